This design comes from an exercise in tuning for small area, a short achievable clock period and few clock cycles on the open sky130 flow, not from production work.
Only simulation tests tie the RTL to the original design; equivalence was not proved.
The runs stand in the order in which they began. Some may have run side by side, so a run need not build on the results above it, and the first need not be the original design.
Not every run is shown, and edits may drop behaviour that the tests do not exercise.

**flow/run.sh**
```bash
#!/bin/bash
# synth_recipe.tcl (not shown) runs the flow's synth.tcl, then flattens the netlist and writes it again
# the make line also repeats each setting of config.mk as NAME=value (left out here)
make -C /OpenROAD-flow-scripts/flow DESIGN_CONFIG=/design/flow/config.mk WORK_HOME=/design/flow/orfs CLKGATE_MAP_FILE= SYNTH_SCRIPT=/design/flow/synth_recipe.tcl finish
```
**flow/config.mk**
```make
export PLATFORM = sky130hd
export DESIGN_NAME = JAM
export DESIGN_NICKNAME = JAM
export VERILOG_FILES = /design/flow/design.v
export SDC_FILE = /design/flow/constraint.sdc
export NUM_CORES = 4
export LEC_CHECK = 0
export CAP_MARGIN = 20
export CORE_MARGIN = 2
export CORE_UTILIZATION = 40
export SLEW_MARGIN = 20
```
**flow/constraint.sdc**
```tcl
create_clock -name core_clock -period 4.5 [get_ports {CLK}]
set_input_delay 0.9000 -clock core_clock [delete_from_list [all_inputs] [get_ports {CLK}]]
set_output_delay 0.9000 -clock core_clock [all_outputs]
set_load 0.01 [all_outputs]
```
**flow/design.v**
```verilog
module permutation ( 
input CLK,
input RST,
input [4 - 1 : 0] cnt,
input [24 - 1 : 0] top_order,
output reg [24 - 1 : 0] new_order
);
reg write_order_en, sw_en, sw_en2, swap_en, rev_en, sw_not_yet, sw_done ;
reg [2 : 0] sw_pt, n_sw_pt, left_pt, right_pt, left_val, middle_val, right_val ;
reg [23 : 0] swap_order, rev_order, n_new_order ;
always@* begin
    sw_en2 = 0 ;
    n_sw_pt = right_pt ;
    if(middle_val < right_val) begin
        sw_en2 = 1 ;
    end
    else begin
        if(left_val < middle_val) begin
            sw_en2 = 1 ;
            n_sw_pt = left_pt ;
        end
    end
end
always@* begin
    swap_order = new_order ;
    case(sw_pt)
        3'd1 : begin
            swap_order[2 : 0] = new_order[5 : 3] ;
            swap_order[5 : 3] = new_order[2 : 0] ;
        end 
        3'd2 : begin
            if(new_order[2 : 0] > new_order[8 : 6]) begin
                swap_order[2 : 0] = new_order[8 : 6] ;
                swap_order[8 : 6] = new_order[2 : 0] ;
            end
            else begin
                swap_order[5 : 3] = new_order[8 : 6] ;
                swap_order[8 : 6] = new_order[5 : 3] ;
            end
        end
        3'd3 : begin
            if(new_order[5 : 3] > new_order[11 : 9]) begin
                if(new_order[2 : 0] > new_order[11 : 9]) begin
                    swap_order[2 : 0] = new_order[11 : 9] ;
                    swap_order[11 : 9] = new_order[2 : 0] ;
                end
                else begin
                    swap_order[5 : 3] = new_order[11 : 9] ;
                    swap_order[11 : 9] = new_order[5 : 3] ;
                end
            end
            else begin
                swap_order[8 : 6] = new_order[11 : 9] ;
                swap_order[11 : 9] = new_order[8 : 6] ;
            end
        end
        3'd4 : begin
            if(new_order[8 : 6] > new_order[14 : 12]) begin
                if(new_order[5 : 3] > new_order[14 : 12]) begin
                    if(new_order[2 : 0] > new_order[14 : 12]) begin
                        swap_order[2 : 0] = new_order[14 : 12] ;
                        swap_order[14 : 12] = new_order[2 : 0] ;
                    end
                    else begin
                        swap_order[5 : 3] = new_order[14 : 12] ;
                        swap_order[14 : 12] = new_order[5 : 3] ;
                    end
                end
                else begin
                    swap_order[8 : 6] = new_order[14 : 12] ;
                    swap_order[14 : 12] = new_order[8 : 6] ;
                end
            end
            else begin
                swap_order[11 : 9] = new_order[14 : 12] ;
                swap_order[14 : 12] = new_order[11 : 9] ;
            end
        end
        3'd5 : begin
            if(new_order[11 : 9] > new_order[17 : 15]) begin
                if(new_order[8 : 6] > new_order[17 : 15]) begin
                    if(new_order[5 : 3] > new_order[17 : 15]) begin
                        if(new_order[2 : 0] > new_order[17 : 15]) begin
                            swap_order[2 : 0] = new_order[17 : 15] ;
                            swap_order[17 : 15] = new_order[2 : 0] ;                   
                        end
                        else begin
                            swap_order[5 : 3] = new_order[17 : 15] ;
                            swap_order[17 : 15] = new_order[5 : 3] ;      
                        end
                    end
                    else begin
                        swap_order[8 : 6] = new_order[17 : 15] ;
                        swap_order[17 : 15] = new_order[8 : 6] ;        
                    end
                end
                else begin
                    swap_order[11 : 9] = new_order[17 : 15] ;
                    swap_order[17 : 15] = new_order[11 : 9] ;      
                end
            end
            else begin
                swap_order[14 : 12] = new_order[17 : 15] ;
                swap_order[17 : 15] = new_order[14 : 12] ;   
            end
        end
        3'd6 : begin
            if(new_order[14 : 12] > new_order[20 : 18]) begin
                if(new_order[11 : 9] > new_order[20 : 18]) begin
                    if(new_order[8 : 6] > new_order[20 : 18]) begin
                        if(new_order[5 : 3] > new_order[20 : 18]) begin
                            if(new_order[2 : 0] > new_order[20 : 18]) begin
                                swap_order[2 : 0] = new_order[20 : 18] ;
                                swap_order[20 : 18] = new_order[2 : 0] ;                     
                            end
                            else begin
                                swap_order[5 : 3] = new_order[20 : 18] ;
                                swap_order[20 : 18] = new_order[5 : 3] ; 
                            end
                        end
                        else begin
                            swap_order[8 : 6] = new_order[20 : 18] ;
                            swap_order[20 : 18] = new_order[8 : 6] ;   
                        end
                    end
                    else begin
                        swap_order[11 : 9] = new_order[20 : 18] ;
                        swap_order[20 : 18] = new_order[11 : 9] ;   
                    end
                end
                else begin
                    swap_order[14 : 12] = new_order[20 : 18] ;
                    swap_order[20 : 18] = new_order[14 : 12] ;    
                end
            end
            else begin
                swap_order[17 : 15] = new_order[20 : 18] ;
                swap_order[20 : 18] = new_order[17 : 15] ;    
            end
        end
        3'd7 : begin
            if(new_order[17 : 15] > new_order[23 : 21]) begin
                if(new_order[14 : 12] > new_order[23 : 21]) begin
                    if(new_order[11 : 9] > new_order[23 : 21]) begin
                        if(new_order[8 : 6] > new_order[23 : 21]) begin
                            if(new_order[5 : 3] > new_order[23 : 21]) begin
                                if(new_order[2 : 0] > new_order[23 : 21]) begin
                                    swap_order[2 : 0] = new_order[23 : 21] ;
                                    swap_order[23 : 21] = new_order[2 : 0] ;                        
                                end
                                else begin
                                    swap_order[5 : 3] = new_order[23 : 21] ;
                                    swap_order[23 : 21] = new_order[5 : 3] ;  
                                end
                            end
                            else begin
                                swap_order[8 : 6] = new_order[23 : 21] ;
                                swap_order[23 : 21] = new_order[8 : 6] ;     
                            end
                        end
                        else begin
                            swap_order[11 : 9] = new_order[23 : 21] ;
                            swap_order[23 : 21] = new_order[11 : 9] ;     
                        end
                    end
                    else begin
                        swap_order[14 : 12] = new_order[23 : 21] ;
                        swap_order[23 : 21] = new_order[14 : 12] ;  
                    end
                end
                else begin
                    swap_order[17 : 15] = new_order[23 : 21] ;
                    swap_order[23 : 21] = new_order[17 : 15] ;  
                end
            end
            else begin
                swap_order[20 : 18] = new_order[23 : 21] ;
                swap_order[23 : 21] = new_order[20 : 18] ;  
            end
        end
    endcase
end
always@* begin
    rev_order = new_order ;
    case(sw_pt) 
        3'd2 : begin
            rev_order[2 : 0] = new_order[5 : 3] ;
            rev_order[5 : 3] = new_order[2 : 0] ;
        end
        3'd3 : begin
            rev_order[2 : 0] = new_order[8 : 6] ;
            rev_order[5 : 3] = new_order[5 : 3] ;
            rev_order[8 : 6] = new_order[2 : 0] ;
        end
        3'd4 : begin
            rev_order[2 : 0] = new_order[11 : 9] ;
            rev_order[5 : 3] = new_order[8 : 6] ;
            rev_order[8 : 6] = new_order[5 : 3] ;
            rev_order[11 : 9] = new_order[2 : 0] ;
        end
        3'd5 : begin
            rev_order[2 : 0] = new_order[14 : 12] ;
            rev_order[5 : 3] = new_order[11 : 9] ;
            rev_order[8 : 6] = new_order[8 : 6] ;
            rev_order[11 : 9] = new_order[5 : 3] ;
            rev_order[14 : 12] = new_order[2 : 0] ;
        end
        3'd6 : begin
            rev_order[2 : 0] = new_order[17 : 15] ;
            rev_order[5 : 3] = new_order[14 : 12] ;
            rev_order[8 : 6] = new_order[11 : 9] ;
            rev_order[11 : 9] = new_order[8 : 6] ;
            rev_order[14 : 12] = new_order[5 : 3] ;
            rev_order[17 : 15] = new_order[2 : 0] ;
        end
        3'd7 : begin
            rev_order[2 : 0] = new_order[20 : 18] ;
            rev_order[5 : 3] = new_order[17 : 15] ;
            rev_order[8 : 6] = new_order[14 : 12] ;
            rev_order[11 : 9] = new_order[11 : 9] ;
            rev_order[14 : 12] = new_order[8 : 6] ;
            rev_order[17 : 15] = new_order[5 : 3] ;
            rev_order[20 : 18] = new_order[2 : 0] ;
        end
        default : begin
            rev_order = new_order ;
        end
    endcase
end
always@* begin
    n_new_order = new_order ;
    write_order_en = 0 ;
    sw_not_yet = 0 ;
    sw_en = 0 ;
    swap_en = 0 ;
    rev_en = 0 ;
    right_pt = 1 ;
    left_pt = 2 ;
    right_val = new_order[2 : 0] ;
    middle_val = new_order[5 : 3] ;
    left_val = new_order[8 : 6] ;
    case(cnt)
        4'd0 : begin
            write_order_en = 1 ;
        end
        4'd1 : begin
            sw_en = 1 ;
            right_pt = 1 ;
            left_pt = 2 ;
            right_val = new_order[2 : 0] ;
            middle_val = new_order[5 : 3] ;
            left_val = new_order[8 : 6] ;
        end
        4'd2 : begin
            sw_en = 1 ;
            right_pt = 3 ;
            left_pt = 4 ;
            right_val = new_order[8 : 6] ;
            middle_val = new_order[11 : 9] ;
            left_val = new_order[14 : 12] ;
        end
        4'd3 : begin
            sw_en = 1 ;
            right_pt = 5 ;
            left_pt = 6 ;
            right_val = new_order[14 : 12] ;
            middle_val = new_order[17 : 15] ;
            left_val = new_order[20 : 18] ;
        end
        4'd4 : begin
            sw_en = 1 ;
            right_pt = 7 ;
            left_pt = 7 ;
            right_val = new_order[20 : 18] ;
            middle_val = new_order[23 : 21] ;
            left_val = new_order[23 : 21] ;
        end
        4'd5 : begin
            swap_en = 1 ;
        end
        4'd6 : begin
            rev_en = 1 ;
        end
        4'd7 : begin
            sw_not_yet = 1 ;
        end
        default : begin
            sw_not_yet = 0 ;
        end
    endcase
end
always@(posedge CLK) begin
    if(RST) begin
        sw_done <= 1'b0 ;
    end
    else begin
        if(write_order_en) begin 
            new_order <= top_order ;
        end
        else if(swap_en) begin
            new_order <= swap_order ;
        end
        else if(rev_en) begin
            new_order <= rev_order ;
        end
        else begin
            new_order <= n_new_order ;
        end
        if(sw_en & sw_en2 & (~sw_done)) begin
            sw_done <= 1'b1 ;
            sw_pt <= n_sw_pt ;
        end
        else if(sw_not_yet) begin
            sw_done <= 1'b0 ;
        end
    end
end
endmodule
module sum_update(
    input clk,
    input rst_p,
    input [4-1:0] cnt,
    input [24-1:0] order,
    input [7-1:0] cost,
    output reg [4-1:0] match_count,
    output reg [10-1:0] min_cost,
    output reg [3-1:0] J,
    output reg [3-1:0] W
);
reg [4-1:0] match_count_next;
reg [10-1:0] min_cost_next;
reg [10-1:0] sum, sum_next;
reg [7-1:0] prev, prev_next;
always @* begin
    W = cnt[2:0];
end
always @* begin
    case (cnt)
        4'd0: J = order[2:0];
        4'd1: J = order[5:3];
        4'd2: J = order[8:6];
        4'd3: J = order[11:9];
        4'd4: J = order[14:12];
        4'd5: J = order[17:15];
        4'd6: J = order[20:18];
        4'd7: J = order[23:21];
        default: J = order[2:0];
    endcase
end
always @* begin
    prev_next = cost;
end
always @* begin
    if (cnt == 0) begin
        sum_next = 0;
    end
    else if (cnt >= 1 && cnt <= 8) begin
        sum_next = sum + prev;
    end
    else begin
        sum_next = sum;
    end
end
always @* begin
    if (cnt == 9) begin
        if (sum == min_cost) begin
            min_cost_next = min_cost;
            match_count_next = match_count + 1;
        end
        else if (sum < min_cost) begin
            min_cost_next = sum;
            match_count_next = 1;
        end
        else begin
            min_cost_next = min_cost;
            match_count_next = match_count;
        end
    end
    else begin
        min_cost_next = min_cost;
        match_count_next = match_count;
    end
end
always @(posedge clk) begin
    if (rst_p) begin     
        match_count <= 0;
        min_cost <= 10'h3ff;     
        prev <= 0;
        sum <= 0;
    end
    else begin
        match_count <= match_count_next;
        min_cost <= min_cost_next;
        prev <= prev_next;
        sum <= sum_next;
    end
end
endmodule
module JAM (
    input CLK,
    input RST,
    output [2:0] W,
    output [2:0] J,
    input [6:0] Cost,
    output [3:0] MatchCount,
    output [9:0] MinCost,
    output reg Valid 
);
parameter IDLE = 2'd0, CAL = 2'd1, FINISH = 2'd2;
reg [2-1:0] state, state_next;
reg [4-1:0] cnt, cnt_next;
reg [24-1:0] top_order, top_order_next;
reg Valid_next;
wire [24-1:0] new_order;
always @* begin
    if (cnt == 9) begin
        top_order_next = new_order;
    end
    else begin
        top_order_next = top_order;
    end
end
always @* begin
    if (RST == 0) begin
        if (top_order == {3'd7, 3'd6, 3'd5, 3'd4, 3'd3, 3'd2, 3'd1, 3'd0} && cnt == 4'd8) begin
            state_next = FINISH;
        end
        else begin
            state_next = CAL;
        end
    end
    else begin
        state_next = IDLE;
    end
end
always @* begin
    if (state == CAL) begin
        if (cnt == 9) begin
            cnt_next = 0;
        end
        else begin
            cnt_next = cnt + 1;
        end
    end
    else begin
        cnt_next = cnt;
    end
end
always @(posedge CLK) begin
    if (RST == 1) begin
        state <= IDLE;
        cnt <= 0;
        top_order <= {3'd0, 3'd1, 3'd2, 3'd3, 3'd4, 3'd5, 3'd6, 3'd7};
        Valid <= 0;
    end
    else begin
        state <= state_next;
        cnt <= cnt_next;
        top_order <= top_order_next;
        Valid <= Valid_next;
    end
end
sum_update U0 (
    .clk(CLK),
    .rst_p(RST),
    .cnt(cnt),
    .order(top_order),
    .cost(Cost),
    .match_count(MatchCount),
    .min_cost(MinCost),
    .J(J),
    .W(W)
);
permutation U1 ( 
    .CLK(CLK),
    .RST(RST),
    .cnt(cnt),
    .top_order(top_order),
    .new_order(new_order)
);
always @* begin
    if (state == FINISH)
        Valid_next = 1;
    else 
        Valid_next = 0;
end
endmodule
```
==> flow_summary_export.csv, run 1 <==
group,metric,value,unit
sta,setup_viol,0,
global_routing,grt_pass1_vias,7843,
floorplanning,die_y,148,microns
logic_synthesis,post_synth.cell_area_avg,7.86,sq um
logic_synthesis,synth_top_area_frac,0.153,
placement,dp_hpwl,21900,microns
floorplanning,rows,52,
detailed_routing,initialDrtViolationCount,998,
setup_path,cp-start-kind,"flip-flop",
sta,setup_slack,0.760,ns
floorplanning,boundaryPins,30,
logic_synthesis,yosysWarnings,3,
setup_path,critPathArrivalTime,2.84,ns
sta,worst_slew_pin_slew,1.01,ns
clocking,post_cts_buffers,0,
sta,fin_skew,0.0131,ns
cells_and_area,final_cell_mix,"nand2_1 (125), a21oi_1 (85), ha_1 (83), o21ai_0 (78), nor2_1 (70)",
cells_and_area,drive_above_1_share,0.0850,
logic_synthesis,synth_nets,1143,
global_routing,antenna_found_initial,0,
clocking,cts_root_buf,"clkbuf_16",
logic_synthesis,async_flop_share,0,
sta,fmax,0.267,GHz
sta,fin_crit,3.74,ns
clocking,ctsHtreeMaxLevel,3,
detailed_routing,viasPerCell,6.47,
global_routing,grt_pass1_wl,47100,microns
cells_and_area,finish.instance_area,9150,sq um
placement,gp_congestion,0.996,
global_routing,use_met3,0.0556,
floorplanning,die_w,148,microns
setup_path,cp_cell_sequence,"buf_4, nand2b_1, o311ai_0, a21oi_1, o21ai_0, clkdlybuf4s50_1",
clocking,cts_resized,0,
sta,report.final.slew_viol_count,0,
floorplanning,initial_core_util,0.408,
global_routing,use_met2,0.422,
setup_path,critPathCaptureType,"primary output",
global_routing,overflow,0,
setup_path,crit_path_max_fanout,17,
clocking,cts_tree,"built",
logic_synthesis,ys_types,84,
clocking,clk-insertion-delay-late,0.36,ns
run,cap_violations,0,
setup_path,critPathKind,"reg -> out",
cells_and_area,nets,1147,
logic_synthesis,synth_flop_cell,"dfxtp_1",
global_routing,grt_max_degree,40,
logic_synthesis,synth_seq_cells,90,
sta,hold_violations,0,
detailed_routing,drc,0,
clocking,cts_sinks,90,
placement,placed_cell_area,8850,sq um
floorplanning,dieArea,21800,sq um
sta,rsz0062_at_grt,"false",
cells_and_area,fill_cells,2029,
setup_path,crit_buf_inv,2,
setup_path,cp_slowest_cell,"dfxtp_1",
logic_synthesis,synth_edf_count,27,
logic_synthesis,synth_top_area_cell,"dfxtp_1",
detailed_routing,drt_pass1_iterations,6,
logic_synthesis,seq_area_frac_synth,0.251,
global_routing,use_met1,0.379,
clocking,postCtsHoldBufs,0,
global_routing,top_usage_layer,"met2",
placement,io_buffers,29,
clocking,clockBufferDepth,2,
cells_and_area,syn_to_final_growth,10.9,%
placement,post-place-ws,1.04,ns
setup_path,slowest_delay,0.75,ns
sta,worst_slew_margin_rel,0.326,
logic_synthesis,synth_area_leaders,"dfxtp_1 (15%), ha_1 (13%), edfxtp_1 (9.8%)",
floorplanning,core-area,20200,sq um
cells_and_area,diodes,0,
cells_and_area,mostFrequentLayoutCell,"nand2_1",
hold_path,hold_path_class,"reg -> reg",
clocking,cts-buffers-inserted,9,
global_routing,grtUsageTotal,0.278,
detailed_routing,final_antenna_net_count,0,
clocking,clkTransAtPathRegs,0.08,ns
logic_synthesis,synthCells,1050,
setup_path,worst_ep_required_time,3.60,ns
detailed_routing,wl_per_cell,23.0,microns
logic_synthesis,synth_area,8260,sq um
sta,setup_tns,0,ns
run_status,outcome,"complete, no violations",
detailed_routing,vias,8592,
detailed_routing,routed_wl,30600,microns
sta,fin_crit_sh,0.831,
setup_path,path_delay_family,"buffers and inverters",
synthesized netlist by cell type, types with 6 or more instances:
library cell  count
a211oi_1         32
a21o_1            9
a21oi_1          85
a221oi_1         13
a22oi_1          13
a32o_1            8
a32oi_1          15
and3_1           10
buf_1             6
clkbuf_1         57
dfxtp_1          63
edfxtp_1         27
ha_1             83
inv_1            64
mux2i_1          30
nand2_1         125
nand3_1          23
nor2_1           70
nor2b_1          38
nor3_1           13
nor4_1            6
o211ai_1         28
o21a_1            6
o21ai_0          78
o22ai_1          12
xnor2_1           7
area by class of cell:
class,instances,area (sq um),area share
multi-input cells,817,5600,0.611
well taps,270,338,0.0369
clock inverters,7,76.3,0.00834
clock buffers,9,225,0.0246
repair buffers,70,598,0.0653
flip-flops and latches,90,2070,0.226
inverters,66,248,0.0271
metrics by stage:
stage	cells	utilization	hold slack (ns)
floorplan	1050	-	0.390
detailed placement	1313	0.437	0.399
finish	1329	0.452	0.412
global placement	1313	0.437	0.398
global route	1329	0.452	0.448
CTS	1329	0.452	0.411
path summary, 6_finish.rpt:
| kind | start | endpoint | slack (ns) | cells past startpoint |
|---|---|---|---|---|
| setup / recovery | cnt[0] | J[2] | 0.76 | 6 |
| hold / removal | state[0] | Valid | 0.41 | 1 |
| setup reg to reg | cnt[2] | U1.sw_pt[1] | 0.90 | 11 |
| hold reg to reg | state[0] | Valid | 0.41 | 1 |
cell families (layout without fill, tap and decap cells):
group	Yosys count	count (layout)	synth area share
buffers and inverters	143	152	0.0727
muxes	38	38	0.0527
adders and majority gates	84	84	0.128
DFF	90	90	0.251
AOI/OAI and AO/OA	368	368	0.301
xor gates and xnor gates	9	9	0.00955
and+or+nand+nor	318	318	0.185
metal layers:
| metal | routed length [microns] | vias to the layer above |
|---|---|---|
| met2 | 13300 | 518 |
| met3 | 3070 | 104 |
| met5 | 0 | - |
| met1 | 12700 | 4036 |
| li1 | - | 3934 |
| met4 | 1530 | 0 |
state kept, by name, summed over array words and instances (netlist names), 2 cells and up:
signal	flops
U0.match_count	4
U0.min_cost	10
U0.prev	7
U0.sum	10
U1.new_order	24
U1.sw_pt	3
cnt	4
state	2
top_order	24
Testbench counts, summed over its fixed seeds: cycles 3,225,624.
Power of run 1 is not shown: the default activity estimate is doubtful for this run.
==> run 2, diff against run 1 <==
==> flow/design.v (replaced) <==
module JAM (
    input CLK,
    input RST,
    output [2:0] W,
    output [2:0] J,
    input [6:0] Cost,
    output reg [3:0] MatchCount,
    output reg [9:0] MinCost,
    output reg Valid
);
reg [7:0] t;           
reg [3:0] pat;         
assign W = RST ? 3'd0 : t[5:3];
assign J = RST ? 3'd0 : t[2:0];
reg [6:0] R [0:7][0:7];
integer wi, pi;
always @(posedge CLK) begin
    for (wi = 0; wi < 8; wi = wi + 1) begin
        for (pi = 7; pi > 0; pi = pi - 1)
            R[wi][pi] <= R[wi][pi-1];
        if (RST ? (wi == 0) : (t < 8'd64 && t[5:3] == wi))
            R[wi][0] <= Cost;
        else
            R[wi][0] <= R[wi][7];
    end
end
function [3:0] pat_of(input [7:0] tt);
    begin
        pat_of = 4'd0;
        case (tt)
            8'd71: pat_of = 4'd1;
            8'd72: pat_of = 4'd1;
            8'd73: pat_of = 4'd1;
            8'd74: pat_of = 4'd1;
            8'd75: pat_of = 4'd1;
            8'd76: pat_of = 4'd1;
            8'd77: pat_of = 4'd1;
            8'd78: pat_of = 4'd1;
            8'd79: pat_of = 4'd2;
            8'd80: pat_of = 4'd2;
            8'd81: pat_of = 4'd2;
            8'd82: pat_of = 4'd2;
            8'd83: pat_of = 4'd2;
            8'd84: pat_of = 4'd2;
            8'd85: pat_of = 4'd2;
            8'd86: pat_of = 4'd2;
            8'd87: pat_of = 4'd3;
            8'd88: pat_of = 4'd3;
            8'd89: pat_of = 4'd3;
            8'd90: pat_of = 4'd3;
            8'd91: pat_of = 4'd3;
            8'd92: pat_of = 4'd3;
            8'd93: pat_of = 4'd3;
            8'd94: pat_of = 4'd3;
            8'd95: pat_of = 4'd4;
            8'd96: pat_of = 4'd4;
            8'd97: pat_of = 4'd4;
            8'd98: pat_of = 4'd4;
            8'd99: pat_of = 4'd4;
            8'd100: pat_of = 4'd4;
            8'd101: pat_of = 4'd4;
            8'd102: pat_of = 4'd4;
            8'd103: pat_of = 4'd5;
            8'd104: pat_of = 4'd5;
            8'd105: pat_of = 4'd5;
            8'd106: pat_of = 4'd5;
            8'd107: pat_of = 4'd5;
            8'd108: pat_of = 4'd5;
            8'd109: pat_of = 4'd5;
            8'd110: pat_of = 4'd5;
            8'd111: pat_of = 4'd6;
            8'd112: pat_of = 4'd6;
            8'd113: pat_of = 4'd6;
            8'd114: pat_of = 4'd6;
            8'd115: pat_of = 4'd6;
            8'd116: pat_of = 4'd6;
            8'd117: pat_of = 4'd6;
            8'd118: pat_of = 4'd6;
            8'd119: pat_of = 4'd7;
            8'd120: pat_of = 4'd7;
            8'd121: pat_of = 4'd7;
            8'd122: pat_of = 4'd7;
            8'd123: pat_of = 4'd7;
            8'd124: pat_of = 4'd7;
            8'd125: pat_of = 4'd7;
            8'd126: pat_of = 4'd7;
            8'd127: pat_of = 4'd8;
            8'd128: pat_of = 4'd8;
            8'd129: pat_of = 4'd8;
            8'd130: pat_of = 4'd8;
            8'd131: pat_of = 4'd9;
            8'd132: pat_of = 4'd9;
            default: pat_of = 4'd0;
        endcase
    end
endfunction
wire [7:0] t_next = RST ? 8'd1 : (t == 8'd135 ? t : t + 8'd1);
always @(posedge CLK) begin
    t <= t_next;
    pat <= pat_of(t_next);
end
reg [6:0] a00;
always @* a00 = R[0][0];
reg [6:0] a10;
always @* a10 = R[1][0];
reg [6:0] a20;
always @* a20 = R[2][0];
reg [6:0] a30;
always @* a30 = R[3][0];
reg [6:0] a01;
always @* begin
    case (pat)
        4'd2, 4'd4, 4'd5, 4'd6, 4'd7, 4'd8: a01 = R[0][1];
        default: a01 = R[0][2];
    endcase
end
reg [6:0] a11;
always @* begin
    case (pat)
        4'd2, 4'd4, 4'd5, 4'd6, 4'd7, 4'd8: a11 = R[1][1];
        default: a11 = R[1][2];
    endcase
end
reg [6:0] a21;
always @* begin
    case (pat)
        4'd2, 4'd4, 4'd5, 4'd6, 4'd7, 4'd8: a21 = R[2][1];
        default: a21 = R[2][2];
    endcase
end
reg [6:0] a31;
always @* begin
    case (pat)
        4'd2, 4'd4, 4'd5, 4'd6, 4'd7, 4'd8: a31 = R[3][1];
        default: a31 = R[3][2];
    endcase
end
reg [6:0] a02;
always @* begin
    case (pat)
        4'd0, 4'd1, 4'd3: a02 = R[0][1];
        4'd4, 4'd6: a02 = R[0][3];
        4'd2, 4'd7, 4'd9: a02 = R[0][4];
        default: a02 = R[0][5];
    endcase
end
reg [6:0] a12;
always @* begin
    case (pat)
        4'd0, 4'd1, 4'd3: a12 = R[1][1];
        4'd4, 4'd6: a12 = R[1][3];
        4'd2, 4'd7, 4'd9: a12 = R[1][4];
        default: a12 = R[1][5];
    endcase
end
reg [6:0] a22;
always @* begin
    case (pat)
        4'd0, 4'd1, 4'd3: a22 = R[2][1];
        4'd4, 4'd6: a22 = R[2][3];
        4'd2, 4'd7, 4'd9: a22 = R[2][4];
        default: a22 = R[2][5];
    endcase
end
reg [6:0] a32;
always @* begin
    case (pat)
        4'd0, 4'd1, 4'd3: a32 = R[3][1];
        4'd4, 4'd6: a32 = R[3][3];
        4'd2, 4'd7, 4'd9: a32 = R[3][4];
        default: a32 = R[3][5];
    endcase
end
reg [6:0] a03;
always @* begin
    case (pat)
        4'd5: a03 = R[0][3];
        4'd1, 4'd4, 4'd8: a03 = R[0][4];
        4'd3, 4'd6, 4'd7, 4'd9: a03 = R[0][6];
        default: a03 = R[0][7];
    endcase
end
reg [6:0] a13;
always @* begin
    case (pat)
        4'd5: a13 = R[1][3];
        4'd1, 4'd4, 4'd8: a13 = R[1][4];
        4'd3, 4'd6, 4'd7, 4'd9: a13 = R[1][6];
        default: a13 = R[1][7];
    endcase
end
reg [6:0] a23;
always @* begin
    case (pat)
        4'd5: a23 = R[2][3];
        4'd1, 4'd4, 4'd8: a23 = R[2][4];
        4'd3, 4'd6, 4'd7, 4'd9: a23 = R[2][6];
        default: a23 = R[2][7];
    endcase
end
reg [6:0] a33;
always @* begin
    case (pat)
        4'd5: a33 = R[3][3];
        4'd1, 4'd4, 4'd8: a33 = R[3][4];
        4'd3, 4'd6, 4'd7, 4'd9: a33 = R[3][6];
        default: a33 = R[3][7];
    endcase
end
reg [6:0] b00;
always @* begin
    case (pat)
        4'd9: b00 = R[4][1];
        4'd2, 4'd7, 4'd8: b00 = R[4][2];
        4'd0, 4'd3, 4'd5, 4'd6: b00 = R[4][4];
        default: b00 = R[4][5];
    endcase
end
reg [6:0] b10;
always @* begin
    case (pat)
        4'd9: b10 = R[5][1];
        4'd2, 4'd7, 4'd8: b10 = R[5][2];
        4'd0, 4'd3, 4'd5, 4'd6: b10 = R[5][4];
        default: b10 = R[5][5];
    endcase
end
reg [6:0] b20;
always @* begin
    case (pat)
        4'd9: b20 = R[6][1];
        4'd2, 4'd7, 4'd8: b20 = R[6][2];
        4'd0, 4'd3, 4'd5, 4'd6: b20 = R[6][4];
        default: b20 = R[6][5];
    endcase
end
reg [6:0] b30;
always @* begin
    case (pat)
        4'd9: b30 = R[7][1];
        4'd2, 4'd7, 4'd8: b30 = R[7][2];
        4'd0, 4'd3, 4'd5, 4'd6: b30 = R[7][4];
        default: b30 = R[7][5];
    endcase
end
reg [6:0] b01;
always @* begin
    case (pat)
        4'd4, 4'd5, 4'd6: b01 = R[4][2];
        default: b01 = R[4][3];
    endcase
end
reg [6:0] b11;
always @* begin
    case (pat)
        4'd4, 4'd5, 4'd6: b11 = R[5][2];
        default: b11 = R[5][3];
    endcase
end
reg [6:0] b21;
always @* begin
    case (pat)
        4'd4, 4'd5, 4'd6: b21 = R[6][2];
        default: b21 = R[6][3];
    endcase
end
reg [6:0] b31;
always @* begin
    case (pat)
        4'd4, 4'd5, 4'd6: b31 = R[7][2];
        default: b31 = R[7][3];
    endcase
end
reg [6:0] b02;
always @* begin
    case (pat)
        4'd0, 4'd2, 4'd3, 4'd6, 4'd7, 4'd9: b02 = R[4][5];
        default: b02 = R[4][7];
    endcase
end
reg [6:0] b12;
always @* begin
    case (pat)
        4'd0, 4'd2, 4'd3, 4'd6, 4'd7, 4'd9: b12 = R[5][5];
        default: b12 = R[5][7];
    endcase
end
reg [6:0] b22;
always @* begin
    case (pat)
        4'd0, 4'd2, 4'd3, 4'd6, 4'd7, 4'd9: b22 = R[6][5];
        default: b22 = R[6][7];
    endcase
end
reg [6:0] b32;
always @* begin
    case (pat)
        4'd0, 4'd2, 4'd3, 4'd6, 4'd7, 4'd9: b32 = R[7][5];
        default: b32 = R[7][7];
    endcase
end
reg [6:0] b03;
always @* begin
    case (pat)
        4'd0, 4'd1, 4'd2, 4'd4, 4'd5, 4'd8: b03 = R[4][6];
        default: b03 = R[4][7];
    endcase
end
reg [6:0] b13;
always @* begin
    case (pat)
        4'd0, 4'd1, 4'd2, 4'd4, 4'd5, 4'd8: b13 = R[5][6];
        default: b13 = R[5][7];
    endcase
end
reg [6:0] b23;
always @* begin
    case (pat)
        4'd0, 4'd1, 4'd2, 4'd4, 4'd5, 4'd8: b23 = R[6][6];
        default: b23 = R[6][7];
    endcase
end
reg [6:0] b33;
always @* begin
    case (pat)
        4'd0, 4'd1, 4'd2, 4'd4, 4'd5, 4'd8: b33 = R[7][6];
        default: b33 = R[7][7];
    endcase
end
wire [65:0] sa, sb;
side_split UA (.c({a33, a32, a31, a30, a23, a22, a21, a20, a13, a12, a11, a10, a03, a02, a01, a00}), .s(sa));
side_split UB (.c({b33, b32, b31, b30, b23, b22, b21, b20, b13, b12, b11, b10, b03, b02, b01, b00}), .s(sb));
reg [65:0] sa_q, sb_q;
reg v1, v2;
always @(posedge CLK) begin
    sa_q <= sa;
    sb_q <= sb;
    v1 <= ~RST && t >= 8'd63 && t <= 8'd132;
    v2 <= ~RST && v1;
end
wire [8:0] ma, mb;
wire [3:0] ka, kb;
side_min UMA (.s(sa_q), .m(ma), .k(ka));
side_min UMB (.s(sb_q), .m(mb), .k(kb));
reg [8:0] ma_q, mb_q;
reg [3:0] ka_q, kb_q;
always @(posedge CLK) begin
    ma_q <= ma; mb_q <= mb; ka_q <= ka; kb_q <= kb;
end
wire vg = v2;
wire [9:0] cand = ma_q + mb_q;
wire [3:0] cc = ka_q * kb_q;
always @(posedge CLK) begin
    if (RST) begin
        MinCost <= 10'h3ff;
        MatchCount <= 4'd0;
        Valid <= 1'b0;
    end else begin
        if (vg) begin
            if (cand < MinCost) begin
                MinCost <= cand;
                MatchCount <= cc;
            end else if (cand == MinCost) begin
                MatchCount <= MatchCount + cc;
            end
        end
        Valid <= (t == 8'd134);
    end
end
endmodule
module side_split (
    input  [111:0] c,       
    output [65:0] s         
);
function [8:0] pair;        
    input [6:0] x0, y1, y0, x1;    
    reg [7:0] u, v;
    begin
        u = x0 + y1;
        v = y0 + x1;
        pair = {u == v, (u < v) ? u : v};
    end
endfunction
wire [6:0] q [0:3][0:3];
genvar gr, gs;
generate for (gr = 0; gr < 4; gr = gr + 1) begin : g_r
    for (gs = 0; gs < 4; gs = gs + 1) begin : g_s
        assign q[gr][gs] = c[(gr*4+gs)*7 +: 7];
    end
end endgenerate
wire [8:0] p01_01 = pair(q[0][0], q[1][1], q[0][1], q[1][0]);
wire [8:0] p23_01 = pair(q[2][0], q[3][1], q[2][1], q[3][0]);
wire [8:0] p01_02 = pair(q[0][0], q[1][2], q[0][2], q[1][0]);
wire [8:0] p23_02 = pair(q[2][0], q[3][2], q[2][2], q[3][0]);
wire [8:0] p01_03 = pair(q[0][0], q[1][3], q[0][3], q[1][0]);
wire [8:0] p23_03 = pair(q[2][0], q[3][3], q[2][3], q[3][0]);
wire [8:0] p01_12 = pair(q[0][1], q[1][2], q[0][2], q[1][1]);
wire [8:0] p23_12 = pair(q[2][1], q[3][2], q[2][2], q[3][1]);
wire [8:0] p01_13 = pair(q[0][1], q[1][3], q[0][3], q[1][1]);
wire [8:0] p23_13 = pair(q[2][1], q[3][3], q[2][3], q[3][1]);
wire [8:0] p01_23 = pair(q[0][2], q[1][3], q[0][3], q[1][2]);
wire [8:0] p23_23 = pair(q[2][2], q[3][3], q[2][3], q[3][2]);
assign s[0*11 +: 11] = {{1'b0, p01_01[8]} + {1'b0, p23_23[8]}, {1'b0, p01_01[7:0]} + {1'b0, p23_23[7:0]}};
assign s[1*11 +: 11] = {{1'b0, p01_02[8]} + {1'b0, p23_13[8]}, {1'b0, p01_02[7:0]} + {1'b0, p23_13[7:0]}};
assign s[2*11 +: 11] = {{1'b0, p01_03[8]} + {1'b0, p23_12[8]}, {1'b0, p01_03[7:0]} + {1'b0, p23_12[7:0]}};
assign s[3*11 +: 11] = {{1'b0, p01_12[8]} + {1'b0, p23_03[8]}, {1'b0, p01_12[7:0]} + {1'b0, p23_03[7:0]}};
assign s[4*11 +: 11] = {{1'b0, p01_13[8]} + {1'b0, p23_02[8]}, {1'b0, p01_13[7:0]} + {1'b0, p23_02[7:0]}};
assign s[5*11 +: 11] = {{1'b0, p01_23[8]} + {1'b0, p23_01[8]}, {1'b0, p01_23[7:0]} + {1'b0, p23_01[7:0]}};
endmodule
module side_min (
    input  [65:0] s,
    output [8:0] m,
    output [3:0] k
);
function [12:0] comb;       
    input [12:0] a, b;
    begin
        if (a[8:0] < b[8:0]) comb = a;
        else if (b[8:0] < a[8:0]) comb = b;
        else comb = {a[12:9] + b[12:9], a[8:0]};
    end
endfunction
wire [12:0] e [0:5];
genvar gi;
generate for (gi = 0; gi < 6; gi = gi + 1) begin : g_e
    assign e[gi] = {4'd1 << s[gi*11+9 +: 2], s[gi*11 +: 9]};
end endgenerate
wire [12:0] x0 = comb(e[0], e[1]);
wire [12:0] x1 = comb(e[2], e[3]);
wire [12:0] x2 = comb(e[4], e[5]);
wire [12:0] x3 = comb(x0, x1);
wire [12:0] x4 = comb(x3, x2);
assign m = x4[8:0];
assign k = x4[12:9];
endmodule
==> flow_summary_export.csv, run 2 <==
group,metric,value,unit
setup_path,critPathCaptureType,"flip-flop",
clocking,cts_root_buf,"clkbuf_16",
sta,fin_crit_sh,1.27,
logic_synthesis,synth_area,44500,sq um
floorplanning,rows,122,
floorplanning,die_y,338,microns
logic_synthesis,synth_top_area_cell,"dfxtp_1",
clocking,cts_sinks,635,
cells_and_area,diodes,0,
placement,dp_hpwl,121000,microns
logic_synthesis,synth_top_area_frac,0.285,
cells_and_area,fill_cells,9209,
setup_path,slowest_delay,0.38,ns
logic_synthesis,synth_most_common_cell,"ha_1",
sta,rsz0062_at_grt,"true",
run_status,so_faults,"negative setup slack",
cells_and_area,final_cell_mix,"buf_4 (1368), ha_1 (639), dfxtp_1 (617), inv_1 (480), nand2_1 (235)",
logic_synthesis,ys_types,72,
logic_synthesis,synth_edf_count,0,
logic_synthesis,synth_common_cells,"ha_1 (785), dfxtp_1 (635), inv_1 (511), a21oi_1 (455)",
clocking,ctsHtreeMaxLevel,3,
global_routing,grt_max_degree,22,
cells_and_area,seqCellArea,12700,sq um
setup_path,worst_ep_required_time,5.02,ns
setup_path,worstReg2RegStart,"pat[0]",
sta,setup_viol,137,
setup_path,path_depth,30,
setup_path,rrSetupSlack,-1.23,ns
logic_synthesis,async_flop_share,0,
placement,gp_congestion,0.976,
setup_path,critPathArrivalTime,6.25,ns
global_routing,grtUsageTotal,0.253,
floorplanning,dieArea,114000,sq um
placement,io_buffers,29,
clocking,postCtsHoldBufs,0,
hold_path,hold_path_class,"reg -> reg",
logic_synthesis,synth_area_leaders,"dfxtp_1 (29%), ha_1 (22%), mux2_2 (5.7%)",
logic_synthesis,post_synth.cell_area_avg,9.36,sq um
placement,dp_cells,7512,
floorplanning,core-area,111000,sq um
setup_path,startpoint,"pat[0]",
logic_synthesis,synthCells,4758,
detailed_routing,initialDrtViolationCount,2587,
floorplanning,boundaryPins,30,
logic_synthesis,yosysWarnings,4,
setup_path,crit_buf_inv,5,
clocking,cts-buffers-inserted,69,
setup_path,cp-start-kind,"flip-flop",
setup_path,path_delay_family,"compound AO/OA/AOI/OAI gates",
placement,post-place-ws,-1.40,ns
global_routing,antenna_found_initial,5,
global_routing,grt_pass1_wl,221000,microns
global_routing,grt_pass1_vias,38861,
global_routing,overflow,0,
cells_and_area,syn_to_final_growth,48.6,%
floorplanning,initial_core_util,0.403,
clocking,clk-insertion-delay-late,0.68,ns
cells_and_area,drive_above_1_share,0.418,
clocking,clockBufferDepth,3,
sta,hold_ws,0.294,ns
cells_and_area,multiInputGateArea,34600,sq um
clocking,clkTransAtPathRegs,0.06,ns
logic_synthesis,synth_nets,5624,
detailed_routing,final_antenna_net_count,0,
sta,fmax,0.174,GHz
logic_synthesis,synth_flop_cell,"dfxtp_1",
setup_path,critPathKind,"reg -> reg",
sta,setup_slack,-1.23,ns
detailed_routing,wl_per_cell,19.3,microns
detailed_routing,drc,0,
sta,hold_violations,0,
detailed_routing,drt_pass1_iterations,7,
logic_synthesis,seq_area_frac_synth,0.285,
setup_path,ff2ff_path_depth,30,
cells_and_area,biggestRegsByFlops,"R: 448 flops, sa_q: 66 flops, sb_q: 66 flops",
detailed_routing,viasPerCell,5.14,
setup_path,cp_slowest_cell,"dfxtp_4",
clocking,cts_tree,"built",
setup_path,worst_setup_path_endpoint,"sa_q[30]",
floorplanning,die_w,338,microns
cells_and_area,largest_reg_flops,448,
cells_and_area,final_cells,7830,
cells_and_area,nets,7156,
sta,worst_slew_pin_slew,0.969,ns
setup_path,timing.rr.end,"sa_q[30]",
sta,fin_crit,5.73,ns
run_status,outcome,"finished with violations",
sta,worst_slew_margin_rel,0.352,
detailed_routing,routed_wl,151000,microns
setup_path,crit_path_max_fanout,7,
detailed_routing,vias,40276,
cells_and_area,regMostFlops,"R",
run,cap_violations,0,
cells_and_area,mostFrequentLayoutCell,"buf_4",
sta,report.final.slew_viol_count,0,
logic_synthesis,synth_seq_cells,635,
sta,fin_skew,0.0517,ns
run 2: worst register-to-register path: cells and delay by family (launching register included):
family                     cells  cell delay, ns
AOI/OAI and AO/OA             14            2.26
adders and majority gates      5            1.31
buffers and inverters          5            0.56
and+or+nand+nor                4            0.50
DFF                            1            0.38
muxes                          1            0.36
xor gates and xnor gates       1            0.25
run 2: worst min path at each step:
stage	slack, ns	startpoint	end	depth (start not counted)
2_1_floorplan	0.31	R[32][0]	R[33][0]	0
3_3_place_gp	0.31	R[56][2]	R[57][2]	0
3_5_place_dp	0.31	R[32][1]	R[33][1]	0
4_1_cts	0.31	R[32][2]	R[33][2]	0
5_1_grt	0.32	R[32][2]	R[33][2]	0
6_report	0.29	R[32][2]	R[33][2]	0
run 2: through the flow:
stage               area [sq um]   util  TNS, ns
finish                     66200  0.599   -98.06
global route               66200  0.599  -125.72
CTS                        62800  0.569   -88.44
detailed placement         57900  0.524  -113.28
global placement           57900  0.524  -103.83
floorplan                  46200      -   -55.10
run 2: cell families (layout without fill, tap and decap cells):
kind of cell,after synthesis,count (layout),share of synthesized area
buf+inv,602,2183,0.0509
compound gates,1152,1152,0.167
fa+ha+maj,858,859,0.253
xor+xnor,346,346,0.0680
mux,385,385,0.0930
simple gates,780,782,0.0829
flops,635,635,0.285
run 2: what timing repair did:
action	in CTS	in global routing
hold endpoints to repair	0	0
gates resized for setup	351	510
cloned	6	4
endpoints found under the setup margin	140	151
buffers inserted	111	130
pin swaps	173	275
run 2: area by class of cell:
| cell class | count | area share |
|---|---|---|
| clock buffer | 90 | 0.0285 |
| timing repair buffer | 1549 | 0.191 |
| tap | 1488 | 0.0281 |
| multi-input combinational | 3524 | 0.523 |
| inverter | 511 | 0.0290 |
| clock inverter | 33 | 0.00739 |
| sequential | 635 | 0.193 |
run 2: routing by layer:
metal,vias up,GRT usage,routed length (microns)
li1,19872,-,-
met1,19161,0.352,69500
met2,975,0.399,67800
met3,266,0.0322,7980
met4,2,0.0987,6260
met5,-,0,13
Testbench counts for the RTL of run 2, summed over its fixed seeds: cycles 1,088.
Power of run 2 is not shown: the default activity estimate is doubtful for this run.
==> run 3, diff against run 2 <==
==> flow/design.v (replaced) <==
module JAM (
    input CLK,
    input RST,
    output [2:0] W,
    output [2:0] J,
    input [6:0] Cost,
    output reg [3:0] MatchCount,
    output reg [9:0] MinCost,
    output reg Valid
);
reg [7:0] t;           
assign W = RST ? 3'd0 : t[5:3];
assign J = RST ? 3'd0 : t[2:0];
reg [6:0] R [0:7][0:7];
integer wi, pi;
always @(posedge CLK) begin
    for (wi = 0; wi < 8; wi = wi + 1) begin
        for (pi = 7; pi > 0; pi = pi - 1)
            R[wi][pi] <= R[wi][pi-1];
        if (RST ? (wi == 0) : (t < 8'd64 && t[5:3] == wi))
            R[wi][0] <= Cost;
        else
            R[wi][0] <= R[wi][7];
    end
end
function [3:0] pat_of(input [7:0] tt);
    begin
        pat_of = 4'd0;
        case (tt)
            8'd71: pat_of = 4'd1;
            8'd72: pat_of = 4'd1;
            8'd73: pat_of = 4'd1;
            8'd74: pat_of = 4'd1;
            8'd75: pat_of = 4'd1;
            8'd76: pat_of = 4'd1;
            8'd77: pat_of = 4'd1;
            8'd78: pat_of = 4'd1;
            8'd79: pat_of = 4'd2;
            8'd80: pat_of = 4'd2;
            8'd81: pat_of = 4'd2;
            8'd82: pat_of = 4'd2;
            8'd83: pat_of = 4'd2;
            8'd84: pat_of = 4'd2;
            8'd85: pat_of = 4'd2;
            8'd86: pat_of = 4'd2;
            8'd87: pat_of = 4'd3;
            8'd88: pat_of = 4'd3;
            8'd89: pat_of = 4'd3;
            8'd90: pat_of = 4'd3;
            8'd91: pat_of = 4'd3;
            8'd92: pat_of = 4'd3;
            8'd93: pat_of = 4'd3;
            8'd94: pat_of = 4'd3;
            8'd95: pat_of = 4'd4;
            8'd96: pat_of = 4'd4;
            8'd97: pat_of = 4'd4;
            8'd98: pat_of = 4'd4;
            8'd99: pat_of = 4'd4;
            8'd100: pat_of = 4'd4;
            8'd101: pat_of = 4'd4;
            8'd102: pat_of = 4'd4;
            8'd103: pat_of = 4'd5;
            8'd104: pat_of = 4'd5;
            8'd105: pat_of = 4'd5;
            8'd106: pat_of = 4'd5;
            8'd107: pat_of = 4'd5;
            8'd108: pat_of = 4'd5;
            8'd109: pat_of = 4'd5;
            8'd110: pat_of = 4'd5;
            8'd111: pat_of = 4'd6;
            8'd112: pat_of = 4'd6;
            8'd113: pat_of = 4'd6;
            8'd114: pat_of = 4'd6;
            8'd115: pat_of = 4'd6;
            8'd116: pat_of = 4'd6;
            8'd117: pat_of = 4'd6;
            8'd118: pat_of = 4'd6;
            8'd119: pat_of = 4'd7;
            8'd120: pat_of = 4'd7;
            8'd121: pat_of = 4'd7;
            8'd122: pat_of = 4'd7;
            8'd123: pat_of = 4'd7;
            8'd124: pat_of = 4'd7;
            8'd125: pat_of = 4'd7;
            8'd126: pat_of = 4'd7;
            8'd127: pat_of = 4'd8;
            8'd128: pat_of = 4'd8;
            8'd129: pat_of = 4'd8;
            8'd130: pat_of = 4'd8;
            8'd131: pat_of = 4'd9;
            8'd132: pat_of = 4'd9;
            default: pat_of = 4'd0;
        endcase
    end
endfunction
wire [7:0] t_next = RST ? 8'd1 : (t == 8'd136 ? t : t + 8'd1);
always @(posedge CLK) begin
    t <= t_next;
end
wire [6:0] a00 = R[0][0];
wire [6:0] a10 = R[1][0];
wire [6:0] a20 = R[2][0];
wire [6:0] a30 = R[3][0];
reg [1:0] sel_a1;
always @(posedge CLK) begin
    case (pat_of(t_next))
        4'd2, 4'd4, 4'd5, 4'd6, 4'd7, 4'd8: sel_a1 <= 2'd1;
        default: sel_a1 <= 2'd2;
    endcase
end
wire [6:0] a01 = ({7{sel_a1[0]}} & R[0][1]) | ({7{sel_a1[1]}} & R[0][2]);
wire [6:0] a11 = ({7{sel_a1[0]}} & R[1][1]) | ({7{sel_a1[1]}} & R[1][2]);
wire [6:0] a21 = ({7{sel_a1[0]}} & R[2][1]) | ({7{sel_a1[1]}} & R[2][2]);
wire [6:0] a31 = ({7{sel_a1[0]}} & R[3][1]) | ({7{sel_a1[1]}} & R[3][2]);
reg [3:0] sel_a2;
always @(posedge CLK) begin
    case (pat_of(t_next))
        4'd0, 4'd1, 4'd3: sel_a2 <= 4'd1;
        4'd4, 4'd6: sel_a2 <= 4'd2;
        4'd2, 4'd7, 4'd9: sel_a2 <= 4'd4;
        default: sel_a2 <= 4'd8;
    endcase
end
wire [6:0] a02 = ({7{sel_a2[0]}} & R[0][1]) | ({7{sel_a2[1]}} & R[0][3]) | ({7{sel_a2[2]}} & R[0][4]) | ({7{sel_a2[3]}} & R[0][5]);
wire [6:0] a12 = ({7{sel_a2[0]}} & R[1][1]) | ({7{sel_a2[1]}} & R[1][3]) | ({7{sel_a2[2]}} & R[1][4]) | ({7{sel_a2[3]}} & R[1][5]);
wire [6:0] a22 = ({7{sel_a2[0]}} & R[2][1]) | ({7{sel_a2[1]}} & R[2][3]) | ({7{sel_a2[2]}} & R[2][4]) | ({7{sel_a2[3]}} & R[2][5]);
wire [6:0] a32 = ({7{sel_a2[0]}} & R[3][1]) | ({7{sel_a2[1]}} & R[3][3]) | ({7{sel_a2[2]}} & R[3][4]) | ({7{sel_a2[3]}} & R[3][5]);
reg [3:0] sel_a3;
always @(posedge CLK) begin
    case (pat_of(t_next))
        4'd5: sel_a3 <= 4'd1;
        4'd1, 4'd4, 4'd8: sel_a3 <= 4'd2;
        4'd3, 4'd6, 4'd7, 4'd9: sel_a3 <= 4'd4;
        default: sel_a3 <= 4'd8;
    endcase
end
wire [6:0] a03 = ({7{sel_a3[0]}} & R[0][3]) | ({7{sel_a3[1]}} & R[0][4]) | ({7{sel_a3[2]}} & R[0][6]) | ({7{sel_a3[3]}} & R[0][7]);
wire [6:0] a13 = ({7{sel_a3[0]}} & R[1][3]) | ({7{sel_a3[1]}} & R[1][4]) | ({7{sel_a3[2]}} & R[1][6]) | ({7{sel_a3[3]}} & R[1][7]);
wire [6:0] a23 = ({7{sel_a3[0]}} & R[2][3]) | ({7{sel_a3[1]}} & R[2][4]) | ({7{sel_a3[2]}} & R[2][6]) | ({7{sel_a3[3]}} & R[2][7]);
wire [6:0] a33 = ({7{sel_a3[0]}} & R[3][3]) | ({7{sel_a3[1]}} & R[3][4]) | ({7{sel_a3[2]}} & R[3][6]) | ({7{sel_a3[3]}} & R[3][7]);
reg [3:0] sel_b0;
always @(posedge CLK) begin
    case (pat_of(t_next))
        4'd9: sel_b0 <= 4'd1;
        4'd2, 4'd7, 4'd8: sel_b0 <= 4'd2;
        4'd0, 4'd3, 4'd5, 4'd6: sel_b0 <= 4'd4;
        default: sel_b0 <= 4'd8;
    endcase
end
wire [6:0] b00 = ({7{sel_b0[0]}} & R[4][1]) | ({7{sel_b0[1]}} & R[4][2]) | ({7{sel_b0[2]}} & R[4][4]) | ({7{sel_b0[3]}} & R[4][5]);
wire [6:0] b10 = ({7{sel_b0[0]}} & R[5][1]) | ({7{sel_b0[1]}} & R[5][2]) | ({7{sel_b0[2]}} & R[5][4]) | ({7{sel_b0[3]}} & R[5][5]);
wire [6:0] b20 = ({7{sel_b0[0]}} & R[6][1]) | ({7{sel_b0[1]}} & R[6][2]) | ({7{sel_b0[2]}} & R[6][4]) | ({7{sel_b0[3]}} & R[6][5]);
wire [6:0] b30 = ({7{sel_b0[0]}} & R[7][1]) | ({7{sel_b0[1]}} & R[7][2]) | ({7{sel_b0[2]}} & R[7][4]) | ({7{sel_b0[3]}} & R[7][5]);
reg [1:0] sel_b1;
always @(posedge CLK) begin
    case (pat_of(t_next))
        4'd4, 4'd5, 4'd6: sel_b1 <= 2'd1;
        default: sel_b1 <= 2'd2;
    endcase
end
wire [6:0] b01 = ({7{sel_b1[0]}} & R[4][2]) | ({7{sel_b1[1]}} & R[4][3]);
wire [6:0] b11 = ({7{sel_b1[0]}} & R[5][2]) | ({7{sel_b1[1]}} & R[5][3]);
wire [6:0] b21 = ({7{sel_b1[0]}} & R[6][2]) | ({7{sel_b1[1]}} & R[6][3]);
wire [6:0] b31 = ({7{sel_b1[0]}} & R[7][2]) | ({7{sel_b1[1]}} & R[7][3]);
reg [1:0] sel_b2;
always @(posedge CLK) begin
    case (pat_of(t_next))
        4'd0, 4'd2, 4'd3, 4'd6, 4'd7, 4'd9: sel_b2 <= 2'd1;
        default: sel_b2 <= 2'd2;
    endcase
end
wire [6:0] b02 = ({7{sel_b2[0]}} & R[4][5]) | ({7{sel_b2[1]}} & R[4][7]);
wire [6:0] b12 = ({7{sel_b2[0]}} & R[5][5]) | ({7{sel_b2[1]}} & R[5][7]);
wire [6:0] b22 = ({7{sel_b2[0]}} & R[6][5]) | ({7{sel_b2[1]}} & R[6][7]);
wire [6:0] b32 = ({7{sel_b2[0]}} & R[7][5]) | ({7{sel_b2[1]}} & R[7][7]);
reg [1:0] sel_b3;
always @(posedge CLK) begin
    case (pat_of(t_next))
        4'd0, 4'd1, 4'd2, 4'd4, 4'd5, 4'd8: sel_b3 <= 2'd1;
        default: sel_b3 <= 2'd2;
    endcase
end
wire [6:0] b03 = ({7{sel_b3[0]}} & R[4][6]) | ({7{sel_b3[1]}} & R[4][7]);
wire [6:0] b13 = ({7{sel_b3[0]}} & R[5][6]) | ({7{sel_b3[1]}} & R[5][7]);
wire [6:0] b23 = ({7{sel_b3[0]}} & R[6][6]) | ({7{sel_b3[1]}} & R[6][7]);
wire [6:0] b33 = ({7{sel_b3[0]}} & R[7][6]) | ({7{sel_b3[1]}} & R[7][7]);
wire [107:0] sa, sb;
side_pairs UA (.c({a33, a32, a31, a30, a23, a22, a21, a20, a13, a12, a11, a10, a03, a02, a01, a00}), .s(sa));
side_pairs UB (.c({b33, b32, b31, b30, b23, b22, b21, b20, b13, b12, b11, b10, b03, b02, b01, b00}), .s(sb));
reg [107:0] sa_q, sb_q;
reg v1, v2;
always @(posedge CLK) begin
    sa_q <= sa;
    sb_q <= sb;
    v1 <= ~RST && t >= 8'd63 && t <= 8'd132;
    v2 <= ~RST && v1;
end
wire [8:0] ma, mb;
wire [5:0] fa, fb;
wire [11:0] la, lb;
side_min UMA (.s(sa_q), .m(ma), .mf(fa), .lc(la));
side_min UMB (.s(sb_q), .m(mb), .mf(fb), .lc(lb));
reg [8:0] ma_q, mb_q;
reg [5:0] fa_q, fb_q;
reg [11:0] la_q, lb_q;
always @(posedge CLK) begin
    ma_q <= ma; mb_q <= mb; fa_q <= fa; fb_q <= fb; la_q <= la; lb_q <= lb;
end
wire vg = v2;
function [3:0] cnt6;        
    input [5:0] f;
    input [11:0] lg;
    integer i;
    reg [3:0] c1, c2, c4;
    begin
        c1 = 4'd0; c2 = 4'd0; c4 = 4'd0;
        for (i = 0; i < 6; i = i + 1) begin
            c1 = c1 + (f[i] && lg[2*i +: 2] == 2'd0);
            c2 = c2 + (f[i] && lg[2*i +: 2] == 2'd1);
            c4 = c4 + (f[i] && lg[2*i +: 2] == 2'd2);
        end
        cnt6 = c1 + {c2[2:0], 1'b0} + {c4[1:0], 2'b00};
    end
endfunction
wire [3:0] ka_q = cnt6(fa_q, la_q);
wire [3:0] kb_q = cnt6(fb_q, lb_q);
reg [9:0] cand;
reg [3:0] ka_r, kb_r;
reg v3;
wire [3:0] cc = ka_r * kb_r;
always @(posedge CLK) begin
    cand <= ma_q + mb_q;
    ka_r <= ka_q;
    kb_r <= kb_q;
    v3 <= ~RST && v2;
end
always @(posedge CLK) begin
    if (RST) begin
        MinCost <= 10'h3ff;
        MatchCount <= 4'd0;
        Valid <= 1'b0;
    end else begin
        if (v3) begin
            if (cand < MinCost) begin
                MinCost <= cand;
                MatchCount <= cc;
            end else if (cand == MinCost) begin
                MatchCount <= MatchCount + cc;
            end
        end
        Valid <= (t == 8'd135);
    end
end
endmodule
module side_pairs (
    input  [111:0] c,       
    output [107:0] s        
);
function [8:0] pair;        
    input [6:0] x0, y1, y0, x1;    
    reg [7:0] u, v;
    begin
        u = x0 + y1;
        v = y0 + x1;
        pair = {u == v, (u < v) ? u : v};
    end
endfunction
wire [6:0] q [0:3][0:3];
genvar gr, gs;
generate for (gr = 0; gr < 4; gr = gr + 1) begin : g_r
    for (gs = 0; gs < 4; gs = gs + 1) begin : g_s
        assign q[gr][gs] = c[(gr*4+gs)*7 +: 7];
    end
end endgenerate
assign s[0*9 +: 9] = pair(q[0][0], q[1][1], q[0][1], q[1][0]);
assign s[6*9 +: 9] = pair(q[2][0], q[3][1], q[2][1], q[3][0]);
assign s[1*9 +: 9] = pair(q[0][0], q[1][2], q[0][2], q[1][0]);
assign s[7*9 +: 9] = pair(q[2][0], q[3][2], q[2][2], q[3][0]);
assign s[2*9 +: 9] = pair(q[0][0], q[1][3], q[0][3], q[1][0]);
assign s[8*9 +: 9] = pair(q[2][0], q[3][3], q[2][3], q[3][0]);
assign s[3*9 +: 9] = pair(q[0][1], q[1][2], q[0][2], q[1][1]);
assign s[9*9 +: 9] = pair(q[2][1], q[3][2], q[2][2], q[3][1]);
assign s[4*9 +: 9] = pair(q[0][1], q[1][3], q[0][3], q[1][1]);
assign s[10*9 +: 9] = pair(q[2][1], q[3][3], q[2][3], q[3][1]);
assign s[5*9 +: 9] = pair(q[0][2], q[1][3], q[0][3], q[1][2]);
assign s[11*9 +: 9] = pair(q[2][2], q[3][3], q[2][3], q[3][2]);
endmodule
module side_min (
    input  [107:0] s,
    output [8:0] m,
    output [5:0] mf,           
    output [11:0] lc           
);
wire [8:0] v [0:5];
wire [1:0] l [0:5];
genvar gi, gj;
generate for (gi = 0; gi < 6; gi = gi + 1) begin : g_e
    assign v[gi] = {1'b0, s[gi*9 +: 8]} + {1'b0, s[(5-gi+6)*9 +: 8]};
    assign l[gi] = {1'b0, s[gi*9+8]} + {1'b0, s[(5-gi+6)*9+8]};
end endgenerate
wire le [0:5][0:5];
generate for (gi = 0; gi < 6; gi = gi + 1) begin : g_i
    for (gj = 0; gj < 6; gj = gj + 1) begin : g_j
        if (gi == gj) begin : g_same
            assign le[gi][gj] = 1'b1;
        end else if (gi < gj) begin : g_lo
            assign le[gi][gj] = v[gi] <= v[gj];
        end else begin : g_hi
            assign le[gi][gj] = ~le[gj][gi] | (v[gi] == v[gj]);
        end
    end
end endgenerate
wire [5:0] mn;              
generate for (gi = 0; gi < 6; gi = gi + 1) begin : g_m
    assign mn[gi] = le[gi][0] & le[gi][1] & le[gi][2] & le[gi][3] & le[gi][4] & le[gi][5];
end endgenerate
reg [8:0] mv;
integer ii;
always @* begin
    mv = 9'd0;
    for (ii = 0; ii < 6; ii = ii + 1)
        mv = mv | ({9{mn[ii]}} & v[ii]);
end
assign m = mv;
assign mf = mn;
assign lc = {l[5], l[4], l[3], l[2], l[1], l[0]};
endmodule
==> flow_summary_export.csv, run 3 <==
group,metric,value,unit
run_status,outcome,"complete, no violations",
logic_synthesis,synth_most_common_cell,"ha_1",
cells_and_area,regMostFlops,"R",
detailed_routing,topRoutingLayerUsed,"met5",
logic_synthesis,synth_top_area_frac,0.309,
clocking,cts_sinks,782,
logic_synthesis,synth_nets,6302,
setup_path,critPathKind,"reg -> reg",
clocking,postCtsHoldBufs,0,
cells_and_area,syn_to_final_growth,13.9,%
setup_path,crit_path_max_fanout,17,
hold_path,whs_path_depth,0,
placement,io_buffers,29,
logic_synthesis,synth_area_leaders,"dfxtp_1 (31%), ha_1 (23%), xnor2_1 (5.0%)",
setup_path,ff2ff_path_depth,15,
detailed_routing,vias,39946,
detailed_routing,final_antenna_net_count,0,
logic_synthesis,synthCells,5293,
detailed_routing,wl_per_cell,21.9,microns
clocking,cts-buffers-inserted,88,
placement,gp_congestion,0.977,
sta,fin_skew,0.0619,ns
setup_path,cp_slowest_cell,"dfxtp_1",
detailed_routing,drt_pass1_iterations,5,
clocking,cts_tree,"built",
detailed_routing,wl_met1,69100,microns
setup_path,critPathArrivalTime,4.80,ns
logic_synthesis,ys_types,94,
global_routing,grtUsageTotal,0.241,
global_routing,antenna_found_initial,9,
logic_synthesis,synth_common_cells,"ha_1 (922), dfxtp_1 (782), inv_1 (507), a21oi_1 (456), xnor2_1 (287)",
clocking,clk-insertion-delay-late,0.69,ns
sta,fmax,0.234,GHz
clocking,clkTransAtPathRegs,0.06,ns
cells_and_area,fill_cells,11858,
cells_and_area,nets,6553,
logic_synthesis,synth_area,50700,sq um
clocking,cts_root_buf,"clkbuf_16",
logic_synthesis,post_synth.cell_area_avg,9.58,sq um
logic_synthesis,synth_seq_cells,782,
global_routing,grt_pass1_wl,239000,microns
clocking,ctsHtreeMaxLevel,3,
detailed_routing,wl_met3,7110,microns
logic_synthesis,seq_area_frac_synth,0.309,
sta,hold_violations,0,
detailed_routing,viasPerCell,5.50,
detailed_routing,drc,0,
logic_synthesis,synth_edf_count,0,
floorplanning,dieArea,130000,sq um
global_routing,grt_pass1_vias,39751,
logic_synthesis,synth_flop_cell,"dfxtp_1",
setup_path,crit_path_frequent_cell,"a21oi_1",
detailed_routing,initialDrtViolationCount,2452,
detailed_routing,wl_met2,74300,microns
placement,post-place-ws,0.138,ns
sta,fin_crit,4.28,ns
logic_synthesis,async_flop_share,0,
cells_and_area,final_cell_mix,"ha_1 (922), dfxtp_1 (781), inv_1 (505), a21oi_1 (449), xnor2_1 (282)",
floorplanning,die_w,360,microns
logic_synthesis,yosysWarnings,4,
floorplanning,rows,130,
sta,worst_slew_margin_rel,0.337,
setup_path,path_depth,15,
hold_path,hold_path_class,"reg -> reg",
floorplanning,boundaryPins,30,
global_routing,grt_max_degree,22,
detailed_routing,routed_wl,159000,microns
cells_and_area,drive_above_1_share,0.103,
setup_path,cp_cell_sequence,"buf_4, a22o_1, ha_1, a21oi_1, o21bai_1, a21oi_1, xnor2_1, inv_1, ha_1, a21o_1, a21o_1, a21oi_1, o21ai_0, buf_4, mux2i_1",
cells_and_area,largest_reg_flops,448,
setup_path,critPathCaptureType,"flip-flop",
floorplanning,initial_core_util,0.403,
logic_synthesis,synth_top_area_cell,"dfxtp_1",
placement,dp_hpwl,131000,microns
global_routing,overflow,0,
floorplanning,core-area,126000,sq um
clocking,clockBufferDepth,3,
sta,worst_slew_pin_slew,0.990,ns
sta,fin_crit_sh,0.952,
setup_path,worst_ep_required_time,5.02,ns
setup_path,slowest_delay,0.74,ns
cells_and_area,biggestRegsByFlops,"R: 448 flops, sa_q: 108 flops, sb_q: 108 flops",
sta,setup_slack,0.218,ns
cells_and_area,mostFrequentLayoutCell,"ha_1",
sta,setup_viol,0,
setup_path,crit_buf_inv,3,
sta,report.final.slew_viol_count,0,
setup_path,path_delay_family,"compound AO/OA/AOI/OAI gates",
cells_and_area,finish.utilization,0.460,
setup_path,cp-start-kind,"flip-flop",
run,cap_violations,0,
floorplanning,die_y,360,microns
[run 3: metal layers]
metal,global-route usage,vias to the layer above
li1,-,19671
met1,0.302,18987
met2,0.411,970
met3,0.0245,316
met4,0.126,2
met5,0,-
[run 3: final timing paths]
| check | startpoint | endpoint | slack, ns |
|---|---|---|---|
| worst max register to register | sel_b3[1] | sb_q[95] | 0.22 |
| worst min register to register | R[56][6] | R[57][6] | 0.31 |
| worst max-delay path | sel_b3[1] | sb_q[95] | 0.22 |
| worst min-delay path | R[56][6] | R[57][6] | 0.31 |
[run 3: final cells by class]
| cell class | instances | area, sq um | share of cell area |
|---|---|---|---|
| diodes | 1 | 2.50 | 0.0000433 |
| clock buffers | 112 | 2440 | 0.0423 |
| inverters | 510 | 1910 | 0.0331 |
| well taps | 1650 | 2060 | 0.0357 |
| multi-input cells | 3892 | 32900 | 0.569 |
| repair buffers | 270 | 2120 | 0.0367 |
| clock inverters | 50 | 711 | 0.0123 |
| flip-flops and latches | 782 | 15700 | 0.271 |
[run 3: worst reg2reg max path, stage by stage (launching register included)]
cell,delay [ns]
dfxtp_1,0.74
buf_4,0.35
a22o_1,0.28
ha_1,0.30
a21oi_1,0.23
o21bai_1,0.13
a21oi_1,0.25
xnor2_1,0.21
inv_1,0.08
ha_1,0.32
a21o_1,0.19
a21o_1,0.17
a21oi_1,0.14
o21ai_0,0.13
buf_4,0.17
mux2i_1,0.42
[run 3: logic make-up (layout without fill, tap and decap cells)]
group,Yosys count,after routing,share of synthesized area
compound gates,1528,1528,0.203
fa+ha+maj,1009,1009,0.260
simple gates,817,817,0.0818
flops,782,782,0.309
buf+inv,619,942,0.0460
xor+xnor,353,353,0.0617
mux,185,185,0.0391
other cells,0,1,0
[run 3: stage by stage]
step / TNS [ns] / hold slack, ns / instance area (sq um) / instances
2_1_floorplan: 0 / 0.310 / 50700 / 5293
3_3_place_gp: 0 / 0.310 / 54500 / 7100
3_5_place_dp: 0 / 0.312 / 54500 / 7100
4_1_cts: 0 / 0.303 / 57600 / 7262
5_1_grt: -0.0176 / 0.329 / 57800 / 7267
6_report: 0 / 0.309 / 57800 / 7267
[run 3: what timing repair did]
item / in CTS / in global routing
buffers inserted: 0 / 4
gates resized for setup: 0 / 37
setup endpoints to repair: 0 / 24
Testbench counts for the RTL of run 3, summed over its fixed seeds: cycles 1,096.
Power of run 3 is not shown: the default activity estimate is doubtful for this run.
==> run 4, diff against run 3 <==
--- a/flow/config.mk
+++ b/flow/config.mk
@@ -9,3 +9,4 @@
 export CORE_MARGIN = 2
-export CORE_UTILIZATION = 40
+export CORE_UTILIZATION = 65
+export SETUP_SLACK_MARGIN = 0.4
 export SLEW_MARGIN = 20
==> flow_summary_export.csv, run 4 <==
group,metric,value,unit
detailed_routing,drt_pass1_iterations,6,
setup_path,critPathKind,"reg -> reg",
floorplanning,initial_core_util,0.656,
setup_path,timing.rr.end,"ma_q[2]",
logic_synthesis,async_flop_share,0,
detailed_routing,final_antenna_net_count,0,
setup_path,worst_ep_required_time,4.98,ns
detailed_routing,initialDrtViolationCount,4195,
clocking,ctsHtreeMaxLevel,3,
run_status,outcome,"complete, no violations",
logic_synthesis,synthCells,5293,
placement,placed_cell_area,53500,sq um
sta,rsz0062_at_grt,"true",
logic_synthesis,post_synth.cell_area_avg,9.58,sq um
setup_path,startpoint,"sa_q[54]",
sta,fmax,0.247,GHz
logic_synthesis,synth_top_area_frac,0.309,
floorplanning,dieArea,80300,sq um
global_routing,grt_max_degree,29,
clocking,cts_sinks,782,
setup_path,crit_path_max_fanout,5,
sta,report.final.slew_viol_count,0,
logic_synthesis,synth_nets,6302,
detailed_routing,viasPerCell,6.29,
floorplanning,die_w,283,microns
sta,worst_slew_pin_slew,1.18,ns
run,cap_violations,0,
setup_path,critPathCaptureType,"flip-flop",
sta,hold_violations,0,
floorplanning,rows,102,
global_routing,antenna_found_initial,9,
logic_synthesis,synth_most_common_cell,"ha_1",
cells_and_area,drive_above_1_share,0.144,
floorplanning,core-area,77300,sq um
global_routing,grt_pass1_wl,235000,microns
sta,fin_skew,0.0471,ns
setup_path,ff2ff_path_depth,18,
logic_synthesis,seq_area_frac_synth,0.309,
cells_and_area,final_cell_mix,"ha_1 (894), dfxtp_1 (762), inv_1 (492), a21oi_1 (420), xnor2_1 (272)",
cells_and_area,syn_to_final_growth,14.4,%
cells_and_area,nets,6575,
placement,io_buffers,29,
sta,hold_ws,0.326,ns
detailed_routing,drc,0,
clocking,cts-buffers-inserted,79,
clocking,postCtsHoldBufs,0,
cells_and_area,biggestRegsByFlops,"R: 448 flops, sa_q: 108 flops, sb_q: 108 flops",
global_routing,overflow,0,
setup_path,worstReg2RegStart,"sa_q[54]",
setup_path,worst_setup_path_endpoint,"ma_q[2]",
setup_path,cp-start-kind,"flip-flop",
clocking,clockBufferDepth,3,
sta,setup_tns,0,ns
global_routing,grt_pass1_vias,40050,
detailed_routing,vias,41933,
floorplanning,boundaryPins,30,
sta,setup_viol,0,
floorplanning,die_y,283,microns
placement,dp_hpwl,126000,microns
clocking,cts_tree,"built",
logic_synthesis,synth_common_cells,"ha_1 (922), dfxtp_1 (782), inv_1 (507), a21oi_1 (456), xnor2_1 (287)",
setup_path,critPathArrivalTime,4.54,ns
cells_and_area,regMostFlops,"R",
global_routing,grtUsageTotal,0.380,
logic_synthesis,yosysWarnings,4,
logic_synthesis,synth_flop_cell,"dfxtp_1",
logic_synthesis,synth_seq_cells,782,
detailed_routing,wl_per_cell,23.7,microns
logic_synthesis,synth_top_area_cell,"dfxtp_1",
clocking,clk-insertion-delay-late,0.66,ns
setup_path,rrSetupSlack,0.44,ns
clocking,clkTransAtPathRegs,0.06,ns
detailed_routing,routed_wl,158000,microns
cells_and_area,finish.utilization,0.750,
cells_and_area,finish.instance_area,58000,sq um
placement,gp_congestion,1.03,
logic_synthesis,synth_area,50700,sq um
sta,fin_crit,4.06,ns
cells_and_area,mostFrequentLayoutCell,"ha_1",
sta,fin_crit_sh,0.901,
cells_and_area,largest_reg_flops,448,
logic_synthesis,synth_edf_count,0,
hold_path,hold_path_class,"reg -> reg",
logic_synthesis,ys_types,94,
sta,worst_slew_margin_rel,0.210,
logic_synthesis,synth_area_leaders,"dfxtp_1 (31%), ha_1 (23%), xnor2_1 (5.0%)",
clocking,cts_root_buf,"clkbuf_16",
## run 4: cell types whose count changed in the layout (fill, tap and decap cells not counted), sizes merged
cell / before / now
buf: 242 / 270
bufinv: 11 / 5
clkinvlp: 9 / 4
clkinv: 17 / 14
clkbuf: 112 / 110
inv: 523 / 521
diode: 1 / 2
or2: 12 / 13
or3: 9 / 10
## run 4: critical path, stage by stage, from the launching register on
cell and delay (ns):
dfxtp_2 0.33, ha_4 0.16, fa_2 0.35, a21o_1 0.20, a21oi_2 0.16, o21bai_1 0.11, a21oi_2 0.22, o21bai_1 0.13
a21oi_2 0.30, buf_4 0.23, ha_1 0.29, nand4_1 0.13, o21ai_0 0.11, a211o_1 0.31, o211ai_1 0.15, buf_4 0.23
o22ai_2 0.07, a221oi_2 0.22, o221ai_1 0.18
## run 4: timing repair
| item | CTS | global route |
|---|---|---|
| buffers inserted | 20 | 40 |
| setup endpoints to repair | 39 | 182 |
| gates cloned | 2 | 7 |
| resized for setup | 81 | 249 |
| pin swaps | 22 | 108 |
## run 4: logic make-up (layout without fill, tap and decap cells)
| family | count (synthesis) | in the layout | synth area share |
|---|---|---|---|
| buffers and inverters | 619 | 952 | 0.0460 |
| muxes | 185 | 185 | 0.0391 |
| and+or+nand+nor | 817 | 819 | 0.0818 |
| adders and majority gates | 1009 | 1009 | 0.260 |
| xor gates and xnor gates | 353 | 353 | 0.0617 |
| AOI/OAI and AO/OA | 1528 | 1528 | 0.203 |
| DFF | 782 | 782 | 0.309 |
| other | 0 | 2 | 0 |
## run 4: area by class of cell
| cell class | instances | area, sq um |
|---|---|---|
| antenna | 2 | 5.00 |
| clock buffer | 109 | 2280 |
| clock inverter | 34 | 442 |
| fill | 5599 | 19300 |
| inverter | 510 | 1930 |
| multi-input combinational | 3894 | 34000 |
| sequential | 782 | 15700 |
| tap | 1040 | 1300 |
| timing repair buffer | 299 | 2420 |
## run 4: worst min-delay path by stage
stage / cells past startpoint / end / slack, ns / start
after detailed placement: 0 / R[41][1] / 0.31 / R[40][1]
after CTS: 0 / R[41][1] / 0.33 / R[40][1]
final: 0 / R[57][0] / 0.33 / R[56][0]
after floorplan: 0 / R[33][0] / 0.31 / R[32][0]
after global placement: 0 / R[49][3] / 0.31 / R[48][3]
after global routing: 0 / R[57][2] / 0.33 / R[56][2]
## run 4: per-layer routing
layer	GRT usage	part of all wire	wire [microns]
met5	0	0.00023	36
met4	0.154	0.045	7160
met3	0.0703	0.094	14800
met2	0.559	0.41	65100
met1	0.547	0.45	71000
## run 4: stage by stage
step	cells	setup slack, ns
5_1_grt	6668	0.285
2_1_floorplan	5293	0.449
6_report	6670	0.444
3_3_place_gp	6456	0.167
3_5_place_dp	6456	0.0370
4_1_cts	6621	0.404
Power of run 4 is not shown: the default activity estimate is doubtful for this run.
==> run 5, diff against run 4 <==
--- a/flow/config.mk
+++ b/flow/config.mk
@@ -7,2 +7,3 @@
 export LEC_CHECK = 0
+export ABC_AREA = 1
 export CAP_MARGIN = 20
@@ -10,3 +11,2 @@
 export CORE_UTILIZATION = 65
-export SETUP_SLACK_MARGIN = 0.4
 export SLEW_MARGIN = 20
==> flow_summary_export.csv, run 5 <==
group,metric,value,unit
logic_synthesis,ys_types,55,
placement,io_buffers,29,
detailed_routing,viasPerCell,5.86,
global_routing,overflow,0,
floorplanning,core-area,79000,sq um
sta,rsz0062_at_grt,"false",
detailed_routing,final_antenna_net_count,0,
logic_synthesis,seq_area_frac_synth,0.302,
hold_path,hold_path_class,"reg -> reg",
logic_synthesis,synth_top_area_frac,0.302,
global_routing,grtUsageTotal,0.388,
setup_path,worst_ep_required_time,5.01,ns
sta,worst_slew_margin_rel,0.245,
cells_and_area,final_cells,7963,
global_routing,grt_max_degree,29,
logic_synthesis,synth_area_leaders,"dfxtp_1 (30%), ha_1 (22%), nand2_1 (10%)",
run_status,outcome,"complete, no violations",
logic_synthesis,synth_top_area_cell,"dfxtp_1",
sta,setup_viol,0,
global_routing,grt_pass1_vias,43747,
cells_and_area,largest_reg_flops,448,
cells_and_area,regMostFlops,"R",
floorplanning,die_w,286,microns
cells_and_area,nets,7857,
placement,dp_hpwl,130000,microns
setup_path,cp-start-kind,"flip-flop",
logic_synthesis,synth_common_cells,"nand2_1 (1420), ha_1 (922), inv_1 (899), dfxtp_1 (782), o21ai_0 (542)",
clocking,clockBufferDepth,3,
cells_and_area,mostFrequentLayoutCell,"nand2_1",
cells_and_area,finish.utilization,0.727,
sta,fin_crit_sh,0.963,
hold_path,whs_path_depth,0,
sta,worst_slew_pin_slew,1.12,ns
clocking,postCtsHoldBufs,0,
floorplanning,initial_core_util,0.656,
sta,setup_tns,0,ns
cells_and_area,biggestRegsByFlops,"R: 448 flops, sa_q: 108 flops, sb_q: 108 flops",
placement,placed_cell_area,54500,sq um
placement,gp_congestion,1.08,
logic_synthesis,synth_nets,7645,
setup_path,critPathCaptureType,"flip-flop",
setup_path,cp_slowest_cell,"inv_1",
logic_synthesis,synth_most_common_cell,"nand2_1",
detailed_routing,drt_pass1_iterations,7,
detailed_routing,routed_wl,162000,microns
cells_and_area,seqCellArea,15700,sq um
cells_and_area,drive_above_1_share,0.0563,
setup_path,critPathArrivalTime,4.84,ns
sta,fmax,0.231,GHz
cells_and_area,final_cell_mix,"nand2_1 (1420), ha_1 (922), inv_1 (898), dfxtp_1 (781), o21ai_0 (537)",
logic_synthesis,async_flop_share,0,
setup_path,cp_cell_sequence,"inv_1, buf_4, o21ai_0, ha_1, fa_1, nand3_1, and2_1, nor2_1, o21ai_0, nand2_1, xnor2_1, ha_1, nand2_1, nor2_1, a211oi_1, nand2_1, inv_1, o21ai_0",
detailed_routing,vias,46698,
logic_synthesis,synth_flop_cell,"dfxtp_1",
placement,dp_cells,7815,
logic_synthesis,synthCells,6636,
clocking,cts_sinks,782,
floorplanning,rows,103,
clocking,cts-buffers-inserted,81,
setup_path,ff2ff_path_depth,18,
logic_synthesis,yosysWarnings,4,
setup_path,crit_path_max_fanout,16,
clocking,cts_tree,"built",
sta,fin_crit,4.33,ns
clocking,ctsHtreeMaxLevel,3,
global_routing,grt_pass1_wl,245000,microns
clocking,clkTransAtPathRegs,0.07,ns
detailed_routing,drc,0,
cells_and_area,fill_cells,6227,
floorplanning,boundaryPins,30,
setup_path,critPathKind,"reg -> reg",
cells_and_area,multiInputGateArea,32400,sq um
clocking,cts_root_buf,"clkbuf_16",
detailed_routing,wl_per_cell,20.3,microns
logic_synthesis,synth_area,51900,sq um
cells_and_area,finish.instance_area,57400,sq um
cells_and_area,syn_to_final_growth,10.7,%
floorplanning,dieArea,82100,sq um
logic_synthesis,synth_edf_count,0,
setup_path,slowest_delay,0.45,ns
sta,fin_skew,0.0539,ns
sta,report.final.slew_viol_count,0,
clocking,clk-insertion-delay-late,0.68,ns
logic_synthesis,synth_seq_cells,782,
sta,hold_violations,0,
logic_synthesis,post_synth.cell_area_avg,7.81,sq um
run,cap_violations,0,
floorplanning,die_y,286,microns
detailed_routing,initialDrtViolationCount,4789,
global_routing,antenna_found_initial,11,
run 5: cell count changes in the layout (fill, tap and decap cells not counted), sizes merged, moves of 72 or more:
cell,previous run,this run
nand2,200,1435
inv,521,916
o21ai,162,545
nand3,38,414
a21o,191,8
a22oi,174,0
xnor2,290,154
a22o,114,4
mux2,105,0
o21bai,173,72
buf,270,183
mux2i,80,0
nor2b,73,1
run 5: layer usage:
| layer | global-route usage | share of wire | wire, microns |
|---|---|---|---|
| met2 | 0.594 | 0.42 | 68200 |
| met5 | 0 | 0.00061 | 98 |
| met1 | 0.533 | 0.43 | 68900 |
| met3 | 0.0820 | 0.11 | 17400 |
| met4 | 0.155 | 0.046 | 7380 |
run 5: kinds of logic (layout without fill, tap and decap cells):
kind of cell | after synthesis | after routing | share of synthesized area
AND/OR/NAND/NOR | 2278 | 2278 | 0.188
AO/OA/AOI/OAI | 1285 | 1285 | 0.136
buffers and inverters | 1005 | 1281 | 0.0728
adder cells (fa/ha/maj) | 1000 | 1000 | 0.253
flip-flops | 782 | 782 | 0.302
XOR/XNOR | 286 | 286 | 0.0484
other | 0 | 1 | 0
run 5: repair_timing:
action / in CTS / in global routing
gates resized for setup: 0 / 9
buffers inserted: 0 / 0
setup endpoints to repair: 0 / 14
run 5: path summary, 6_finish.rpt:
check | startpoint | to | slack (ns)
max reg2reg | sel_b0[3] | sb_q[7] | 0.17
min reg2reg | R[37][0] | R[38][0] | 0.32
max | sel_b0[3] | sb_q[7] | 0.17
min | R[37][0] | R[38][0] | 0.32
run 5: cell type report:
class,count,share of cell area
multi-input cells,4849,0.565
flip-flops and latches,782,0.273
inverters,922,0.0604
clock buffers,108,0.0392
repair buffers,212,0.0289
well taps,1050,0.0229
clock inverters,39,0.0109
diodes,1,0.0000436
run 5: stage by stage:
step                hold slack (ns)  setup slack, ns
global placement              0.309           0.0478
detailed placement            0.312           0.0557
floorplan                     0.310            0.899
global route                  0.330          0.00328
finish                        0.320            0.167
CTS                           0.323          0.00336
run 5: critical path, delay by kind of cell, from the launching register on:
family | cells | cell delay (ns)
AO/OA/AOI/OAI | 4 | 0.86
XOR/XNOR | 1 | 0.24
adder cells (fa/ha/maj) | 3 | 1.07
buffers and inverters | 3 | 0.99
flip-flops | 1 | 0.34
AND/OR/NAND/NOR | 7 | 0.66
Power of run 5 is not shown: the default activity estimate is doubtful for this run.
==> run 6, diff against run 5 <==
==> flow/design.v (replaced) <==
module JAM (
    input CLK,
    input RST,
    output [2:0] W,
    output [2:0] J,
    input [6:0] Cost,
    output reg [3:0] MatchCount,
    output reg [9:0] MinCost,
    output reg Valid
);
reg [7:0] t;           
wire [7:0] t_next = RST ? 8'd1 : (t == 8'd127 ? t : t + 8'd1);
always @(posedge CLK) t <= t_next;
function [2:0] w_of(input [5:0] tt);
    begin
        case (tt)
            6'd0: w_of = 3'd4;
            6'd1: w_of = 3'd4;
            6'd2: w_of = 3'd5;
            6'd3: w_of = 3'd7;
            6'd4: w_of = 3'd1;
            6'd5: w_of = 3'd0;
            6'd6: w_of = 3'd3;
            6'd7: w_of = 3'd7;
            6'd8: w_of = 3'd2;
            6'd9: w_of = 3'd7;
            6'd10: w_of = 3'd7;
            6'd11: w_of = 3'd5;
            6'd12: w_of = 3'd2;
            6'd13: w_of = 3'd7;
            6'd14: w_of = 3'd4;
            6'd15: w_of = 3'd3;
            6'd16: w_of = 3'd5;
            6'd17: w_of = 3'd3;
            6'd18: w_of = 3'd3;
            6'd19: w_of = 3'd0;
            6'd20: w_of = 3'd7;
            6'd21: w_of = 3'd1;
            6'd22: w_of = 3'd0;
            6'd23: w_of = 3'd4;
            6'd24: w_of = 3'd6;
            6'd25: w_of = 3'd6;
            6'd26: w_of = 3'd4;
            6'd27: w_of = 3'd6;
            6'd28: w_of = 3'd3;
            6'd29: w_of = 3'd6;
            6'd30: w_of = 3'd2;
            6'd31: w_of = 3'd2;
            6'd32: w_of = 3'd1;
            6'd33: w_of = 3'd5;
            6'd34: w_of = 3'd2;
            6'd35: w_of = 3'd1;
            6'd36: w_of = 3'd4;
            6'd37: w_of = 3'd3;
            6'd38: w_of = 3'd7;
            6'd39: w_of = 3'd5;
            6'd40: w_of = 3'd0;
            6'd41: w_of = 3'd1;
            6'd42: w_of = 3'd6;
            6'd43: w_of = 3'd4;
            6'd44: w_of = 3'd5;
            6'd45: w_of = 3'd2;
            6'd46: w_of = 3'd1;
            6'd47: w_of = 3'd0;
            6'd48: w_of = 3'd7;
            6'd49: w_of = 3'd0;
            6'd50: w_of = 3'd1;
            6'd51: w_of = 3'd2;
            6'd52: w_of = 3'd6;
            6'd53: w_of = 3'd5;
            6'd54: w_of = 3'd6;
            6'd55: w_of = 3'd1;
            6'd56: w_of = 3'd3;
            6'd57: w_of = 3'd2;
            6'd58: w_of = 3'd0;
            6'd59: w_of = 3'd3;
            6'd60: w_of = 3'd0;
            6'd61: w_of = 3'd4;
            6'd62: w_of = 3'd5;
            6'd63: w_of = 3'd6;
            default: w_of = 3'd0;
        endcase
    end
endfunction
wire [2:0] lw = w_of(t[5:0]);
reg [2:0] lj;           
always @* begin
    case (lw)
        3'd0: lj = t[2:0] - 3'd0;
        3'd1: lj = t[2:0] - 3'd6;
        3'd2: lj = t[2:0] - 3'd7;
        3'd3: lj = t[2:0] - 3'd7;
        3'd4: lj = t[2:0] - 3'd5;
        3'd5: lj = t[2:0] - 3'd6;
        3'd6: lj = t[2:0] - 3'd7;
        3'd7: lj = t[2:0] - 3'd0;
        default: lj = t[2:0];
    endcase
end
assign W = RST ? 3'd4 : lw;
assign J = RST ? 3'd3 : lj;
reg [6:0] R [0:7][0:7];
integer wi, pi;
always @(posedge CLK) begin
    for (wi = 0; wi < 8; wi = wi + 1) begin
        for (pi = 7; pi > 0; pi = pi - 1)
            R[wi][pi] <= R[wi][pi-1];
        if (RST ? (wi == 4) : (t < 8'd64 && lw == wi))
            R[wi][0] <= Cost;
        else
            R[wi][0] <= R[wi][7];
    end
end
function [4:0] pat_of(input [7:0] tt);    
    begin
        case (tt)
            8'd46: pat_of = 5'd16;
            8'd47: pat_of = 5'd21;
            8'd53: pat_of = 5'd22;
            8'd54: pat_of = 5'd18;
            8'd55: pat_of = 5'd16;
            8'd56: pat_of = 5'd22;
            8'd57: pat_of = 5'd17;
            8'd58: pat_of = 5'd22;
            8'd59: pat_of = 5'd23;
            8'd60: pat_of = 5'd21;
            8'd61: pat_of = 5'd19;
            8'd62: pat_of = 5'd25;
            8'd63: pat_of = 5'd25;
            8'd64: pat_of = 5'd24;
            8'd65: pat_of = 5'd16;
            8'd66: pat_of = 5'd21;
            8'd67: pat_of = 5'd20;
            8'd68: pat_of = 5'd23;
            8'd69: pat_of = 5'd24;
            8'd70: pat_of = 5'd24;
            8'd71: pat_of = 5'd24;
            8'd72: pat_of = 5'd23;
            8'd73: pat_of = 5'd23;
            8'd74: pat_of = 5'd20;
            8'd75: pat_of = 5'd18;
            8'd76: pat_of = 5'd22;
            8'd77: pat_of = 5'd23;
            8'd78: pat_of = 5'd23;
            8'd79: pat_of = 5'd23;
            8'd80: pat_of = 5'd20;
            8'd81: pat_of = 5'd22;
            8'd82: pat_of = 5'd23;
            8'd83: pat_of = 5'd17;
            8'd84: pat_of = 5'd20;
            8'd85: pat_of = 5'd21;
            8'd86: pat_of = 5'd22;
            8'd87: pat_of = 5'd22;
            8'd88: pat_of = 5'd19;
            8'd89: pat_of = 5'd21;
            8'd90: pat_of = 5'd19;
            8'd91: pat_of = 5'd22;
            8'd92: pat_of = 5'd19;
            8'd93: pat_of = 5'd20;
            8'd94: pat_of = 5'd21;
            8'd95: pat_of = 5'd20;
            8'd96: pat_of = 5'd17;
            8'd97: pat_of = 5'd20;
            8'd98: pat_of = 5'd18;
            8'd99: pat_of = 5'd21;
            8'd100: pat_of = 5'd18;
            8'd101: pat_of = 5'd18;
            8'd102: pat_of = 5'd20;
            8'd103: pat_of = 5'd19;
            8'd104: pat_of = 5'd21;
            8'd105: pat_of = 5'd19;
            8'd106: pat_of = 5'd17;
            8'd107: pat_of = 5'd19;
            8'd108: pat_of = 5'd17;
            8'd109: pat_of = 5'd17;
            8'd110: pat_of = 5'd19;
            8'd111: pat_of = 5'd18;
            8'd112: pat_of = 5'd18;
            8'd113: pat_of = 5'd18;
            8'd114: pat_of = 5'd16;
            8'd115: pat_of = 5'd16;
            8'd116: pat_of = 5'd16;
            8'd117: pat_of = 5'd16;
            8'd118: pat_of = 5'd17;
            8'd119: pat_of = 5'd17;
            8'd120: pat_of = 5'd16;
            default: pat_of = 5'd0;
        endcase
    end
endfunction
reg [4:0] pn;           
reg iv;                 
always @(posedge CLK) begin
    pn <= RST ? pat_of(8'd0) : pat_of(t);
    iv <= ~RST & pn[4];
end
wire [6:0] a00 = R[0][0];
wire [6:0] a10 = R[1][2];
wire [6:0] a20 = R[2][1];
wire [6:0] a30 = R[3][1];
reg [1:0] sel_a1_0;
always @(posedge CLK) begin
    case (pn[3:0])
        4'd2, 4'd4, 4'd5, 4'd6, 4'd7, 4'd8: sel_a1_0 <= 2'd1;
        default: sel_a1_0 <= 2'd2;
    endcase
end
wire [6:0] a01 = ({7{sel_a1_0[0]}} & R[0][1]) | ({7{sel_a1_0[1]}} & R[0][2]);
reg [1:0] sel_a1_1;
always @(posedge CLK) begin
    if (RST) sel_a1_1 <= 2'd0;
    else begin
        case (pn[3:0])
            4'd2, 4'd4, 4'd5, 4'd6, 4'd7, 4'd8: sel_a1_1 <= 2'd1;
            default: sel_a1_1 <= 2'd2;
        endcase
    end
end
wire [6:0] a11 = ({7{sel_a1_1[0]}} & R[1][3]) | ({7{sel_a1_1[1]}} & R[1][4]);
reg [1:0] sel_a1_2;
always @(posedge CLK) begin
    if (RST) sel_a1_2 <= 2'd3;
    else begin
        case (pn[3:0])
            4'd2, 4'd4, 4'd5, 4'd6, 4'd7, 4'd8: sel_a1_2 <= 2'd1;
            default: sel_a1_2 <= 2'd2;
        endcase
    end
end
wire [6:0] a21 = ({7{sel_a1_2[0]}} & R[2][2]) | ({7{sel_a1_2[1]}} & R[2][3]);
reg [1:0] sel_a1_3;
always @(posedge CLK) begin
    if (RST) sel_a1_3 <= 2'd1;
    else begin
        case (pn[3:0])
            4'd2, 4'd4, 4'd5, 4'd6, 4'd7, 4'd8: sel_a1_3 <= 2'd1;
            default: sel_a1_3 <= 2'd2;
        endcase
    end
end
wire [6:0] a31 = ({7{sel_a1_3[0]}} & R[3][2]) | ({7{sel_a1_3[1]}} & R[3][3]);
reg [3:0] sel_a2_0;
always @(posedge CLK) begin
    case (pn[3:0])
        4'd0, 4'd1, 4'd3: sel_a2_0 <= 4'd1;
        4'd4, 4'd6: sel_a2_0 <= 4'd2;
        4'd2, 4'd7, 4'd9: sel_a2_0 <= 4'd4;
        default: sel_a2_0 <= 4'd8;
    endcase
end
wire [6:0] a02 = ({7{sel_a2_0[0]}} & R[0][1]) | ({7{sel_a2_0[1]}} & R[0][3]) | ({7{sel_a2_0[2]}} & R[0][4]) | ({7{sel_a2_0[3]}} & R[0][5]);
reg [3:0] sel_a2_1;
always @(posedge CLK) begin
    if (RST) sel_a2_1 <= 4'd0;
    else begin
        case (pn[3:0])
            4'd0, 4'd1, 4'd3: sel_a2_1 <= 4'd1;
            4'd4, 4'd6: sel_a2_1 <= 4'd2;
            4'd2, 4'd7, 4'd9: sel_a2_1 <= 4'd4;
            default: sel_a2_1 <= 4'd8;
        endcase
    end
end
wire [6:0] a12 = ({7{sel_a2_1[0]}} & R[1][3]) | ({7{sel_a2_1[1]}} & R[1][5]) | ({7{sel_a2_1[2]}} & R[1][6]) | ({7{sel_a2_1[3]}} & R[1][7]);
reg [3:0] sel_a2_2;
always @(posedge CLK) begin
    if (RST) sel_a2_2 <= 4'd15;
    else begin
        case (pn[3:0])
            4'd0, 4'd1, 4'd3: sel_a2_2 <= 4'd1;
            4'd4, 4'd6: sel_a2_2 <= 4'd2;
            4'd2, 4'd7, 4'd9: sel_a2_2 <= 4'd4;
            default: sel_a2_2 <= 4'd8;
        endcase
    end
end
wire [6:0] a22 = ({7{sel_a2_2[0]}} & R[2][2]) | ({7{sel_a2_2[1]}} & R[2][4]) | ({7{sel_a2_2[2]}} & R[2][5]) | ({7{sel_a2_2[3]}} & R[2][6]);
reg [3:0] sel_a2_3;
always @(posedge CLK) begin
    if (RST) sel_a2_3 <= 4'd1;
    else begin
        case (pn[3:0])
            4'd0, 4'd1, 4'd3: sel_a2_3 <= 4'd1;
            4'd4, 4'd6: sel_a2_3 <= 4'd2;
            4'd2, 4'd7, 4'd9: sel_a2_3 <= 4'd4;
            default: sel_a2_3 <= 4'd8;
        endcase
    end
end
wire [6:0] a32 = ({7{sel_a2_3[0]}} & R[3][2]) | ({7{sel_a2_3[1]}} & R[3][4]) | ({7{sel_a2_3[2]}} & R[3][5]) | ({7{sel_a2_3[3]}} & R[3][6]);
reg [3:0] sel_a3_0;
always @(posedge CLK) begin
    case (pn[3:0])
        4'd5: sel_a3_0 <= 4'd1;
        4'd1, 4'd4, 4'd8: sel_a3_0 <= 4'd2;
        4'd3, 4'd6, 4'd7, 4'd9: sel_a3_0 <= 4'd4;
        default: sel_a3_0 <= 4'd8;
    endcase
end
wire [6:0] a03 = ({7{sel_a3_0[0]}} & R[0][3]) | ({7{sel_a3_0[1]}} & R[0][4]) | ({7{sel_a3_0[2]}} & R[0][6]) | ({7{sel_a3_0[3]}} & R[0][7]);
reg [3:0] sel_a3_1;
always @(posedge CLK) begin
    if (RST) sel_a3_1 <= 4'd0;
    else begin
        case (pn[3:0])
            4'd5: sel_a3_1 <= 4'd1;
            4'd1, 4'd4, 4'd8: sel_a3_1 <= 4'd2;
            4'd3, 4'd6, 4'd7, 4'd9: sel_a3_1 <= 4'd4;
            default: sel_a3_1 <= 4'd8;
        endcase
    end
end
wire [6:0] a13 = ({7{sel_a3_1[0]}} & R[1][5]) | ({7{sel_a3_1[1]}} & R[1][6]) | ({7{sel_a3_1[2]}} & R[1][0]) | ({7{sel_a3_1[3]}} & R[1][1]);
reg [3:0] sel_a3_2;
always @(posedge CLK) begin
    if (RST) sel_a3_2 <= 4'd15;
    else begin
        case (pn[3:0])
            4'd5: sel_a3_2 <= 4'd1;
            4'd1, 4'd4, 4'd8: sel_a3_2 <= 4'd2;
            4'd3, 4'd6, 4'd7, 4'd9: sel_a3_2 <= 4'd4;
            default: sel_a3_2 <= 4'd8;
        endcase
    end
end
wire [6:0] a23 = ({7{sel_a3_2[0]}} & R[2][4]) | ({7{sel_a3_2[1]}} & R[2][5]) | ({7{sel_a3_2[2]}} & R[2][7]) | ({7{sel_a3_2[3]}} & R[2][0]);
reg [3:0] sel_a3_3;
always @(posedge CLK) begin
    if (RST) sel_a3_3 <= 4'd1;
    else begin
        case (pn[3:0])
            4'd5: sel_a3_3 <= 4'd1;
            4'd1, 4'd4, 4'd8: sel_a3_3 <= 4'd2;
            4'd3, 4'd6, 4'd7, 4'd9: sel_a3_3 <= 4'd4;
            default: sel_a3_3 <= 4'd8;
        endcase
    end
end
wire [6:0] a33 = ({7{sel_a3_3[0]}} & R[3][4]) | ({7{sel_a3_3[1]}} & R[3][5]) | ({7{sel_a3_3[2]}} & R[3][7]) | ({7{sel_a3_3[3]}} & R[3][0]);
reg [3:0] sel_b0_0;
always @(posedge CLK) begin
    case (pn[3:0])
        4'd9: sel_b0_0 <= 4'd1;
        4'd2, 4'd7, 4'd8: sel_b0_0 <= 4'd2;
        4'd0, 4'd3, 4'd5, 4'd6: sel_b0_0 <= 4'd4;
        default: sel_b0_0 <= 4'd8;
    endcase
end
wire [6:0] b00 = ({7{sel_b0_0[0]}} & R[4][4]) | ({7{sel_b0_0[1]}} & R[4][5]) | ({7{sel_b0_0[2]}} & R[4][7]) | ({7{sel_b0_0[3]}} & R[4][0]);
reg [3:0] sel_b0_1;
always @(posedge CLK) begin
    if (RST) sel_b0_1 <= 4'd0;
    else begin
        case (pn[3:0])
            4'd9: sel_b0_1 <= 4'd1;
            4'd2, 4'd7, 4'd8: sel_b0_1 <= 4'd2;
            4'd0, 4'd3, 4'd5, 4'd6: sel_b0_1 <= 4'd4;
            default: sel_b0_1 <= 4'd8;
        endcase
    end
end
wire [6:0] b10 = ({7{sel_b0_1[0]}} & R[5][3]) | ({7{sel_b0_1[1]}} & R[5][4]) | ({7{sel_b0_1[2]}} & R[5][6]) | ({7{sel_b0_1[3]}} & R[5][7]);
reg [3:0] sel_b0_2;
always @(posedge CLK) begin
    if (RST) sel_b0_2 <= 4'd15;
    else begin
        case (pn[3:0])
            4'd9: sel_b0_2 <= 4'd1;
            4'd2, 4'd7, 4'd8: sel_b0_2 <= 4'd2;
            4'd0, 4'd3, 4'd5, 4'd6: sel_b0_2 <= 4'd4;
            default: sel_b0_2 <= 4'd8;
        endcase
    end
end
wire [6:0] b20 = ({7{sel_b0_2[0]}} & R[6][2]) | ({7{sel_b0_2[1]}} & R[6][3]) | ({7{sel_b0_2[2]}} & R[6][5]) | ({7{sel_b0_2[3]}} & R[6][6]);
reg [3:0] sel_b0_3;
always @(posedge CLK) begin
    if (RST) sel_b0_3 <= 4'd1;
    else begin
        case (pn[3:0])
            4'd9: sel_b0_3 <= 4'd1;
            4'd2, 4'd7, 4'd8: sel_b0_3 <= 4'd2;
            4'd0, 4'd3, 4'd5, 4'd6: sel_b0_3 <= 4'd4;
            default: sel_b0_3 <= 4'd8;
        endcase
    end
end
wire [6:0] b30 = ({7{sel_b0_3[0]}} & R[7][1]) | ({7{sel_b0_3[1]}} & R[7][2]) | ({7{sel_b0_3[2]}} & R[7][4]) | ({7{sel_b0_3[3]}} & R[7][5]);
reg [1:0] sel_b1_0;
always @(posedge CLK) begin
    case (pn[3:0])
        4'd4, 4'd5, 4'd6: sel_b1_0 <= 2'd1;
        default: sel_b1_0 <= 2'd2;
    endcase
end
wire [6:0] b01 = ({7{sel_b1_0[0]}} & R[4][5]) | ({7{sel_b1_0[1]}} & R[4][6]);
reg [1:0] sel_b1_1;
always @(posedge CLK) begin
    if (RST) sel_b1_1 <= 2'd0;
    else begin
        case (pn[3:0])
            4'd4, 4'd5, 4'd6: sel_b1_1 <= 2'd1;
            default: sel_b1_1 <= 2'd2;
        endcase
    end
end
wire [6:0] b11 = ({7{sel_b1_1[0]}} & R[5][4]) | ({7{sel_b1_1[1]}} & R[5][5]);
reg [1:0] sel_b1_2;
always @(posedge CLK) begin
    if (RST) sel_b1_2 <= 2'd3;
    else begin
        case (pn[3:0])
            4'd4, 4'd5, 4'd6: sel_b1_2 <= 2'd1;
            default: sel_b1_2 <= 2'd2;
        endcase
    end
end
wire [6:0] b21 = ({7{sel_b1_2[0]}} & R[6][3]) | ({7{sel_b1_2[1]}} & R[6][4]);
reg [1:0] sel_b1_3;
always @(posedge CLK) begin
    if (RST) sel_b1_3 <= 2'd1;
    else begin
        case (pn[3:0])
            4'd4, 4'd5, 4'd6: sel_b1_3 <= 2'd1;
            default: sel_b1_3 <= 2'd2;
        endcase
    end
end
wire [6:0] b31 = ({7{sel_b1_3[0]}} & R[7][2]) | ({7{sel_b1_3[1]}} & R[7][3]);
reg [1:0] sel_b2_0;
always @(posedge CLK) begin
    case (pn[3:0])
        4'd0, 4'd2, 4'd3, 4'd6, 4'd7, 4'd9: sel_b2_0 <= 2'd1;
        default: sel_b2_0 <= 2'd2;
    endcase
end
wire [6:0] b02 = ({7{sel_b2_0[0]}} & R[4][0]) | ({7{sel_b2_0[1]}} & R[4][2]);
reg [1:0] sel_b2_1;
always @(posedge CLK) begin
    if (RST) sel_b2_1 <= 2'd0;
    else begin
        case (pn[3:0])
            4'd0, 4'd2, 4'd3, 4'd6, 4'd7, 4'd9: sel_b2_1 <= 2'd1;
            default: sel_b2_1 <= 2'd2;
        endcase
    end
end
wire [6:0] b12 = ({7{sel_b2_1[0]}} & R[5][7]) | ({7{sel_b2_1[1]}} & R[5][1]);
reg [1:0] sel_b2_2;
always @(posedge CLK) begin
    if (RST) sel_b2_2 <= 2'd3;
    else begin
        case (pn[3:0])
            4'd0, 4'd2, 4'd3, 4'd6, 4'd7, 4'd9: sel_b2_2 <= 2'd1;
            default: sel_b2_2 <= 2'd2;
        endcase
    end
end
wire [6:0] b22 = ({7{sel_b2_2[0]}} & R[6][6]) | ({7{sel_b2_2[1]}} & R[6][0]);
reg [1:0] sel_b2_3;
always @(posedge CLK) begin
    if (RST) sel_b2_3 <= 2'd1;
    else begin
        case (pn[3:0])
            4'd0, 4'd2, 4'd3, 4'd6, 4'd7, 4'd9: sel_b2_3 <= 2'd1;
            default: sel_b2_3 <= 2'd2;
        endcase
    end
end
wire [6:0] b32 = ({7{sel_b2_3[0]}} & R[7][5]) | ({7{sel_b2_3[1]}} & R[7][7]);
reg [1:0] sel_b3_0;
always @(posedge CLK) begin
    case (pn[3:0])
        4'd0, 4'd1, 4'd2, 4'd4, 4'd5, 4'd8: sel_b3_0 <= 2'd1;
        default: sel_b3_0 <= 2'd2;
    endcase
end
wire [6:0] b03 = ({7{sel_b3_0[0]}} & R[4][1]) | ({7{sel_b3_0[1]}} & R[4][2]);
reg [1:0] sel_b3_1;
always @(posedge CLK) begin
    if (RST) sel_b3_1 <= 2'd0;
    else begin
        case (pn[3:0])
            4'd0, 4'd1, 4'd2, 4'd4, 4'd5, 4'd8: sel_b3_1 <= 2'd1;
            default: sel_b3_1 <= 2'd2;
        endcase
    end
end
wire [6:0] b13 = ({7{sel_b3_1[0]}} & R[5][0]) | ({7{sel_b3_1[1]}} & R[5][1]);
reg [1:0] sel_b3_2;
always @(posedge CLK) begin
    if (RST) sel_b3_2 <= 2'd3;
    else begin
        case (pn[3:0])
            4'd0, 4'd1, 4'd2, 4'd4, 4'd5, 4'd8: sel_b3_2 <= 2'd1;
            default: sel_b3_2 <= 2'd2;
        endcase
    end
end
wire [6:0] b23 = ({7{sel_b3_2[0]}} & R[6][7]) | ({7{sel_b3_2[1]}} & R[6][0]);
reg [1:0] sel_b3_3;
always @(posedge CLK) begin
    if (RST) sel_b3_3 <= 2'd1;
    else begin
        case (pn[3:0])
            4'd0, 4'd1, 4'd2, 4'd4, 4'd5, 4'd8: sel_b3_3 <= 2'd1;
            default: sel_b3_3 <= 2'd2;
        endcase
    end
end
wire [6:0] b33 = ({7{sel_b3_3[0]}} & R[7][6]) | ({7{sel_b3_3[1]}} & R[7][7]);
wire [107:0] pa, pb;
side_pairs UPA (.c({a33, a32, a31, a30, a23, a22, a21, a20, a13, a12, a11, a10, a03, a02, a01, a00}), .s(pa));
side_pairs UPB (.c({b33, b32, b31, b30, b23, b22, b21, b20, b13, b12, b11, b10, b03, b02, b01, b00}), .s(pb));
reg [107:0] pa_q, pb_q;
reg v1, v2, v3, v4;
always @(posedge CLK) begin
    pa_q <= pa;
    pb_q <= pb;
    v1 <= ~RST & iv;
    v2 <= ~RST & v1;
    v3 <= ~RST & v2;
    v4 <= ~RST & v3;
end
wire [38:0] ha, hb;
side_half UHA (.s(pa_q), .h(ha));
side_half UHB (.s(pb_q), .h(hb));
reg [38:0] ha_q, hb_q;
always @(posedge CLK) begin
    ha_q <= ha;
    hb_q <= hb;
end
wire [25:0] ga, gb;
mc_comb UGA (.a(ha_q[12:0]), .b(ha_q[25:13]), .y(ga[12:0]));
mc_comb UGB (.a(hb_q[12:0]), .b(hb_q[25:13]), .y(gb[12:0]));
assign ga[25:13] = ha_q[38:26];
assign gb[25:13] = hb_q[38:26];
reg [25:0] ga_q, gb_q;
always @(posedge CLK) begin
    ga_q <= ga;
    gb_q <= gb;
end
wire [12:0] ma, mb;
mc_comb UMA (.a(ga_q[12:0]), .b(ga_q[25:13]), .y(ma));
mc_comb UMB (.a(gb_q[12:0]), .b(gb_q[25:13]), .y(mb));
reg [9:0] cand;
reg [3:0] ka, kb;
always @(posedge CLK) begin
    cand <= {1'b0, ma[8:0]} + {1'b0, mb[8:0]};
    ka <= ma[12:9];
    kb <= mb[12:9];
end
wire [3:0] cc = ka * kb;
always @(posedge CLK) begin
    if (RST) begin
        MinCost <= 10'h3ff;
        MatchCount <= 4'd0;
        Valid <= 1'b0;
    end else begin
        if (v4) begin
            if (cand < MinCost) begin
                MinCost <= cand;
                MatchCount <= cc;
            end else if (cand == MinCost) begin
                MatchCount <= MatchCount + cc;
            end
        end
        Valid <= (t == 8'd126);
    end
end
endmodule
module mc_comb (
    input  [12:0] a,
    input  [12:0] b,
    output [12:0] y
);
wire lt = a[8:0] < b[8:0];
wire eq = a[8:0] == b[8:0];
assign y = eq ? {a[12:9] + b[12:9], a[8:0]} : (lt ? a : b);
endmodule
module side_pairs (
    input  [111:0] c,       
    output [107:0] s        
);
function [8:0] pair;        
    input [6:0] x0, y1, y0, x1;    
    reg [7:0] u, v;
    begin
        u = x0 + y1;
        v = y0 + x1;
        pair = {u == v, (u < v) ? u : v};
    end
endfunction
wire [6:0] q [0:3][0:3];
genvar gr, gs;
generate for (gr = 0; gr < 4; gr = gr + 1) begin : g_r
    for (gs = 0; gs < 4; gs = gs + 1) begin : g_s
        assign q[gr][gs] = c[(gr*4+gs)*7 +: 7];
    end
end endgenerate
assign s[0*9 +: 9] = pair(q[0][0], q[1][1], q[0][1], q[1][0]);
assign s[6*9 +: 9] = pair(q[2][0], q[3][1], q[2][1], q[3][0]);
assign s[1*9 +: 9] = pair(q[0][0], q[1][2], q[0][2], q[1][0]);
assign s[7*9 +: 9] = pair(q[2][0], q[3][2], q[2][2], q[3][0]);
assign s[2*9 +: 9] = pair(q[0][0], q[1][3], q[0][3], q[1][0]);
assign s[8*9 +: 9] = pair(q[2][0], q[3][3], q[2][3], q[3][0]);
assign s[3*9 +: 9] = pair(q[0][1], q[1][2], q[0][2], q[1][1]);
assign s[9*9 +: 9] = pair(q[2][1], q[3][2], q[2][2], q[3][1]);
assign s[4*9 +: 9] = pair(q[0][1], q[1][3], q[0][3], q[1][1]);
assign s[10*9 +: 9] = pair(q[2][1], q[3][3], q[2][3], q[3][1]);
assign s[5*9 +: 9] = pair(q[0][2], q[1][3], q[0][3], q[1][2]);
assign s[11*9 +: 9] = pair(q[2][2], q[3][3], q[2][3], q[3][2]);
endmodule
module side_half (
    input  [107:0] s,
    output [38:0] h         
);
wire [12:0] e [0:5];
genvar gi;
generate for (gi = 0; gi < 6; gi = gi + 1) begin : g_e
    wire [1:0] lg = {1'b0, s[gi*9+8]} + {1'b0, s[(11-gi)*9+8]};
    assign e[gi] = {4'd1 << lg, {1'b0, s[gi*9 +: 8]} + {1'b0, s[(11-gi)*9 +: 8]}};
end endgenerate
mc_comb C0 (.a(e[0]), .b(e[1]), .y(h[12:0]));
mc_comb C1 (.a(e[2]), .b(e[3]), .y(h[25:13]));
mc_comb C2 (.a(e[4]), .b(e[5]), .y(h[38:26]));
endmodule
--- a/flow/config.mk
+++ b/flow/config.mk
@@ -7,3 +7,2 @@
 export LEC_CHECK = 0
-export ABC_AREA = 1
 export CAP_MARGIN = 20
@@ -11,2 +10,3 @@
 export CORE_UTILIZATION = 65
+export SETUP_SLACK_MARGIN = 0.6
 export SLEW_MARGIN = 20
==> flow_summary_export.csv, run 6 <==
group,metric,value,unit
setup_path,cp_cell_sequence,"buf_4, a22o_1, or2_4, xor2_1, ha_1, a211o_1, a21oi_2, o21bai_1, a21o_1, xnor2_2, ha_1, a21o_1, a21oi_1, o21ai_0, buf_4, mux2i_2",
logic_synthesis,synthCells,5277,
floorplanning,boundaryPins,30,
setup_path,critPathKind,"reg -> reg",
global_routing,grt_max_degree,39,
clocking,ctsHtreeMaxLevel,3,
clocking,cts-buffers-inserted,90,
global_routing,overflow,0,
sta,hold_ws,0.320,ns
clocking,cts_root_buf,"clkbuf_16",
global_routing,antenna_found_initial,16,
detailed_routing,initialDrtViolationCount,3350,
sta,setup_tns,0,ns
setup_path,cp_slowest_cell,"dfxtp_2",
cells_and_area,largest_reg_flops,448,
placement,dp_hpwl,114000,microns
cells_and_area,biggestRegsByFlops,"R: 448 flops, pa_q: 108 flops, pb_q: 108 flops",
logic_synthesis,synth_most_common_cell,"dfxtp_1",
placement,io_buffers,29,
setup_path,critPathCaptureType,"flip-flop",
placement,gp_congestion,0.995,
logic_synthesis,synth_area,51200,sq um
sta,fmax,0.259,GHz
setup_path,crit_path_max_fanout,10,
setup_path,worst_ep_required_time,5.02,ns
floorplanning,dieArea,81100,sq um
hold_path,worstHoldStart,"hb_q[38]",
clocking,cts_tree,"built",
cells_and_area,syn_to_final_growth,11.0,%
logic_synthesis,seq_area_frac_synth,0.355,
sta,setup_slack,0.646,ns
detailed_routing,final_antenna_net_count,0,
logic_synthesis,synth_nets,6190,
global_routing,grt_pass1_wl,217000,microns
cells_and_area,final_cell_mix,"dfxtp_1 (881), ha_1 (837), inv_1 (499), a21oi_1 (392), nand2_1 (287)",
logic_synthesis,async_flop_share,0,
cells_and_area,nets,6333,
hold_path,holdPathEnd,"gb_q[25]",
sta,fin_crit_sh,0.856,
detailed_routing,drc,0,
setup_path,cp-start-kind,"flip-flop",
floorplanning,die_y,285,microns
detailed_routing,viasPerCell,6.01,
floorplanning,die_w,285,microns
detailed_routing,drt_pass1_iterations,7,
sta,rsz0062_at_grt,"true",
sta,setup_viol,0,
sta,worst_slew_pin_slew,1.08,ns
logic_synthesis,synth_seq_cells,908,
detailed_routing,wl_per_cell,22.1,microns
logic_synthesis,synth_edf_count,0,
placement,post-place-ws,0.295,ns
setup_path,path_delay_family,"compound AO/OA/AOI/OAI gates",
detailed_routing,routed_wl,144000,microns
sta,hold_violations,0,
logic_synthesis,ys_types,67,
floorplanning,core-area,77700,sq um
setup_path,timing.rr.end,"pb_q[74]",
logic_synthesis,synth_top_area_frac,0.355,
sta,worst_slew_margin_rel,0.282,
setup_path,rrSetupSlack,0.65,ns
sta,fin_crit,3.85,ns
logic_synthesis,synth_common_cells,"dfxtp_1 (908), ha_1 (837), inv_1 (500), a21oi_1 (435), nand2_1 (298)",
setup_path,critPathArrivalTime,4.37,ns
sta,report.final.slew_viol_count,0,
logic_synthesis,post_synth.cell_area_avg,9.71,sq um
logic_synthesis,synth_area_leaders,"dfxtp_1 (35%), ha_1 (20%), a21oi_1 (4.3%)",
clocking,clk-insertion-delay-late,0.66,ns
setup_path,slowest_delay,0.36,ns
logic_synthesis,yosysWarnings,4,
cells_and_area,drive_above_1_share,0.109,
floorplanning,rows,102,
detailed_routing,vias,39283,
cells_and_area,regMostFlops,"R",
logic_synthesis,synth_flop_cell,"dfxtp_1",
logic_synthesis,synth_top_area_cell,"dfxtp_1",
floorplanning,initial_core_util,0.659,
hold_path,hold_path_class,"reg -> reg",
clocking,clockBufferDepth,3,
setup_path,worstReg2RegStart,"sel_b0_1[3]",
run,cap_violations,0,
sta,fin_skew,0.0245,ns
run_status,outcome,"complete, no violations",
hold_path,whs_path_depth,0,
clocking,clkTransAtPathRegs,0.06,ns
clocking,postCtsHoldBufs,0,
setup_path,crit_buf_inv,2,
cells_and_area,mostFrequentLayoutCell,"dfxtp_1",
setup_path,ff2ff_path_depth,16,
clocking,cts_sinks,908,
global_routing,grt_pass1_vias,37517,
global_routing,grtUsageTotal,0.348,
[run 6: cell types whose count changed after synthesis, moves of 60 or more]
cell	change
a22o_1	+114
o22ai_1	-60
o21ai_0	-307
a22oi_1	+167
mux2i_1	+71
nand3_1	-366
xnor2_1	+90
dfxtp_1	+126
nand2_1	-1122
inv_1	-399
mux2_2	+163
ha_1	-85
nand2b_1	+63
a21o_1	+201
[run 6: worst register-to-register path, stage by stage (launching register included)]
cell	delay, ns
dfxtp_2	0.36
buf_4	0.19
a22o_1	0.25
or2_4	0.32
xor2_1	0.18
ha_1	0.20
a211o_1	0.28
a21oi_2	0.18
o21bai_1	0.08
a21o_1	0.22
xnor2_2	0.22
ha_1	0.29
a21o_1	0.17
a21oi_1	0.14
o21ai_0	0.12
buf_4	0.18
mux2i_2	0.35
[run 6: cell type report]
type	instances	area (sq um)
clock buffer	124	2610
timing repair buffer	141	1140
sequential	908	18200
clock inverter	38	440
inverter	501	1880
fill	5806	20900
tap	1040	1300
antenna	5	12.5
multi-input combinational	3778	31200
[run 6: cell families (layout without fill, tap and decap cells)]
group                      count (synthesis)  after routing  synth area share
AOI/OAI and AO/OA                       1433           1433             0.183
adders and majority gates                910            910             0.232
DFF                                      908            908             0.355
and+or+nand+nor                          847            847            0.0760
buffers and inverters                    591            804            0.0441
xor gates and xnor gates                 353            353            0.0604
muxes                                    235            235            0.0502
other                                      0              5                 0
[run 6: what timing repair did]
item,4_1_cts,5_1_grt
setup buffers,1,14
gates cloned,0,0
endpoints found under the setup margin,66,230
gates resized for setup,36,142
pin swaps,1,18
[run 6: per-layer routing]
metal  wire (microns)  global-route usage  up-vias
met4             4320               0.108        6
met3            12900              0.0703      252
met1            65500               0.496    18596
li1                 -                   -    18995
met2            61500               0.527     1434
met5               41                   0        -
[run 6: how the worst max path moves through the flow]
| stage | start | cells past startpoint | to | slack [ns] |
|---|---|---|---|---|
| floorplan | ga_q[17] | 20 | cand[8] | 0.84 |
| global placement | sel_b0_2[0] | 17 | pb_q[54] | 0.24 |
| detailed placement | sel_b0_2[0] | 18 | pb_q[54] | 0.30 |
| CTS | sel_b0_2[0] | 18 | pb_q[54] | 0.53 |
| global route | sel_b1_3[1] | 17 | pb_q[54] | 0.54 |
| finish | sel_b0_1[3] | 16 | pb_q[74] | 0.65 |
[run 6: stage by stage]
stage               std cells  utilization  instance area, sq um
detailed placement       6353        0.684                 53200
floorplan                5277            -                 51200
global placement         6352        0.684                 53200
CTS                      6516        0.724                 56300
global route             6530        0.731                 56800
finish                   6535        0.731                 56800
Testbench counts for the RTL of run 6, summed over its fixed seeds: cycles 1,024.
Power of run 6 is not shown: the default activity estimate is doubtful for this run.
==> run 7, diff against run 6 <==
--- a/flow/design.v
+++ b/flow/design.v
@@ -6,4 +6,4 @@
     input [6:0] Cost,
-    output reg [3:0] MatchCount,
-    output reg [9:0] MinCost,
+    output [3:0] MatchCount,
+    output [9:0] MinCost,
     output reg Valid
@@ -553,17 +553,17 @@
 wire [3:0] cc = ka * kb;
+reg [9:0] best;
+reg [3:0] nbest;
+wire lt = v4 && cand < best;
+wire eq = v4 && cand == best;
+assign MinCost = lt ? cand : best;
+assign MatchCount = lt ? cc : (eq ? nbest + cc : nbest);
 always @(posedge CLK) begin
     if (RST) begin
-        MinCost <= 10'h3ff;
-        MatchCount <= 4'd0;
+        best <= 10'h3ff;
+        nbest <= 4'd0;
         Valid <= 1'b0;
     end else begin
-        if (v4) begin
-            if (cand < MinCost) begin
-                MinCost <= cand;
-                MatchCount <= cc;
-            end else if (cand == MinCost) begin
-                MatchCount <= MatchCount + cc;
-            end
-        end
-        Valid <= (t == 8'd126);
+        best <= MinCost;
+        nbest <= MatchCount;
+        Valid <= (t == 8'd125);
     end
--- a/flow/config.mk
+++ b/flow/config.mk
@@ -9,3 +9,3 @@
 export CORE_MARGIN = 2
-export CORE_UTILIZATION = 65
+export CORE_UTILIZATION = 72
 export SETUP_SLACK_MARGIN = 0.6
==> flow_summary_export.csv, run 7 <==
group,metric,value,unit
sta,fin_crit_sh,0.863,
global_routing,top_usage_layer,"met2",
global_routing,grt_max_degree,68,
setup_path,ff2ff_path_depth,16,
clocking,cts_tree,"built",
sta,rsz0062_at_grt,"true",
run_status,outcome,"complete, no violations",
setup_path,worst_setup_path_endpoint,"pb_q[104]",
detailed_routing,routed_wl,150000,microns
logic_synthesis,synth_most_common_cell,"dfxtp_1",
setup_path,critPathCaptureType,"flip-flop",
logic_synthesis,synth_top_area_frac,0.350,
cells_and_area,final_cell_mix,"dfxtp_1 (868), ha_1 (832), inv_1 (470), a21oi_1 (331), nand2_1 (271)",
logic_synthesis,seq_area_frac_synth,0.350,
clocking,clkTransAtPathRegs,0.06,ns
sta,hold_ws,0.320,ns
setup_path,timing.rr.end,"pb_q[104]",
cells_and_area,drive_above_1_share,0.125,
detailed_routing,wl_per_cell,22.8,microns
logic_synthesis,ys_types,78,
sta,setup_viol,0,
cells_and_area,biggestRegsByFlops,"R: 448 flops, pa_q: 108 flops, pb_q: 108 flops",
floorplanning,rows,98,
logic_synthesis,synth_compound_area_frac,0.181,
placement,io_buffers,29,
clocking,cts_sinks,908,
clocking,cts-buffers-inserted,91,
global_routing,use_met2,0.598,
logic_synthesis,synth_area,52000,sq um
floorplanning,dieArea,74400,sq um
logic_synthesis,synth_nets,6307,
sta,report.final.slew_viol_count,0,
logic_synthesis,yosys.area_share.simple,0.0932,
detailed_routing,viasPerCell,6.31,
global_routing,grtUsageTotal,0.392,
logic_synthesis,synth-adder-area-share,0.229,
floorplanning,boundaryPins,30,
run,cap_violations,0,
floorplanning,core-area,71500,sq um
placement,dp_hpwl,115000,microns
setup_path,worst_ep_required_time,5.01,ns
clocking,ctsHtreeMaxLevel,3,
global_routing,use_met1,0.539,
logic_synthesis,muxShareOfSynthArea,0.0510,
sta,worst_slew_pin_slew,1.10,ns
logic_synthesis,yosysWarnings,4,
detailed_routing,initialDrtViolationCount,3830,
sta,setup_tns,0,ns
logic_synthesis,synth_flop_cell,"dfxtp_1",
logic_synthesis,post_synth.cell_area_avg,9.64,sq um
detailed_routing,drc,0,
logic_synthesis,synthXorXnorAreaFrac,0.0549,
detailed_routing,vias,41646,
setup_path,crit_path_max_fanout,9,
logic_synthesis,synth_edf_count,0,
clocking,postCtsHoldBufs,0,
floorplanning,initial_core_util,0.727,
cells_and_area,nets,6482,
floorplanning,die_y,273,microns
clocking,clk-insertion-delay-late,0.67,ns
sta,worst_slew_margin_rel,0.263,
sta,fmax,0.258,GHz
logic_synthesis,synth_area_leaders,"dfxtp_1 (35%), ha_1 (20%), a21oi_1 (3.5%)",
logic_synthesis,synth_top_area_cell,"dfxtp_1",
logic_synthesis,synth_seq_cells,908,
global_routing,antenna_found_initial,23,
sta,fin_skew,0.0287,ns
setup_path,worstReg2RegStart,"sel_b2_3[0]",
setup_path,critPathKind,"reg -> reg",
setup_path,critPathArrivalTime,4.39,ns
setup_path,cp-start-kind,"flip-flop",
global_routing,grt_pass1_vias,39897,
global_routing,grt_pass1_wl,225000,microns
cells_and_area,syn_to_final_growth,12.3,%
detailed_routing,drt_pass1_iterations,9,
global_routing,use_met3,0.0927,
logic_synthesis,synth_top_family_by_area,"adder cells",
cells_and_area,regMostFlops,"R",
sta,fin_crit,3.88,ns
detailed_routing,final_antenna_net_count,0,
hold_path,hold_path_class,"reg -> reg",
clocking,cts_root_buf,"clkbuf_16",
clocking,clockBufferDepth,3,
setup_path,rrSetupSlack,0.62,ns
setup_path,startpoint,"sel_b2_3[0]",
logic_synthesis,synthCells,5394,
cells_and_area,largest_reg_flops,448,
placement,gp_congestion,1.05,
cells_and_area,mostFrequentLayoutCell,"dfxtp_1",
floorplanning,die_w,273,microns
sta,hold_violations,0,
logic_synthesis,synth_common_cells,"dfxtp_1 (908), ha_1 (837), inv_1 (471), a21oi_1 (368), nand2_1 (288)",
global_routing,overflow,0,
logic_synthesis,async_flop_share,0,
run 7: cell types whose count changed after synthesis, moves of 45 or more:
cell / change
o21ai_0: +45
mux2i_1: +51
o21a_1: +72
a21oi_1: -67
nor2b_1: +62
o21bai_1: -49
xnor2_1: -73
run 7: worst min path at each step:
stage,slack [ns],cells after the start,to,from
6_report,0.32,0,R[43][5],R[42][5]
5_1_grt,0.33,0,ga_q[14],ha_q[27]
4_1_cts,0.32,0,R[43][2],R[42][2]
3_5_place_dp,0.31,0,R[43][0],R[42][0]
3_3_place_gp,0.31,0,R[57][3],R[56][3]
2_1_floorplan,0.31,0,R[36][0],R[35][0]
run 7: cells by family (layout without fill, tap and decap cells):
group / Yosys count / in the layout
AO/OA/AOI/OAI: 1434 / 1435
flip-flops: 908 / 908
adder cells (fa/ha/maj): 910 / 910
other: 0 / 6
buffers and inverters: 569 / 816
AND/OR/NAND/NOR: 999 / 1000
XOR/XNOR: 325 / 325
multiplexers: 249 / 249
run 7: layout make-up:
class	instances	area, sq um
fill	4544	13100
antenna	6	15.0
timing repair buffer	176	1390
clock buffer	120	2540
tap	950	1190
inverter	473	1780
sequential	908	18300
clock inverter	47	788
multi-input combinational	3919	32400
run 7: worst max-delay path: stages, from the launching register on:
cell	delay [ns]
dfxtp_4	0.38
buf_4	0.17
a22o_1	0.34
ha_1	0.37
nor2b_1	0.14
o21a_1	0.18
o21a_1	0.17
o21ai_0	0.17
nand2b_1	0.12
xnor2_2	0.28
inv_1	0.08
ha_1	0.31
a21o_1	0.16
a21oi_1	0.22
o21ai_2	0.12
buf_6	0.16
mux2_2	0.35
run 7: per-stage QoR:
step           cell area [sq um]  setup slack (ns)   util  cells
3_5_place_dp               53800             0.267  0.752   6372
6_report                   58400             0.618  0.817   6599
5_1_grt                    58400             0.468  0.816   6593
4_1_cts                    57400             0.419  0.803   6552
2_1_floorplan              52000             0.783      -   5394
3_3_place_gp               53800             0.259  0.752   6372
run 7: routing by layer:
| layer | part of all wire | vias to the layer above |
|---|---|---|
| met4 | 0.042 | 8 |
| li1 | - | 19436 |
| met1 | 0.42 | 19815 |
| met3 | 0.10 | 433 |
| met5 | 0.00037 | - |
| met2 | 0.43 | 1954 |
run 7: repair_timing:
action	in CTS	in global routing
resized for setup	88	226
pin swaps	8	52
gates cloned	1	7
setup buffers	12	34
endpoints found under the hold margin	0	0
endpoints found under the setup margin	142	249
Testbench counts for the RTL of run 7, summed over its fixed seeds: cycles 1,016.
Power of run 7 is not shown: the default activity estimate is doubtful for this run.
==> run 8, diff against run 7 <==
--- a/flow/config.mk
+++ b/flow/config.mk
@@ -9,4 +9,4 @@
 export CORE_MARGIN = 2
-export CORE_UTILIZATION = 72
-export SETUP_SLACK_MARGIN = 0.6
+export CORE_UTILIZATION = 65
+export SETUP_SLACK_MARGIN = 1.0
 export SLEW_MARGIN = 20
==> flow_summary_export.csv, run 8 <==
group,metric,value,unit
sta,worst_slew_pin_slew,1.12,ns
logic_synthesis,synth_seq_cells,908,
logic_synthesis,yosys.area_share.simple,0.0932,
clocking,clk-insertion-delay-late,0.67,ns
cells_and_area,syn_to_final_growth,24.6,%
setup_path,cp_slowest_cell,"o21ai_4",
clocking,cts_sinks,908,
logic_synthesis,synth_common_cells,"dfxtp_1 (908), ha_1 (837), inv_1 (471), a21oi_1 (368), nand2_1 (288)",
logic_synthesis,synth_area_leaders,"dfxtp_1 (35%), ha_1 (20%), a21oi_1 (3.5%)",
global_routing,grt_pass1_vias,40123,
detailed_routing,drt_pass1_iterations,6,
cells_and_area,nets,6815,
logic_synthesis,seq_area_frac_synth,0.350,
detailed_routing,routed_wl,165000,microns
sta,fin_skew,0.0203,ns
setup_path,ff2ff_path_depth,20,
hold_path,hold_path_class,"reg -> reg",
clocking,ctsHtreeMaxLevel,3,
cells_and_area,mostFrequentLayoutCell,"dfxtp_1",
placement,io_buffers,29,
detailed_routing,viasPerCell,6.17,
sta,worst_slew_margin_rel,0.250,
logic_synthesis,yosysWarnings,4,
cells_and_area,largest_reg_flops,448,
logic_synthesis,synth_flop_cell,"dfxtp_1",
sta,setup_tns,0,ns
detailed_routing,vias,43397,
global_routing,antenna_found_initial,17,
logic_synthesis,synth_top_family_by_area,"adder cells",
setup_path,cp_cell_sequence,"buf_12, buf_8, a22oi_2, nand2_4, buf_6, buf_6, xnor2_2, ha_2, a21oi_2, nor2b_1, a311o_1, a21o_1, a21oi_2, xor2_1, ha_1, nand4_1, o21ai_4, nand2_1, o21ai_2, buf_6",
floorplanning,die_w,287,microns
hold_path,whs_path_depth,0,
placement,dp_hpwl,116000,microns
logic_synthesis,synth_compound_area_frac,0.181,
setup_path,worst_ep_required_time,5.09,ns
logic_synthesis,muxShareOfSynthArea,0.0510,
clocking,clkTransAtPathRegs,0.07,ns
logic_synthesis,synth_nets,6307,
detailed_routing,drc,0,
sta,report.final.slew_viol_count,0,
logic_synthesis,async_flop_share,0,
run,cap_violations,0,
sta,fmax,0.260,GHz
floorplanning,initial_core_util,0.657,
cells_and_area,drive_above_1_share,0.273,
sta,rsz0062_at_grt,"true",
floorplanning,rows,103,
logic_synthesis,synth_edf_count,0,
clocking,cts-buffers-inserted,92,
floorplanning,core-area,79100,sq um
global_routing,grtUsageTotal,0.365,
detailed_routing,final_antenna_net_count,0,
floorplanning,dieArea,82200,sq um
logic_synthesis,ys_types,78,
global_routing,overflow,0,
logic_synthesis,synth_most_common_cell,"dfxtp_1",
clocking,clockBufferDepth,3,
detailed_routing,initialDrtViolationCount,3871,
sta,fin_crit_sh,0.855,
setup_path,critPathArrivalTime,4.44,ns
setup_path,cp-start-kind,"flip-flop",
clocking,postCtsHoldBufs,0,
cells_and_area,fill_cells,4768,
logic_synthesis,synth-adder-area-share,0.229,
logic_synthesis,synth_top_area_frac,0.350,
floorplanning,die_y,287,microns
detailed_routing,wl_per_cell,23.4,microns
logic_synthesis,post_synth.cell_area_avg,9.64,sq um
setup_path,critPathCaptureType,"flip-flop",
cells_and_area,final_cell_mix,"dfxtp_1 (816), ha_1 (728), inv_1 (441), buf_4 (352), a21oi_1 (228)",
placement,gp_congestion,1.03,
cells_and_area,biggestRegsByFlops,"R: 448 flops, pa_q: 108 flops, pb_q: 108 flops",
logic_synthesis,synth_area,52000,sq um
cells_and_area,regMostFlops,"R",
setup_path,slowest_delay,0.40,ns
global_routing,grt_pass1_wl,231000,microns
setup_path,crit_path_frequent_cell,"buf_6",
global_routing,grt_max_degree,58,
logic_synthesis,synthXorXnorAreaFrac,0.0549,
sta,setup_viol,0,
clocking,cts_root_buf,"clkbuf_16",
setup_path,crit_path_max_fanout,8,
sta,fin_crit,3.85,ns
floorplanning,boundaryPins,30,
sta,hold_violations,0,
setup_path,critPathKind,"reg -> reg",
logic_synthesis,synthCells,5394,
clocking,cts_tree,"built",
logic_synthesis,synth_top_area_cell,"dfxtp_1",
run_status,outcome,"complete, no violations",
run 8: path summary, 6_finish.rpt:
kind | start | to | slack (ns)
worst max-delay path | sel_b0_1[1] | pb_q[63] | 0.65
worst min-delay path | R[56][6] | R[57][6] | 0.32
worst max register to register | sel_b0_1[1] | pb_q[63] | 0.65
worst min register to register | R[56][6] | R[57][6] | 0.32
run 8: stage by stage:
step	hold slack (ns)	cell area (sq um)	worst slack, ns	cells	util
after floorplan	0.310	52100	0.909	5394	-
after global placement	0.310	54000	0.105	6476	0.683
after detailed placement	0.312	54000	0.223	6476	0.683
after CTS	0.325	60400	0.692	6818	0.763
after global routing	0.328	64800	0.580	7028	0.819
final	0.322	64800	0.653	7031	0.819
run 8: cell type report:
cell class,instances,area (sq um),area share
clock inverter,42,606,0.00935
clock buffer,127,2660,0.0410
multi-input combinational,3922,35700,0.551
antenna,4,10.0,0.000155
timing repair buffer,505,4330,0.0669
inverter,473,1790,0.0277
sequential,908,18400,0.284
tap,1050,1310,0.0203
run 8: routing by layer:
layer  vias up  wire length [microns]  share of wire  GRT usage
met5         -                    142        0.00086          0
met4         4                   7060          0.043      0.114
met3       481                  14900          0.091     0.0748
met2      2012                  72700           0.44      0.568
met1     20779                  69900           0.42      0.508
li1      20121                      -              -          -
run 8: kinds of logic (layout without fill, tap and decap cells):
group,after synthesis,in the layout
adder cells (fa/ha/maj),910,910
flip-flops,908,908
AO/OA/AOI/OAI,1434,1438
AND/OR/NAND/NOR,999,1000
buffers and inverters,569,1147
XOR/XNOR,325,325
multiplexers,249,249
other,0,4
run 8: critical path, delay by kind of cell, from the launching register on:
family | cells | cell delay, ns
buffers and inverters | 5 | 0.65
AO/OA/AOI/OAI | 7 | 1.56
flip-flops | 1 | 0.36
XOR/XNOR | 2 | 0.22
AND/OR/NAND/NOR | 4 | 0.48
adder cells (fa/ha/maj) | 2 | 0.50
run 8: what timing repair did:
| action | in CTS | in global routing |
|---|---|---|
| setup buffers | 164 | 201 |
| setup endpoints to repair | 286 | 296 |
| resized for setup | 580 | 694 |
| gates cloned | 9 | 8 |
| pin swaps | 156 | 386 |
Power of run 8 is not shown: the default activity estimate is doubtful for this run.
==> run 9, diff against run 8 <==
--- a/flow/config.mk
+++ b/flow/config.mk
@@ -10,3 +10,3 @@
 export CORE_UTILIZATION = 65
-export SETUP_SLACK_MARGIN = 1.0
+export SETUP_SLACK_MARGIN = 0.6
 export SLEW_MARGIN = 20
==> flow_summary_export.csv, run 9 <==
group,metric,value,unit
placement,post-place-ws,0.368,ns
logic_synthesis,synth_nets,6307,
sta,fin_crit,3.88,ns
setup_path,cp_cell_sequence,"buf_4, a22oi_1, nand2_2, buf_4, buf_4, fa_2, a21o_1, a21oi_2, o21bai_1, a21oi_1, xor2_1, inv_1, ha_1, nand4_1, buf_4, nor2_1",
logic_synthesis,ys_types,78,
logic_synthesis,synth_most_common_cell,"dfxtp_1",
floorplanning,core-area,79100,sq um
logic_synthesis,synth_edf_count,0,
setup_path,critPathCaptureType,"flip-flop",
cells_and_area,drive_above_1_share,0.127,
logic_synthesis,synth_top_family_by_area,"adder cells",
logic_synthesis,synth_area,52000,sq um
clocking,clockBufferDepth,3,
logic_synthesis,yosys.area_share.simple,0.0932,
cells_and_area,nets,6501,
cells_and_area,syn_to_final_growth,12.7,%
sta,setup_viol,0,
sta,worst_slew_pin_slew,1.12,ns
cells_and_area,biggestRegsByFlops,"R: 448 flops, pa_q: 108 flops, pb_q: 108 flops",
floorplanning,initial_core_util,0.657,
clocking,cts_tree,"built",
setup_path,crit_buf_inv,5,
run,cap_violations,0,
detailed_routing,drc,0,
logic_synthesis,synthCells,5394,
clocking,clkTransAtPathRegs,0.06,ns
clocking,clk-insertion-delay-late,0.67,ns
global_routing,grtUsageTotal,0.352,
logic_synthesis,async_flop_share,0,
logic_synthesis,synth_area_leaders,"dfxtp_1 (35%), ha_1 (20%), a21oi_1 (3.5%)",
placement,gp_congestion,1.10,
setup_path,crit_path_frequent_cell,"buf_4",
clocking,cts_root_buf,"clkbuf_16",
setup_path,critPathArrivalTime,4.35,ns
run_status,outcome,"complete, no violations",
logic_synthesis,synth_top_area_frac,0.350,
setup_path,worst_ep_required_time,4.97,ns
sta,report.final.slew_viol_count,0,
cells_and_area,mostFrequentLayoutCell,"dfxtp_1",
logic_synthesis,post_synth.cell_area_avg,9.64,sq um
detailed_routing,vias,40499,
floorplanning,die_w,287,microns
setup_path,cp-start-kind,"flip-flop",
floorplanning,die_y,287,microns
setup_path,cp_slowest_cell,"nor2_1",
logic_synthesis,synthXorXnorAreaFrac,0.0549,
sta,rsz0062_at_grt,"true",
sta,worst_slew_margin_rel,0.251,
detailed_routing,viasPerCell,6.03,
clocking,cts-buffers-inserted,93,
cells_and_area,final_cell_mix,"dfxtp_1 (867), ha_1 (829), inv_1 (469), a21oi_1 (340), nand2_1 (270)",
setup_path,slowest_delay,0.62,ns
sta,fin_skew,0.0343,ns
logic_synthesis,synth-adder-area-share,0.229,
global_routing,overflow,0,
global_routing,antenna_found_initial,17,
sta,hold_violations,0,
sta,setup_tns,0,ns
clocking,ctsHtreeMaxLevel,3,
logic_synthesis,synth_common_cells,"dfxtp_1 (908), ha_1 (837), inv_1 (471), a21oi_1 (368), nand2_1 (288)",
clocking,postCtsHoldBufs,0,
setup_path,crit_path_max_fanout,8,
detailed_routing,routed_wl,148000,microns
placement,io_buffers,29,
logic_synthesis,synth_seq_cells,908,
cells_and_area,fill_cells,5893,
floorplanning,rows,103,
global_routing,grt_max_degree,56,
logic_synthesis,seq_area_frac_synth,0.350,
cells_and_area,regMostFlops,"R",
logic_synthesis,yosysWarnings,4,
detailed_routing,wl_per_cell,22.0,microns
setup_path,critPathKind,"reg -> reg",
placement,dp_hpwl,116000,microns
sta,setup_slack,0.620,ns
logic_synthesis,synth_compound_area_frac,0.181,
global_routing,grt_pass1_wl,222000,microns
logic_synthesis,synth_flop_cell,"dfxtp_1",
floorplanning,dieArea,82200,sq um
detailed_routing,initialDrtViolationCount,3563,
cells_and_area,largest_reg_flops,448,
detailed_routing,final_antenna_net_count,0,
clocking,cts_sinks,908,
detailed_routing,drt_pass1_iterations,6,
logic_synthesis,muxShareOfSynthArea,0.0510,
sta,fmax,0.258,GHz
setup_path,path_delay_family,"simple AND/OR/NAND/NOR gates",
global_routing,grt_pass1_vias,38470,
sta,fin_crit_sh,0.862,
floorplanning,boundaryPins,30,
logic_synthesis,synth_top_area_cell,"dfxtp_1",
hold_path,hold_path_class,"reg -> reg",
-- run 9: changes by cell type in the layout (fill, tap and decap cells not counted), moves of 38 or more --
cell,previous run,this run
a22oi_2,51,13
buf_6,116,9
a22oi_1,118,156
o21ai_0,151,236
nand2_1,225,270
a21oi_1,228,340
o21ai_2,59,12
ha_1,728,829
ha_4,92,6
buf_4,352,150
dfxtp_1,816,867
a21oi_2,137,30
-- run 9: layout make-up --
cell class                      instances  area, sq um  share of cell area
Antenna cell                            1         2.50           0.0000427
Clock buffer                          121         2620              0.0448
Clock inverter                         51          708              0.0121
Inverter                              473         1780              0.0304
Multi-Input combinational cell       3918        32400               0.552
Sequential cell                       908        18200               0.311
Tap cell                             1050         1310              0.0224
Timing Repair Buffer                  194         1560              0.0266
-- run 9: metrics by stage --
stage,util,instances,area [sq um],hold slack (ns)
floorplan,-,5394,52000,0.310
global placement,0.683,6489,54000,0.310
detailed placement,0.683,6490,54000,0.312
CTS,0.728,6671,57600,0.320
global route,0.741,6715,58600,0.325
finish,0.741,6716,58600,0.321
-- run 9: timing repair --
action,4_1_cts,5_1_grt
pin swaps,6,42
buffers inserted,8,39
setup endpoints to repair,120,238
gates resized for setup,68,236
gates cloned,1,5
-- run 9: final timing paths --
check                    from        to  slack (ns)  cells after the start
setup / recovery  sel_a2_3[1]  pa_q[17]        0.62                     16
setup reg to reg  sel_a2_3[1]  pa_q[17]        0.62                     16
hold / removal       ha_q[30]  ga_q[17]        0.32                      0
hold reg to reg      ha_q[30]  ga_q[17]        0.32                      0
-- run 9: cells by family (layout without fill, tap and decap cells) --
group / after synthesis / after routing
AOI/OAI and AO/OA: 1434 / 1434
and+or+nand+nor: 999 / 1000
adders and majority gates: 910 / 910
DFF: 908 / 908
buffers and inverters: 569 / 839
xor gates and xnor gates: 325 / 325
muxes: 249 / 249
other: 0 / 1
-- run 9: per-layer routing --
metal	global-route usage	wire [microns]	up-vias
met5	0	26	-
met4	0.125	5760	4
met3	0.0696	12900	307
met2	0.521	61200	1563
met1	0.509	67800	19137
li1	-	-	19488
Power of run 9 is not shown: the default activity estimate is doubtful for this run.
==> run 10, diff against run 9 <==
--- a/flow/config.mk
+++ b/flow/config.mk
@@ -10,3 +10,3 @@
 export CORE_UTILIZATION = 65
-export SETUP_SLACK_MARGIN = 0.6
+export SETUP_SLACK_MARGIN = 0.75
 export SLEW_MARGIN = 20
==> flow_summary_export.csv, run 10 <==
group,metric,value,unit
cells_and_area,drive_above_1_share,0.164,
floorplanning,die_y,287,microns
sta,fin_skew,0.0388,ns
cells_and_area,fill_cells,5697,
clocking,cts_tree,"built",
setup_path,timing.rr.end,"pa_q[17]",
floorplanning,initial_core_util,0.657,
sta,setup_tns,0,ns
floorplanning,dieArea,82200,sq um
setup_path,critPathCaptureType,"primary output",
placement,post-place-ws,0.368,ns
sta,setup_slack,0.699,ns
sta,fin_crit_sh,0.845,
sta,worst_slew_pin_slew,1.14,ns
setup_path,critPathKind,"reg -> out",
logic_synthesis,synth_common_cells,"dfxtp_1 (908), ha_1 (837), inv_1 (471), a21oi_1 (368), nand2_1 (288)",
logic_synthesis,synthCells,5394,
setup_path,critPathArrivalTime,2.90,ns
cells_and_area,mostFrequentLayoutCell,"dfxtp_1",
logic_synthesis,synth_flop_cell,"dfxtp_1",
clocking,cts_root_buf,"clkbuf_16",
setup_path,rrSetupSlack,0.71,ns
run_status,outcome,"complete, no violations",
placement,io_buffers,29,
cells_and_area,syn_to_final_growth,14.9,%
floorplanning,rows,103,
clocking,cts_sinks,908,
global_routing,overflow,0,
clocking,clk-insertion-delay-late,0.68,ns
global_routing,antenna_found_initial,22,
floorplanning,die_w,287,microns
global_routing,grt_pass1_wl,223000,microns
sta,setup_viol,0,
detailed_routing,viasPerCell,6.06,
sta,fmax,0.263,GHz
clocking,ctsHtreeMaxLevel,3,
logic_synthesis,synth_seq_cells,908,
setup_path,startpoint,"ka[0]",
run,cap_violations,0,
hold_path,hold_path_class,"reg -> reg",
logic_synthesis,ys_types,78,
setup_path,worst_setup_path_endpoint,"MatchCount[3]",
sta,rsz0062_at_grt,"true",
cells_and_area,biggestRegsByFlops,"R: 448 flops, pa_q: 108 flops, pb_q: 108 flops",
clocking,clockBufferDepth,3,
sta,report.final.slew_viol_count,0,
logic_synthesis,synth_edf_count,0,
logic_synthesis,synth_most_common_cell,"dfxtp_1",
detailed_routing,drc,0,
logic_synthesis,synth_top_area_frac,0.350,
logic_synthesis,synth_nets,6307,
logic_synthesis,post_synth.cell_area_avg,9.64,sq um
clocking,cts-buffers-inserted,93,
detailed_routing,final_antenna_net_count,0,
sta,hold_violations,0,
detailed_routing,vias,40967,
logic_synthesis,synth_area,52000,sq um
global_routing,grtUsageTotal,0.354,
sta,worst_slew_margin_rel,0.243,
placement,dp_hpwl,116000,microns
detailed_routing,routed_wl,150000,microns
setup_path,crit_path_max_fanout,4,
cells_and_area,nets,6547,
cells_and_area,regMostFlops,"R",
setup_path,worst_ep_required_time,3.60,ns
clocking,clkTransAtPathRegs,0.06,ns
global_routing,grt_max_degree,56,
setup_path,worstReg2RegStart,"sel_a2_3[2]",
setup_path,cp-start-kind,"flip-flop",
placement,dp_cells,6490,
logic_synthesis,synth_top_area_cell,"dfxtp_1",
floorplanning,core-area,79100,sq um
detailed_routing,wl_per_cell,22.2,microns
global_routing,grt_pass1_vias,38680,
detailed_routing,initialDrtViolationCount,3396,
logic_synthesis,synth_area_leaders,"dfxtp_1 (35%), ha_1 (20%), a21oi_1 (3.5%)",
cells_and_area,final_cells,6763,
cells_and_area,largest_reg_flops,448,
detailed_routing,drt_pass1_iterations,6,
placement,gp_congestion,1.10,
cells_and_area,final_cell_mix,"dfxtp_1 (854), ha_1 (815), inv_1 (464), a21oi_1 (295), nand2_1 (257)",
logic_synthesis,yosysWarnings,4,
logic_synthesis,seq_area_frac_synth,0.350,
setup_path,ff2ff_path_depth,16,
logic_synthesis,async_flop_share,0,
floorplanning,boundaryPins,30,
sta,fin_crit,3.80,ns
-- run 10: cell counts after synthesis --
No cell type changed its count.
-- run 10: worst min path at each step --
stage               slack (ns)  startpoint  cells past startpoint        to
floorplan                 0.31    R[35][0]                      0  R[36][0]
global placement          0.31    R[49][5]                      0  R[50][5]
detailed placement        0.31    hb_q[26]                      0  gb_q[13]
CTS                       0.32    ha_q[26]                      0  ga_q[13]
global route              0.33    ha_q[29]                      0  ga_q[16]
finish                    0.32    ha_q[26]                      0  ga_q[13]
-- run 10: final cells by class --
class	instances	area, sq um	area share
tap	1050	1310	0.0220
inverter	473	1790	0.0300
timing repair buffer	240	1920	0.0322
clock inverter	51	708	0.0119
multi-input combinational	3918	33100	0.554
antenna	2	5.00	0.0000838
sequential	908	18300	0.306
clock buffer	121	2620	0.0439
-- run 10: stage by stage --
stage	hold slack [ns]	utilization	cell area, sq um
floorplan	0.310	-	52000
global placement	0.310	0.683	54000
finish	0.318	0.755	59700
detailed placement	0.312	0.683	54000
global route	0.325	0.755	59700
CTS	0.320	0.733	58000
-- run 10: per-layer routing --
| layer | GRT usage | part of all wire | vias to the layer above |
|---|---|---|---|
| met5 | 0 | 0.00035 | - |
| met4 | 0.127 | 0.038 | 8 |
| met3 | 0.0708 | 0.087 | 339 |
| met2 | 0.524 | 0.42 | 1640 |
| met1 | 0.509 | 0.46 | 19412 |
| li1 | - | - | 19568 |
-- run 10: cell families (layout without fill, tap and decap cells) --
family	Yosys count	count (layout)	synth area share
other cells	0	2	0
compound gates	1434	1434	0.181
simple gates	999	1000	0.0932
xor+xnor	325	325	0.0549
mux	249	249	0.0510
flops	908	908	0.350
buf+inv	569	885	0.0416
fa+ha+maj	910	910	0.229
-- run 10: what timing repair did --
item                                    4_1_cts  5_1_grt
gates cloned                                  3        7
pin swaps                                    19       92
setup buffers                                26       63
hold buffers                                  0        0
endpoints found under the setup margin      206      263
gates resized for setup                     166      377
-- run 10: worst max-delay path, stage by stage, from the launching register on --
cell,delay (ns)
dfxtp_2,0.34
and2_4,0.15
ha_4,0.24
ha_4,0.27
ha_4,0.20
ha_4,0.25
a21oi_4,0.15
nor3_1,0.06
a21o_1,0.16
a22oi_1,0.15
o21ai_1,0.11
buf_2,0.15
Power of run 10 is not shown: the default activity estimate is doubtful for this run.
==> run 11, diff against run 10 <==
--- a/flow/config.mk
+++ b/flow/config.mk
@@ -10,3 +10,3 @@
 export CORE_UTILIZATION = 65
-export SETUP_SLACK_MARGIN = 0.75
+export SETUP_SLACK_MARGIN = 0.45
 export SLEW_MARGIN = 20
==> flow_summary_export.csv, run 11 <==
group,metric,value,unit
run_status,outcome,"complete, no violations",
setup_path,crit_path_max_fanout,8,
logic_synthesis,synth_top_area_frac,0.350,
logic_synthesis,synth_edf_count,0,
placement,dp_hpwl,116000,microns
logic_synthesis,yosysWarnings,4,
logic_synthesis,synth_flop_cell,"dfxtp_1",
floorplanning,die_w,287,microns
cells_and_area,nets,6466,
setup_path,critPathArrivalTime,4.46,ns
cells_and_area,final_cell_mix,"dfxtp_1 (885), ha_1 (834), inv_1 (471), a21oi_1 (358), nand2_1 (281)",
logic_synthesis,synth_top_area_cell,"dfxtp_1",
floorplanning,initial_core_util,0.657,
detailed_routing,final_antenna_net_count,0,
cells_and_area,largest_reg_flops,448,
clocking,clk-insertion-delay-late,0.68,ns
cells_and_area,regMostFlops,"R",
setup_path,cp_cell_sequence,"buf_4, a22oi_2, nand2_2, ha_1, fa_1, a21o_1, a21oi_1, o21bai_1, a21oi_1, xor2_1, inv_1, ha_1, nand4_1, o21ai_2, buf_6, mux2i_2",
setup_path,path_delay_family,"compound AO/OA/AOI/OAI gates",
run,cap_violations,0,
sta,fin_crit,3.94,ns
setup_path,timing.rr.end,"pa_q[12]",
logic_synthesis,synth_area,52000,sq um
sta,report.final.slew_viol_count,0,
setup_path,worst_ep_required_time,5.02,ns
setup_path,cp_slowest_cell,"fa_1",
detailed_routing,routed_wl,147000,microns
setup_path,worst_setup_path_endpoint,"pa_q[12]",
hold_path,whs_path_depth,0,
setup_path,critPathCaptureType,"flip-flop",
logic_synthesis,synth_common_cells,"dfxtp_1 (908), ha_1 (837), inv_1 (471), a21oi_1 (368), nand2_1 (288)",
logic_synthesis,async_flop_share,0,
detailed_routing,wl_per_cell,21.9,microns
logic_synthesis,synth_seq_cells,908,
clocking,postCtsHoldBufs,0,
floorplanning,dieArea,82200,sq um
floorplanning,boundaryPins,30,
placement,io_buffers,29,
logic_synthesis,synth_area_leaders,"dfxtp_1 (35%), ha_1 (20%), a21oi_1 (3.5%)",
floorplanning,core-area,79100,sq um
sta,worst_slew_pin_slew,1.10,ns
setup_path,ff2ff_path_depth,16,
sta,rsz0062_at_grt,"false",
global_routing,grt_pass1_vias,38381,
setup_path,rrSetupSlack,0.56,ns
sta,fin_skew,0.0330,ns
detailed_routing,initialDrtViolationCount,3620,
sta,worst_slew_margin_rel,0.268,
clocking,clkTransAtPathRegs,0.06,ns
clocking,ctsHtreeMaxLevel,3,
global_routing,grt_max_degree,56,
setup_path,cp-start-kind,"flip-flop",
clocking,cts_sinks,908,
setup_path,worstReg2RegStart,"sel_a2_3[2]",
clocking,clockBufferDepth,3,
cells_and_area,drive_above_1_share,0.103,
setup_path,critPathKind,"reg -> reg",
clocking,cts_tree,"built",
logic_synthesis,seq_area_frac_synth,0.350,
cells_and_area,biggestRegsByFlops,"R: 448 flops, pa_q: 108 flops, pb_q: 108 flops",
global_routing,overflow,0,
setup_path,crit_buf_inv,3,
global_routing,grt_pass1_wl,221000,microns
sta,fmax,0.254,GHz
setup_path,slowest_delay,0.40,ns
placement,gp_congestion,1.10,
sta,setup_viol,0,
logic_synthesis,post_synth.cell_area_avg,9.64,sq um
detailed_routing,vias,40388,
logic_synthesis,synthCells,5394,
cells_and_area,syn_to_final_growth,11.3,%
sta,setup_tns,0,ns
cells_and_area,mostFrequentLayoutCell,"dfxtp_1",
detailed_routing,drt_pass1_iterations,6,
clocking,cts-buffers-inserted,93,
detailed_routing,drc,0,
sta,hold_violations,0,
logic_synthesis,ys_types,78,
clocking,cts_root_buf,"clkbuf_16",
setup_path,startpoint,"sel_a2_3[2]",
global_routing,grtUsageTotal,0.351,
floorplanning,rows,103,
global_routing,antenna_found_initial,18,
hold_path,hold_path_class,"reg -> reg",
logic_synthesis,synth_nets,6307,
sta,fin_crit_sh,0.876,
detailed_routing,viasPerCell,6.04,
setup_path,path_depth,16,
floorplanning,die_y,287,microns
logic_synthesis,synth_most_common_cell,"dfxtp_1",
## run 11: cell count changes in the layout (fill, tap and decap cells not counted), sizes merged
cell,previous run,this run
clkdlybuf4s15,5,0
inv,475,480
dlymetal6s2s,0,12
clkbuf,127,121
diode,2,3
clkdlybuf4s50,12,14
dlygate4sd2,5,1
or2,47,46
buf,212,133
clkinvlp,9,4
## run 11: worst register-to-register path, cell delays in order (launching register included)
cell and delay [ns]:
dfxtp_1 0.37, buf_4 0.20, a22oi_2 0.17, nand2_2 0.15, ha_1 0.25, fa_1 0.40
a21o_1 0.17, a21oi_1 0.22, o21bai_1 0.09, a21oi_1 0.18, xor2_1 0.23, inv_1 0.07
ha_1 0.31, nand4_1 0.20, o21ai_2 0.24, buf_6 0.17, mux2i_2 0.38
## run 11: timing repair
action / 4_1_cts / 5_1_grt
resized for setup: 15 / 119
setup buffers: 1 / 15
pin swaps: 1 / 12
gates cloned: 0 / 2
endpoints found under the setup margin: 36 / 185
## run 11: worst min-delay path by stage
stage,from,end,slack (ns)
floorplan,R[35][0],R[36][0],0.31
global placement,R[49][5],R[50][5],0.31
detailed placement,hb_q[26],gb_q[13],0.31
CTS,ha_q[26],ga_q[13],0.32
global route,ha_q[29],ga_q[16],0.33
finish,ha_q[26],ga_q[13],0.32
## run 11: metal layers
| metal | vias up | wire [microns] | track usage |
|---|---|---|---|
| met4 | 4 | 5420 | 0.123 |
| met2 | 1627 | 60400 | 0.520 |
| li1 | 19404 | - | - |
| met1 | 19054 | 67800 | 0.508 |
| met3 | 299 | 13000 | 0.0687 |
| met5 | - | 21 | 0 |
## run 11: cell type report
type                       count  area [sq um]
inverter                     473          1780
fill                        5999         21300
clock inverter                51           708
tap                         1050          1310
antenna                        3          7.51
timing repair buffer         160          1300
sequential                   908         18200
multi-input combinational   3917         31900
clock buffer                 121          2620
## run 11: cells by family (layout without fill, tap and decap cells)
family / count (synthesis) / after routing / synth area share
AOI/OAI and AO/OA: 1434 / 1434 / 0.181
xor gates and xnor gates: 325 / 325 / 0.0549
adders and majority gates: 910 / 910 / 0.229
buffers and inverters: 569 / 805 / 0.0416
DFF: 908 / 908 / 0.350
muxes: 249 / 249 / 0.0510
other: 0 / 3 / 0
and+or+nand+nor: 999 / 999 / 0.0932
## run 11: per-stage QoR
step                      setup slack (ns)  utilization  area, sq um  instances  hold WS (ns)
final                                0.560        0.731        57900       6683         0.318
after global routing                 0.372        0.731        57900       6681         0.326
after CTS                            0.315        0.726        57400       6663         0.320
after detailed placement             0.368        0.683        54000       6490         0.312
after global placement               0.219        0.683        54000       6489         0.310
after floorplan                      0.783            -        52000       5394         0.310
Power of run 11 is not shown: the default activity estimate is doubtful for this run.
==> run 12, diff against run 11 <==
--- a/flow/design.v
+++ b/flow/design.v
@@ -6,4 +6,4 @@
     input [6:0] Cost,
-    output [3:0] MatchCount,
-    output [9:0] MinCost,
+    output reg [3:0] MatchCount,
+    output reg [9:0] MinCost,
     output reg Valid
@@ -11,3 +11,3 @@
 reg [7:0] t;           
-wire [7:0] t_next = RST ? 8'd1 : (t == 8'd127 ? t : t + 8'd1);
+wire [7:0] t_next = RST ? 8'd1 : (t == 8'd126 ? t : t + 8'd1);
 always @(posedge CLK) t <= t_next;
@@ -16,66 +16,66 @@
         case (tt)
-            6'd0: w_of = 3'd4;
-            6'd1: w_of = 3'd4;
-            6'd2: w_of = 3'd5;
-            6'd3: w_of = 3'd7;
-            6'd4: w_of = 3'd1;
-            6'd5: w_of = 3'd0;
-            6'd6: w_of = 3'd3;
-            6'd7: w_of = 3'd7;
-            6'd8: w_of = 3'd2;
-            6'd9: w_of = 3'd7;
-            6'd10: w_of = 3'd7;
-            6'd11: w_of = 3'd5;
+            6'd0: w_of = 3'd1;
+            6'd1: w_of = 3'd5;
+            6'd2: w_of = 3'd3;
+            6'd3: w_of = 3'd6;
+            6'd4: w_of = 3'd5;
+            6'd5: w_of = 3'd2;
+            6'd6: w_of = 3'd0;
+            6'd7: w_of = 3'd1;
+            6'd8: w_of = 3'd6;
+            6'd9: w_of = 3'd2;
+            6'd10: w_of = 3'd4;
+            6'd11: w_of = 3'd2;
             6'd12: w_of = 3'd2;
-            6'd13: w_of = 3'd7;
-            6'd14: w_of = 3'd4;
-            6'd15: w_of = 3'd3;
-            6'd16: w_of = 3'd5;
-            6'd17: w_of = 3'd3;
-            6'd18: w_of = 3'd3;
-            6'd19: w_of = 3'd0;
-            6'd20: w_of = 3'd7;
-            6'd21: w_of = 3'd1;
-            6'd22: w_of = 3'd0;
-            6'd23: w_of = 3'd4;
-            6'd24: w_of = 3'd6;
-            6'd25: w_of = 3'd6;
-            6'd26: w_of = 3'd4;
-            6'd27: w_of = 3'd6;
-            6'd28: w_of = 3'd3;
-            6'd29: w_of = 3'd6;
-            6'd30: w_of = 3'd2;
-            6'd31: w_of = 3'd2;
-            6'd32: w_of = 3'd1;
-            6'd33: w_of = 3'd5;
-            6'd34: w_of = 3'd2;
-            6'd35: w_of = 3'd1;
-            6'd36: w_of = 3'd4;
-            6'd37: w_of = 3'd3;
-            6'd38: w_of = 3'd7;
-            6'd39: w_of = 3'd5;
+            6'd13: w_of = 3'd4;
+            6'd14: w_of = 3'd1;
+            6'd15: w_of = 3'd6;
+            6'd16: w_of = 3'd3;
+            6'd17: w_of = 3'd6;
+            6'd18: w_of = 3'd0;
+            6'd19: w_of = 3'd4;
+            6'd20: w_of = 3'd3;
+            6'd21: w_of = 3'd0;
+            6'd22: w_of = 3'd4;
+            6'd23: w_of = 3'd3;
+            6'd24: w_of = 3'd4;
+            6'd25: w_of = 3'd7;
+            6'd26: w_of = 3'd6;
+            6'd27: w_of = 3'd7;
+            6'd28: w_of = 3'd1;
+            6'd29: w_of = 3'd7;
+            6'd30: w_of = 3'd5;
+            6'd31: w_of = 3'd7;
+            6'd32: w_of = 3'd2;
+            6'd33: w_of = 3'd1;
+            6'd34: w_of = 3'd7;
+            6'd35: w_of = 3'd3;
+            6'd36: w_of = 3'd0;
+            6'd37: w_of = 3'd6;
+            6'd38: w_of = 3'd2;
+            6'd39: w_of = 3'd2;
             6'd40: w_of = 3'd0;
-            6'd41: w_of = 3'd1;
-            6'd42: w_of = 3'd6;
-            6'd43: w_of = 3'd4;
-            6'd44: w_of = 3'd5;
-            6'd45: w_of = 3'd2;
-            6'd46: w_of = 3'd1;
+            6'd41: w_of = 3'd3;
+            6'd42: w_of = 3'd5;
+            6'd43: w_of = 3'd5;
+            6'd44: w_of = 3'd7;
+            6'd45: w_of = 3'd3;
+            6'd46: w_of = 3'd6;
             6'd47: w_of = 3'd0;
-            6'd48: w_of = 3'd7;
-            6'd49: w_of = 3'd0;
+            6'd48: w_of = 3'd5;
+            6'd49: w_of = 3'd4;
             6'd50: w_of = 3'd1;
-            6'd51: w_of = 3'd2;
-            6'd52: w_of = 3'd6;
-            6'd53: w_of = 3'd5;
-            6'd54: w_of = 3'd6;
-            6'd55: w_of = 3'd1;
-            6'd56: w_of = 3'd3;
-            6'd57: w_of = 3'd2;
-            6'd58: w_of = 3'd0;
-            6'd59: w_of = 3'd3;
-            6'd60: w_of = 3'd0;
-            6'd61: w_of = 3'd4;
-            6'd62: w_of = 3'd5;
-            6'd63: w_of = 3'd6;
+            6'd51: w_of = 3'd0;
+            6'd52: w_of = 3'd4;
+            6'd53: w_of = 3'd1;
+            6'd54: w_of = 3'd3;
+            6'd55: w_of = 3'd5;
+            6'd56: w_of = 3'd7;
+            6'd57: w_of = 3'd0;
+            6'd58: w_of = 3'd2;
+            6'd59: w_of = 3'd1;
+            6'd60: w_of = 3'd6;
+            6'd61: w_of = 3'd5;
+            6'd62: w_of = 3'd7;
+            6'd63: w_of = 3'd4;
             default: w_of = 3'd0;
@@ -88,10 +88,10 @@
     case (lw)
-        3'd0: lj = t[2:0] - 3'd0;
-        3'd1: lj = t[2:0] - 3'd6;
+        3'd0: lj = t[2:0] - 3'd6;
+        3'd1: lj = t[2:0] - 3'd0;
         3'd2: lj = t[2:0] - 3'd7;
-        3'd3: lj = t[2:0] - 3'd7;
-        3'd4: lj = t[2:0] - 3'd5;
-        3'd5: lj = t[2:0] - 3'd6;
-        3'd6: lj = t[2:0] - 3'd7;
-        3'd7: lj = t[2:0] - 3'd0;
+        3'd3: lj = t[2:0] - 3'd6;
+        3'd4: lj = t[2:0] - 3'd3;
+        3'd5: lj = t[2:0] - 3'd1;
+        3'd6: lj = t[2:0] - 3'd0;
+        3'd7: lj = t[2:0] - 3'd2;
         default: lj = t[2:0];
@@ -99,4 +99,4 @@
 end
-assign W = RST ? 3'd4 : lw;
-assign J = RST ? 3'd3 : lj;
+assign W = RST ? 3'd1 : lw;
+assign J = RST ? 3'd0 : lj;
 reg [6:0] R [0:7][0:7];
@@ -107,3 +107,3 @@
             R[wi][pi] <= R[wi][pi-1];
-        if (RST ? (wi == 4) : (t < 8'd64 && lw == wi))
+        if (RST ? (wi == 1) : (t < 8'd64 && lw == wi))
             R[wi][0] <= Cost;
@@ -116,72 +116,72 @@
         case (tt)
-            8'd46: pat_of = 5'd16;
-            8'd47: pat_of = 5'd21;
-            8'd53: pat_of = 5'd22;
-            8'd54: pat_of = 5'd18;
-            8'd55: pat_of = 5'd16;
-            8'd56: pat_of = 5'd22;
-            8'd57: pat_of = 5'd17;
-            8'd58: pat_of = 5'd22;
+            8'd46: pat_of = 5'd22;
+            8'd49: pat_of = 5'd23;
+            8'd52: pat_of = 5'd18;
+            8'd53: pat_of = 5'd25;
+            8'd54: pat_of = 5'd21;
+            8'd55: pat_of = 5'd20;
+            8'd56: pat_of = 5'd21;
+            8'd57: pat_of = 5'd19;
+            8'd58: pat_of = 5'd18;
             8'd59: pat_of = 5'd23;
-            8'd60: pat_of = 5'd21;
+            8'd60: pat_of = 5'd24;
             8'd61: pat_of = 5'd19;
             8'd62: pat_of = 5'd25;
-            8'd63: pat_of = 5'd25;
-            8'd64: pat_of = 5'd24;
-            8'd65: pat_of = 5'd16;
-            8'd66: pat_of = 5'd21;
-            8'd67: pat_of = 5'd20;
+            8'd63: pat_of = 5'd24;
+            8'd64: pat_of = 5'd23;
+            8'd65: pat_of = 5'd24;
+            8'd66: pat_of = 5'd16;
+            8'd67: pat_of = 5'd22;
             8'd68: pat_of = 5'd23;
-            8'd69: pat_of = 5'd24;
+            8'd69: pat_of = 5'd17;
             8'd70: pat_of = 5'd24;
-            8'd71: pat_of = 5'd24;
-            8'd72: pat_of = 5'd23;
-            8'd73: pat_of = 5'd23;
-            8'd74: pat_of = 5'd20;
-            8'd75: pat_of = 5'd18;
+            8'd71: pat_of = 5'd23;
+            8'd72: pat_of = 5'd22;
+            8'd73: pat_of = 5'd22;
+            8'd74: pat_of = 5'd23;
+            8'd75: pat_of = 5'd21;
             8'd76: pat_of = 5'd22;
-            8'd77: pat_of = 5'd23;
+            8'd77: pat_of = 5'd16;
             8'd78: pat_of = 5'd23;
-            8'd79: pat_of = 5'd23;
+            8'd79: pat_of = 5'd18;
             8'd80: pat_of = 5'd20;
-            8'd81: pat_of = 5'd22;
-            8'd82: pat_of = 5'd23;
-            8'd83: pat_of = 5'd17;
-            8'd84: pat_of = 5'd20;
-            8'd85: pat_of = 5'd21;
-            8'd86: pat_of = 5'd22;
-            8'd87: pat_of = 5'd22;
+            8'd81: pat_of = 5'd21;
+            8'd82: pat_of = 5'd22;
+            8'd83: pat_of = 5'd20;
+            8'd84: pat_of = 5'd21;
+            8'd85: pat_of = 5'd23;
+            8'd86: pat_of = 5'd20;
+            8'd87: pat_of = 5'd17;
             8'd88: pat_of = 5'd19;
-            8'd89: pat_of = 5'd21;
-            8'd90: pat_of = 5'd19;
-            8'd91: pat_of = 5'd22;
-            8'd92: pat_of = 5'd19;
-            8'd93: pat_of = 5'd20;
-            8'd94: pat_of = 5'd21;
-            8'd95: pat_of = 5'd20;
-            8'd96: pat_of = 5'd17;
-            8'd97: pat_of = 5'd20;
-            8'd98: pat_of = 5'd18;
-            8'd99: pat_of = 5'd21;
-            8'd100: pat_of = 5'd18;
-            8'd101: pat_of = 5'd18;
-            8'd102: pat_of = 5'd20;
-            8'd103: pat_of = 5'd19;
-            8'd104: pat_of = 5'd21;
-            8'd105: pat_of = 5'd19;
-            8'd106: pat_of = 5'd17;
-            8'd107: pat_of = 5'd19;
+            8'd89: pat_of = 5'd20;
+            8'd90: pat_of = 5'd21;
+            8'd91: pat_of = 5'd19;
+            8'd92: pat_of = 5'd20;
+            8'd93: pat_of = 5'd22;
+            8'd94: pat_of = 5'd19;
+            8'd95: pat_of = 5'd22;
+            8'd96: pat_of = 5'd18;
+            8'd97: pat_of = 5'd18;
+            8'd98: pat_of = 5'd20;
+            8'd99: pat_of = 5'd18;
+            8'd100: pat_of = 5'd19;
+            8'd101: pat_of = 5'd21;
+            8'd102: pat_of = 5'd18;
+            8'd103: pat_of = 5'd21;
+            8'd104: pat_of = 5'd17;
+            8'd105: pat_of = 5'd17;
+            8'd106: pat_of = 5'd19;
+            8'd107: pat_of = 5'd17;
             8'd108: pat_of = 5'd17;
-            8'd109: pat_of = 5'd17;
-            8'd110: pat_of = 5'd19;
-            8'd111: pat_of = 5'd18;
-            8'd112: pat_of = 5'd18;
-            8'd113: pat_of = 5'd18;
-            8'd114: pat_of = 5'd16;
+            8'd109: pat_of = 5'd20;
+            8'd110: pat_of = 5'd17;
+            8'd111: pat_of = 5'd19;
+            8'd112: pat_of = 5'd16;
+            8'd113: pat_of = 5'd16;
+            8'd114: pat_of = 5'd17;
             8'd115: pat_of = 5'd16;
             8'd116: pat_of = 5'd16;
-            8'd117: pat_of = 5'd16;
-            8'd118: pat_of = 5'd17;
-            8'd119: pat_of = 5'd17;
-            8'd120: pat_of = 5'd16;
+            8'd117: pat_of = 5'd18;
+            8'd118: pat_of = 5'd16;
+            8'd119: pat_of = 5'd16;
             default: pat_of = 5'd0;
@@ -196,6 +196,6 @@
 end
-wire [6:0] a00 = R[0][0];
-wire [6:0] a10 = R[1][2];
+wire [6:0] a00 = R[0][2];
+wire [6:0] a10 = R[1][0];
 wire [6:0] a20 = R[2][1];
-wire [6:0] a30 = R[3][1];
+wire [6:0] a30 = R[3][2];
 reg [1:0] sel_a1_0;
@@ -207,3 +207,3 @@
 end
-wire [6:0] a01 = ({7{sel_a1_0[0]}} & R[0][1]) | ({7{sel_a1_0[1]}} & R[0][2]);
+wire [6:0] a01 = ({7{sel_a1_0[0]}} & R[0][3]) | ({7{sel_a1_0[1]}} & R[0][4]);
 reg [1:0] sel_a1_1;
@@ -218,3 +218,3 @@
 end
-wire [6:0] a11 = ({7{sel_a1_1[0]}} & R[1][3]) | ({7{sel_a1_1[1]}} & R[1][4]);
+wire [6:0] a11 = ({7{sel_a1_1[0]}} & R[1][1]) | ({7{sel_a1_1[1]}} & R[1][2]);
 reg [1:0] sel_a1_2;
@@ -240,3 +240,3 @@
 end
-wire [6:0] a31 = ({7{sel_a1_3[0]}} & R[3][2]) | ({7{sel_a1_3[1]}} & R[3][3]);
+wire [6:0] a31 = ({7{sel_a1_3[0]}} & R[3][3]) | ({7{sel_a1_3[1]}} & R[3][4]);
 reg [3:0] sel_a2_0;
@@ -250,3 +250,3 @@
 end
-wire [6:0] a02 = ({7{sel_a2_0[0]}} & R[0][1]) | ({7{sel_a2_0[1]}} & R[0][3]) | ({7{sel_a2_0[2]}} & R[0][4]) | ({7{sel_a2_0[3]}} & R[0][5]);
+wire [6:0] a02 = ({7{sel_a2_0[0]}} & R[0][3]) | ({7{sel_a2_0[1]}} & R[0][5]) | ({7{sel_a2_0[2]}} & R[0][6]) | ({7{sel_a2_0[3]}} & R[0][7]);
 reg [3:0] sel_a2_1;
@@ -263,3 +263,3 @@
 end
-wire [6:0] a12 = ({7{sel_a2_1[0]}} & R[1][3]) | ({7{sel_a2_1[1]}} & R[1][5]) | ({7{sel_a2_1[2]}} & R[1][6]) | ({7{sel_a2_1[3]}} & R[1][7]);
+wire [6:0] a12 = ({7{sel_a2_1[0]}} & R[1][1]) | ({7{sel_a2_1[1]}} & R[1][3]) | ({7{sel_a2_1[2]}} & R[1][4]) | ({7{sel_a2_1[3]}} & R[1][5]);
 reg [3:0] sel_a2_2;
@@ -289,3 +289,3 @@
 end
-wire [6:0] a32 = ({7{sel_a2_3[0]}} & R[3][2]) | ({7{sel_a2_3[1]}} & R[3][4]) | ({7{sel_a2_3[2]}} & R[3][5]) | ({7{sel_a2_3[3]}} & R[3][6]);
+wire [6:0] a32 = ({7{sel_a2_3[0]}} & R[3][3]) | ({7{sel_a2_3[1]}} & R[3][5]) | ({7{sel_a2_3[2]}} & R[3][6]) | ({7{sel_a2_3[3]}} & R[3][7]);
 reg [3:0] sel_a3_0;
@@ -299,3 +299,3 @@
 end
-wire [6:0] a03 = ({7{sel_a3_0[0]}} & R[0][3]) | ({7{sel_a3_0[1]}} & R[0][4]) | ({7{sel_a3_0[2]}} & R[0][6]) | ({7{sel_a3_0[3]}} & R[0][7]);
+wire [6:0] a03 = ({7{sel_a3_0[0]}} & R[0][5]) | ({7{sel_a3_0[1]}} & R[0][6]) | ({7{sel_a3_0[2]}} & R[0][0]) | ({7{sel_a3_0[3]}} & R[0][1]);
 reg [3:0] sel_a3_1;
@@ -312,3 +312,3 @@
 end
-wire [6:0] a13 = ({7{sel_a3_1[0]}} & R[1][5]) | ({7{sel_a3_1[1]}} & R[1][6]) | ({7{sel_a3_1[2]}} & R[1][0]) | ({7{sel_a3_1[3]}} & R[1][1]);
+wire [6:0] a13 = ({7{sel_a3_1[0]}} & R[1][3]) | ({7{sel_a3_1[1]}} & R[1][4]) | ({7{sel_a3_1[2]}} & R[1][6]) | ({7{sel_a3_1[3]}} & R[1][7]);
 reg [3:0] sel_a3_2;
@@ -338,3 +338,3 @@
 end
-wire [6:0] a33 = ({7{sel_a3_3[0]}} & R[3][4]) | ({7{sel_a3_3[1]}} & R[3][5]) | ({7{sel_a3_3[2]}} & R[3][7]) | ({7{sel_a3_3[3]}} & R[3][0]);
+wire [6:0] a33 = ({7{sel_a3_3[0]}} & R[3][5]) | ({7{sel_a3_3[1]}} & R[3][6]) | ({7{sel_a3_3[2]}} & R[3][0]) | ({7{sel_a3_3[3]}} & R[3][1]);
 reg [3:0] sel_b0_0;
@@ -348,3 +348,3 @@
 end
-wire [6:0] b00 = ({7{sel_b0_0[0]}} & R[4][4]) | ({7{sel_b0_0[1]}} & R[4][5]) | ({7{sel_b0_0[2]}} & R[4][7]) | ({7{sel_b0_0[3]}} & R[4][0]);
+wire [6:0] b00 = ({7{sel_b0_0[0]}} & R[4][6]) | ({7{sel_b0_0[1]}} & R[4][7]) | ({7{sel_b0_0[2]}} & R[4][1]) | ({7{sel_b0_0[3]}} & R[4][2]);
 reg [3:0] sel_b0_1;
@@ -361,3 +361,3 @@
 end
-wire [6:0] b10 = ({7{sel_b0_1[0]}} & R[5][3]) | ({7{sel_b0_1[1]}} & R[5][4]) | ({7{sel_b0_1[2]}} & R[5][6]) | ({7{sel_b0_1[3]}} & R[5][7]);
+wire [6:0] b10 = ({7{sel_b0_1[0]}} & R[5][0]) | ({7{sel_b0_1[1]}} & R[5][1]) | ({7{sel_b0_1[2]}} & R[5][3]) | ({7{sel_b0_1[3]}} & R[5][4]);
 reg [3:0] sel_b0_2;
@@ -374,3 +374,3 @@
 end
-wire [6:0] b20 = ({7{sel_b0_2[0]}} & R[6][2]) | ({7{sel_b0_2[1]}} & R[6][3]) | ({7{sel_b0_2[2]}} & R[6][5]) | ({7{sel_b0_2[3]}} & R[6][6]);
+wire [6:0] b20 = ({7{sel_b0_2[0]}} & R[6][1]) | ({7{sel_b0_2[1]}} & R[6][2]) | ({7{sel_b0_2[2]}} & R[6][4]) | ({7{sel_b0_2[3]}} & R[6][5]);
 reg [3:0] sel_b0_3;
@@ -387,3 +387,3 @@
 end
-wire [6:0] b30 = ({7{sel_b0_3[0]}} & R[7][1]) | ({7{sel_b0_3[1]}} & R[7][2]) | ({7{sel_b0_3[2]}} & R[7][4]) | ({7{sel_b0_3[3]}} & R[7][5]);
+wire [6:0] b30 = ({7{sel_b0_3[0]}} & R[7][7]) | ({7{sel_b0_3[1]}} & R[7][0]) | ({7{sel_b0_3[2]}} & R[7][2]) | ({7{sel_b0_3[3]}} & R[7][3]);
 reg [1:0] sel_b1_0;
@@ -395,3 +395,3 @@
 end
-wire [6:0] b01 = ({7{sel_b1_0[0]}} & R[4][5]) | ({7{sel_b1_0[1]}} & R[4][6]);
+wire [6:0] b01 = ({7{sel_b1_0[0]}} & R[4][7]) | ({7{sel_b1_0[1]}} & R[4][0]);
 reg [1:0] sel_b1_1;
@@ -406,3 +406,3 @@
 end
-wire [6:0] b11 = ({7{sel_b1_1[0]}} & R[5][4]) | ({7{sel_b1_1[1]}} & R[5][5]);
+wire [6:0] b11 = ({7{sel_b1_1[0]}} & R[5][1]) | ({7{sel_b1_1[1]}} & R[5][2]);
 reg [1:0] sel_b1_2;
@@ -417,3 +417,3 @@
 end
-wire [6:0] b21 = ({7{sel_b1_2[0]}} & R[6][3]) | ({7{sel_b1_2[1]}} & R[6][4]);
+wire [6:0] b21 = ({7{sel_b1_2[0]}} & R[6][2]) | ({7{sel_b1_2[1]}} & R[6][3]);
 reg [1:0] sel_b1_3;
@@ -428,3 +428,3 @@
 end
-wire [6:0] b31 = ({7{sel_b1_3[0]}} & R[7][2]) | ({7{sel_b1_3[1]}} & R[7][3]);
+wire [6:0] b31 = ({7{sel_b1_3[0]}} & R[7][0]) | ({7{sel_b1_3[1]}} & R[7][1]);
 reg [1:0] sel_b2_0;
@@ -436,3 +436,3 @@
 end
-wire [6:0] b02 = ({7{sel_b2_0[0]}} & R[4][0]) | ({7{sel_b2_0[1]}} & R[4][2]);
+wire [6:0] b02 = ({7{sel_b2_0[0]}} & R[4][2]) | ({7{sel_b2_0[1]}} & R[4][4]);
 reg [1:0] sel_b2_1;
@@ -447,3 +447,3 @@
 end
-wire [6:0] b12 = ({7{sel_b2_1[0]}} & R[5][7]) | ({7{sel_b2_1[1]}} & R[5][1]);
+wire [6:0] b12 = ({7{sel_b2_1[0]}} & R[5][4]) | ({7{sel_b2_1[1]}} & R[5][6]);
 reg [1:0] sel_b2_2;
@@ -458,3 +458,3 @@
 end
-wire [6:0] b22 = ({7{sel_b2_2[0]}} & R[6][6]) | ({7{sel_b2_2[1]}} & R[6][0]);
+wire [6:0] b22 = ({7{sel_b2_2[0]}} & R[6][5]) | ({7{sel_b2_2[1]}} & R[6][7]);
 reg [1:0] sel_b2_3;
@@ -469,3 +469,3 @@
 end
-wire [6:0] b32 = ({7{sel_b2_3[0]}} & R[7][5]) | ({7{sel_b2_3[1]}} & R[7][7]);
+wire [6:0] b32 = ({7{sel_b2_3[0]}} & R[7][3]) | ({7{sel_b2_3[1]}} & R[7][5]);
 reg [1:0] sel_b3_0;
@@ -477,3 +477,3 @@
 end
-wire [6:0] b03 = ({7{sel_b3_0[0]}} & R[4][1]) | ({7{sel_b3_0[1]}} & R[4][2]);
+wire [6:0] b03 = ({7{sel_b3_0[0]}} & R[4][3]) | ({7{sel_b3_0[1]}} & R[4][4]);
 reg [1:0] sel_b3_1;
@@ -488,3 +488,3 @@
 end
-wire [6:0] b13 = ({7{sel_b3_1[0]}} & R[5][0]) | ({7{sel_b3_1[1]}} & R[5][1]);
+wire [6:0] b13 = ({7{sel_b3_1[0]}} & R[5][5]) | ({7{sel_b3_1[1]}} & R[5][6]);
 reg [1:0] sel_b3_2;
@@ -499,3 +499,3 @@
 end
-wire [6:0] b23 = ({7{sel_b3_2[0]}} & R[6][7]) | ({7{sel_b3_2[1]}} & R[6][0]);
+wire [6:0] b23 = ({7{sel_b3_2[0]}} & R[6][6]) | ({7{sel_b3_2[1]}} & R[6][7]);
 reg [1:0] sel_b3_3;
@@ -510,3 +510,3 @@
 end
-wire [6:0] b33 = ({7{sel_b3_3[0]}} & R[7][6]) | ({7{sel_b3_3[1]}} & R[7][7]);
+wire [6:0] b33 = ({7{sel_b3_3[0]}} & R[7][4]) | ({7{sel_b3_3[1]}} & R[7][5]);
 wire [107:0] pa, pb;
@@ -553,16 +553,16 @@
 wire [3:0] cc = ka * kb;
-reg [9:0] best;
-reg [3:0] nbest;
-wire lt = v4 && cand < best;
-wire eq = v4 && cand == best;
-assign MinCost = lt ? cand : best;
-assign MatchCount = lt ? cc : (eq ? nbest + cc : nbest);
 always @(posedge CLK) begin
     if (RST) begin
-        best <= 10'h3ff;
-        nbest <= 4'd0;
+        MinCost <= 10'h3ff;
+        MatchCount <= 4'd0;
         Valid <= 1'b0;
     end else begin
-        best <= MinCost;
-        nbest <= MatchCount;
+        if (v4) begin
+            if (cand < MinCost) begin
+                MinCost <= cand;
+                MatchCount <= cc;
+            end else if (cand == MinCost) begin
+                MatchCount <= MatchCount + cc;
+            end
+        end
         Valid <= (t == 8'd125);
--- a/flow/config.mk
+++ b/flow/config.mk
@@ -10,3 +10,3 @@
 export CORE_UTILIZATION = 65
-export SETUP_SLACK_MARGIN = 0.45
+export SETUP_SLACK_MARGIN = 0.6
 export SLEW_MARGIN = 20
==> flow_summary_export.csv, run 12 <==
group,metric,value,unit
global_routing,overflow,0,
detailed_routing,viasPerCell,6.08,
placement,io_buffers,29,
placement,dp_hpwl,114000,microns
detailed_routing,final_antenna_net_count,0,
global_routing,grt_pass1_vias,37916,
setup_path,slowest_delay,0.46,ns
clocking,cts-buffers-inserted,93,
cells_and_area,final_cell_mix,"dfxtp_1 (876), ha_1 (830), inv_1 (458), a21oi_1 (458), nand2_1 (358)",
global_routing,use_met3,0.0616,
sta,fin_skew,0.0243,ns
clocking,cts_root_buf,"clkbuf_16",
cells_and_area,drive_above_1_share,0.100,
run,cap_violations,0,
floorplanning,die_y,284,microns
clocking,cts_sinks,908,
logic_synthesis,post_synth.cell_area_avg,9.60,sq um
detailed_routing,initialDrtViolationCount,3610,
clocking,clockBufferDepth,3,
clocking,postCtsHoldBufs,0,
logic_synthesis,synth_most_common_cell,"dfxtp_1",
floorplanning,initial_core_util,0.658,
detailed_routing,drt_pass1_iterations,6,
global_routing,grtUsageTotal,0.346,
clocking,clkTransAtPathRegs,0.07,ns
logic_synthesis,synth_top_area_cell,"dfxtp_1",
sta,fin_crit_sh,0.850,
logic_synthesis,async_flop_share,0,
cells_and_area,mostFrequentLayoutCell,"dfxtp_1",
logic_synthesis,synth_edf_count,0,
cells_and_area,biggestRegsByFlops,"R: 448 flops, pa_q: 108 flops, pb_q: 108 flops",
setup_path,worst_ep_required_time,5.10,ns
global_routing,use_met2,0.524,
logic_synthesis,synth_area_leaders,"dfxtp_1 (36%), ha_1 (20%), a21oi_1 (4.7%)",
detailed_routing,wl_per_cell,21.8,microns
hold_path,hold_path_class,"reg -> reg",
clocking,clk-insertion-delay-late,0.66,ns
setup_path,critPathCaptureType,"flip-flop",
setup_path,critPathArrivalTime,4.43,ns
setup_path,cp-start-kind,"flip-flop",
floorplanning,core-area,77600,sq um
run_status,outcome,"complete, no violations",
sta,fin_crit,3.82,ns
logic_synthesis,synth_area,51100,sq um
global_routing,use_met1,0.501,
detailed_routing,drc,0,
logic_synthesis,synth_flop_cell,"dfxtp_1",
floorplanning,die_w,284,microns
sta,worst_slew_margin_rel,0.243,
clocking,cts_tree,"built",
sta,report.final.slew_viol_count,0,
setup_path,crit_path_max_fanout,9,
cells_and_area,syn_to_final_growth,11.1,%
logic_synthesis,synth_seq_cells,908,
logic_synthesis,seq_area_frac_synth,0.356,
logic_synthesis,synth_top_area_frac,0.356,
cells_and_area,largest_reg_flops,448,
global_routing,antenna_found_initial,13,
floorplanning,boundaryPins,30,
clocking,ctsHtreeMaxLevel,3,
cells_and_area,nets,6356,
setup_path,cp_cell_sequence,"a22o_1, ha_1, inv_1, fa_1, inv_1, a21oi_1, o21bai_1, a21o_1, a21o_1, xor2_1, inv_1, ha_1, a21o_1, a21oi_1, o21ai_1, buf_4, o21ai_1, buf_4",
detailed_routing,vias,39940,
detailed_routing,routed_wl,143000,microns
floorplanning,dieArea,80800,sq um
cells_and_area,fill_cells,5870,
logic_synthesis,ys_types,67,
sta,worst_slew_pin_slew,1.13,ns
setup_path,cp_slowest_cell,"dfxtp_1",
cells_and_area,regMostFlops,"R",
sta,fmax,0.261,GHz
setup_path,critPathKind,"reg -> reg",
placement,gp_congestion,0.987,
sta,setup_viol,0,
sta,setup_tns,0,ns
logic_synthesis,synth_common_cells,"dfxtp_1 (908), ha_1 (831), a21oi_1 (480), inv_1 (459), nand2_1 (368)",
logic_synthesis,yosysWarnings,4,
logic_synthesis,synth_nets,6226,
floorplanning,rows,102,
sta,rsz0062_at_grt,"true",
global_routing,grt_max_degree,35,
sta,hold_violations,0,
global_routing,top_usage_layer,"met2",
global_routing,grt_pass1_wl,217000,microns
logic_synthesis,synthCells,5319,
run 12: cell count changes after synthesis, sizes merged, moves of 26 or more:
cell	before	now
nand2	290	368
o21ai	289	263
mux2i	122	49
nor2b	120	52
xor2	153	110
o21a	98	31
a21oi	372	486
nor2	255	216
o21bai	56	109
nand2b	82	36
or2	46	15
xnor2	172	245
run 12: layer usage:
layer / wire length, microns / part of all wire
met1: 65600 / 0.46
met2: 60700 / 0.42
met3: 12400 / 0.087
met4: 4540 / 0.032
met5: 40 / 0.00028
run 12: worst paths after layout:
kind               start        to  slack, ns  cells after the start
max          sel_a1_0[0]   pa_q[0]       0.68                     18
min             R[37][0]  R[38][0]       0.32                      0
max reg2reg  sel_a1_0[0]   pa_q[0]       0.68                     18
min reg2reg     R[37][0]  R[38][0]       0.32                      0
run 12: repair_timing:
action,CTS,global route
endpoints found under the hold margin,0,0
pin swaps,1,8
resized for setup,29,136
cloned,0,1
setup buffers,1,9
endpoints found under the setup margin,70,207
run 12: kinds of logic (layout without fill, tap and decap cells):
group,count (synthesis),in the layout,synth area share
fa+ha+maj,904,904,0.231
mux,190,190,0.0407
buf+inv,557,761,0.0415
xor+xnor,355,355,0.0611
compound gates,1529,1529,0.192
flops,908,908,0.356
simple gates,876,876,0.0773
other cells,0,2,0
run 12: metrics by stage:
step                cells   util  worst slack (ns)  hold WS (ns)  instance area [sq um]
detailed placement   6383  0.682             0.383         0.312                  52900
global placement     6383  0.682             0.279         0.310                  52900
finish               6565  0.731             0.675         0.320                  56700
floorplan            5319      -             0.840         0.310                  51100
CTS                  6553  0.725             0.492         0.322                  56200
global route         6563  0.731             0.482         0.327                  56700
run 12: layout make-up:
type / instances / area [sq um] / area share
Multi-Input combinational cell: 3854 / 31100 / 0.549
Sequential cell: 908 / 18200 / 0.322
Clock buffer: 127 / 2700 / 0.0476
Inverter: 460 / 1730 / 0.0305
Tap cell: 1040 / 1300 / 0.0229
Timing Repair Buffer: 132 / 1070 / 0.0189
Clock inverter: 42 / 539 / 0.00951
Antenna cell: 2 / 5.00 / 0.0000883
run 12: worst max-delay path, delay by kind of cell, from the launching register on:
family          cells  cell delay, ns
compound gates      9            1.57
fa+ha+maj           3            0.91
buf+inv             5            0.58
flops               1            0.46
xor+xnor            1            0.25
Testbench counts for the RTL of run 12, summed over its fixed seeds: cycles 1,016.
Power of run 12 is not shown: the default activity estimate is doubtful for this run.
==> run 13, diff against run 12 <==
--- a/flow/design.v
+++ b/flow/design.v
@@ -208,2 +208,3 @@
 wire [6:0] a01 = ({7{sel_a1_0[0]}} & R[0][3]) | ({7{sel_a1_0[1]}} & R[0][4]);
+wire [6:0] a11 = ({7{sel_a1_0[0]}} & R[1][1]) | ({7{sel_a1_0[1]}} & R[1][2]);
 reg [1:0] sel_a1_1;
@@ -218,25 +219,4 @@
 end
-wire [6:0] a11 = ({7{sel_a1_1[0]}} & R[1][1]) | ({7{sel_a1_1[1]}} & R[1][2]);
-reg [1:0] sel_a1_2;
-always @(posedge CLK) begin
-    if (RST) sel_a1_2 <= 2'd3;
-    else begin
-        case (pn[3:0])
-            4'd2, 4'd4, 4'd5, 4'd6, 4'd7, 4'd8: sel_a1_2 <= 2'd1;
-            default: sel_a1_2 <= 2'd2;
-        endcase
-    end
-end
-wire [6:0] a21 = ({7{sel_a1_2[0]}} & R[2][2]) | ({7{sel_a1_2[1]}} & R[2][3]);
-reg [1:0] sel_a1_3;
-always @(posedge CLK) begin
-    if (RST) sel_a1_3 <= 2'd1;
-    else begin
-        case (pn[3:0])
-            4'd2, 4'd4, 4'd5, 4'd6, 4'd7, 4'd8: sel_a1_3 <= 2'd1;
-            default: sel_a1_3 <= 2'd2;
-        endcase
-    end
-end
-wire [6:0] a31 = ({7{sel_a1_3[0]}} & R[3][3]) | ({7{sel_a1_3[1]}} & R[3][4]);
+wire [6:0] a21 = ({7{sel_a1_1[0]}} & R[2][2]) | ({7{sel_a1_1[1]}} & R[2][3]);
+wire [6:0] a31 = ({7{sel_a1_1[0]}} & R[3][3]) | ({7{sel_a1_1[1]}} & R[3][4]);
 reg [3:0] sel_a2_0;
@@ -251,2 +231,3 @@
 wire [6:0] a02 = ({7{sel_a2_0[0]}} & R[0][3]) | ({7{sel_a2_0[1]}} & R[0][5]) | ({7{sel_a2_0[2]}} & R[0][6]) | ({7{sel_a2_0[3]}} & R[0][7]);
+wire [6:0] a12 = ({7{sel_a2_0[0]}} & R[1][1]) | ({7{sel_a2_0[1]}} & R[1][3]) | ({7{sel_a2_0[2]}} & R[1][4]) | ({7{sel_a2_0[3]}} & R[1][5]);
 reg [3:0] sel_a2_1;
@@ -263,29 +244,4 @@
 end
-wire [6:0] a12 = ({7{sel_a2_1[0]}} & R[1][1]) | ({7{sel_a2_1[1]}} & R[1][3]) | ({7{sel_a2_1[2]}} & R[1][4]) | ({7{sel_a2_1[3]}} & R[1][5]);
-reg [3:0] sel_a2_2;
-always @(posedge CLK) begin
-    if (RST) sel_a2_2 <= 4'd15;
-    else begin
-        case (pn[3:0])
-            4'd0, 4'd1, 4'd3: sel_a2_2 <= 4'd1;
-            4'd4, 4'd6: sel_a2_2 <= 4'd2;
-            4'd2, 4'd7, 4'd9: sel_a2_2 <= 4'd4;
-            default: sel_a2_2 <= 4'd8;
-        endcase
-    end
-end
-wire [6:0] a22 = ({7{sel_a2_2[0]}} & R[2][2]) | ({7{sel_a2_2[1]}} & R[2][4]) | ({7{sel_a2_2[2]}} & R[2][5]) | ({7{sel_a2_2[3]}} & R[2][6]);
-reg [3:0] sel_a2_3;
-always @(posedge CLK) begin
-    if (RST) sel_a2_3 <= 4'd1;
-    else begin
-        case (pn[3:0])
-            4'd0, 4'd1, 4'd3: sel_a2_3 <= 4'd1;
-            4'd4, 4'd6: sel_a2_3 <= 4'd2;
-            4'd2, 4'd7, 4'd9: sel_a2_3 <= 4'd4;
-            default: sel_a2_3 <= 4'd8;
-        endcase
-    end
-end
-wire [6:0] a32 = ({7{sel_a2_3[0]}} & R[3][3]) | ({7{sel_a2_3[1]}} & R[3][5]) | ({7{sel_a2_3[2]}} & R[3][6]) | ({7{sel_a2_3[3]}} & R[3][7]);
+wire [6:0] a22 = ({7{sel_a2_1[0]}} & R[2][2]) | ({7{sel_a2_1[1]}} & R[2][4]) | ({7{sel_a2_1[2]}} & R[2][5]) | ({7{sel_a2_1[3]}} & R[2][6]);
+wire [6:0] a32 = ({7{sel_a2_1[0]}} & R[3][3]) | ({7{sel_a2_1[1]}} & R[3][5]) | ({7{sel_a2_1[2]}} & R[3][6]) | ({7{sel_a2_1[3]}} & R[3][7]);
 reg [3:0] sel_a3_0;
@@ -300,2 +256,3 @@
 wire [6:0] a03 = ({7{sel_a3_0[0]}} & R[0][5]) | ({7{sel_a3_0[1]}} & R[0][6]) | ({7{sel_a3_0[2]}} & R[0][0]) | ({7{sel_a3_0[3]}} & R[0][1]);
+wire [6:0] a13 = ({7{sel_a3_0[0]}} & R[1][3]) | ({7{sel_a3_0[1]}} & R[1][4]) | ({7{sel_a3_0[2]}} & R[1][6]) | ({7{sel_a3_0[3]}} & R[1][7]);
 reg [3:0] sel_a3_1;
@@ -312,29 +269,4 @@
 end
-wire [6:0] a13 = ({7{sel_a3_1[0]}} & R[1][3]) | ({7{sel_a3_1[1]}} & R[1][4]) | ({7{sel_a3_1[2]}} & R[1][6]) | ({7{sel_a3_1[3]}} & R[1][7]);
-reg [3:0] sel_a3_2;
-always @(posedge CLK) begin
-    if (RST) sel_a3_2 <= 4'd15;
-    else begin
-        case (pn[3:0])
-            4'd5: sel_a3_2 <= 4'd1;
-            4'd1, 4'd4, 4'd8: sel_a3_2 <= 4'd2;
-            4'd3, 4'd6, 4'd7, 4'd9: sel_a3_2 <= 4'd4;
-            default: sel_a3_2 <= 4'd8;
-        endcase
-    end
-end
-wire [6:0] a23 = ({7{sel_a3_2[0]}} & R[2][4]) | ({7{sel_a3_2[1]}} & R[2][5]) | ({7{sel_a3_2[2]}} & R[2][7]) | ({7{sel_a3_2[3]}} & R[2][0]);
-reg [3:0] sel_a3_3;
-always @(posedge CLK) begin
-    if (RST) sel_a3_3 <= 4'd1;
-    else begin
-        case (pn[3:0])
-            4'd5: sel_a3_3 <= 4'd1;
-            4'd1, 4'd4, 4'd8: sel_a3_3 <= 4'd2;
-            4'd3, 4'd6, 4'd7, 4'd9: sel_a3_3 <= 4'd4;
-            default: sel_a3_3 <= 4'd8;
-        endcase
-    end
-end
-wire [6:0] a33 = ({7{sel_a3_3[0]}} & R[3][5]) | ({7{sel_a3_3[1]}} & R[3][6]) | ({7{sel_a3_3[2]}} & R[3][0]) | ({7{sel_a3_3[3]}} & R[3][1]);
+wire [6:0] a23 = ({7{sel_a3_1[0]}} & R[2][4]) | ({7{sel_a3_1[1]}} & R[2][5]) | ({7{sel_a3_1[2]}} & R[2][7]) | ({7{sel_a3_1[3]}} & R[2][0]);
+wire [6:0] a33 = ({7{sel_a3_1[0]}} & R[3][5]) | ({7{sel_a3_1[1]}} & R[3][6]) | ({7{sel_a3_1[2]}} & R[3][0]) | ({7{sel_a3_1[3]}} & R[3][1]);
 reg [3:0] sel_b0_0;
@@ -349,2 +281,3 @@
 wire [6:0] b00 = ({7{sel_b0_0[0]}} & R[4][6]) | ({7{sel_b0_0[1]}} & R[4][7]) | ({7{sel_b0_0[2]}} & R[4][1]) | ({7{sel_b0_0[3]}} & R[4][2]);
+wire [6:0] b10 = ({7{sel_b0_0[0]}} & R[5][0]) | ({7{sel_b0_0[1]}} & R[5][1]) | ({7{sel_b0_0[2]}} & R[5][3]) | ({7{sel_b0_0[3]}} & R[5][4]);
 reg [3:0] sel_b0_1;
@@ -361,29 +294,4 @@
 end
-wire [6:0] b10 = ({7{sel_b0_1[0]}} & R[5][0]) | ({7{sel_b0_1[1]}} & R[5][1]) | ({7{sel_b0_1[2]}} & R[5][3]) | ({7{sel_b0_1[3]}} & R[5][4]);
-reg [3:0] sel_b0_2;
-always @(posedge CLK) begin
-    if (RST) sel_b0_2 <= 4'd15;
-    else begin
-        case (pn[3:0])
-            4'd9: sel_b0_2 <= 4'd1;
-            4'd2, 4'd7, 4'd8: sel_b0_2 <= 4'd2;
-            4'd0, 4'd3, 4'd5, 4'd6: sel_b0_2 <= 4'd4;
-            default: sel_b0_2 <= 4'd8;
-        endcase
-    end
-end
-wire [6:0] b20 = ({7{sel_b0_2[0]}} & R[6][1]) | ({7{sel_b0_2[1]}} & R[6][2]) | ({7{sel_b0_2[2]}} & R[6][4]) | ({7{sel_b0_2[3]}} & R[6][5]);
-reg [3:0] sel_b0_3;
-always @(posedge CLK) begin
-    if (RST) sel_b0_3 <= 4'd1;
-    else begin
-        case (pn[3:0])
-            4'd9: sel_b0_3 <= 4'd1;
-            4'd2, 4'd7, 4'd8: sel_b0_3 <= 4'd2;
-            4'd0, 4'd3, 4'd5, 4'd6: sel_b0_3 <= 4'd4;
-            default: sel_b0_3 <= 4'd8;
-        endcase
-    end
-end
-wire [6:0] b30 = ({7{sel_b0_3[0]}} & R[7][7]) | ({7{sel_b0_3[1]}} & R[7][0]) | ({7{sel_b0_3[2]}} & R[7][2]) | ({7{sel_b0_3[3]}} & R[7][3]);
+wire [6:0] b20 = ({7{sel_b0_1[0]}} & R[6][1]) | ({7{sel_b0_1[1]}} & R[6][2]) | ({7{sel_b0_1[2]}} & R[6][4]) | ({7{sel_b0_1[3]}} & R[6][5]);
+wire [6:0] b30 = ({7{sel_b0_1[0]}} & R[7][7]) | ({7{sel_b0_1[1]}} & R[7][0]) | ({7{sel_b0_1[2]}} & R[7][2]) | ({7{sel_b0_1[3]}} & R[7][3]);
 reg [1:0] sel_b1_0;
@@ -396,2 +304,3 @@
 wire [6:0] b01 = ({7{sel_b1_0[0]}} & R[4][7]) | ({7{sel_b1_0[1]}} & R[4][0]);
+wire [6:0] b11 = ({7{sel_b1_0[0]}} & R[5][1]) | ({7{sel_b1_0[1]}} & R[5][2]);
 reg [1:0] sel_b1_1;
@@ -406,25 +315,4 @@
 end
-wire [6:0] b11 = ({7{sel_b1_1[0]}} & R[5][1]) | ({7{sel_b1_1[1]}} & R[5][2]);
-reg [1:0] sel_b1_2;
-always @(posedge CLK) begin
-    if (RST) sel_b1_2 <= 2'd3;
-    else begin
-        case (pn[3:0])
-            4'd4, 4'd5, 4'd6: sel_b1_2 <= 2'd1;
-            default: sel_b1_2 <= 2'd2;
-        endcase
-    end
-end
-wire [6:0] b21 = ({7{sel_b1_2[0]}} & R[6][2]) | ({7{sel_b1_2[1]}} & R[6][3]);
-reg [1:0] sel_b1_3;
-always @(posedge CLK) begin
-    if (RST) sel_b1_3 <= 2'd1;
-    else begin
-        case (pn[3:0])
-            4'd4, 4'd5, 4'd6: sel_b1_3 <= 2'd1;
-            default: sel_b1_3 <= 2'd2;
-        endcase
-    end
-end
-wire [6:0] b31 = ({7{sel_b1_3[0]}} & R[7][0]) | ({7{sel_b1_3[1]}} & R[7][1]);
+wire [6:0] b21 = ({7{sel_b1_1[0]}} & R[6][2]) | ({7{sel_b1_1[1]}} & R[6][3]);
+wire [6:0] b31 = ({7{sel_b1_1[0]}} & R[7][0]) | ({7{sel_b1_1[1]}} & R[7][1]);
 reg [1:0] sel_b2_0;
@@ -437,2 +325,3 @@
 wire [6:0] b02 = ({7{sel_b2_0[0]}} & R[4][2]) | ({7{sel_b2_0[1]}} & R[4][4]);
+wire [6:0] b12 = ({7{sel_b2_0[0]}} & R[5][4]) | ({7{sel_b2_0[1]}} & R[5][6]);
 reg [1:0] sel_b2_1;
@@ -447,25 +336,4 @@
 end
-wire [6:0] b12 = ({7{sel_b2_1[0]}} & R[5][4]) | ({7{sel_b2_1[1]}} & R[5][6]);
-reg [1:0] sel_b2_2;
-always @(posedge CLK) begin
-    if (RST) sel_b2_2 <= 2'd3;
-    else begin
-        case (pn[3:0])
-            4'd0, 4'd2, 4'd3, 4'd6, 4'd7, 4'd9: sel_b2_2 <= 2'd1;
-            default: sel_b2_2 <= 2'd2;
-        endcase
-    end
-end
-wire [6:0] b22 = ({7{sel_b2_2[0]}} & R[6][5]) | ({7{sel_b2_2[1]}} & R[6][7]);
-reg [1:0] sel_b2_3;
-always @(posedge CLK) begin
-    if (RST) sel_b2_3 <= 2'd1;
-    else begin
-        case (pn[3:0])
-            4'd0, 4'd2, 4'd3, 4'd6, 4'd7, 4'd9: sel_b2_3 <= 2'd1;
-            default: sel_b2_3 <= 2'd2;
-        endcase
-    end
-end
-wire [6:0] b32 = ({7{sel_b2_3[0]}} & R[7][3]) | ({7{sel_b2_3[1]}} & R[7][5]);
+wire [6:0] b22 = ({7{sel_b2_1[0]}} & R[6][5]) | ({7{sel_b2_1[1]}} & R[6][7]);
+wire [6:0] b32 = ({7{sel_b2_1[0]}} & R[7][3]) | ({7{sel_b2_1[1]}} & R[7][5]);
 reg [1:0] sel_b3_0;
@@ -478,2 +346,3 @@
 wire [6:0] b03 = ({7{sel_b3_0[0]}} & R[4][3]) | ({7{sel_b3_0[1]}} & R[4][4]);
+wire [6:0] b13 = ({7{sel_b3_0[0]}} & R[5][5]) | ({7{sel_b3_0[1]}} & R[5][6]);
 reg [1:0] sel_b3_1;
@@ -488,25 +357,4 @@
 end
-wire [6:0] b13 = ({7{sel_b3_1[0]}} & R[5][5]) | ({7{sel_b3_1[1]}} & R[5][6]);
-reg [1:0] sel_b3_2;
-always @(posedge CLK) begin
-    if (RST) sel_b3_2 <= 2'd3;
-    else begin
-        case (pn[3:0])
-            4'd0, 4'd1, 4'd2, 4'd4, 4'd5, 4'd8: sel_b3_2 <= 2'd1;
-            default: sel_b3_2 <= 2'd2;
-        endcase
-    end
-end
-wire [6:0] b23 = ({7{sel_b3_2[0]}} & R[6][6]) | ({7{sel_b3_2[1]}} & R[6][7]);
-reg [1:0] sel_b3_3;
-always @(posedge CLK) begin
-    if (RST) sel_b3_3 <= 2'd1;
-    else begin
-        case (pn[3:0])
-            4'd0, 4'd1, 4'd2, 4'd4, 4'd5, 4'd8: sel_b3_3 <= 2'd1;
-            default: sel_b3_3 <= 2'd2;
-        endcase
-    end
-end
-wire [6:0] b33 = ({7{sel_b3_3[0]}} & R[7][4]) | ({7{sel_b3_3[1]}} & R[7][5]);
+wire [6:0] b23 = ({7{sel_b3_1[0]}} & R[6][6]) | ({7{sel_b3_1[1]}} & R[6][7]);
+wire [6:0] b33 = ({7{sel_b3_1[0]}} & R[7][4]) | ({7{sel_b3_1[1]}} & R[7][5]);
 wire [107:0] pa, pb;
==> flow_summary_export.csv, run 13 <==
group,metric,value,unit
floorplanning,initial_core_util,0.660,
setup_path,critPathKind,"reg -> reg",
detailed_routing,vias,40054,
sta,setup_viol,0,
clocking,cts-buffers-inserted,89,
cells_and_area,largest_reg_flops,448,
global_routing,grt_pass1_wl,218000,microns
clocking,clkTransAtPathRegs,0.07,ns
sta,hold_ws,0.323,ns
setup_path,critPathArrivalTime,4.38,ns
global_routing,use_met3,0.0610,
floorplanning,die_w,285,microns
sta,hold_violations,0,
logic_synthesis,synth_flop_cell,"dfxtp_1",
cells_and_area,final_cell_mix,"dfxtp_1 (864), ha_1 (831), inv_1 (480), a21oi_1 (413), nand2_1 (325)",
global_routing,antenna_found_initial,9,
logic_synthesis,synth_area,51300,sq um
clocking,clk-insertion-delay-late,0.67,ns
placement,gp_congestion,1.00,
sta,fmax,0.262,GHz
logic_synthesis,synth_top_area_frac,0.347,
setup_path,critPathCaptureType,"flip-flop",
clocking,ctsHtreeMaxLevel,3,
logic_synthesis,ys_types,77,
global_routing,use_met2,0.530,
logic_synthesis,synth_most_common_cell,"dfxtp_1",
run_status,outcome,"complete, no violations",
logic_synthesis,synth_top_area_cell,"dfxtp_1",
global_routing,use_met1,0.492,
placement,dp_cells,6414,
sta,worst_slew_pin_slew,0.947,ns
clocking,clockBufferDepth,3,
cells_and_area,final_cells,6601,
detailed_routing,final_antenna_net_count,0,
cells_and_area,biggestRegsByFlops,"R: 448 flops, pa_q: 108 flops, pb_q: 108 flops",
logic_synthesis,post_synth.cell_area_avg,9.55,sq um
floorplanning,core-area,77700,sq um
logic_synthesis,yosysWarnings,4,
sta,report.final.slew_viol_count,0,
sta,rsz0062_at_grt,"true",
logic_synthesis,synthCells,5369,
placement,dp_hpwl,113000,microns
logic_synthesis,synth_nets,6276,
cells_and_area,syn_to_final_growth,10.8,%
global_routing,grt_max_degree,35,
floorplanning,dieArea,81100,sq um
run,cap_violations,0,
sta,fin_crit,3.81,ns
setup_path,cp-start-kind,"flip-flop",
cells_and_area,drive_above_1_share,0.0985,
logic_synthesis,synth_seq_cells,888,
logic_synthesis,synth_area_leaders,"dfxtp_1 (35%), ha_1 (20%), a21oi_1 (4.2%)",
placement,io_buffers,29,
cells_and_area,mostFrequentLayoutCell,"dfxtp_1",
global_routing,grtUsageTotal,0.344,
global_routing,grt_pass1_vias,38218,
clocking,cts_root_buf,"clkbuf_16",
sta,fin_skew,0.0298,ns
setup_path,worst_ep_required_time,5.07,ns
sta,setup_tns,0,ns
hold_path,hold_path_class,"reg -> reg",
logic_synthesis,synth_edf_count,0,
detailed_routing,wl_per_cell,21.6,microns
floorplanning,rows,102,
detailed_routing,initialDrtViolationCount,3104,
logic_synthesis,seq_area_frac_synth,0.347,
cells_and_area,nets,6394,
global_routing,top_usage_layer,"met2",
clocking,postCtsHoldBufs,0,
setup_path,crit_path_max_fanout,14,
sta,worst_slew_margin_rel,0.366,
detailed_routing,drc,0,
logic_synthesis,async_flop_share,0,
detailed_routing,viasPerCell,6.07,
floorplanning,boundaryPins,30,
cells_and_area,regMostFlops,"R",
floorplanning,die_y,285,microns
detailed_routing,drt_pass1_iterations,5,
clocking,cts_sinks,888,
cells_and_area,finish.instance_area,56800,sq um
logic_synthesis,synth_common_cells,"dfxtp_1 (888), ha_1 (831), inv_1 (480), a21oi_1 (431), nand2_1 (340)",
global_routing,overflow,0,
cells_and_area,diodes,0,
clocking,cts_tree,"built",
sta,fin_crit_sh,0.847,
detailed_routing,routed_wl,143000,microns
placement,placed_cell_area,53100,sq um
run 13: cell types whose count changed in the layout (fill, tap and decap cells not counted), moves of 20 or more:
| cell | previous run | this run |
|---|---|---|
| xnor2_1 | 242 | 186 |
| a21o_1 | 209 | 177 |
| xor2_1 | 110 | 152 |
| o21bai_1 | 109 | 50 |
| nor3_1 | 57 | 32 |
| o21a_1 | 31 | 65 |
| a21oi_1 | 458 | 413 |
| o31ai_1 | 3 | 46 |
| nor2_1 | 216 | 241 |
| nand2_1 | 358 | 325 |
| nand2b_1 | 36 | 56 |
| nor2b_1 | 52 | 72 |
| inv_1 | 458 | 480 |
| mux2i_1 | 42 | 101 |
run 13: layout make-up:
type                       instances  area, sq um
clock buffer                     111         2430
clock inverter                    54          676
fill                            5889        20900
inverter                         482         1810
multi-input combinational       3883        31600
sequential                       888        17800
tap                             1040         1300
timing repair buffer             143         1150
run 13: layer usage:
metal / vias up / part of all wire
met5: - / 0.000049
met4: 2 / 0.032
met3: 267 / 0.080
met2: 1429 / 0.43
met1: 19009 / 0.46
li1: 19347 / -
run 13: worst max-delay path, cell delays in order (launching register included):
cell,delay [ns]
dfxtp_1,0.30
buf_4,0.19
a22oi_1,0.23
nand2_2,0.15
buf_4,0.19
ha_1,0.29
a21o_1,0.15
a21oi_1,0.22
o21bai_1,0.11
a21oi_1,0.24
xor2_1,0.26
ha_1,0.29
a21o_1,0.16
a21o_1,0.17
a21oi_1,0.18
o21ai_2,0.09
clkdlybuf4s15_2,0.27
o21ai_1,0.24
run 13: logic make-up after synthesis:
logic type | share of synthesized area
and+or+nand+nor | 0.0843
buffers and inverters | 0.0442
muxes | 0.0490
xor gates and xnor gates | 0.0581
AOI/OAI and AO/OA | 0.189
adders and majority gates | 0.229
DFF | 0.347
run 13: final timing paths:
kind	start	to	slack (ns)	cells past startpoint
max	sel_a2_1[0]	pa_q[100]	0.69	17
min	hb_q[26]	gb_q[13]	0.32	0
max reg2reg	sel_a2_1[0]	pa_q[100]	0.69	17
min reg2reg	hb_q[26]	gb_q[13]	0.32	0
run 13: metrics by stage:
step / util / worst slack, ns
CTS: 0.724 / 0.602
global placement: 0.683 / 0.481
detailed placement: 0.683 / 0.385
global route: 0.731 / 0.533
finish: 0.731 / 0.690
floorplan: - / 0.920
run 13: timing repair:
item,in CTS,in global routing
resized for setup,21,134
endpoints found under the setup margin,49,196
gates cloned,0,1
buffers inserted,1,20
pin swaps,0,26
Testbench counts for the RTL of run 13, summed over its fixed seeds: cycles 1,016.
Power of run 13 is not shown: the default activity estimate is doubtful for this run.
==> run 14, diff against run 13 <==
--- a/flow/design.v
+++ b/flow/design.v
@@ -11,3 +11,3 @@
 reg [7:0] t;           
-wire [7:0] t_next = RST ? 8'd1 : (t == 8'd126 ? t : t + 8'd1);
+wire [7:0] t_next = RST ? 8'd1 : (t == 8'd125 ? t : t + 8'd1);
 always @(posedge CLK) t <= t_next;
@@ -363,3 +363,3 @@
 reg [107:0] pa_q, pb_q;
-reg v1, v2, v3, v4;
+reg v1, v2, v3;
 always @(posedge CLK) begin
@@ -370,3 +370,2 @@
     v3 <= ~RST & v2;
-    v4 <= ~RST & v3;
 end
@@ -380,23 +379,12 @@
 end
-wire [25:0] ga, gb;
-mc_comb UGA (.a(ha_q[12:0]), .b(ha_q[25:13]), .y(ga[12:0]));
-mc_comb UGB (.a(hb_q[12:0]), .b(hb_q[25:13]), .y(gb[12:0]));
-assign ga[25:13] = ha_q[38:26];
-assign gb[25:13] = hb_q[38:26];
-reg [25:0] ga_q, gb_q;
-always @(posedge CLK) begin
-    ga_q <= ga;
-    gb_q <= gb;
-end
 wire [12:0] ma, mb;
-mc_comb UMA (.a(ga_q[12:0]), .b(ga_q[25:13]), .y(ma));
-mc_comb UMB (.a(gb_q[12:0]), .b(gb_q[25:13]), .y(mb));
-reg [9:0] cand;
-reg [3:0] ka, kb;
-always @(posedge CLK) begin
-    cand <= {1'b0, ma[8:0]} + {1'b0, mb[8:0]};
-    ka <= ma[12:9];
-    kb <= mb[12:9];
+mc_min3 UMA (.h(ha_q), .y(ma));
+mc_min3 UMB (.h(hb_q), .y(mb));
+reg [12:0] ma_q, mb_q;
+always @(posedge CLK) begin
+    ma_q <= ma;
+    mb_q <= mb;
 end
-wire [3:0] cc = ka * kb;
+wire [9:0] cand = {1'b0, ma_q[8:0]} + {1'b0, mb_q[8:0]};
+wire [3:0] cc = ma_q[12:9] * mb_q[12:9];
 always @(posedge CLK) begin
@@ -407,3 +395,3 @@
     end else begin
-        if (v4) begin
+        if (v3) begin
             if (cand < MinCost) begin
@@ -415,3 +403,3 @@
         end
-        Valid <= (t == 8'd125);
+        Valid <= (t == 8'd124);
     end
@@ -428,2 +416,16 @@
 endmodule
+module mc_min3 (
+    input  [38:0] h,
+    output [12:0] y
+);
+wire [8:0] x0 = h[8:0], x1 = h[21:13], x2 = h[34:26];
+wire [3:0] k0 = h[12:9], k1 = h[25:22], k2 = h[38:35];
+wire l01 = x0 < x1, l02 = x0 < x2, l12 = x1 < x2;
+wire e01 = x0 == x1, e02 = x0 == x2, e12 = x1 == x2;
+wire m0 = (l01 | e01) & (l02 | e02);         
+wire m1 = ~l01 & (l12 | e12);                
+wire m2 = ~l02 & ~l12;                       
+assign y[8:0] = m0 ? x0 : (m1 ? x1 : x2);
+assign y[12:9] = ({4{m0}} & k0) + ({4{m1}} & k1) + ({4{m2}} & k2);
+endmodule
 module side_pairs (
==> flow_summary_export.csv, run 14 <==
group,metric,value,unit
logic_synthesis,synth_area,50600,sq um
cells_and_area,largest_reg_flops,448,
floorplanning,die_w,283,microns
setup_path,cp-start-kind,"flip-flop",
setup_path,timing.rr.end,"pa_q[36]",
logic_synthesis,synth_top_area_cell,"dfxtp_1",
global_routing,grt_pass1_wl,217000,microns
detailed_routing,initialDrtViolationCount,3506,
floorplanning,boundaryPins,30,
floorplanning,core-area,77300,sq um
global_routing,grt_pass1_vias,38215,
logic_synthesis,post_synth.cell_area_avg,9.47,sq um
clocking,cts_sinks,843,
logic_synthesis,synthXorXnorAreaFrac,0.0589,
floorplanning,die_y,283,microns
logic_synthesis,yosys.area_share.simple,0.0920,
logic_synthesis,synth_seq_cells,843,
logic_synthesis,ys_types,83,
detailed_routing,viasPerCell,6.08,
sta,fin_crit,3.86,ns
detailed_routing,vias,40086,
setup_path,ff2ff_path_depth,16,
setup_path,critPathKind,"reg -> reg",
clocking,clockBufferDepth,3,
sta,fin_skew,0.0380,ns
hold_path,worstHoldStart,"R[62][4]",
global_routing,overflow,0,
setup_path,rrSetupSlack,0.64,ns
logic_synthesis,seq_area_frac_synth,0.333,
placement,dp_hpwl,114000,microns
setup_path,crit_path_max_fanout,12,
logic_synthesis,async_flop_share,0,
logic_synthesis,synth-adder-area-share,0.235,
sta,setup_viol,0,
clocking,postCtsHoldBufs,0,
setup_path,worst_ep_required_time,4.98,ns
logic_synthesis,synth_flop_cell,"dfxtp_1",
sta,setup_slack,0.637,ns
cells_and_area,nets,6404,
clocking,clk-insertion-delay-late,0.67,ns
floorplanning,rows,102,
clocking,cts-buffers-inserted,86,
detailed_routing,wl_per_cell,21.9,microns
run,cap_violations,0,
detailed_routing,topRoutingLayerUsed,"met5",
detailed_routing,final_antenna_net_count,0,
logic_synthesis,synth_top_area_frac,0.333,
placement,io_buffers,29,
sta,hold_ws,0.327,ns
logic_synthesis,synth_most_common_cell,"dfxtp_1",
logic_synthesis,synth_edf_count,0,
hold_path,whs_path_depth,0,
setup_path,worstReg2RegStart,"sel_a3_0[0]",
sta,report.final.slew_viol_count,0,
clocking,ctsHtreeMaxLevel,3,
sta,fin_crit_sh,0.858,
sta,rsz0062_at_grt,"true",
cells_and_area,mostFrequentLayoutCell,"ha_1",
clocking,clkTransAtPathRegs,0.06,ns
floorplanning,dieArea,80200,sq um
run_status,outcome,"complete, no violations",
placement,post-place-ws,0.0252,ns
logic_synthesis,synth_area_leaders,"dfxtp_1 (33%), ha_1 (21%), a21oi_1 (4.1%)",
detailed_routing,wl_met2,61200,microns
detailed_routing,drt_pass1_iterations,6,
cells_and_area,drive_above_1_share,0.104,
detailed_routing,wl_met1,66100,microns
sta,worst_slew_pin_slew,0.875,ns
logic_synthesis,synthCells,5350,
logic_synthesis,synth_nets,6269,
placement,gp_congestion,1.01,
cells_and_area,final_cell_mix,"ha_1 (836), dfxtp_1 (815), inv_1 (484), a21oi_1 (383), nand2_1 (268)",
floorplanning,initial_core_util,0.655,
logic_synthesis,yosysWarnings,4,
logic_synthesis,synth_top_family_by_area,"adder cells",
detailed_routing,drc,0,
global_routing,grtUsageTotal,0.348,
clocking,cts_root_buf,"clkbuf_16",
cells_and_area,regMostFlops,"R",
setup_path,critPathArrivalTime,4.34,ns
sta,fmax,0.259,GHz
cells_and_area,biggestRegsByFlops,"R: 448 flops, pa_q: 108 flops, pb_q: 108 flops",
logic_synthesis,muxShareOfSynthArea,0.0411,
cells_and_area,fill_cells,5901,
global_routing,antenna_found_initial,10,
logic_synthesis,synth_compound_area_frac,0.193,
detailed_routing,wl_met3,12700,microns
sta,hold_violations,0,
setup_path,critPathCaptureType,"flip-flop",
logic_synthesis,synth_common_cells,"dfxtp_1 (843), ha_1 (839), inv_1 (485), a21oi_1 (418), nand2_1 (291)",
cells_and_area,syn_to_final_growth,11.5,%
hold_path,hold_path_class,"reg -> reg",
detailed_routing,routed_wl,145000,microns
clocking,cts_tree,"built",
hold_path,holdPathEnd,"R[63][4]",
global_routing,grt_max_degree,46,
sta,worst_slew_margin_rel,0.415,
==> run 14: per-stage QoR <==
step	util	area [sq um]	instances	setup TNS [ns]
finish	0.730	56500	6596	0
global route	0.730	56500	6594	0
CTS	0.719	55600	6567	0
detailed placement	0.679	52500	6406	0
global placement	0.679	52500	6406	-0.0376
floorplan	-	50600	5350	0
==> run 14: logic make-up (layout without fill, tap and decap cells) <==
logic type | after synthesis | count (layout)
compound gates | 1486 | 1486
xor+xnor | 335 | 335
fa+ha+maj | 910 | 910
buf+inv | 604 | 808
flops | 843 | 843
mux | 198 | 198
other cells | 0 | 2
simple gates | 974 | 974
==> run 14: metal layers <==
layer / GRT usage / vias to the layer above
li1: - / 19254
met1: 0.505 / 19027
met2: 0.521 / 1508
met3: 0.0682 / 293
met4: 0.109 / 4
met5: 0 / -
==> run 14: timing repair <==
action | 4_1_cts | 5_1_grt
setup endpoints to repair | 119 | 234
buffers inserted | 4 | 27
gates resized for setup | 54 | 199
endpoints found under the hold margin | 0 | 0
pin swaps | 3 | 35
==> run 14: worst max path at each step <==
stage                startpoint   endpoint  slack (ns)  depth (start not counted)
floorplan              hb_q[30]   mb_q[12]        0.72                         17
global placement    sel_b3_1[1]  pb_q[100]       -0.02                         14
detailed placement  sel_b3_1[1]   pb_q[99]        0.03                         14
CTS                    pa_q[19]   ha_q[25]        0.52                         14
global route        sel_a2_1[2]  pa_q[100]        0.52                         18
finish              sel_a3_0[0]   pa_q[36]        0.64                         16
==> run 14: worst max-delay path: stages, from the launching register on <==
cell	delay [ns]
dfxtp_1	0.34
buf_4	0.21
a22oi_2	0.20
nand2_2	0.14
ha_1	0.24
fa_1	0.41
a21oi_1	0.15
nor2_1	0.05
nor2_1	0.17
o21bai_1	0.12
a21oi_2	0.17
xor2_1	0.27
ha_1	0.30
a21o_1	0.16
a21oi_1	0.17
o21ai_2	0.11
o21ai_0	0.47
==> run 14: area by class of cell <==
cell class	count	area [sq um]	area share
tap	1040	1300	0.0230
multi-input combinational	3903	32100	0.569
antenna	2	5.00	0.0000886
clock inverter	35	448	0.00793
clock buffer	122	2490	0.0441
timing repair buffer	165	1340	0.0236
sequential	843	16900	0.300
inverter	486	1820	0.0323
Testbench counts for the RTL of run 14, summed over its fixed seeds: cycles 1,008.
Power of run 14 is not shown: the default activity estimate is doubtful for this run.
==> run 15, diff against run 14 <==
--- a/flow/design.v
+++ b/flow/design.v
@@ -209,14 +209,4 @@
 wire [6:0] a11 = ({7{sel_a1_0[0]}} & R[1][1]) | ({7{sel_a1_0[1]}} & R[1][2]);
-reg [1:0] sel_a1_1;
-always @(posedge CLK) begin
-    if (RST) sel_a1_1 <= 2'd0;
-    else begin
-        case (pn[3:0])
-            4'd2, 4'd4, 4'd5, 4'd6, 4'd7, 4'd8: sel_a1_1 <= 2'd1;
-            default: sel_a1_1 <= 2'd2;
-        endcase
-    end
-end
-wire [6:0] a21 = ({7{sel_a1_1[0]}} & R[2][2]) | ({7{sel_a1_1[1]}} & R[2][3]);
-wire [6:0] a31 = ({7{sel_a1_1[0]}} & R[3][3]) | ({7{sel_a1_1[1]}} & R[3][4]);
+wire [6:0] a21 = ({7{sel_a1_0[0]}} & R[2][2]) | ({7{sel_a1_0[1]}} & R[2][3]);
+wire [6:0] a31 = ({7{sel_a1_0[0]}} & R[3][3]) | ({7{sel_a1_0[1]}} & R[3][4]);
 reg [3:0] sel_a2_0;
@@ -232,16 +222,4 @@
 wire [6:0] a12 = ({7{sel_a2_0[0]}} & R[1][1]) | ({7{sel_a2_0[1]}} & R[1][3]) | ({7{sel_a2_0[2]}} & R[1][4]) | ({7{sel_a2_0[3]}} & R[1][5]);
-reg [3:0] sel_a2_1;
-always @(posedge CLK) begin
-    if (RST) sel_a2_1 <= 4'd0;
-    else begin
-        case (pn[3:0])
-            4'd0, 4'd1, 4'd3: sel_a2_1 <= 4'd1;
-            4'd4, 4'd6: sel_a2_1 <= 4'd2;
-            4'd2, 4'd7, 4'd9: sel_a2_1 <= 4'd4;
-            default: sel_a2_1 <= 4'd8;
-        endcase
-    end
-end
-wire [6:0] a22 = ({7{sel_a2_1[0]}} & R[2][2]) | ({7{sel_a2_1[1]}} & R[2][4]) | ({7{sel_a2_1[2]}} & R[2][5]) | ({7{sel_a2_1[3]}} & R[2][6]);
-wire [6:0] a32 = ({7{sel_a2_1[0]}} & R[3][3]) | ({7{sel_a2_1[1]}} & R[3][5]) | ({7{sel_a2_1[2]}} & R[3][6]) | ({7{sel_a2_1[3]}} & R[3][7]);
+wire [6:0] a22 = ({7{sel_a2_0[0]}} & R[2][2]) | ({7{sel_a2_0[1]}} & R[2][4]) | ({7{sel_a2_0[2]}} & R[2][5]) | ({7{sel_a2_0[3]}} & R[2][6]);
+wire [6:0] a32 = ({7{sel_a2_0[0]}} & R[3][3]) | ({7{sel_a2_0[1]}} & R[3][5]) | ({7{sel_a2_0[2]}} & R[3][6]) | ({7{sel_a2_0[3]}} & R[3][7]);
 reg [3:0] sel_a3_0;
@@ -257,16 +235,4 @@
 wire [6:0] a13 = ({7{sel_a3_0[0]}} & R[1][3]) | ({7{sel_a3_0[1]}} & R[1][4]) | ({7{sel_a3_0[2]}} & R[1][6]) | ({7{sel_a3_0[3]}} & R[1][7]);
-reg [3:0] sel_a3_1;
-always @(posedge CLK) begin
-    if (RST) sel_a3_1 <= 4'd0;
-    else begin
-        case (pn[3:0])
-            4'd5: sel_a3_1 <= 4'd1;
-            4'd1, 4'd4, 4'd8: sel_a3_1 <= 4'd2;
-            4'd3, 4'd6, 4'd7, 4'd9: sel_a3_1 <= 4'd4;
-            default: sel_a3_1 <= 4'd8;
-        endcase
-    end
-end
-wire [6:0] a23 = ({7{sel_a3_1[0]}} & R[2][4]) | ({7{sel_a3_1[1]}} & R[2][5]) | ({7{sel_a3_1[2]}} & R[2][7]) | ({7{sel_a3_1[3]}} & R[2][0]);
-wire [6:0] a33 = ({7{sel_a3_1[0]}} & R[3][5]) | ({7{sel_a3_1[1]}} & R[3][6]) | ({7{sel_a3_1[2]}} & R[3][0]) | ({7{sel_a3_1[3]}} & R[3][1]);
+wire [6:0] a23 = ({7{sel_a3_0[0]}} & R[2][4]) | ({7{sel_a3_0[1]}} & R[2][5]) | ({7{sel_a3_0[2]}} & R[2][7]) | ({7{sel_a3_0[3]}} & R[2][0]);
+wire [6:0] a33 = ({7{sel_a3_0[0]}} & R[3][5]) | ({7{sel_a3_0[1]}} & R[3][6]) | ({7{sel_a3_0[2]}} & R[3][0]) | ({7{sel_a3_0[3]}} & R[3][1]);
 reg [3:0] sel_b0_0;
@@ -282,16 +248,4 @@
 wire [6:0] b10 = ({7{sel_b0_0[0]}} & R[5][0]) | ({7{sel_b0_0[1]}} & R[5][1]) | ({7{sel_b0_0[2]}} & R[5][3]) | ({7{sel_b0_0[3]}} & R[5][4]);
-reg [3:0] sel_b0_1;
-always @(posedge CLK) begin
-    if (RST) sel_b0_1 <= 4'd0;
-    else begin
-        case (pn[3:0])
-            4'd9: sel_b0_1 <= 4'd1;
-            4'd2, 4'd7, 4'd8: sel_b0_1 <= 4'd2;
-            4'd0, 4'd3, 4'd5, 4'd6: sel_b0_1 <= 4'd4;
-            default: sel_b0_1 <= 4'd8;
-        endcase
-    end
-end
-wire [6:0] b20 = ({7{sel_b0_1[0]}} & R[6][1]) | ({7{sel_b0_1[1]}} & R[6][2]) | ({7{sel_b0_1[2]}} & R[6][4]) | ({7{sel_b0_1[3]}} & R[6][5]);
-wire [6:0] b30 = ({7{sel_b0_1[0]}} & R[7][7]) | ({7{sel_b0_1[1]}} & R[7][0]) | ({7{sel_b0_1[2]}} & R[7][2]) | ({7{sel_b0_1[3]}} & R[7][3]);
+wire [6:0] b20 = ({7{sel_b0_0[0]}} & R[6][1]) | ({7{sel_b0_0[1]}} & R[6][2]) | ({7{sel_b0_0[2]}} & R[6][4]) | ({7{sel_b0_0[3]}} & R[6][5]);
+wire [6:0] b30 = ({7{sel_b0_0[0]}} & R[7][7]) | ({7{sel_b0_0[1]}} & R[7][0]) | ({7{sel_b0_0[2]}} & R[7][2]) | ({7{sel_b0_0[3]}} & R[7][3]);
 reg [1:0] sel_b1_0;
@@ -305,14 +259,4 @@
 wire [6:0] b11 = ({7{sel_b1_0[0]}} & R[5][1]) | ({7{sel_b1_0[1]}} & R[5][2]);
-reg [1:0] sel_b1_1;
-always @(posedge CLK) begin
-    if (RST) sel_b1_1 <= 2'd0;
-    else begin
-        case (pn[3:0])
-            4'd4, 4'd5, 4'd6: sel_b1_1 <= 2'd1;
-            default: sel_b1_1 <= 2'd2;
-        endcase
-    end
-end
-wire [6:0] b21 = ({7{sel_b1_1[0]}} & R[6][2]) | ({7{sel_b1_1[1]}} & R[6][3]);
-wire [6:0] b31 = ({7{sel_b1_1[0]}} & R[7][0]) | ({7{sel_b1_1[1]}} & R[7][1]);
+wire [6:0] b21 = ({7{sel_b1_0[0]}} & R[6][2]) | ({7{sel_b1_0[1]}} & R[6][3]);
+wire [6:0] b31 = ({7{sel_b1_0[0]}} & R[7][0]) | ({7{sel_b1_0[1]}} & R[7][1]);
 reg [1:0] sel_b2_0;
@@ -326,14 +270,4 @@
 wire [6:0] b12 = ({7{sel_b2_0[0]}} & R[5][4]) | ({7{sel_b2_0[1]}} & R[5][6]);
-reg [1:0] sel_b2_1;
-always @(posedge CLK) begin
-    if (RST) sel_b2_1 <= 2'd0;
-    else begin
-        case (pn[3:0])
-            4'd0, 4'd2, 4'd3, 4'd6, 4'd7, 4'd9: sel_b2_1 <= 2'd1;
-            default: sel_b2_1 <= 2'd2;
-        endcase
-    end
-end
-wire [6:0] b22 = ({7{sel_b2_1[0]}} & R[6][5]) | ({7{sel_b2_1[1]}} & R[6][7]);
-wire [6:0] b32 = ({7{sel_b2_1[0]}} & R[7][3]) | ({7{sel_b2_1[1]}} & R[7][5]);
+wire [6:0] b22 = ({7{sel_b2_0[0]}} & R[6][5]) | ({7{sel_b2_0[1]}} & R[6][7]);
+wire [6:0] b32 = ({7{sel_b2_0[0]}} & R[7][3]) | ({7{sel_b2_0[1]}} & R[7][5]);
 reg [1:0] sel_b3_0;
@@ -347,14 +281,4 @@
 wire [6:0] b13 = ({7{sel_b3_0[0]}} & R[5][5]) | ({7{sel_b3_0[1]}} & R[5][6]);
-reg [1:0] sel_b3_1;
-always @(posedge CLK) begin
-    if (RST) sel_b3_1 <= 2'd0;
-    else begin
-        case (pn[3:0])
-            4'd0, 4'd1, 4'd2, 4'd4, 4'd5, 4'd8: sel_b3_1 <= 2'd1;
-            default: sel_b3_1 <= 2'd2;
-        endcase
-    end
-end
-wire [6:0] b23 = ({7{sel_b3_1[0]}} & R[6][6]) | ({7{sel_b3_1[1]}} & R[6][7]);
-wire [6:0] b33 = ({7{sel_b3_1[0]}} & R[7][4]) | ({7{sel_b3_1[1]}} & R[7][5]);
+wire [6:0] b23 = ({7{sel_b3_0[0]}} & R[6][6]) | ({7{sel_b3_0[1]}} & R[6][7]);
+wire [6:0] b33 = ({7{sel_b3_0[0]}} & R[7][4]) | ({7{sel_b3_0[1]}} & R[7][5]);
 wire [107:0] pa, pb;
==> flow_summary_export.csv, run 15 <==
group,metric,value,unit
placement,placed_cell_area,52300,sq um
logic_synthesis,ys_types,80,
setup_path,worstReg2RegStart,"sel_a3_0[1]",
setup_path,ff2ff_path_depth,17,
setup_path,rrSetupSlack,0.63,ns
setup_path,critPathCaptureType,"flip-flop",
hold_path,whs_path_depth,0,
placement,dp_hpwl,115000,microns
setup_path,startpoint,"sel_a3_0[1]",
cells_and_area,diodes,0,
setup_path,cp_slowest_cell,"fa_1",
cells_and_area,drive_above_1_share,0.109,
placement,post-place-ws,0.178,ns
global_routing,grt_pass1_wl,216000,microns
logic_synthesis,synth_top_area_cell,"dfxtp_1",
logic_synthesis,synthCells,5364,
floorplanning,die_w,282,microns
cells_and_area,biggestRegsByFlops,"R: 448 flops, pa_q: 108 flops, pb_q: 108 flops",
clocking,cts-buffers-inserted,82,
logic_synthesis,synth_common_cells,"ha_1 (840), dfxtp_1 (823), inv_1 (455), a21oi_1 (437), nand2_1 (347)",
cells_and_area,nets,6449,
detailed_routing,viasPerCell,6.10,
global_routing,antenna_found_initial,14,
floorplanning,boundaryPins,30,
clocking,cts_tree,"built",
setup_path,slowest_delay,0.41,ns
logic_synthesis,yosysWarnings,4,
placement,io_buffers,29,
detailed_routing,initialDrtViolationCount,4033,
floorplanning,dieArea,79400,sq um
clocking,cts_sinks,823,
setup_path,critPathArrivalTime,4.43,ns
sta,fin_crit_sh,0.860,
hold_path,holdPathEnd,"R[38][6]",
sta,hold_violations,0,
hold_path,worstHoldStart,"R[37][6]",
cells_and_area,syn_to_final_growth,11.8,%
sta,worst_slew_pin_slew,0.778,ns
sta,fin_skew,0.0319,ns
setup_path,crit_path_max_fanout,14,
sta,report.final.slew_viol_count,0,
global_routing,grtUsageTotal,0.358,
clocking,clkTransAtPathRegs,0.06,ns
run_status,outcome,"complete, no violations",
sta,setup_slack,0.632,ns
logic_synthesis,synth_area_leaders,"dfxtp_1 (33%), ha_1 (21%), a21oi_1 (4.4%)",
global_routing,overflow,0,
detailed_routing,drt_pass1_iterations,6,
cells_and_area,finish.instance_area,56100,sq um
sta,setup_viol,0,
logic_synthesis,post_synth.cell_area_avg,9.35,sq um
global_routing,grt_pass1_vias,37770,
detailed_routing,routed_wl,145000,microns
floorplanning,initial_core_util,0.658,
clocking,clockBufferDepth,3,
logic_synthesis,synth_edf_count,0,
sta,fmax,0.259,GHz
placement,gp_congestion,1.06,
global_routing,grt_max_degree,47,
setup_path,cp_cell_sequence,"buf_12, a22oi_1, nand2_2, ha_1, fa_1, a21o_1, a21oi_2, o21bai_1, a21oi_1, xor2_1, ha_1, a21o_1, a21oi_1, o21ai_0, buf_4, o21ai_0, buf_4",
logic_synthesis,seq_area_frac_synth,0.329,
setup_path,cp-start-kind,"flip-flop",
cells_and_area,final_cell_mix,"ha_1 (829), dfxtp_1 (803), inv_1 (453), a21oi_1 (399), nand2_1 (316)",
detailed_routing,vias,40369,
detailed_routing,drc,0,
run,cap_violations,0,
cells_and_area,fill_cells,5743,
detailed_routing,wl_per_cell,21.9,microns
floorplanning,die_y,282,microns
cells_and_area,mostFrequentLayoutCell,"ha_1",
logic_synthesis,synth_flop_cell,"dfxtp_1",
logic_synthesis,synth_nets,6284,
sta,fin_crit,3.87,ns
cells_and_area,finish.utilization,0.736,
logic_synthesis,synth_top_area_frac,0.329,
hold_path,hold_path_class,"reg -> reg",
logic_synthesis,synth_most_common_cell,"ha_1",
cells_and_area,regMostFlops,"R",
sta,setup_tns,0,ns
setup_path,worst_ep_required_time,5.06,ns
clocking,cts_root_buf,"clkbuf_16",
cells_and_area,largest_reg_flops,448,
sta,worst_slew_margin_rel,0.479,
setup_path,timing.rr.end,"pa_q[46]",
floorplanning,core-area,76200,sq um
clocking,clk-insertion-delay-late,0.66,ns
cells_and_area,multiInputGateArea,32000,sq um
setup_path,critPathKind,"reg -> reg",
floorplanning,rows,101,
logic_synthesis,synth_seq_cells,823,
cells_and_area,seqCellArea,16500,sq um
sta,rsz0062_at_grt,"true",
detailed_routing,final_antenna_net_count,0,
logic_synthesis,synth_area,50200,sq um
logic_synthesis,async_flop_share,0,
clocking,ctsHtreeMaxLevel,3,
## run 15: kinds of logic after synthesis
kind of cell | after synthesis | share of synthesized area
fa+ha+maj | 917 | 0.239
compound gates | 1504 | 0.192
mux | 203 | 0.0428
xor+xnor | 326 | 0.0569
buf+inv | 601 | 0.0461
flops | 823 | 0.329
simple gates | 990 | 0.0944
## run 15: worst max-delay path, delay by kind of cell, from the launching register on
family / cells / cell delay [ns]
flops: 1 / 0.36
xor+xnor: 1 / 0.25
simple gates: 1 / 0.16
buf+inv: 3 / 0.56
fa+ha+maj: 3 / 0.95
compound gates: 9 / 1.50
## run 15: per-stage QoR
step | instances | hold slack (ns)
2_1_floorplan | 5364 | 0.310
3_3_place_gp | 6429 | 0.310
3_5_place_dp | 6429 | 0.312
4_1_cts | 6578 | 0.316
5_1_grt | 6622 | 0.324
6_report | 6622 | 0.312
## run 15: how the worst max path moves through the flow
| stage | end | slack [ns] | cells after the start |
|---|---|---|---|
| final | pa_q[46] | 0.63 | 17 |
| after global routing | pa_q[64] | 0.52 | 20 |
| after CTS | pb_q[72] | 0.60 | 19 |
| after detailed placement | pa_q[39] | 0.18 | 15 |
| after global placement | pa_q[40] | 0.38 | 14 |
| after floorplan | pb_q[14] | 0.64 | 18 |
## run 15: routing by layer
metal  GRT usage  vias up  wire length [microns]
li1            -    19386                      -
met1       0.519    19045                  66500
met2       0.525     1587                  59700
met3      0.0668      339                  12800
met4       0.138       12                   6090
met5           0        -                    115
## run 15: final cells by class
cell class	instances	share of cell area
Sequential cell	823	0.295
Timing Repair Buffer	223	0.0326
Tap cell	1030	0.0230
Clock inverter	36	0.00670
Inverter	458	0.0308
Multi-Input combinational cell	3941	0.571
Clock buffer	111	0.0412
## run 15: what timing repair did
item | CTS | global route
endpoints found under the setup margin | 143 | 255
resized for setup | 52 | 224
hold buffers | 0 | 0
pin swaps | 2 | 61
hold endpoints to repair | 0 | 0
buffers inserted | 2 | 38
gates cloned | 0 | 6
Testbench counts for the RTL of run 15, summed over its fixed seeds: cycles 1,008.
Power of run 15 is not shown: the default activity estimate is doubtful for this run.
==> run 16, diff against run 15 <==
--- a/flow/config.mk
+++ b/flow/config.mk
@@ -10,2 +10,3 @@
 export CORE_UTILIZATION = 65
+export CTS_CLUSTER_SIZE = 30
 export SETUP_SLACK_MARGIN = 0.6
==> flow_summary_export.csv, run 16 <==
group,metric,value,unit
cells_and_area,biggestRegsByFlops,"R: 448 flops, pa_q: 108 flops, pb_q: 108 flops",
placement,gp_congestion,1.06,
sta,fin_skew,0.0319,ns
detailed_routing,viasPerCell,6.10,
setup_path,cp_cell_sequence,"buf_12, a22oi_1, nand2_2, ha_1, fa_1, a21o_1, a21oi_2, o21bai_1, a21oi_1, xor2_1, ha_1, a21o_1, a21oi_1, o21ai_0, buf_4, o21ai_0, buf_4",
setup_path,slowest_delay,0.41,ns
cells_and_area,largest_reg_flops,448,
placement,dp_hpwl,115000,microns
floorplanning,die_y,282,microns
setup_path,critPathKind,"reg -> reg",
setup_path,path_delay_family,"compound AO/OA/AOI/OAI gates",
setup_path,cp-start-kind,"flip-flop",
logic_synthesis,synth_common_cells,"ha_1 (840), dfxtp_1 (823), inv_1 (455), a21oi_1 (437), nand2_1 (347)",
logic_synthesis,synthCells,5364,
hold_path,whs_path_depth,0,
global_routing,overflow,0,
logic_synthesis,synth_nets,6284,
setup_path,cp_slowest_cell,"fa_1",
logic_synthesis,synth_seq_cells,823,
cells_and_area,diodes,0,
run_status,outcome,"complete, no violations",
cells_and_area,nets,6449,
logic_synthesis,synth_flop_cell,"dfxtp_1",
logic_synthesis,seq_area_frac_synth,0.329,
sta,rsz0062_at_grt,"true",
logic_synthesis,synth_area,50200,sq um
clocking,ctsHtreeMaxLevel,3,
logic_synthesis,post_synth.cell_area_avg,9.35,sq um
hold_path,hold_path_class,"reg -> reg",
floorplanning,rows,101,
detailed_routing,initialDrtViolationCount,4033,
detailed_routing,wl_per_cell,21.9,microns
sta,setup_viol,0,
setup_path,worst_ep_required_time,5.06,ns
detailed_routing,drt_pass1_iterations,6,
sta,hold_violations,0,
logic_synthesis,synth_area_leaders,"dfxtp_1 (33%), ha_1 (21%), a21oi_1 (4.4%)",
floorplanning,dieArea,79400,sq um
cells_and_area,syn_to_final_growth,11.8,%
global_routing,grt_pass1_vias,37770,
logic_synthesis,ys_types,80,
setup_path,crit_buf_inv,3,
floorplanning,core-area,76200,sq um
floorplanning,initial_core_util,0.658,
run,cap_violations,0,
logic_synthesis,synth_top_area_cell,"dfxtp_1",
floorplanning,die_w,282,microns
sta,report.final.slew_viol_count,0,
detailed_routing,drc,0,
sta,worst_slew_margin_rel,0.479,
logic_synthesis,synth_most_common_cell,"ha_1",
clocking,cts_root_buf,"clkbuf_16",
setup_path,critPathArrivalTime,4.43,ns
clocking,clockBufferDepth,3,
sta,worst_slew_pin_slew,0.778,ns
clocking,clk-insertion-delay-late,0.66,ns
detailed_routing,routed_wl,145000,microns
clocking,cts-buffers-inserted,82,
global_routing,grt_max_degree,47,
cells_and_area,mostFrequentLayoutCell,"ha_1",
setup_path,path_depth,17,
clocking,postCtsHoldBufs,0,
clocking,clkTransAtPathRegs,0.06,ns
cells_and_area,regMostFlops,"R",
detailed_routing,final_antenna_net_count,0,
setup_path,ff2ff_path_depth,17,
detailed_routing,vias,40369,
logic_synthesis,synth_edf_count,0,
sta,fin_crit_sh,0.860,
sta,fin_crit,3.87,ns
setup_path,crit_path_max_fanout,14,
global_routing,grtUsageTotal,0.358,
logic_synthesis,async_flop_share,0,
placement,io_buffers,29,
logic_synthesis,yosysWarnings,4,
global_routing,antenna_found_initial,14,
floorplanning,boundaryPins,30,
global_routing,grt_pass1_wl,216000,microns
setup_path,critPathCaptureType,"flip-flop",
cells_and_area,final_cell_mix,"ha_1 (829), dfxtp_1 (803), inv_1 (453), a21oi_1 (399), nand2_1 (316)",
clocking,cts_sinks,823,
sta,fmax,0.259,GHz
sta,setup_tns,0,ns
cells_and_area,drive_above_1_share,0.109,
clocking,cts_tree,"built",
logic_synthesis,synth_top_area_frac,0.329,
[run 16: cell counts after synthesis]
Identical to the previous run, type by type.
[run 16: layer usage]
metal  up-vias  track usage  part of all wire
li1      19386            -                 -
met1     19045        0.519              0.46
met2      1587        0.525              0.41
met3       339       0.0668             0.088
met4        12        0.138             0.042
met5         -            0           0.00079
[run 16: stage by stage]
stage               worst slack, ns  cell area (sq um)  hold slack [ns]  std cells  utilization
floorplan                     0.637              50200            0.310       5364            -
global placement              0.385              52300            0.310       6429        0.686
detailed placement            0.178              52300            0.312       6429        0.686
CTS                           0.603              55100            0.316       6578        0.723
global route                  0.522              56100            0.324       6622        0.736
finish                        0.632              56100            0.312       6622        0.736
[run 16: repair_timing]
item                       4_1_cts  5_1_grt
gates resized for setup         52      224
pin swaps                        2       61
gates cloned                     0        6
buffers inserted                 2       38
hold endpoints to repair         0        0
setup endpoints to repair      143      255
[run 16: kinds of logic after synthesis]
group,count (synthesis),share of synthesized area
DFF,823,0.329
buffers and inverters,601,0.0461
xor gates and xnor gates,326,0.0569
and+or+nand+nor,990,0.0944
adders and majority gates,917,0.239
AOI/OAI and AO/OA,1504,0.192
muxes,203,0.0428
[run 16: final timing paths]
check	startpoint	end	slack (ns)
hold reg to reg	R[37][6]	R[38][6]	0.31
setup / recovery	sel_a3_0[1]	pa_q[46]	0.63
hold / removal	R[37][6]	R[38][6]	0.31
setup reg to reg	sel_a3_0[1]	pa_q[46]	0.63
[run 16: worst reg2reg max path, delay by kind of cell, from the launching register on]
family / cells / cell delay (ns)
AO/OA/AOI/OAI: 9 / 1.50
adder cells (fa/ha/maj): 3 / 0.95
buffers and inverters: 3 / 0.56
AND/OR/NAND/NOR: 1 / 0.16
flip-flops: 1 / 0.36
XOR/XNOR: 1 / 0.25
[run 16: layout make-up]
type                       count  area (sq um)
fill                        5743         20100
tap                         1030          1290
inverter                     458          1730
sequential                   823         16500
timing repair buffer         223          1830
multi-input combinational   3941         32000
clock buffer                 111          2310
clock inverter                36           375
Power of run 16 is not shown: the default activity estimate is doubtful for this run.
==> run 17, diff against run 16 <==
--- a/flow/config.mk
+++ b/flow/config.mk
@@ -9,4 +9,3 @@
 export CORE_MARGIN = 2
-export CORE_UTILIZATION = 65
-export CTS_CLUSTER_SIZE = 30
+export CORE_UTILIZATION = 58
 export SETUP_SLACK_MARGIN = 0.6
==> flow_summary_export.csv, run 17 <==
group,metric,value,unit
detailed_routing,routed_wl,147000,microns
clocking,ctsHtreeMaxLevel,3,
detailed_routing,initialDrtViolationCount,3337,
detailed_routing,final_antenna_net_count,0,
floorplanning,initial_core_util,0.587,
logic_synthesis,synthCells,5364,
sta,worst_slew_margin_rel,0.383,
cells_and_area,regMostFlops,"R",
placement,gp_congestion,0.993,
logic_synthesis,yosysWarnings,4,
clocking,clockBufferDepth,3,
setup_path,startpoint,"sel_a3_0[0]",
sta,setup_tns,0,ns
cells_and_area,largest_reg_flops,448,
cells_and_area,final_cell_mix,"ha_1 (826), dfxtp_1 (804), inv_1 (453), a21oi_1 (394), nand2_1 (315)",
floorplanning,core-area,85400,sq um
sta,fin_skew,0.0314,ns
global_routing,grt_max_degree,46,
placement,dp_hpwl,118000,microns
logic_synthesis,synth_area_leaders,"dfxtp_1 (33%), ha_1 (21%), a21oi_1 (4.4%)",
run,cap_violations,0,
logic_synthesis,muxShareOfSynthArea,0.0428,
global_routing,antenna_found_initial,13,
logic_synthesis,synth_top_family_by_area,"adder cells",
logic_synthesis,synth_flop_cell,"dfxtp_1",
setup_path,critPathArrivalTime,4.38,ns
detailed_routing,wl_per_cell,21.8,microns
global_routing,grt_pass1_vias,37666,
setup_path,crit_path_max_fanout,13,
hold_path,worstHoldStart,"R[37][1]",
sta,worst_slew_pin_slew,0.922,ns
cells_and_area,syn_to_final_growth,13.1,%
sta,fmax,0.261,GHz
setup_path,ff2ff_path_depth,17,
logic_synthesis,seq_area_frac_synth,0.329,
clocking,clk-insertion-delay-late,0.67,ns
clocking,postCtsHoldBufs,0,
logic_synthesis,synth_seq_cells,823,
logic_synthesis,synth-adder-area-share,0.239,
global_routing,overflow,0,
logic_synthesis,synth_area,50200,sq um
sta,fin_crit,3.83,ns
floorplanning,boundaryPins,30,
detailed_routing,viasPerCell,5.83,
logic_synthesis,synth_most_common_cell,"ha_1",
cells_and_area,mostFrequentLayoutCell,"ha_1",
logic_synthesis,synth_edf_count,0,
hold_path,hold_path_class,"reg -> reg",
logic_synthesis,synthXorXnorAreaFrac,0.0569,
placement,placed_cell_area,52400,sq um
setup_path,rrSetupSlack,0.67,ns
cells_and_area,nets,6448,
floorplanning,die_y,298,microns
floorplanning,die_w,298,microns
setup_path,worst_ep_required_time,5.05,ns
clocking,cts_tree,"built",
logic_synthesis,ys_types,80,
sta,hold_violations,0,
logic_synthesis,synth_top_area_cell,"dfxtp_1",
clocking,cts-buffers-inserted,87,
setup_path,critPathCaptureType,"flip-flop",
global_routing,grt_pass1_wl,220000,microns
cells_and_area,finish.instance_area,56700,sq um
sta,report.final.slew_viol_count,0,
logic_synthesis,post_synth.cell_area_avg,9.35,sq um
detailed_routing,drt_pass1_iterations,6,
clocking,cts_sinks,823,
sta,rsz0062_at_grt,"true",
logic_synthesis,yosys.area_share.simple,0.0944,
setup_path,timing.rr.end,"pa_q[45]",
setup_path,worstReg2RegStart,"sel_a3_0[0]",
cells_and_area,biggestRegsByFlops,"R: 448 flops, pa_q: 108 flops, pb_q: 108 flops",
global_routing,grtUsageTotal,0.323,
logic_synthesis,synth_top_area_frac,0.329,
logic_synthesis,synth_compound_area_frac,0.192,
clocking,clkTransAtPathRegs,0.06,ns
hold_path,whs_path_depth,0,
placement,io_buffers,29,
setup_path,critPathKind,"reg -> reg",
cells_and_area,drive_above_1_share,0.111,
hold_path,holdPathEnd,"R[38][1]",
cells_and_area,diodes,0,
run_status,outcome,"complete, no violations",
detailed_routing,vias,39290,
logic_synthesis,async_flop_share,0,
logic_synthesis,synth_nets,6284,
logic_synthesis,synth_common_cells,"ha_1 (840), dfxtp_1 (823), inv_1 (455), a21oi_1 (437), nand2_1 (347)",
floorplanning,rows,107,
cells_and_area,fill_cells,7142,
sta,setup_viol,0,
sta,fin_crit_sh,0.851,
clocking,cts_root_buf,"clkbuf_16",
detailed_routing,drc,0,
setup_path,cp-start-kind,"flip-flop",
floorplanning,dieArea,88800,sq um
## run 17: cell counts after synthesis
No cell type changed its count.
## run 17: timing repair
action,4_1_cts,5_1_grt
buffers inserted,1,32
endpoints found under the setup margin,171,256
resized for setup,55,242
endpoints found under the hold margin,0,0
cloned,0,2
pin swaps,2,58
## run 17: kinds of logic (layout without fill, tap and decap cells)
| family | count (synthesis) | after routing |
|---|---|---|
| flops | 823 | 823 |
| fa+ha+maj | 917 | 917 |
| xor+xnor | 326 | 326 |
| compound gates | 1504 | 1504 |
| simple gates | 990 | 990 |
| buf+inv | 601 | 833 |
| mux | 203 | 203 |
## run 17: worst max path at each step
stage	endpoint	slack, ns	cells after the start
floorplan	pb_q[14]	0.64	18
global placement	pa_q[31]	0.19	17
CTS	pb_q[69]	0.58	17
detailed placement	pa_q[31]	0.16	17
finish	pa_q[45]	0.67	17
global route	pb_q[67]	0.55	16
## run 17: area by class of cell
type	count	area, sq um	area share
clock buffers	114	2410	0.0425
clock inverters	43	663	0.0117
inverters	458	1720	0.0304
multi-input cells	3940	32200	0.568
flip-flops and latches	823	16500	0.292
well taps	1144	1430	0.0252
repair buffers	218	1750	0.0308
## run 17: metal layers
layer / vias to the layer above / global-route usage / wire (microns)
met4: 2 / 0.0900 / 3830
met3: 215 / 0.0720 / 11900
met5: - / 0 / 13
li1: 19376 / - / -
met1: 18477 / 0.469 / 69900
met2: 1220 / 0.480 / 61100
## run 17: per-stage QoR
step           setup WS [ns]   util  std cells  hold WS (ns)
3_3_place_gp           0.189  0.614       6548         0.310
4_1_cts                0.582  0.651       6706         0.329
2_1_floorplan          0.637      -       5364         0.310
5_1_grt                0.553  0.664       6740         0.330
3_5_place_dp           0.160  0.614       6548         0.314
6_report               0.671  0.664       6740         0.326
## run 17: worst max-delay path: stages, from the launching register on
cell      delay [ns]
dfxtp_4         0.41
a22oi_1         0.21
nand2_1         0.23
ha_1            0.30
fa_1            0.43
a21o_1          0.19
a21oi_2         0.18
o21bai_1        0.09
a21oi_1         0.20
xor2_1          0.24
ha_1            0.31
a21o_1          0.18
a21oi_2         0.14
o21ai_2         0.10
buf_6           0.15
nand2_1         0.07
o21ai_0         0.11
buf_4           0.16
Power of run 17 is not shown: the default activity estimate is doubtful for this run.

## port drivers added, routing unchanged
Ports are ideal in the flow. The routed layouts listed here were re-timed in OpenROAD.
Step 1 sets driving cells, clkbuf_16 on the clock port and buf_2 on the other inputs (assumed; they add their load-dependent delay and slew).
Step 2 times the ports against the registers' clock, not the clock port: input delays grow and output delays shrink by t, the midpoint of the rising clock arrivals with the driver on.
Three values: ideal ports, drivers, drivers and shift; two values: the first two.
run	shift t [ns]	setup slack, ns	worst hold slack (ns)	worst data-port slew with drivers (ns)	pins driven straight from the clock port
run 1	0.400	0.760 / 0.713 / 0.905	0.412 / 0.412 / 0.412	0.03	1
run 2	0.720	-1.233 / -1.233 / -1.233	0.294 / 0.294 / 0.294	0.03	1
run 3	0.734	0.218 / 0.218 / 0.218	0.309 / 0.309 / 0.309	0.03	1
run 4	0.710	0.444 / 0.444 / 0.444	0.326 / 0.326 / 0.326	0.03	1
run 5	0.727	0.167 / 0.167 / 0.167	0.320 / 0.320 / 0.320	0.04	1
run 6	0.716	0.646 / 0.646 / 0.646	0.320 / 0.320 / 0.320	0.03	1
run 7	0.724	0.618 / 0.608 / 0.618	0.320 / 0.320 / 0.320	0.03	1
run 8	0.729	0.653 / 0.623 / 0.653	0.322 / 0.322 / 0.322	0.03	1
run 9	0.727	0.620 / 0.620 / 0.620	0.321 / 0.321 / 0.321	0.03	1
run 10	0.734	0.699 / 0.628 / 0.709	0.318 / 0.318 / 0.318	0.03	1
run 11	0.728	0.560 / 0.500 / 0.560	0.318 / 0.318 / 0.318	0.03	1
run 12	0.721	0.675 / 0.675 / 0.675	0.320 / 0.320 / 0.320	0.04	1
run 13	0.730	0.690 / 0.690 / 0.690	0.323 / 0.323 / 0.323	0.03	1
run 14	0.723	0.637 / 0.628 / 0.637	0.327 / 0.327 / 0.327	0.06	1
run 15	0.713	0.632 / 0.632 / 0.632	0.312 / 0.312 / 0.312	0.04	1
run 16	0.713	0.632 / 0.632 / 0.632	0.312 / 0.312 / 0.312	0.04	1
run 17	0.719	0.671 / 0.671 / 0.671	0.326 / 0.326 / 0.326	0.04	1
